This is an optimization exercise on Yosys and OpenROAD, whose aim is small area, not a production implementation.
At most, simulation tests tie the RTL to the original design; equivalence was not proved.
Runs are listed by start time; runs that overlapped did not see each other's results, and the first one shown may already differ from the original design.
The series may have gaps, and a smaller design here may also do less where the tests do not look.
Function not checked in runs 2 to 5, 7 to 10 and 15: the RTL went through the layout flow alone.

File: flow/run.sh
#!/bin/bash
# synth_recipe.tcl (not shown) runs the flow's synth.tcl, then flattens the netlist and writes it again
# the make line also repeats each setting of config.mk as NAME=value (left out here)
make -C /OpenROAD-flow-scripts/flow DESIGN_CONFIG=/design/flow/config.mk WORK_HOME=/design/flow/orfs CLKGATE_MAP_FILE= SYNTH_SCRIPT=/design/flow/synth_recipe.tcl finish
File: flow/config.mk
export PLATFORM = sky130hd
export DESIGN_NAME = uart_stopwatch
export DESIGN_NICKNAME = uart_stopwatch
export VERILOG_FILES = /design/flow/design.v
export SDC_FILE = /design/flow/constraint.sdc
export NUM_CORES = 4
export LEC_CHECK = 0
export CAP_MARGIN = 20
export CORE_MARGIN = 2
export CORE_UTILIZATION = 40
export SLEW_MARGIN = 20
File: flow/constraint.sdc
create_clock -name core_clock -period 20.0 [get_ports {clk}]
set_input_delay 4.0000 -clock core_clock [delete_from_list [all_inputs] [get_ports {clk}]]
set_output_delay 4.0000 -clock core_clock [all_outputs]
set_load 0.01 [all_outputs]
File: flow/design.v
`timescale 1ns / 1ps
module fifo (
    input  logic       clk,
    input  logic       rst,
    input  logic       wr,
    input  logic       rd,
    input  logic [7:0] wdata,
    output logic [7:0] rdata,
    output logic       full,
    output logic       empty
);
    logic [2:0] waddr,raddr;
    logic wr_en;
    assign wr_en = wr & ~full;
    register_file U_REG_FILE (.*,.wr(wr_en));
    fifo_control_unit U_FIFO_CU (.*);
endmodule
module register_file #(
    parameter AWIDTH = 3
) (
    input  logic                clk,
    input  logic                wr,
    input  logic [         7:0] wdata,
    input  logic [AWIDTH - 1:0] waddr,
    input  logic [AWIDTH - 1:0] raddr,
    output logic [         7:0] rdata
);
    logic [7:0] ram[0 : 2**AWIDTH -1];
    assign rdata = ram[raddr];
    always_ff @(posedge clk) begin
        if (wr) begin
            ram[waddr] = wdata;
        end
    end
endmodule
module fifo_control_unit #(
    parameter AWIDTH = 3
) (
    input  logic                clk,
    input  logic                rst,
    input  logic                wr,
    input  logic                rd,
    output logic [AWIDTH - 1:0] waddr,
    output logic [AWIDTH - 1:0] raddr,
    output logic                full,
    output logic                empty
);
    logic [AWIDTH-1 : 0] waddr_reg, waddr_next;
    logic [AWIDTH-1 : 0] raddr_reg, raddr_next;
    logic full_reg, full_next;
    logic empty_reg, empty_next;
    assign waddr = waddr_reg;
    assign raddr = raddr_reg;
    assign full  = full_reg;
    assign empty = empty_reg;
    always_ff @(posedge clk, posedge rst) begin
        if (rst) begin
            waddr_reg <= 0;
            raddr_reg <= 0;
            full_reg  <= 0;
            empty_reg <= 1'b1;
        end else begin
            waddr_reg <= waddr_next;
            raddr_reg <= raddr_next;
            full_reg  <= full_next;
            empty_reg <= empty_next;
        end
    end
    always_comb begin
        waddr_next = waddr_reg;
        raddr_next = raddr_reg;
        full_next  = full_reg;
        empty_next = empty_reg;
        case ({
            wr, rd
        })
            2'b01: begin   
                if (!empty_reg) begin
                    raddr_next = raddr_reg + 1;
                    full_next  = 1'b0;
                    if (waddr_reg == raddr_next) begin
                        empty_next = 1'b1;
                    end
                end
            end
            2'b10: begin   
                if (!full_reg) begin
                    waddr_next = waddr_reg + 1;
                    empty_next = 1'b0;
                    if (waddr_next == raddr_reg) begin
                        full_next = 1'b1;
                    end
                end
            end
            2'b11: begin   
                if (full_reg) begin
                    raddr_next = raddr_reg + 1;
                    full_next  = 1'b0;
                end else if (empty_reg) begin
                    waddr_next = waddr_reg + 1;
                    empty_next = 1'b0;
                end else begin
                    raddr_next = raddr_reg + 1;
                    waddr_next = waddr_reg + 1;
                end
            end
        endcase
    end
endmodule
`timescale 1ns / 1ps
module button_debounce (
    input  clk,
    input  rst,
    input  i_btn,
    output o_btn
);
    parameter [2:0] IDLE = 3'b000, detect_1 = 3'b001, detect_2 = 3'b010, detect_3 = 3'b011, WAIT = 3'b100;
    reg [2:0] c_state, n_state;
    reg o_btn_reg, o_btn_next;
    assign o_btn = o_btn_reg;
    always @(posedge clk, posedge rst) begin
        if (rst) begin
            o_btn_reg <= 0;
            c_state   <= IDLE;
        end else begin
            o_btn_reg <= o_btn_next;
            c_state   <= n_state;
        end
    end
    always @(*) begin
        o_btn_next = o_btn_reg;
        n_state = c_state;
        case (c_state)
            IDLE: begin
                if (i_btn == 1) begin
                    n_state = detect_1;
                end
            end
            detect_1: begin
                if (i_btn == 1) begin
                    n_state = detect_2;
                end else begin
                    n_state = IDLE;
                end
            end
            detect_2: begin
                if (i_btn == 1) begin
                    n_state = detect_3;
                end else begin
                    n_state = IDLE;
                end
            end
            detect_3: begin
                if (i_btn == 1) begin
                    n_state = WAIT;
                    o_btn_next = 1;
                end else begin
                    n_state = IDLE;
                end
            end
            WAIT: begin
                o_btn_next = 0;
                if (i_btn == 1) begin
                    n_state = WAIT;
                end else begin
                    n_state = IDLE;
                end
            end
        endcase
    end
endmodule
`timescale 1ns / 1ps
module uart_command (
    input        clk,
    input        rst,
    input  [7:0] rx_data,
    input        rx_done,
    output       uart_enable,
    output       uart_clear,
    output       uart_mode
);
    reg uart_enable_reg;   
    reg uart_mode_reg;   
    reg uart_clear_reg;   
    assign uart_enable = uart_enable_reg;
    assign uart_clear = uart_clear_reg;
    assign uart_mode = uart_mode_reg;
    always @(posedge clk, posedge rst) begin
        if (rst) begin
            uart_enable_reg <= 0;
            uart_mode_reg   <= 0;
            uart_clear_reg  <= 0;
        end else begin
            if (rx_done) begin
                if (rx_data == 8'h72) begin
                    uart_enable_reg <= 1;
                end else begin
                    uart_enable_reg <= 0;
                end
                if (rx_data == 8'h6D) begin
                    uart_mode_reg <= 1;
                end else begin
                    uart_mode_reg <= 0;
                end
                if (rx_data == 8'h63) begin
                    uart_clear_reg <= 1;
                end else begin
                    uart_clear_reg <= 0;
                end
            end else begin
                uart_clear_reg <=0;
                uart_enable_reg <= 0;
                uart_mode_reg <= 0;
            end
        end
    end
endmodule
`timescale 1ns / 1ps
module uart_top (
    input        clk,
    input        rst,
    input        rx,
    output       tx,
    output uart_clear,
    output uart_enable,
    output uart_mode
);
    wire w_baud_tick;
    wire [7:0] w_rx_data;
    wire w_rx_done;
    wire w_rx_full;
    wire w_rx_empty;
    wire [7:0] w_rx_rdata,w_tx_rdata;
    wire w_tx_full;
    wire w_tx_empty;
    wire w_tx_busy;
    baud_tick_gen U_BAUD_TICK_GEN (
        .clk(clk),
        .rst(rst),
        .o_baud_tick(w_baud_tick)
    );
    UART_TX U_UART_TX (
        .clk(clk),
        .rst(rst),
        .tx_start(~w_tx_empty),
        .tx_data(w_tx_rdata),
        .b_tick(w_baud_tick),
        .tx_busy(w_tx_busy),
        .tx(tx)
    );
    UART_RX U_UART_RX (
        .clk(clk),
        .rst(rst),
        .rx(rx),
        .b_tick(w_baud_tick),
        .rx_done(w_rx_done),
        .rx_data(w_rx_data)
    );
    fifo U_RX_FIFO (
    .clk(clk),
    .rst(rst),
    .wr(w_rx_done),
    .rd(~w_tx_full),
    .wdata(w_rx_data),
    .rdata(w_rx_rdata),
    .full(w_rx_full),
    .empty(w_rx_empty)
);
fifo U_TX_FIFO (
    .clk(clk),
    .rst(rst),
    .wr(~w_rx_empty),
    .rd(~w_tx_busy),
    .wdata(w_rx_rdata),
    .rdata(w_tx_rdata),
    .full(w_tx_full),
    .empty(w_tx_empty)
);
    uart_command U_COMMAND_CU(
    .clk(clk),
    .rst(rst),
    .rx_data(w_rx_data),
    .rx_done(~w_rx_empty),
    .uart_enable(uart_enable),
    .uart_clear(uart_clear),
    .uart_mode(uart_mode)
);
endmodule
module UART_TX (
    input clk,
    input rst,
    input tx_start,
    input [7:0] tx_data,
    input b_tick,
    output tx_busy,
    output tx
);
    parameter [1:0] IDLE = 2'b0, START = 2'b01, DATA = 2'b10, STOP = 2'b11;
    reg [1:0] state_reg, state_next;
    reg tx_busy_reg, tx_busy_next;
    reg [2:0] bit_cnt_reg, bit_cnt_next;
    reg [3:0] b_tick_cnt_reg, b_tick_cnt_next;
    reg [7:0] data_buf_reg, data_buf_next;
    reg tx_reg, tx_next;
    assign tx = tx_reg;
    assign tx_busy = tx_busy_reg;
    always @(posedge clk, posedge rst) begin
        if (rst) begin
            state_reg <= IDLE;
            tx_busy_reg <= 1'b0;
            data_buf_reg <= 8'h00;
            tx_reg <= 1'b1;
            b_tick_cnt_reg <= 4'b0000;
            bit_cnt_reg <= 3'b000;
        end else begin
            state_reg <= state_next;
            tx_busy_reg <= tx_busy_next;
            data_buf_reg <= data_buf_next;
            tx_reg <= tx_next;
            b_tick_cnt_reg <= b_tick_cnt_next;
            bit_cnt_reg <= bit_cnt_next;
        end
    end
    always @(*) begin
        state_next = state_reg;
        tx_busy_next = tx_busy_reg;
        tx_next = tx_reg;
        data_buf_next = data_buf_reg;
        b_tick_cnt_next = b_tick_cnt_reg;
        bit_cnt_next = bit_cnt_reg;
        case (state_reg)
            IDLE: begin
                tx_next = 1;
                tx_busy_next = 0;
                if (tx_start == 1) begin
                    data_buf_next = tx_data;
                    state_next = START;
                end
            end
            START: begin
                tx_next = 0;
                tx_busy_next = 1;
                if (b_tick) begin
                    if (b_tick_cnt_reg == 15) begin
                        b_tick_cnt_next = 0;
                        bit_cnt_next = 0;
                        state_next = DATA;
                    end else begin
                        b_tick_cnt_next = b_tick_cnt_reg + 1;
                    end
                end
            end
            DATA: begin
                tx_next = data_buf_reg[0];
                if (b_tick) begin
                    if (b_tick_cnt_next == 15) begin
                        if (bit_cnt_reg == 7) begin
                            state_next = STOP;
                            b_tick_cnt_next = 0;
                            bit_cnt_next = 0;
                        end else begin
                            b_tick_cnt_next = 0;
                            bit_cnt_next = bit_cnt_reg + 1;
                            data_buf_next = data_buf_reg >> 1;
                        end
                    end else begin
                        b_tick_cnt_next = b_tick_cnt_reg + 1;
                    end
                end
            end
            STOP: begin
                tx_next = 1'b1;
                if (b_tick) begin
                    if (b_tick_cnt_reg == 15) begin
                        state_next = IDLE;
                        b_tick_cnt_next = 0;
                    end else begin
                        b_tick_cnt_next = b_tick_cnt_reg + 1;
                    end
                end
            end
        endcase
    end
endmodule
module baud_tick_gen (
    input  clk,
    input  rst,
    output o_baud_tick
);
    parameter baud = 6;   
    reg [$clog2(baud) -1 : 0] clk_cnt;
    reg baud_tick;
    assign o_baud_tick = baud_tick;
    always @(posedge clk, posedge rst) begin
        if (rst) begin
            clk_cnt   <= 0;
            baud_tick <= 0;
        end else begin
            if (clk_cnt == baud - 1) begin
                baud_tick <= 1;
                clk_cnt   <= 0;
            end else begin
                baud_tick <= 0;
                clk_cnt   <= clk_cnt + 1;
            end
        end
    end
endmodule
module UART_RX (
    input        clk,
    input        rst,
    input        rx,
    input        b_tick,
    output       rx_done,
    output [7:0] rx_data
);
    parameter [1:0] IDLE = 2'b00, START = 2'b01, DATA = 2'b10, STOP = 2'b11;
    reg [1:0] state_reg, state_next;
    reg [4:0] b_tick_cnt_reg, b_tick_cnt_next;
    reg [3:0] bit_cnt_reg, bit_cnt_next;
    reg rx_done_reg, rx_done_next;
    reg [7:0] rx_data_reg, rx_data_next;
    assign rx_data = rx_data_reg;
    assign rx_done = rx_done_reg;
    always @(posedge clk, posedge rst) begin
        if (rst) begin
            state_reg      <= IDLE;
            b_tick_cnt_reg <= 0;
            bit_cnt_reg    <= 0;
            rx_done_reg    <= 0;
            rx_data_reg    <= 0;
        end else begin
            state_reg      <= state_next;
            b_tick_cnt_reg <= b_tick_cnt_next;
            bit_cnt_reg    <= bit_cnt_next;
            rx_done_reg    <= rx_done_next;
            rx_data_reg    <= rx_data_next;
        end
    end
    always @(*) begin
        state_next      = state_reg;
        b_tick_cnt_next = b_tick_cnt_reg;
        bit_cnt_next    = bit_cnt_reg;
        rx_done_next    = rx_done_reg;
        rx_data_next    = rx_data_reg;
        case (state_reg)
            IDLE: begin
                rx_done_next = 0;
                if (!rx) begin
                    b_tick_cnt_next = 0;
                    bit_cnt_next = 0;
                    state_next = START;
                    rx_data_next = 0;
                end
            end
            START: begin
                if (b_tick) begin
                    if (b_tick_cnt_reg == 23) begin
                        state_next = DATA;
                        rx_data_next[7] = rx;
                        b_tick_cnt_next = 0;
                    end else begin
                        b_tick_cnt_next = b_tick_cnt_reg + 1;
                    end
                end
            end
            DATA: begin
                if (b_tick) begin
                    if (bit_cnt_reg == 7) begin
                        bit_cnt_next = 0;
                        state_next   = STOP;
                    end else begin
                        if (b_tick_cnt_reg == 15) begin
                            b_tick_cnt_next = 0;
                            rx_data_next = rx_data_reg >> 1;
                            rx_data_next[7] = rx;
                            bit_cnt_next = bit_cnt_reg + 1;
                        end else begin
                            b_tick_cnt_next = b_tick_cnt_reg + 1;
                        end
                    end
                end
            end
            STOP: begin
                if (b_tick) begin
                    if (b_tick_cnt_reg == 7) begin
                        state_next = IDLE;
                        b_tick_cnt_next = 0;
                        rx_done_next = 1;
                    end else begin
                        b_tick_cnt_next = b_tick_cnt_reg + 1;
                    end
                end
            end
        endcase
    end
endmodule
`timescale 1ns / 1ps
module segment (
    input        clk,
    input        rst,
    input        mode,
    input        enable,
    input        clear,
    input        uart_enable,
    input        uart_mode,
    input        uart_clear,
    output [3:0] fnd_com,
    output [7:0] fnd_data
);
    wire [13:0] w_counter;
    wire        w_tick;
    wire [ 1:0] w_sel;
    wire [3:0] w_digit_1, w_digit_10, w_digit_100, w_digit_1000;
    wire [3:0] w_bcd;
    wire       w_1khz_clk;
    wire w_enable, w_mode, w_clear;
    wire w_bd_enable, w_bd_mode, w_bd_clear;
    wire w_mix_enable, w_mix_mode, w_mix_clear;
    assign w_mix_enable = w_bd_enable | uart_enable;
    assign w_mix_mode   = w_bd_mode | uart_mode;
    assign w_mix_clear  = w_bd_clear | uart_clear;
    button_debounce U_BUTTON_DEBOUNCE_ENABLE (
        .clk  (clk),
        .rst  (rst),
        .i_btn(enable),
        .o_btn(w_bd_enable)
    );
    button_debounce U_BUTTON_DEBOUNCE_MODE (
        .clk  (clk),
        .rst  (rst),
        .i_btn(mode),
        .o_btn(w_bd_mode)
    );
    button_debounce U_BUTTON_DEBOUNCE_CLEAR (
        .clk  (clk),
        .rst  (rst),
        .i_btn(clear),
        .o_btn(w_bd_clear)
    );
    counter_cu U_COUNTER_CU (
        .clk(clk),
        .rst(rst),
        .i_enable(w_mix_enable),
        .i_mode(w_mix_mode),
        .i_clear(w_mix_clear),
        .o_enable(w_enable),
        .o_mode(w_mode),
        .o_clear(w_clear)
    );
    decoder_2x4 U_DECODER_2x4 (
        .sel(w_sel),
        .fnd_com(fnd_com)
    );
    counter U_COUNTER (
        .clk(clk),
        .rst(rst),
        .mode(w_mode),
        .clear(w_clear),
        .i_tick(w_tick),
        .counter(w_counter)
    );
    fnd_controller U_FND_CNTL (
        .bcd(w_bcd),
        .fnd_com(),
        .fnd_data(fnd_data)
    );
    tick_10hz_gen U_TICK_10HZ_GEN (
        .clk(clk),
        .rst(rst),
        .clear(w_clear),
        .enable(w_enable),
        .o_tick_10hz(w_tick)
    );
    clk_divider_10khz U_CLK_DIV (
        .clk(clk),
        .rst(rst),
        .o_clk_1khz(w_1khz_clk)
    );
    digit_splitter U_DIGIT_SPLITTER (
        .i_counter(w_counter),
        .o_digit_1(w_digit_1),
        .o_digit_10(w_digit_10),
        .o_digit_100(w_digit_100),
        .o_digit_1000(w_digit_1000)
    );
    mux_4x1 U_4x1_MUX (
        .i_digit_1(w_digit_1),
        .i_digit_10(w_digit_10),
        .i_digit_100(w_digit_100),
        .i_digit_1000(w_digit_1000),
        .sel(w_sel),
        .o_digit(w_bcd)
    );
    counter_4 U_COUNTER4 (
        .clk(clk),
        .i_tick(w_1khz_clk),
        .rst(rst),
        .sel(w_sel)
    );
endmodule
module counter_cu (
    input  clk,
    input  rst,
    input  i_enable,
    input  i_mode,
    input  i_clear,
    output o_enable,
    output o_mode,
    output o_clear
);
    parameter [1:0] IDLE = 1'b0, CMD = 1'b1;
    reg n_state, c_state;
    reg n_mode, c_mode;
    reg n_clear, c_clear;
    reg n_enable, c_enable;
    assign o_enable = c_enable;
    assign o_clear  = c_clear;
    assign o_mode   = c_mode;
    always @(posedge clk, posedge rst) begin
        if (rst) begin
            c_state  <= IDLE;
            c_mode   <= 0;
            c_clear  <= 0;
            c_enable <= 0;
        end else begin
            c_state  <= n_state;
            c_mode   <= n_mode;
            c_clear  <= n_clear;
            c_enable <= n_enable;
        end
    end
    always @(*) begin
        n_state  = c_state;
        n_mode   = c_mode;
        n_clear  = c_clear;
        n_enable = c_enable;
        case (c_state)
            IDLE: begin
                if (i_enable == 1) begin
                    if (c_enable == 1) begin
                        n_enable = 0;
                    end else begin
                        n_enable = 1;
                    end
                end
                if (i_clear == 1) begin
                    n_clear = 1;
                    n_state = CMD;
                end
                if (i_mode == 1) begin
                    if (c_mode == 1) begin
                        n_mode = 0;
                    end else begin
                        n_mode = 1;
                    end
                end
            end
            CMD: begin
                n_state = IDLE;
                n_clear = 0;
            end
        endcase
    end
endmodule
module counter (
    input         clk,
    input         rst,
    input         i_tick,
    input         mode,
    input         clear,
    output [13:0] counter
);
    reg [13:0] r_counter;
    assign counter = r_counter;
    always @(posedge clk, posedge rst) begin
        if (rst) begin
            r_counter <= 0;
        end else begin
            if (mode == 0) begin
                if (i_tick) begin
                    r_counter <= r_counter + 1;
                    if (r_counter == 9999) begin
                        r_counter <= 0;
                    end
                end
            end else if (mode == 1) begin
                if (i_tick) begin
                    r_counter <= r_counter - 1;
                    if (r_counter == 0) begin
                        r_counter <= 9999;
                    end
                end
            end
            if (clear) begin
                r_counter <= 0;
            end
        end
    end
endmodule
module fnd_controller (
    input      [3:0] bcd,
    output     [3:0] fnd_com,
    output reg [7:0] fnd_data
);
    always @(bcd) begin
        case (bcd)
            4'b0000: fnd_data = 8'hc0;
            4'b0001: fnd_data = 8'hF9;
            4'b0010: fnd_data = 8'hA4;
            4'b0011: fnd_data = 8'hB0;
            4'b0100: fnd_data = 8'h99;
            4'b0101: fnd_data = 8'h92;
            4'b0110: fnd_data = 8'h82;
            4'b0111: fnd_data = 8'hF8;
            4'b1000: fnd_data = 8'h80;
            4'b1001: fnd_data = 8'h90;
            default: fnd_data = 8'hff;
        endcase
    end
endmodule
module tick_10hz_gen (
    input  clk,
    input  rst,
    input  clear,
    input  enable,
    output o_tick_10hz
);
    parameter TICK_MAX = 30;   
    reg [$clog2(TICK_MAX) - 1:0] clk_cnt;
    reg tick_10hz;
    assign o_tick_10hz = tick_10hz;
    always @(posedge clk, posedge rst) begin
        if (rst) begin
            tick_10hz <= 0;
            clk_cnt   <= 0;
        end else begin
            if (enable == 0) begin
                if (clk_cnt == TICK_MAX) begin
                    tick_10hz <= 1;
                    clk_cnt   <= 0;
                end else begin
                    tick_10hz <= 0;
                    clk_cnt   <= clk_cnt + 1;
                end
                if (clear) begin
                    tick_10hz <= 0;
                    clk_cnt   <= 0;
                end
            end else if (enable == 1) begin
                clk_cnt <= clk_cnt;
            end
        end
    end
endmodule
module digit_splitter (
    input  [13:0] i_counter,
    output [ 3:0] o_digit_1,
    output [ 3:0] o_digit_10,
    output [ 3:0] o_digit_100,
    output [ 3:0] o_digit_1000
);
    reg [3:0] digit_1;
    reg [3:0] digit_10;
    reg [3:0] digit_100;
    reg [3:0] digit_1000;
    assign o_digit_1 = digit_1;
    assign o_digit_10 = digit_10;
    assign o_digit_100 = digit_100;
    assign o_digit_1000 = digit_1000;
    always @(*) begin
        digit_1 = i_counter % 10;
        digit_10 = (i_counter % 100) / 10;
        digit_100 = (i_counter % 1000) / 100;
        digit_1000 = i_counter / 1000;
    end
endmodule
module mux_4x1 (
    input  [3:0] i_digit_1,
    input  [3:0] i_digit_10,
    input  [3:0] i_digit_100,
    input  [3:0] i_digit_1000,
    input  [1:0] sel,
    output [3:0] o_digit
);
    reg [3:0] o_digit_reg;
    assign o_digit = o_digit_reg;
    always @(*) begin
        case (sel)
            2'b00: begin
                o_digit_reg = i_digit_1;
            end
            2'b01: begin
                o_digit_reg = i_digit_10;
            end
            2'b10: begin
                o_digit_reg = i_digit_100;
            end
            2'b11: begin
                o_digit_reg = i_digit_1000;
            end
            default: o_digit_reg = i_digit_1;
        endcase
    end
endmodule
module clk_divider_10khz (
    input  clk,
    input  rst,
    output o_clk_1khz
);
    parameter DIV = 10;   
    reg [$clog2(DIV) - 1:0] clk_cnt;
    reg clk_1khz;
    assign o_clk_1khz = clk_1khz;
    always @(posedge clk, posedge rst) begin
        if (rst) begin
            clk_1khz <= 0;
            clk_cnt  <= 0;
        end else begin
            if (clk_cnt == DIV - 1) begin
                clk_1khz <= 1;
                clk_cnt  <= 0;
            end else begin
                clk_cnt  <= clk_cnt + 1;
                clk_1khz <= 0;
            end
        end
    end
endmodule
module counter_4 (
    input        clk,
    input        i_tick,
    input        rst,
    output [1:0] sel
);
    reg [1:0] sel_reg;
    assign sel = sel_reg;
    always @(posedge clk, posedge rst) begin
        if (rst) begin
            sel_reg <= 0;
        end else begin
            if (i_tick) begin
                sel_reg <= sel_reg + 1;
            end
        end
    end
endmodule
module decoder_2x4 (
    input      [1:0] sel,
    output reg [3:0] fnd_com
);
    always @(*) begin
        case (sel)
            2'b00:   fnd_com = 4'b1110;
            2'b01:   fnd_com = 4'b1101;
            2'b10:   fnd_com = 4'b1011;
            2'b11:   fnd_com = 4'b0111;
            default: fnd_com = 4'b1111;
        endcase
    end
endmodule
`timescale 1ns / 1ps
module uart_stopwatch (
    input        clk,
    input        rst,
    input        btn_R,
    input        btn_L,
    input        btn_U,
    input        rx,
    output       tx,
    output [3:0] fnd_com,
    output [7:0] fnd_data
);
    wire w_uart_clear, w_uart_enable, w_uart_mode;
    segment U_SEGMENT (
        .clk(clk),
        .rst(rst),
        .mode(btn_U),
        .enable(btn_R),
        .clear(btn_L),
        .uart_clear(w_uart_clear),
        .uart_enable(w_uart_enable),
        .uart_mode(w_uart_mode),
        .fnd_com(fnd_com),
        .fnd_data(fnd_data)
    );
    uart_top U_UART_TOP (
        .clk        (clk),
        .rst        (rst),
        .tx         (tx),
        .rx         (rx),
        .uart_clear (w_uart_clear),
        .uart_enable(w_uart_enable),
        .uart_mode  (w_uart_mode)
    );
endmodule
==> results.ini, run 1 <==
[final_layout]
drive_above_1_share=0.111
fin_nets=1942
design_area_mm2=0.0193
mostFrequentLayoutCells=187 x nor2_1, 171 x nand2_1, 138 x o21ai_0
syn_to_final_growth_pct=8.42
final_common_cell=nor2_1
antenna_cells=0

[synth]
ys_async_sr_fraction=0.451
synth-seq-area-share=0.363
synth_cells=1925
synth-seq-cells=233
yosys.cell_types.count=125
ys_warn_count=16
syn_area_mm2=0.0178
syn-num-nets=1974
ys_dominant_reg_cell=edfxtp_1
synth_edf_count=128
syn_avg_cell_area_um2=9.26

[global_route]
grt_use_total=0.188
antenna_found_initial=0
grt_max_degree=57
overflow=0
grt_pass1_vias=14173
grt_pass1_wl_um=73400

[clock_tree]
cts_setup_buffers=0
cts_tree=yes
postCtsHoldBufs=0
clkLatencyLatePin_ps=550
htreeDepth=1
numCtsBuffers=24
clk_pin_slew_worst_paths_ps=60
clockRootBuffer=clkbuf_16
clockBufferDepth=3
cts_resized=0
cts.sinks=233

[route]
wl_met2_um=20700
drt-initial-drc-count=1354
via_per_inst=6.03
wl_per_cell_um=17.7
top_layer_used=met4
drt_wl_total_um=44200
drt-met1-wl_um=20400
wl_met3_um=2190
dr.pass1.iters=8
ant_nets=0
vias=15092
drcViolationCount=0

[timing]
finalCriticalPeriod_ps=16300
worst_pin_slew_ps=1000
skew_ps=20.6
fin_crit_sh=0.815
rsz0062_at_grt=false
slew_headroom=0.321
tns_ps=0
drv_slew=0
setup_viol=0
fmax_mhz=61.3
finalHoldViolations=0

[setup_path]
critical_path.top_delay_family=compound AO/OA/AOI/OAI gates
crit_top_cell=nor2_1
arrival_ps=12300
critPathSlowestCell=dfrtp_1
critPathLaunchType=register
cp.required_ps=16000
worst-path-buf-inv=2
worstSetupPathType=reg -> out
critPathMaxFanout=22
slowest_delay_ps=820
end_kind=output pin

[job]
drv_cap=0

[place]
port_buffers=17
routabilityCongestion=0.906
dpl_cell_area_mm2=0.0185
dp_hpwl_um=31300

[floorplan]
dieHeight_um=215
io_pins=19
fp-row-count=77
dieArea_mm2=0.0462
die_w_um=215
start_util=0.404
core_mm2=0.0441

[worst_hold_path]
hp-class=reg -> reg

[status]
status=timing/DRC/antenna clean

[cell usage after synthesis (all sizes together) (23+ instances only)]
cell | count | area [um2]
nand2 | 171 | 642
nor4 | 25 | 175
dfrtp | 102 | 2550
clkbuf | 58 | 219
a21oi | 107 | 547
edfxtp | 128 | 3840
mux2i | 39 | 390
o21ai | 150 | 766
nand3 | 64 | 320
nor2 | 188 | 708
nor2b | 23 | 144
o211ai | 31 | 263
xnor2 | 61 | 561
a211oi | 29 | 243
inv | 56 | 213
xor2 | 26 | 235
mux4 | 32 | 721
nand2b | 26 | 163
mux2 | 26 | 297
buf | 42 | 230
a31oi | 33 | 240
nor3 | 57 | 305
ha | 43 | 538
[logic make-up after synthesis]
| group | count (synthesis) | synth area share |
|---|---|---|
| muxes | 97 | 0.0790 |
| xor gates and xnor gates | 87 | 0.0447 |
| adders and majority gates | 53 | 0.0358 |
| DFF | 233 | 0.363 |
| other | 1 | 0.000210 |
| AOI/OAI and AO/OA | 613 | 0.251 |
| and+or+nand+nor | 682 | 0.188 |
| buffers and inverters | 159 | 0.0378 |
[path summary, 6_finish.rpt]
kind                                                            start                               endpoint  slack, ps  cells after the start
worst max-delay path                U_SEGMENT.U_COUNTER.r_counter[12]                            fnd_data[3]       3700                     34
worst min-delay path            U_UART_TOP.U_BAUD_TICK_GEN.clk_cnt[2]  U_UART_TOP.U_BAUD_TICK_GEN.clk_cnt[1]        460                      1
worst max register to register       U_SEGMENT.U_COUNTER.r_counter[6]      U_SEGMENT.U_COUNTER.r_counter[10]      16820                      7
worst min register to register  U_UART_TOP.U_BAUD_TICK_GEN.clk_cnt[2]  U_UART_TOP.U_BAUD_TICK_GEN.clk_cnt[1]        460                      1
max in group asynchronous                                         rst   U_UART_TOP.U_UART_TX.data_buf_reg[5]      14920                      3
min in group asynchronous                                         rst    U_UART_TOP.U_UART_RX.rx_data_reg[3]       3890                      2
[worst reg2reg max path, delay by kind of cell (launching register included)]
kind | cells | cell delay, ps
buffers and inverters | 1 | 250
DFF | 1 | 360
AOI/OAI and AO/OA | 2 | 450
and+or+nand+nor | 4 | 2010
[cell type report]
type	count	area [um2]
clock inverters	16	195
flip-flops and latches	233	6470
multi-input cells	1533	10700
clock buffers	28	636
repair buffers	42	358
fillers	4297	24800
well taps	592	741
inverters	59	226
[metal layers]
metal  up-vias  GRT usage
li1       7316          -
met2       426      0.317
met3        63     0.0204
met1      7287      0.258
met5         -          0
met4         0     0.0515
[stage by stage]
stage | hold WS, ps | setup WS [ps] | instances | util
after detailed placement | 460 | 4210 | 2459 | 0.419
after floorplan | 436 | 7320 | 1925 | -
after CTS | 471 | 3620 | 2503 | 0.437
after global routing | 506 | 2680 | 2503 | 0.438
after global placement | 448 | 4460 | 2459 | 0.419
final | 462 | 3700 | 2503 | 0.438
Power of run 1 is not shown: the default activity estimate is doubtful for this run.
==> run 2: changes to the inputs <==
==> flow/design.v (replaced) <==
`timescale 1ns / 1ps
module uart_stopwatch (
    input        clk,
    input        rst,
    input        btn_R,
    input        btn_L,
    input        btn_U,
    input        rx,
    output       tx,
    output [3:0] fnd_com,
    output [7:0] fnd_data
);
    reg [2:0] bcnt;
    wire      btick = (bcnt == 3'd0);
    always @(posedge clk, posedge rst) begin
        if (rst) bcnt <= 3'd6;
        else if (bcnt == 3'd5) bcnt <= 3'd0;
        else if (bcnt == 3'd6) bcnt <= 3'd1;
        else bcnt <= bcnt + 3'd1;
    end
    localparam [7:0] R_IDLE = 8'hFF, R_DONE = 8'h99, R_FIRST = 8'h08;
    reg  [7:0] rc;
    reg  [7:0] rxd;   
    wire       r_wait   = (rc == R_IDLE) | (rc == R_DONE);
    wire       rx_done  = (rc == R_DONE);
    wire       r_start  = (rc[7:5] == 3'd0);   
    wire       r_sample = btick & (rc[3:0] == 4'hF) & (rc[7:4] != 4'h0) & ~r_wait;
    always @(posedge clk, posedge rst) begin
        if (rst) rc <= R_IDLE;
        else if (r_wait) rc <= rx ? R_IDLE : R_FIRST;
        else if (btick) rc <= rc + 8'd1;
    end
    always @(posedge clk) begin
        if (r_sample) rxd <= {rx, r_start ? 7'd0 : rxd[7:1]};
    end
    reg  [7:0] tc;
    reg        busy;
    reg        tx_reg;
    reg  [7:0] dbuf;
    wire       t_idle = (tc[7:4] == 4'h1);
    wire       t_start_bit = ~tc[7] & (tc[6:4] == 3'd7);
    wire       txE;
    wire       t_go = t_idle & ~txE;
    always @(posedge clk, posedge rst) begin
        if (rst) begin
            tc     <= 8'h10;
            busy   <= 1'b0;
            tx_reg <= 1'b1;
        end else begin
            if (t_idle) tc <= txE ? 8'h10 : 8'h70;
            else if (btick) tc <= tc + 8'd1;
            busy   <= ~t_idle;
            tx_reg <= tc[7] ? dbuf[tc[6:4]] : ~t_start_bit;
        end
    end
    assign tx = tx_reg;
    reg  [3:0] H, B, T, Y, C1;
    reg        wpend, cpend;
    reg  [127:0] ring;   
    wire [3:0] Hp1 = H + 4'd1;
    wire rxE = (T == B);
    wire rxF = (T == {~B[3], B[2:0]});
    assign txE = (B == H);
    wire txF = (B == {~H[3], H[2:0]});
    wire incT = rx_done & ~rxF;
    wire incB = ~rxE & ~txF;
    wire incH = ~busy & ~txE;
    wire ins = wpend & (Y == T);              
    wire imm = wpend & (T == Hp1);            
    wire cap = cpend & (Y == C1);             
    always @(posedge clk, posedge rst) begin
        if (rst) begin
            H <= 4'd0;
            B <= 4'd0;
            T <= 4'd0;
            Y <= 4'd0;
            wpend <= 1'b0;
            cpend <= 1'b0;
        end else begin
            if (incH) H <= Hp1;
            if (incB) B <= B + 4'd1;
            if (incT) T <= T + 4'd1;
            Y <= Y + 4'd1;
            wpend <= incT | (wpend & ~ins);
            cpend <= (t_go & ~imm) | (cpend & ~cap);
        end
    end
    always @(posedge clk) begin
        ring <= {ring[119:0], ins ? rxd : ring[127:120]};
        if (t_go) C1 <= Hp1;
        if (t_go & imm) dbuf <= rxd;
        else if (cap) dbuf <= ring[127:120];
    end
    reg [1:0] cmd;
    always @(posedge clk, posedge rst) begin
        if (rst) cmd <= 2'd0;
        else if (rxE | r_start) cmd <= 2'd0;
        else if (rxd == 8'h72) cmd <= 2'd1;
        else if (rxd == 8'h6D) cmd <= 2'd2;
        else if (rxd == 8'h63) cmd <= 2'd3;
        else cmd <= 2'd0;
    end
    reg [2:0] dR, dL, dU;
    always @(posedge clk, posedge rst) begin
        if (rst) begin
            dR <= 3'd0;
            dL <= 3'd0;
            dU <= 3'd0;
        end else begin
            dR <= ~btn_R ? 3'd0 : (dR == 3'd5) ? 3'd5 : dR + 3'd1;
            dL <= ~btn_L ? 3'd0 : (dL == 3'd5) ? 3'd5 : dL + 3'd1;
            dU <= ~btn_U ? 3'd0 : (dU == 3'd5) ? 3'd5 : dU + 3'd1;
        end
    end
    wire i_run   = (dR == 3'd4) | (cmd == 2'd1);
    wire i_mode  = (dU == 3'd4) | (cmd == 2'd2);
    wire i_clear = (dL == 3'd4) | (cmd == 2'd3);
    reg clr, mode, pause;
    always @(posedge clk, posedge rst) begin
        if (rst) begin
            clr   <= 1'b0;
            mode  <= 1'b0;
            pause <= 1'b0;
        end else if (clr) begin
            clr <= 1'b0;
        end else begin
            clr   <= i_clear;
            mode  <= mode ^ i_mode;
            pause <= pause ^ i_run;
        end
    end
    reg  [4:0] pc;
    wire       ptick = (pc == 5'd31);
    always @(posedge clk, posedge rst) begin
        if (rst) pc <= 5'd0;
        else if (~pause) begin
            if (clr) pc <= 5'd0;
            else if (ptick) pc <= 5'd1;
            else pc <= pc + 5'd1;
        end
    end
    reg [3:0] d0, d1, d2, d3;
    wire up = ~mode;
    wire c0 = up ? (d0 == 4'd9) : (d0 == 4'd0);
    wire c1 = up ? (d1 == 4'd9) : (d1 == 4'd0);
    wire c2 = up ? (d2 == 4'd9) : (d2 == 4'd0);
    wire [3:0] n0 = up ? (c0 ? 4'd0 : d0 + 4'd1) : (c0 ? 4'd9 : d0 - 4'd1);
    wire [3:0] n1 = up ? (c1 ? 4'd0 : d1 + 4'd1) : (c1 ? 4'd9 : d1 - 4'd1);
    wire [3:0] n2 = up ? (c2 ? 4'd0 : d2 + 4'd1) : (c2 ? 4'd9 : d2 - 4'd1);
    wire [3:0] n3 = up ? ((d3 == 4'd9) ? 4'd0 : d3 + 4'd1) : ((d3 == 4'd0) ? 4'd9 : d3 - 4'd1);
    always @(posedge clk, posedge rst) begin
        if (rst) begin
            d0 <= 4'd0;
            d1 <= 4'd0;
            d2 <= 4'd0;
            d3 <= 4'd0;
        end else if (clr) begin
            d0 <= 4'd0;
            d1 <= 4'd0;
            d2 <= 4'd0;
            d3 <= 4'd0;
        end else if (ptick) begin
            d0 <= n0;
            if (c0) d1 <= n1;
            if (c0 & c1) d2 <= n2;
            if (c0 & c1 & c2) d3 <= n3;
        end
    end
    reg [3:0] ph;
    reg [1:0] sel;
    always @(posedge clk, posedge rst) begin
        if (rst) begin
            ph  <= 4'd10;
            sel <= 2'd0;
        end else if (ph == 4'd9) begin
            ph  <= 4'd0;
            sel <= sel + 2'd1;
        end else if (ph == 4'd10) begin
            ph <= 4'd0;
        end else begin
            ph <= ph + 4'd1;
        end
    end
    reg [3:0] dig;
    always @(*) begin
        case (sel)
            2'd0: dig = d0;
            2'd1: dig = d1;
            2'd2: dig = d2;
            default: dig = d3;
        endcase
    end
    reg [6:0] seg;
    always @(*) begin
        if (dig[3]) seg = dig[0] ? 7'h10 : 7'h00;
        else begin
            case (dig[2:0])
                3'd0: seg = 7'h40;
                3'd1: seg = 7'h79;
                3'd2: seg = 7'h24;
                3'd3: seg = 7'h30;
                3'd4: seg = 7'h19;
                3'd5: seg = 7'h12;
                3'd6: seg = 7'h02;
                default: seg = 7'h78;
            endcase
        end
    end
    assign fnd_data = {1'b1, seg};
    assign fnd_com  = ~(4'b0001 << sel);
endmodule
==> run 2 against run 1 <==
Still clean. Setup slack better by 9300 ps. Wire length decreased by 69%. Critical path depth is 26 lower. Via count shrank 68%. Fmax grew 130%. Critical path type unchanged. Critical endpoint is now fnd_data[5]. Highest routed layer unchanged.
==> results.ini, run 2 <==
[setup_path]
worstSetupPathType=reg -> out
arrival_ps=2980
critPathLaunchType=register
critPathMaxFanout=6
cp.required_ps=16000
end_kind=output pin

[synth]
syn_area_mm2=0.00835
ys_warn_count=1
syn-num-nets=703
synth_cells=670
synth-seq-area-share=0.620
syn_avg_cell_area_um2=12.5
synth_edf_count=20
synthTopCellsByCount=128 x dfxtp_1, 66 x dfrtp_1, 37 x inv_1, 37 x xnor2_1, 34 x nor2_1
synth-seq-cells=228
synth.area.top_cells=dfxtp_1 31%, dfrtp_1 20%, edfxtp_1 7.2%
ys_dominant_reg_cell=dfxtp_1
synth_top_area_cell=dfxtp_1
synth_top_cell_area_share=0.307
yosys.cell_types.count=71
ys_async_sr_fraction=0.351
yosysMostFrequentCell=dfxtp_1

[final_layout]
utilization=0.470
top_register=ring
fin_cells=983
mostFrequentLayoutCells=128 x dfxtp_1, 66 x dfrtp_1, 37 x xnor2_1
antenna_cells=0
largest_reg_flops=128
drive_above_1_share=0.116
nFillCells=1816
final_common_cell=dfxtp_1
fin_nets=730
syn_to_final_growth_pct=14.6

[global_route]
use_met2=0.215
grt_use_total=0.128
grt_util_met1=0.167
antenna_found_initial=0
grt_pass1_vias=5066
grt_pass1_wl_um=23800
grt-busiest-layer=met2
overflow=0
grt_max_degree=81
gr-usage-met3=0.0239

[timing]
setup_viol=0
tns_ps=0
slew_headroom=0.360
finalHoldViolations=0
finalCriticalPeriod_ps=6980
skew_ps=9.39
rsz0062_at_grt=false
fmax_mhz=143
worst_pin_slew_ps=952
fin_crit_sh=0.349
drv_slew=0

[job]
drv_cap=0

[floorplan]
io_pins=19
dieHeight_um=149
dieArea_mm2=0.0221
fp-row-count=52
die_w_um=149
start_util=0.410
core_mm2=0.0204

[route]
dr.pass1.iters=4
ant_nets=0
drt-initial-drc-count=184
drt_wl_total_um=13500
wl_per_cell_um=13.8
via_per_inst=4.90
vias=4820
drcViolationCount=0

[clock_tree]
cts_resized=0
cts.sinks=228
htreeDepth=1
cts_setup_buffers=0
postCtsHoldBufs=0
clockRootBuffer=clkbuf_16
clk_pin_slew_worst_paths_ps=60
clkLatencyLatePin_ps=510
cts_tree=yes
clockBufferDepth=3
numCtsBuffers=23

[worst_hold_path]
hp-class=reg -> reg

[status]
status=timing/DRC/antenna clean

[place]
routabilityCongestion=0.761
place_inst=942
port_buffers=17
dp_hpwl_um=8960

[run 2: cell count changes after synthesis, sizes merged, moves of 51 or more]
cell	previous run	this run
a21oi	107	21
nor2	188	34
clkbuf	58	7
nand2	171	30
edfxtp	128	20
dfxtp	0	128
o21ai	150	21
[run 2: metal layers]
layer  wire length, um  part of all wire  up-vias
met5                 0                 0        -
met2              6460              0.48       81
met4               264             0.019        0
met3               501             0.037       24
met1              6310              0.47     2344
li1                  -                 -     2371
[run 2: kinds of logic after synthesis]
logic type / synth area share
DFF: 0.620
xor gates and xnor gates: 0.0650
buffers and inverters: 0.0291
other: 0.000449
adders and majority gates: 0.0428
and+or+nand+nor: 0.107
AOI/OAI and AO/OA: 0.0812
muxes: 0.0545
[run 2: final timing paths]
check                      startpoint           to  slack, ps  cells after the start
max                            sel[0]  fnd_data[5]      13020                      8
min                         ring[110]    ring[118]        320                      0
max reg2reg                     pc[0]        d3[0]      17210                      8
min reg2reg                 ring[110]    ring[118]        320                      0
max in group asynchronous         rst       cmd[0]      15470                      3
min in group asynchronous         rst        d3[1]       4010                      3
[run 2: worst max-delay path, cell delays in order, from the launching register on]
cell	delay (ps)
dfrtp_1	420
inv_1	130
ha_1	260
a222oi_1	140
mux2i_1	400
inv_1	120
maj3_1	360
nor2_1	90
clkdlybuf4s50_1	550
[run 2: metrics by stage]
stage	setup WS [ps]	hold slack [ps]	instance area, um2
global placement	13700	310	8800
global route	12800	324	9570
CTS	13010	323	9570
detailed placement	13560	312	8800
floorplan	13970	310	8350
finish	13020	321	9570
[run 2: area by class of cell]
| class | count | area, um2 | share of cell area |
|---|---|---|---|
| timing repair buffer | 21 | 204 | 0.0213 |
| clock buffer | 32 | 694 | 0.0725 |
| inverter | 39 | 148 | 0.0154 |
| tap | 270 | 338 | 0.0353 |
| sequential | 228 | 5180 | 0.541 |
| multi-input combinational | 384 | 2930 | 0.306 |
| clock inverter | 9 | 78.8 | 0.00823 |
Power of run 2 is not shown: the default activity estimate is doubtful for this run.
==> run 3: changes to the inputs <==
--- a/flow/config.mk
+++ b/flow/config.mk
@@ -7,5 +7,8 @@
 export LEC_CHECK = 0
 export CAP_MARGIN = 20
 export CORE_MARGIN = 2
-export CORE_UTILIZATION = 40
+export CORE_UTILIZATION = 50
+export CTS_BUF_LIST = sky130_fd_sc_hd__clkbuf_8
+export CTS_CLUSTER_DIAMETER = 60
+export CTS_CLUSTER_SIZE = 16
 export SLEW_MARGIN = 20
==> run 3 against run 2 <==
First-iteration DRC count is 35% higher. Worst hold slack gained 6.0 ps. Register-to-register slack improved by 360 ps. Utilization increased by 8.5 points. Count of clock-buffer cells in the layout shrank 11. Critical endpoint is now fnd_data[3]. Largest cell class unchanged.
==> results.ini, run 3 <==
[setup_path]
cp.required_ps=16000
timing.rr.start=pc[0]
crit_start=sel[0]
end_kind=output pin
critPathMaxFanout=5
critPathLaunchType=register
worstSetupPathType=reg -> out
arrival_ps=2990
ff2ff_setup_slack_ps=17570

[synth]
yosys.cell_types.count=71
synthTopCellsByCount=128 x dfxtp_1, 66 x dfrtp_1, 37 x inv_1, 37 x xnor2_1, 34 x nor2_1
syn_area_mm2=0.00835
yosysMostFrequentCell=dfxtp_1
synth-seq-area-share=0.620
synth-seq-cells=228
synth_cells=670
synth.area.top_cells=dfxtp_1 31%, dfrtp_1 20%, edfxtp_1 7.2%
synth_edf_count=20
synth_top_area_cell=dfxtp_1
ys_dominant_reg_cell=dfxtp_1
syn-num-nets=703
synth_top_cell_area_share=0.307
ys_warn_count=1
syn_avg_cell_area_um2=12.5
ys_async_sr_fraction=0.351

[timing]
finalHoldViolations=0
tns_ps=0
skew_ps=21.9
drv_slew=0
setup_viol=0
fin_ws_ps=13010
worst_pin_slew_ps=948
fmax_mhz=143
slew_headroom=0.359
rsz0062_at_grt=false
fin_crit_sh=0.350
finalCriticalPeriod_ps=6990

[global_route]
use_met2=0.246
grt_max_degree=81
grt_util_met1=0.208
grt_use_total=0.152
grt_pass1_vias=4612
antenna_found_initial=0
gr-usage-met3=0.0282
overflow=0
grt_pass1_wl_um=22500
grt-busiest-layer=met2

[floorplan]
core_mm2=0.0165
dieHeight_um=133
dieArea_mm2=0.0178
io_pins=19
start_util=0.507
fp-row-count=47
die_w_um=133

[final_layout]
utilization=0.555
final_common_cell=dfxtp_1
mostFrequentLayoutCells=128 x dfxtp_1, 66 x dfrtp_1, 42 x inv_1
largest_reg_flops=128
regArea_mm2=0.00518
fin_cells=926
multi_input_area_mm2=0.00293
nFillCells=1375
drive_above_1_share=0.106
top_register=ring
syn_to_final_growth_pct=9.48
antenna_cells=0
fin_nets=727

[route]
drcViolationCount=0
ant_nets=0
dr.pass1.iters=5
drt_wl_total_um=13100
wl_per_cell_um=14.1
vias=4684
drt-initial-drc-count=248
via_per_inst=5.06

[clock_tree]
clk_pin_slew_worst_paths_ps=100
clkLatencyLatePin_ps=530
clockBufferDepth=3
cts_tree=yes
cts_resized=0
cts_setup_buffers=0
postCtsHoldBufs=0
cts.sinks=228
clockRootBuffer=clkbuf_8
numCtsBuffers=20
htreeDepth=1

[place]
dp_hpwl_um=8740
port_buffers=17
routabilityCongestion=0.825
dp_slack_ps=13580
place_inst=892

[worst_hold_path]
min_from=ring[87]
hp-class=reg -> reg

[job]
drv_cap=0

[status]
status=timing/DRC/antenna clean

-- run 3: critical path, stage by stage, from the launching register on --
cell and delay [ps]:
dfrtp_1 420, inv_1 100, ha_1 260, a222oi_1 440
mux2i_1 220, xnor2_1 180, nor3_2 150, o21bai_1 130
clkdlybuf4s50_1 550
-- run 3: final cells by class --
| cell class | count | area share |
|---|---|---|
| Multi-Input combinational cell | 384 | 0.320 |
| Sequential cell | 228 | 0.567 |
| Clock buffer | 21 | 0.0316 |
| Clock inverter | 13 | 0.0130 |
| Tap cell | 220 | 0.0301 |
| Inverter | 39 | 0.0161 |
| Timing Repair Buffer | 21 | 0.0223 |
-- run 3: cell families (layout without fill, tap and decap cells) --
kind of cell | Yosys count | after routing | synth area share
buf+inv | 58 | 94 | 0.0291
fa+ha+maj | 29 | 29 | 0.0428
flops | 228 | 228 | 0.620
other cells | 1 | 1 | 0.000449
xor+xnor | 62 | 62 | 0.0650
simple gates | 159 | 159 | 0.107
compound gates | 96 | 96 | 0.0812
mux | 37 | 37 | 0.0545
-- run 3: worst paths after layout --
check	cells after the start	end
setup / recovery	8	fnd_data[3]
hold / removal	0	ring[95]
setup reg to reg	8	d3[1]
hold reg to reg	0	ring[95]
max in group asynchronous	3	d0[0]
min in group asynchronous	3	d3[2]
-- run 3: through the flow --
| stage | hold WS (ps) | cell area (um2) |
|---|---|---|
| floorplan | 310 | 8350 |
| global placement | 311 | 8730 |
| detailed placement | 312 | 8730 |
| CTS | 329 | 9140 |
| global route | 337 | 9150 |
| finish | 327 | 9150 |
-- run 3: layer usage --
layer / vias up / wire, um
met5: - / 0
met4: 0 / 199
met3: 18 / 475
met2: 64 / 6120
met1: 2250 / 6300
li1: 2352 / -
Power of run 3 is not shown: the default activity estimate is doubtful for this run.
==> run 4: changes to the inputs <==
--- a/flow/design.v
+++ b/flow/design.v
@@ -139,31 +139,31 @@
             else pc <= pc + 5'd1;
         end
     end
-    reg [3:0] d0, d1, d2, d3;
+    reg [4:0] j0, j1, j2, j3;
     wire up = ~mode;
-    wire c0 = up ? (d0 == 4'd9) : (d0 == 4'd0);
-    wire c1 = up ? (d1 == 4'd9) : (d1 == 4'd0);
-    wire c2 = up ? (d2 == 4'd9) : (d2 == 4'd0);
-    wire [3:0] n0 = up ? (c0 ? 4'd0 : d0 + 4'd1) : (c0 ? 4'd9 : d0 - 4'd1);
-    wire [3:0] n1 = up ? (c1 ? 4'd0 : d1 + 4'd1) : (c1 ? 4'd9 : d1 - 4'd1);
-    wire [3:0] n2 = up ? (c2 ? 4'd0 : d2 + 4'd1) : (c2 ? 4'd9 : d2 - 4'd1);
-    wire [3:0] n3 = up ? ((d3 == 4'd9) ? 4'd0 : d3 + 4'd1) : ((d3 == 4'd0) ? 4'd9 : d3 - 4'd1);
-    always @(posedge clk, posedge rst) begin
-        if (rst) begin
-            d0 <= 4'd0;
-            d1 <= 4'd0;
-            d2 <= 4'd0;
-            d3 <= 4'd0;
+    wire e0 = up ? (j0[4] & ~j0[3]) : (~j0[4] & ~j0[0]);
+    wire e1 = up ? (j1[4] & ~j1[3]) : (~j1[4] & ~j1[0]);
+    wire e2 = up ? (j2[4] & ~j2[3]) : (~j2[4] & ~j2[0]);
+    wire [4:0] s0 = up ? {j0[3:0], ~j0[4]} : {~j0[0], j0[4:1]};
+    wire [4:0] s1 = up ? {j1[3:0], ~j1[4]} : {~j1[0], j1[4:1]};
+    wire [4:0] s2 = up ? {j2[3:0], ~j2[4]} : {~j2[0], j2[4:1]};
+    wire [4:0] s3 = up ? {j3[3:0], ~j3[4]} : {~j3[0], j3[4:1]};
+    always @(posedge clk, posedge rst) begin
+        if (rst) begin
+            j0 <= 5'd0;
+            j1 <= 5'd0;
+            j2 <= 5'd0;
+            j3 <= 5'd0;
         end else if (clr) begin
-            d0 <= 4'd0;
-            d1 <= 4'd0;
-            d2 <= 4'd0;
-            d3 <= 4'd0;
+            j0 <= 5'd0;
+            j1 <= 5'd0;
+            j2 <= 5'd0;
+            j3 <= 5'd0;
         end else if (ptick) begin
-            d0 <= n0;
-            if (c0) d1 <= n1;
-            if (c0 & c1) d2 <= n2;
-            if (c0 & c1 & c2) d3 <= n3;
+            j0 <= s0;
+            if (e0) j1 <= s1;
+            if (e0 & e1) j2 <= s2;
+            if (e0 & e1 & e2) j3 <= s3;
         end
     end
     reg [3:0] ph;
@@ -181,31 +181,34 @@
             ph <= ph + 4'd1;
         end
     end
-    reg [3:0] dig;
+    reg [4:0] dig;
     always @(*) begin
         case (sel)
-            2'd0: dig = d0;
-            2'd1: dig = d1;
-            2'd2: dig = d2;
-            default: dig = d3;
+            2'd0: dig = j0;
+            2'd1: dig = j1;
+            2'd2: dig = j2;
+            default: dig = j3;
         endcase
     end
-    reg [6:0] seg;
-    always @(*) begin
-        if (dig[3]) seg = dig[0] ? 7'h10 : 7'h00;
-        else begin
-            case (dig[2:0])
-                3'd0: seg = 7'h40;
-                3'd1: seg = 7'h79;
-                3'd2: seg = 7'h24;
-                3'd3: seg = 7'h30;
-                3'd4: seg = 7'h19;
-                3'd5: seg = 7'h12;
-                3'd6: seg = 7'h02;
-                default: seg = 7'h78;
-            endcase
-        end
-    end
+    wire [9:0] is;
+    assign is[0] = ~dig[4] & ~dig[0];
+    assign is[1] = dig[0] & ~dig[1];
+    assign is[2] = dig[1] & ~dig[2];
+    assign is[3] = dig[2] & ~dig[3];
+    assign is[4] = dig[3] & ~dig[4];
+    assign is[5] = dig[4] & dig[0];
+    assign is[6] = dig[1] & ~dig[0];
+    assign is[7] = dig[2] & ~dig[1];
+    assign is[8] = dig[3] & ~dig[2];
+    assign is[9] = dig[4] & ~dig[3];
+    wire [6:0] seg;
+    assign seg[0] = is[1] | is[4];
+    assign seg[1] = is[5] | is[6];
+    assign seg[2] = is[2];
+    assign seg[3] = is[1] | is[4] | is[7];
+    assign seg[4] = is[1] | is[3] | is[4] | is[5] | is[7] | is[9];
+    assign seg[5] = is[1] | is[2] | is[3] | is[7];
+    assign seg[6] = is[0] | is[1] | is[7];
     assign fnd_data = {1'b1, seg};
     assign fnd_com  = ~(4'b0001 << sel);
 endmodule
--- a/flow/config.mk
+++ b/flow/config.mk
@@ -8,7 +8,7 @@
 export CAP_MARGIN = 20
 export CORE_MARGIN = 2
 export CORE_UTILIZATION = 50
-export CTS_BUF_LIST = sky130_fd_sc_hd__clkbuf_8
-export CTS_CLUSTER_DIAMETER = 60
-export CTS_CLUSTER_SIZE = 16
+export CTS_BUF_LIST = sky130_fd_sc_hd__clkbuf_16
+export CTS_CLUSTER_DIAMETER = 80
+export CTS_CLUSTER_SIZE = 32
 export SLEW_MARGIN = 20
==> run 4 against run 3 <==
Critical path depth fell by 1. Worst hold slack worse by 12 ps. Non-clock buffer count fell by 1. Clock skew increased by 12 ps. Flip-flop and latch count rose by 4. First-iteration DRC count is 23% higher. Area after synthesis decreased by 3.2%. Die area down 3.1%. Critical path type unchanged. Critical endpoint is now fnd_data[4]. Largest cell class unchanged.
==> results.ini, run 4 <==
[route]
drt_wl_total_um=12500
dr.pass1.iters=6
top_layer_used=met4
drcViolationCount=0
drt-initial-drc-count=305
via_per_inst=5.12
ant_nets=0
wl_per_cell_um=14.4
drt-met1-wl_um=6350
wl_met2_um=5540
wl_met3_um=351
vias=4447

[synth]
synth_top_cell_area_share=0.317
ys_dominant_reg_cell=dfxtp_1
synth_top_area_cell=dfxtp_1
ys_warn_count=1
synth_edf_count=20
ys_async_sr_fraction=0.362
synth-seq-cells=232
synth_cells=630
syn_avg_cell_area_um2=12.8
syn_area_mm2=0.00808
syn-num-nets=650
synth.area.top_cells=dfxtp_1 32%, dfrtp_1 22%, edfxtp_1 7.4%
yosysMostFrequentCell=dfxtp_1
yosys.cell_types.count=63
synth-seq-area-share=0.654
synthTopCellsByCount=128 x dfxtp_1, 70 x dfrtp_1, 38 x nand2_1

[timing]
drv_slew=0
worst_pin_slew_ps=991
fin_crit_sh=0.346
finalCriticalPeriod_ps=6920
finalHoldViolations=0
rsz0062_at_grt=false
setup_viol=0
slew_headroom=0.334
holdWs_ps=315
tns_ps=0
fmax_mhz=144
skew_ps=33.6

[global_route]
overflow=0
grt_pass1_wl_um=21600
grt_max_degree=85
grt_use_total=0.149
grt_pass1_vias=4275
antenna_found_initial=0

[clock_tree]
cts_tree=yes
cts_resized=0
numCtsBuffers=13
postCtsHoldBufs=0
clockBufferDepth=3
htreeDepth=1
clkLatencyLatePin_ps=480
clockRootBuffer=clkbuf_16
clk_pin_slew_worst_paths_ps=110
cts_setup_buffers=0
cts.sinks=232

[floorplan]
io_pins=19
core_mm2=0.0158
dieArea_mm2=0.0172
dieHeight_um=131
start_util=0.511
fp-row-count=46
die_w_um=131

[setup_path]
ff2ff_setup_slack_ps=17280
critPathMaxFanout=8
worstSetupPathType=reg -> out
end_kind=output pin
arrival_ps=2920
critPathLaunchType=register
r2r_end=dbuf[0]
reg2reg_depth=5
timing.rr.start=tc[4]
cp.required_ps=16000

[status]
status=timing/DRC/antenna clean

[final_layout]
utilization=0.560
fin_nets=666
final_common_cell=dfxtp_1
antenna_cells=0
largest_reg_flops=128
mostFrequentLayoutCells=128 x dfxtp_1, 70 x dfrtp_1, 38 x nand2_1
top_register=ring
drive_above_1_share=0.109
syn_to_final_growth_pct=9.57

[place]
port_buffers=17
dp_hpwl_um=8280
routabilityCongestion=0.773

[job]
drv_cap=0

[worst_hold_path]
min_from=ring[111]
hold-path-endpoint=ring[119]
hp-class=reg -> reg
min_path_cells=0

-- run 4: changes by cell type after synthesis, moves of 6 or more --
cell / before / now
clkbuf_1: 7 / 16
o21bai_1: 6 / 0
ha_1: 27 / 14
inv_1: 37 / 26
mux2_1: 11 / 0
nand3_1: 19 / 12
nand2_1: 30 / 38
mux2i_1: 11 / 24
mux2_4: 8 / 0
mux2_2: 5 / 26
xnor2_1: 37 / 31
buf_2: 8 / 0
a21oi_1: 21 / 15
-- run 4: worst max path at each step --
stage,endpoint,slack [ps],from
floorplan,B[0],13860,rst
global placement,fnd_data[4],13690,sel[0]
detailed placement,fnd_data[4],13610,sel[0]
CTS,fnd_data[4],13080,sel[0]
global route,fnd_data[4],12740,sel[0]
finish,fnd_data[4],13080,sel[0]
-- run 4: cell families after synthesis --
kind of cell / after synthesis / share of synthesized area
multiplexers: 52 / 0.0724
adder cells (fa/ha/maj): 15 / 0.0229
other: 1 / 0.000464
AO/OA/AOI/OAI: 77 / 0.0650
flip-flops: 232 / 0.654
XOR/XNOR: 56 / 0.0625
buffers and inverters: 46 / 0.0231
AND/OR/NAND/NOR: 151 / 0.100
-- run 4: layer usage --
layer	vias to the layer above	track usage
met3	15	0.0243
li1	2202	-
met1	2170	0.221
met2	60	0.233
met4	0	0.0338
met5	-	0
-- run 4: layout make-up --
class	count	area, um2
sequential	232	5280
inverter	27	103
clock buffer	13	325
clock inverter	9	65.1
fill	1336	6970
timing repair buffer	20	196
multi-input combinational	352	2610
tap	216	270
-- run 4: metrics by stage --
| step | cells | instance area [um2] | worst slack (ps) |
|---|---|---|---|
| floorplan | 630 | 8080 | 13860 |
| global placement | 847 | 8460 | 13690 |
| detailed placement | 847 | 8460 | 13610 |
| CTS | 869 | 8850 | 13080 |
| global route | 869 | 8860 | 12740 |
| finish | 869 | 8860 | 13080 |
-- run 4: critical path: stages, from the launching register on --
cell             delay [ps]
dfrtp_1                 410
inv_1                   100
ha_1                    280
a222oi_1                400
mux2i_1                 260
a2111oi_0               420
a21oi_1                  80
clkdlybuf4s50_1         490
Power of run 4 is not shown: the default activity estimate is doubtful for this run.
==> run 5: changes to the inputs <==
--- a/flow/config.mk
+++ b/flow/config.mk
@@ -8,7 +8,7 @@
 export CAP_MARGIN = 20
 export CORE_MARGIN = 2
 export CORE_UTILIZATION = 50
-export CTS_BUF_LIST = sky130_fd_sc_hd__clkbuf_16
-export CTS_CLUSTER_DIAMETER = 80
-export CTS_CLUSTER_SIZE = 32
+export CTS_BUF_LIST = sky130_fd_sc_hd__clkbuf_8
+export CTS_CLUSTER_DIAMETER = 60
+export CTS_CLUSTER_SIZE = 20
 export SLEW_MARGIN = 20
==> run 5 against run 4 <==
Global-route usage increased by 0.25 points. Critical endpoint unchanged. Final area decreased by 1.2%. Synthesized cell count unchanged. Critical path depth unchanged. Non-clock buffer count unchanged. Cell count increased by 0.46%.
==> results.ini, run 5 <==
[timing]
finalHoldViolations=0
setup_viol=0
fin_crit_sh=0.346
worst_pin_slew_ps=941
rsz0062_at_grt=false
tns_ps=0
slew_headroom=0.368
skew_ps=15.3
fmax_mhz=144
drv_slew=0
finalCriticalPeriod_ps=6930

[final_layout]
drive_above_1_share=0.114
syn_to_final_growth_pct=8.24
fin_nets=669
final_common_cell=dfxtp_1
antenna_cells=0
mostFrequentLayoutCells=128 x dfxtp_1, 70 x dfrtp_1, 38 x nand2_1
top_register=ring
largest_reg_flops=128

[floorplan]
dieHeight_um=131
core_mm2=0.0158
start_util=0.511
dieArea_mm2=0.0172
die_w_um=131
io_pins=19
fp-row-count=46

[setup_path]
end_kind=output pin
worstSetupPathType=reg -> out
critPathMaxFanout=8
arrival_ps=2930
cp.required_ps=16000
reg2reg_depth=5
critPathLaunchType=register

[clock_tree]
clockBufferDepth=3
cts_resized=0
clockRootBuffer=clkbuf_8
cts_setup_buffers=0
numCtsBuffers=16
htreeDepth=1
cts.sinks=232
postCtsHoldBufs=0
clkLatencyLatePin_ps=520
cts_tree=yes
clk_pin_slew_worst_paths_ps=110

[synth]
ys_warn_count=1
synth_cells=630
syn-num-nets=650
synth-seq-area-share=0.654
syn_avg_cell_area_um2=12.8
synthTopCellsByCount=128 x dfxtp_1, 70 x dfrtp_1, 38 x nand2_1
synth-seq-cells=232
ys_dominant_reg_cell=dfxtp_1
syn_area_mm2=0.00808
ys_async_sr_fraction=0.362
synth_top_cell_area_share=0.317
synth_top_area_cell=dfxtp_1
synth.area.top_cells=dfxtp_1 32%, dfrtp_1 22%, edfxtp_1 7.4%
yosys.cell_types.count=63
yosysMostFrequentCell=dfxtp_1
synth_edf_count=20

[place]
routabilityCongestion=0.773
port_buffers=17
dp_hpwl_um=8280

[route]
ant_nets=0
dr.pass1.iters=5
drt_wl_total_um=12600
via_per_inst=5.09
drcViolationCount=0
wl_per_cell_um=14.4
vias=4441
drt-initial-drc-count=362

[global_route]
antenna_found_initial=0
grt_max_degree=85
grt_pass1_vias=4315
overflow=0
grt_pass1_wl_um=21800
grt_use_total=0.152

[worst_hold_path]
hp-class=reg -> reg
min_path_cells=0

[job]
drv_cap=0

[status]
status=timing/DRC/antenna clean

-- run 5: cell types whose count changed in the layout (fill, tap and decap cells not counted), moves of 2 or more --
cell       before  now
clkbuf_16      13    0
clkinv_1        2    0
inv_1          28   30
clkbuf_8        0   16
-- run 5: worst paths after layout --
path,startpoint,to,slack (ps)
max,sel[0],fnd_data[4],13070
min,ring[51],ring[59],330
max reg2reg,tc[4],dbuf[2],17250
min reg2reg,ring[51],ring[59],330
max in group asynchronous,rst,Y[3],15460
min in group asynchronous,rst,H[1],4020
-- run 5: routing by layer --
| metal | vias to the layer above | GRT usage | part of all wire |
|---|---|---|---|
| li1 | 2198 | - | - |
| met1 | 2172 | 0.228 | 0.50 |
| met2 | 51 | 0.230 | 0.44 |
| met3 | 20 | 0.0270 | 0.032 |
| met4 | 0 | 0.0374 | 0.021 |
| met5 | - | 0 | 0 |
-- run 5: cell type report --
type,count,area (um2)
clock buffers,16,220
clock inverters,10,62.6
fillers,1362,7080
inverters,27,103
multi-input cells,352,2610
flip-flops and latches,232,5280
well taps,216,270
repair buffers,20,196
-- run 5: logic make-up (layout without fill, tap and decap cells) --
kind of cell / after synthesis / count (layout) / share of synthesized area
flip-flops: 232 / 232 / 0.654
AND/OR/NAND/NOR: 151 / 151 / 0.100
AO/OA/AOI/OAI: 77 / 77 / 0.0650
XOR/XNOR: 56 / 56 / 0.0625
multiplexers: 52 / 52 / 0.0724
buffers and inverters: 46 / 73 / 0.0231
adder cells (fa/ha/maj): 15 / 15 / 0.0229
other: 1 / 1 / 0.000464
-- run 5: worst max-delay path, cell delays in order (launching register included) --
cell and delay [ps]:
dfrtp_1 420, inv_1 100, ha_1 280, a222oi_1 380, mux2i_1 250, a2111oi_0 420, a21oi_1 80, clkdlybuf4s50_1 490
-- run 5: stage by stage --
| stage | hold WS [ps] | cells | util | worst slack (ps) | instance area (um2) |
|---|---|---|---|---|---|
| after floorplan | 310 | 630 | - | 13860 | 8080 |
| after detailed placement | 312 | 847 | 0.535 | 13610 | 8460 |
| after global placement | 311 | 847 | 0.535 | 13690 | 8460 |
| after global routing | 328 | 873 | 0.553 | 12700 | 8750 |
| final | 325 | 873 | 0.553 | 13070 | 8750 |
| after CTS | 328 | 873 | 0.552 | 13040 | 8740 |
Power of run 5 is not shown: the default activity estimate is doubtful for this run.
==> run 6: changes to the inputs <==
--- a/flow/design.v
+++ b/flow/design.v
@@ -107,14 +107,14 @@
             dL <= 3'd0;
             dU <= 3'd0;
         end else begin
-            dR <= ~btn_R ? 3'd0 : (dR == 3'd5) ? 3'd5 : dR + 3'd1;
-            dL <= ~btn_L ? 3'd0 : (dL == 3'd5) ? 3'd5 : dL + 3'd1;
-            dU <= ~btn_U ? 3'd0 : (dU == 3'd5) ? 3'd5 : dU + 3'd1;
-        end
-    end
-    wire i_run   = (dR == 3'd4) | (cmd == 2'd1);
-    wire i_mode  = (dU == 3'd4) | (cmd == 2'd2);
-    wire i_clear = (dL == 3'd4) | (cmd == 2'd3);
+            dR <= {btn_R & (dR[1] | dR[2]), btn_R & dR[0], btn_R & ~dR[2]};
+            dL <= {btn_L & (dL[1] | dL[2]), btn_L & dL[0], btn_L & ~dL[2]};
+            dU <= {btn_U & (dU[1] | dU[2]), btn_U & dU[0], btn_U & ~dU[2]};
+        end
+    end
+    wire i_run   = (dR == 3'b110) | (cmd == 2'd1);
+    wire i_mode  = (dU == 3'b110) | (cmd == 2'd2);
+    wire i_clear = (dL == 3'b110) | (cmd == 2'd3);
     reg clr, mode, pause;
     always @(posedge clk, posedge rst) begin
         if (rst) begin
@@ -190,25 +190,15 @@
             default: dig = j3;
         endcase
     end
-    wire [9:0] is;
-    assign is[0] = ~dig[4] & ~dig[0];
-    assign is[1] = dig[0] & ~dig[1];
-    assign is[2] = dig[1] & ~dig[2];
-    assign is[3] = dig[2] & ~dig[3];
-    assign is[4] = dig[3] & ~dig[4];
-    assign is[5] = dig[4] & dig[0];
-    assign is[6] = dig[1] & ~dig[0];
-    assign is[7] = dig[2] & ~dig[1];
-    assign is[8] = dig[3] & ~dig[2];
-    assign is[9] = dig[4] & ~dig[3];
+    wire [4:0] q = dig;
     wire [6:0] seg;
-    assign seg[0] = is[1] | is[4];
-    assign seg[1] = is[5] | is[6];
-    assign seg[2] = is[2];
-    assign seg[3] = is[1] | is[4] | is[7];
-    assign seg[4] = is[1] | is[3] | is[4] | is[5] | is[7] | is[9];
-    assign seg[5] = is[1] | is[2] | is[3] | is[7];
-    assign seg[6] = is[0] | is[1] | is[7];
+    assign seg[0] = (q[0] & ~q[1]) | (q[3] & ~q[4]);
+    assign seg[1] = q[1] & q[4];
+    assign seg[2] = q[1] & ~q[2];
+    assign seg[3] = seg[0] | (~q[1] & q[2]);
+    assign seg[4] = (q[0] & ~q[1]) | (q[0] & q[2]) | (~q[1] & q[2]) | (~q[3] & q[4]);
+    assign seg[5] = (~q[1] & q[2]) | (q[0] & ~q[3]);
+    assign seg[6] = ~q[1] & (q[2] | ~q[4]);
     assign fnd_data = {1'b1, seg};
     assign fnd_com  = ~(4'b0001 << sel);
 endmodule
--- a/flow/config.mk
+++ b/flow/config.mk
@@ -9,6 +9,6 @@
 export CORE_MARGIN = 2
 export CORE_UTILIZATION = 50
 export CTS_BUF_LIST = sky130_fd_sc_hd__clkbuf_8
-export CTS_CLUSTER_DIAMETER = 60
-export CTS_CLUSTER_SIZE = 20
+export CTS_CLUSTER_DIAMETER = 50
+export CTS_CLUSTER_SIZE = 18
 export SLEW_MARGIN = 20
==> run 6 against run 5 <==
Critical endpoint unchanged. Wire length fell by 0.47%. Flip-flop and latch count is the same. Highest routed layer unchanged. Fmax rose by 3.9%. Count of clock-buffer cells in the layout up 7. Still clean. Sequential share of layout area is 0.90 points lower. Non-clock buffer count did not move. Utilization grew 1.0 points. Final area is 1.5% higher.
==> results.ini, run 6 <==
[clock_tree]
htreeDepth=1
numCtsBuffers=22
clk_pin_slew_worst_paths_ps=100
clockRootBuffer=clkbuf_8
clkLatencyLatePin_ps=540
cts_tree=yes
postCtsHoldBufs=0
cts.sinks=232
cts_resized=0
cts_setup_buffers=0
clockBufferDepth=3

[synth]
yosys.cell_types.count=57
syn_area_mm2=0.00800
synthTopCellsByCount=128 x dfxtp_1, 70 x dfrtp_1, 37 x nor2_1
synth_top_cell_area_share=0.320
synth_cells=617
synth.area.top_cells=dfxtp_1 32%, dfrtp_1 22%, edfxtp_1 7.5%
ys_warn_count=1
synth-seq-cells=232
synth-seq-area-share=0.661
synth_edf_count=20
ys_async_sr_fraction=0.362
syn_avg_cell_area_um2=13.0
syn-num-nets=637
ys_dominant_reg_cell=dfxtp_1
yosysMostFrequentCell=dfxtp_1
synth_top_area_cell=dfxtp_1

[route]
ant_nets=0
drt_wl_total_um=12500
via_per_inst=5.05
dr.pass1.iters=4
drcViolationCount=0
drt-initial-drc-count=258
vias=4401
wl_per_cell_um=14.4

[worst_hold_path]
hp-class=reg -> reg
min_from=ring[100]
min_path_cells=0
hold-path-endpoint=ring[108]

[place]
dp_hpwl_um=8070
port_buffers=17
place_inst=832
routabilityCongestion=0.774

[setup_path]
timing.rr.start=tc[4]
crit_start=sel[0]
end_kind=output pin
critPathLaunchType=register
cp.required_ps=16000
ff2ff_setup_slack_ps=17510
worstSetupPathType=reg -> out
reg2reg_depth=4
critPathMaxFanout=6
arrival_ps=2670
r2r_end=dbuf[2]

[timing]
fin_crit_sh=0.333
worst_pin_slew_ps=749
holdWs_ps=327
tns_ps=0
finalCriticalPeriod_ps=6670
skew_ps=32.1
slew_headroom=0.501
rsz0062_at_grt=false
fmax_mhz=150
drv_slew=0
setup_viol=0
finalHoldViolations=0

[final_layout]
nFillCells=1328
largest_reg_flops=128
multi_input_area_mm2=0.00254
regArea_mm2=0.00528
fin_cells=871
mostFrequentLayoutCells=128 x dfxtp_1, 70 x dfrtp_1, 37 x nor2_1
syn_to_final_growth_pct=11.0
fin_nets=661
top_register=ring
drive_above_1_share=0.134
final_common_cell=dfxtp_1
antenna_cells=0

[floorplan]
fp-row-count=46
dieArea_mm2=0.0170
die_w_um=130
core_mm2=0.0158
io_pins=19
start_util=0.507
dieHeight_um=130

[global_route]
antenna_found_initial=0
grt_pass1_vias=4254
overflow=0
grt_pass1_wl_um=21300
grt_use_total=0.155
grt_max_degree=85

[status]
status=timing/DRC/antenna clean

[job]
drv_cap=0

==> run 6: cells by family after synthesis <==
| group | share of synthesized area |
|---|---|
| AND/OR/NAND/NOR | 0.109 |
| flip-flops | 0.661 |
| other | 0.000469 |
| XOR/XNOR | 0.0580 |
| buffers and inverters | 0.0225 |
| AO/OA/AOI/OAI | 0.0610 |
| adder cells (fa/ha/maj) | 0.0232 |
| multiplexers | 0.0654 |
==> run 6: critical path, cell delays in order, from the launching register on <==
cell,delay [ps]
dfrtp_1,410
inv_1,110
ha_1,270
a222oi_1,330
mux2_2,270
a21oi_1,80
o22ai_1,130
clkdlybuf4s50_1,560
==> run 6: metal layers <==
metal	track usage	vias to the layer above	wire length, um
met3	0.0309	22	383
met5	0	-	0
met2	0.249	44	5740
met1	0.218	2157	6120
met4	0.0426	0	280
li1	-	2178	-
==> run 6: through the flow <==
stage / worst slack, ps / area [um2] / util
floorplan: 13860 / 8000 / -
global placement: 13930 / 8360 / 0.530
detailed placement: 13890 / 8360 / 0.530
CTS: 13310 / 8860 / 0.562
global route: 13050 / 8880 / 0.563
finish: 13330 / 8880 / 0.563
==> run 6: layout make-up <==
| type | instances | share of cell area |
|---|---|---|
| well taps | 216 | 0.0304 |
| flip-flops and latches | 232 | 0.595 |
| clock inverters | 15 | 0.0197 |
| multi-input cells | 341 | 0.286 |
| repair buffers | 20 | 0.0230 |
| clock buffers | 23 | 0.0356 |
| inverters | 24 | 0.0103 |
==> run 6: how the worst max path moves through the flow <==
| stage | to | slack, ps |
|---|---|---|
| 2_1_floorplan | B[0] | 13860 |
| 3_3_place_gp | fnd_data[4] | 13930 |
| 3_5_place_dp | fnd_data[4] | 13890 |
| 4_1_cts | fnd_data[4] | 13310 |
| 5_1_grt | fnd_data[4] | 13050 |
| 6_report | fnd_data[4] | 13330 |
Power of run 6 is not shown: the default activity estimate is doubtful for this run.
==> run 7: changes to the inputs <==
--- a/flow/design.v
+++ b/flow/design.v
@@ -54,10 +54,9 @@
         end
     end
     assign tx = tx_reg;
-    reg  [3:0] H, B, T, Y, C1;
-    reg        wpend, cpend;
+    reg  [3:0] H, B, T, Y, C;
+    reg        cpend, wfix;
     reg  [127:0] ring;   
-    wire [3:0] Hp1 = H + 4'd1;
     wire rxE = (T == B);
     wire rxF = (T == {~B[3], B[2:0]});
     assign txE = (B == H);
@@ -65,31 +64,30 @@
     wire incT = rx_done & ~rxF;
     wire incB = ~rxE & ~txF;
     wire incH = ~busy & ~txE;
-    wire ins = wpend & (Y == T);              
-    wire imm = wpend & (T == Hp1);            
-    wire cap = cpend & (Y == C1);             
+    wire cap = cpend & (Y == C);          
+    wire ins = (Y == T) & (~(rxF & txF) | cap);
+    wire cpend_next = t_go | (cpend & ~cap);
     always @(posedge clk, posedge rst) begin
         if (rst) begin
             H <= 4'd0;
             B <= 4'd0;
             T <= 4'd0;
             Y <= 4'd0;
-            wpend <= 1'b0;
             cpend <= 1'b0;
-        end else begin
-            if (incH) H <= Hp1;
+            wfix  <= 1'b0;
+        end else begin
+            if (incH) H <= H + 4'd1;
             if (incB) B <= B + 4'd1;
             if (incT) T <= T + 4'd1;
             Y <= Y + 4'd1;
-            wpend <= incT | (wpend & ~ins);
-            cpend <= (t_go & ~imm) | (cpend & ~cap);
+            cpend <= cpend_next;
+            wfix  <= cpend_next & (wfix | incT);
         end
     end
     always @(posedge clk) begin
-        ring <= {ring[119:0], ins ? rxd : ring[127:120]};
-        if (t_go) C1 <= Hp1;
-        if (t_go & imm) dbuf <= rxd;
-        else if (cap) dbuf <= ring[127:120];
+        ring <= {ring[119:0], (ins | (cap & wfix)) ? rxd : ring[127:120]};
+        if (t_go) C <= H;
+        if (cap) dbuf <= ring[127:120];
     end
     reg [1:0] cmd;
     always @(posedge clk, posedge rst) begin
==> flow/flow/run.sh (new file) <==
#!/bin/bash
cp standard.sh standard_copy.log 2>/dev/null
export CTS_ARGS="-sink_clustering_enable -repair_clock_nets -dont_use_dummy_load -sink_clustering_size 20 -sink_clustering_max_diameter 60 -buf_list sky130_fd_sc_hd__clkbuf_8"
bash standard.sh > standard_flow.log 2>&1
==> flow/standard.sh (new file) <==
#!/bin/bash
# synth_recipe.tcl (not shown) runs the flow's synth.tcl, then flattens the netlist and writes it again
# the make line also repeats each setting of config.mk as NAME=value (left out here)
make -C /OpenROAD-flow-scripts/flow DESIGN_CONFIG=/design/flow/config.mk WORK_HOME=/design/flow/orfs CLKGATE_MAP_FILE= SYNTH_SCRIPT=/design/flow/synth_recipe.tcl "${@:-finish}"
--- a/flow/config.mk
+++ b/flow/config.mk
@@ -8,7 +8,4 @@
 export CAP_MARGIN = 20
 export CORE_MARGIN = 2
 export CORE_UTILIZATION = 50
-export CTS_BUF_LIST = sky130_fd_sc_hd__clkbuf_8
-export CTS_CLUSTER_DIAMETER = 50
-export CTS_CLUSTER_SIZE = 18
 export SLEW_MARGIN = 20
removed: flow/run.sh
==> run 7 against run 6 <==
Register-to-register slack lost 330 ps. Largest cell class unchanged. Flip-flop and latch count unchanged. Global-route usage decreased by 0.22 points. Highest routed layer unchanged.
==> results.ini, run 7 <==
[timing]
tns_ps=0
setup_viol=0
finalCriticalPeriod_ps=6670
fmax_mhz=150
finalHoldViolations=0
skew_ps=57.5
worst_pin_slew_ps=1020
drv_slew=0
rsz0062_at_grt=false
slew_headroom=0.319
fin_crit_sh=0.333

[job]
drv_cap=0

[final_layout]
antenna_cells=0
final_common_cell=dfxtp_1
nFillCells=1270
mostFrequentLayoutCells=128 x dfxtp_1, 70 x dfrtp_1, 50 x nor2_1
fin_nets=632
top_register=ring
drive_above_1_share=0.0951
largest_reg_flops=128
syn_to_final_growth_pct=7.71

[global_route]
grt_use_total=0.153
antenna_found_initial=0
overflow=0
grt_pass1_wl_um=20500
grt_pass1_vias=4138
grt_max_degree=47

[setup_path]
critPathMaxFanout=6
crit_start=sel[0]
end_kind=output pin
timing.rr.start=pc[0]
arrival_ps=2670
worstSetupPathType=reg -> out
critPathLaunchType=register
cp.required_ps=16000

[synth]
syn-num-nets=608
ys_async_sr_fraction=0.362
syn_area_mm2=0.00771
synth_cells=588
synth.area.top_cells=dfxtp_1 33%, dfrtp_1 23%, edfxtp_1 7.8%
ys_warn_count=1
yosysMostFrequentCell=dfxtp_1
synthTopCellsByCount=128 x dfxtp_1, 70 x dfrtp_1, 50 x nor2_1
syn_avg_cell_area_um2=13.1
synth-seq-area-share=0.685
synth_edf_count=20
synth-seq-cells=232
ys_dominant_reg_cell=dfxtp_1
yosys.cell_types.count=59
synth_top_cell_area_share=0.332
synth_top_area_cell=dfxtp_1

[clock_tree]
cts.sinks=232
cts_resized=0
cts_tree=yes
cts_setup_buffers=0
htreeDepth=1
clk_pin_slew_worst_paths_ps=100
clkLatencyLatePin_ps=510
numCtsBuffers=17
clockRootBuffer=clkbuf_8
clockBufferDepth=3
postCtsHoldBufs=0

[place]
dp_hpwl_um=7740
routabilityCongestion=0.775
port_buffers=17

[route]
via_per_inst=5.15
drcViolationCount=0
dr.pass1.iters=4
drt-initial-drc-count=255
vias=4109
wl_per_cell_um=14.8
drt_wl_total_um=11800
ant_nets=0

[status]
status=timing/DRC/antenna clean

[floorplan]
io_pins=19
start_util=0.509
core_mm2=0.0151
fp-row-count=45
dieArea_mm2=0.0164
dieHeight_um=128
die_w_um=128

[worst_hold_path]
hp-class=reg -> reg
min_from=ring[7]

run 7: layout make-up:
class,instances,area [um2],area share
Sequential cell,232,5280,0.636
Multi-Input combinational cell,323,2290,0.276
Tap cell,188,235,0.0283
Clock buffer,17,234,0.0282
Timing Repair Buffer,20,193,0.0232
Inverter,18,68.8,0.00829
run 7: metal layers:
metal	vias to the layer above	share of wire	global-route usage
li1	2045	-	-
met1	1993	0.49	0.216
met2	48	0.45	0.243
met3	23	0.031	0.0309
met4	0	0.023	0.0414
met5	-	0	0
run 7: cell families (layout without fill, tap and decap cells):
kind of cell | Yosys count | in the layout | share of synthesized area
compound gates | 79 | 79 | 0.0675
fa+ha+maj | 15 | 15 | 0.0240
simple gates | 146 | 146 | 0.100
flops | 232 | 232 | 0.685
other cells | 1 | 1 | 0.000486
mux | 35 | 35 | 0.0508
buf+inv | 33 | 55 | 0.0183
xor+xnor | 47 | 47 | 0.0534
run 7: stage by stage:
stage / worst slack [ps] / cells / area [um2] / utilization / hold WS (ps)
floorplan: 13860 / 588 / 7710 / - / 310
global placement: 13950 / 781 / 8070 / 0.533 / 311
detailed placement: 13850 / 781 / 8070 / 0.533 / 312
CTS: 13310 / 798 / 8310 / 0.548 / 305
global route: 13120 / 798 / 8310 / 0.548 / 299
finish: 13330 / 798 / 8310 / 0.548 / 299
run 7: final timing paths:
check,endpoint,slack (ps),cells after the start
min,ring[15],300,0
max in group asynchronous,j1[4],15060,3
min reg2reg,ring[15],300,0
max reg2reg,j3[1],17180,7
max,fnd_data[3],13330,8
min in group asynchronous,wfix,3910,2
run 7: critical path: stages, from the launching register on:
cell	delay (ps)
dfrtp_1	430
inv_1	140
ha_1	280
a222oi_1	130
a21oi_1	290
inv_1	110
and2_1	150
o21ai_0	130
clkdlybuf4s50_1	550
Power of run 7 is not shown: the default activity estimate is doubtful for this run.
==> run 8: changes to the inputs <==
==> flow/run.sh (new file) <==
#!/bin/bash
# synth_recipe.tcl (not shown) runs the flow's synth.tcl, then flattens the netlist and writes it again
# the make line also repeats each setting of config.mk as NAME=value (left out here)
make -C /OpenROAD-flow-scripts/flow DESIGN_CONFIG=/design/flow/config.mk WORK_HOME=/design/flow/orfs CLKGATE_MAP_FILE= SYNTH_SCRIPT=/design/flow/synth_recipe.tcl finish
--- a/flow/config.mk
+++ b/flow/config.mk
@@ -8,4 +8,7 @@
 export CAP_MARGIN = 20
 export CORE_MARGIN = 2
 export CORE_UTILIZATION = 50
+export CTS_BUF_LIST = sky130_fd_sc_hd__clkbuf_8
+export CTS_CLUSTER_DIAMETER = 60
+export CTS_CLUSTER_SIZE = 20
 export SLEW_MARGIN = 20
removed: flow/flow/run.sh
removed: flow/standard.sh
==> run 8 against run 7 <==
Still clean on timing, DRC and antenna. Final area grew 1.3%. Critical path depth is the same. Die area is the same. Utilization grew 0.71 points. Fmax shrank 0.66%. Non-clock buffer count is the same. Clock skew shrank 26 ps. Area after synthesis is the same. Worst hold slack gained 22 ps. Synthesized cell count is the same. Wire length grew 0.22%. Register-to-register slack is essentially flat.
==> results.ini, run 8 <==
[synth]
ys_warn_count=1
synth-seq-area-share=0.685
syn_avg_cell_area_um2=13.1
yosys.cell_types.count=59
synth_edf_count=20
synth_top_area_cell=dfxtp_1
synth_top_cell_area_share=0.332
synth.area.top_cells=dfxtp_1 33%, dfrtp_1 23%, edfxtp_1 7.8%
synth_cells=588
ys_dominant_reg_cell=dfxtp_1
synthTopCellsByCount=128 x dfxtp_1, 70 x dfrtp_1, 50 x nor2_1
synth-seq-cells=232
yosysMostFrequentCell=dfxtp_1
ys_async_sr_fraction=0.362
syn-num-nets=608
syn_area_mm2=0.00771

[final_layout]
utilization=0.555
top_register=ring
mostFrequentLayoutCells=128 x dfxtp_1, 70 x dfrtp_1, 50 x nor2_1
fin_nets=632
nFillCells=1271
final_common_cell=dfxtp_1
drive_above_1_share=0.106
largest_reg_flops=128
antenna_cells=0
syn_to_final_growth_pct=9.10

[place]
port_buffers=17
dp_hpwl_um=7740
routabilityCongestion=0.775

[setup_path]
slowest_delay_ps=550
crit_chain=inv_1, ha_1, a222oi_1, a21oi_1, inv_1, and2_1, o21ai_0, clkdlybuf4s50_1
crit_top_cell=inv_1
critPathSlowestCell=clkdlybuf4s50_1
timing.rr.start=pc[0]
reg2reg_depth=7
critPathLaunchType=register
worstSetupPathType=reg -> out
end_kind=output pin
r2r_end=j3[3]
arrival_ps=2710
critPathMaxFanout=6
cp.required_ps=16000
ff2ff_setup_slack_ps=17180

[worst_hold_path]
min_from=ring[88]
min_path_cells=0
hold-path-endpoint=ring[96]
hp-class=reg -> reg

[floorplan]
start_util=0.509
die_w_um=128
io_pins=19
dieArea_mm2=0.0164
core_mm2=0.0151
fp-row-count=45
dieHeight_um=128

[global_route]
grt_pass1_vias=4172
grt_max_degree=47
grt_pass1_wl_um=20500
antenna_found_initial=0
grt_use_total=0.153
overflow=0

[route]
ant_nets=0
wl_per_cell_um=14.7
drt_wl_total_um=11900
drt-initial-drc-count=252
vias=4111
dr.pass1.iters=7
drcViolationCount=0
via_per_inst=5.08

[clock_tree]
cts.sinks=232
clkLatencyLatePin_ps=520
clockBufferDepth=3
postCtsHoldBufs=0
clockRootBuffer=clkbuf_8
cts_resized=0
numCtsBuffers=17
cts_tree=yes
cts_setup_buffers=0
htreeDepth=1
clk_pin_slew_worst_paths_ps=110

[timing]
drv_slew=0
rsz0062_at_grt=false
slew_headroom=0.319
fin_crit_sh=0.336
tns_ps=0
skew_ps=31.9
finalCriticalPeriod_ps=6710
worst_pin_slew_ps=1020
finalHoldViolations=0
setup_viol=0
fmax_mhz=149

[job]
drv_cap=0

[status]
status=timing/DRC/antenna clean

[run 8: cell counts after synthesis]
Identical to the previous run, type by type.
[run 8: stage by stage]
stage	hold WS, ps	std cells	setup WS [ps]	instance area [um2]
4_1_cts	329	809	13260	8410
2_1_floorplan	310	588	13860	7710
3_3_place_gp	311	781	13950	8070
5_1_grt	333	809	13080	8410
3_5_place_dp	312	781	13850	8070
6_report	321	809	13290	8410
[run 8: worst max-delay path by stage]
stage | from | end | slack [ps]
3_3_place_gp | sel[0] | fnd_data[4] | 13950
3_5_place_dp | sel[0] | fnd_data[4] | 13850
6_report | sel[0] | fnd_data[3] | 13290
5_1_grt | sel[1] | fnd_data[0] | 13080
2_1_floorplan | rst | B[0] | 13860
4_1_cts | sel[0] | fnd_data[4] | 13260
[run 8: worst max-delay path: cells and delay by family (launching register included)]
kind / cells / cell delay, ps
adder cells (fa/ha/maj): 1 / 270
buffers and inverters: 3 / 790
AND/OR/NAND/NOR: 1 / 150
AO/OA/AOI/OAI: 3 / 550
flip-flops: 1 / 430
[run 8: area by class of cell]
cell class              count  area (um2)  area share
clock buffers              17         234      0.0278
clock inverters            11         108      0.0128
inverters                  18        68.8     0.00818
multi-input cells         323        2290       0.272
flip-flops and latches    232        5280       0.628
well taps                 188         235      0.0280
repair buffers             20         193      0.0229
[run 8: cells by family (layout without fill, tap and decap cells)]
logic type               count (synthesis)  count (layout)  synth area share
XOR/XNOR                                47              47            0.0534
buffers and inverters                   33              66            0.0183
flip-flops                             232             232             0.685
multiplexers                            35              35            0.0508
AND/OR/NAND/NOR                        146             146             0.100
other                                    1               1          0.000486
adder cells (fa/ha/maj)                 15              15            0.0240
AO/OA/AOI/OAI                           79              79            0.0675
[run 8: per-layer routing]
| metal | track usage | part of all wire |
|---|---|---|
| met5 | 0 | 0 |
| met2 | 0.244 | 0.45 |
| met1 | 0.216 | 0.49 |
| met3 | 0.0309 | 0.030 |
| met4 | 0.0407 | 0.025 |
Power of run 8 is not shown: the default activity estimate is doubtful for this run.
==> run 9: changes to the inputs <==
==> flow/flow/run.sh (new file) <==
#!/bin/bash
export CTS_ARGS="-sink_clustering_enable -repair_clock_nets -dont_use_dummy_load -sink_clustering_size 32 -sink_clustering_max_diameter 80 -buf_list sky130_fd_sc_hd__clkbuf_16"
export BUFFER_PORTS_ARGS="-buffer_cell sky130_fd_sc_hd__buf_1"
bash standard.sh > standard_flow.log 2>&1
==> flow/standard.sh (new file) <==
#!/bin/bash
# synth_recipe.tcl (not shown) runs the flow's synth.tcl, then flattens the netlist and writes it again
# the make line also repeats each setting of config.mk as NAME=value (left out here)
make -C /OpenROAD-flow-scripts/flow DESIGN_CONFIG=/design/flow/config.mk WORK_HOME=/design/flow/orfs CLKGATE_MAP_FILE= SYNTH_SCRIPT=/design/flow/synth_recipe.tcl "${@:-finish}"
--- a/flow/config.mk
+++ b/flow/config.mk
@@ -8,7 +8,4 @@
 export CAP_MARGIN = 20
 export CORE_MARGIN = 2
 export CORE_UTILIZATION = 50
-export CTS_BUF_LIST = sky130_fd_sc_hd__clkbuf_8
-export CTS_CLUSTER_DIAMETER = 60
-export CTS_CLUSTER_SIZE = 20
 export SLEW_MARGIN = 20
removed: flow/run.sh
==> run 9 against run 8 <==
Count of clock-buffer cells in the layout fell by 5. First-iteration DRC count rose by 24%. Utilization decreased by 0.97 points. Worst hold slack got worse by 16 ps. Global-route usage down 0.83 points. Non-clock buffer count increased by 1. Sequential share of layout area grew 1.1 points. Via count up 0.36%. Fmax grew 6.8%. Cell count is 1.9% lower. Die area did not move.
==> results.ini, run 9 <==
[timing]
worst_pin_slew_ps=989
setup_viol=0
drv_slew=0
finalCriticalPeriod_ps=6280
skew_ps=62.6
finalHoldViolations=0
slew_headroom=0.341
rsz0062_at_grt=false
tns_ps=0
fin_crit_sh=0.314
fmax_mhz=159

[job]
drv_cap=0

[setup_path]
r2r_end=j3[1]
arrival_ps=2280
ff2ff_setup_slack_ps=17120
critical_path.top_delay_family=compound AO/OA/AOI/OAI gates
worst-path-buf-inv=2
crit_chain=inv_1, ha_1, a222oi_1, nand2_1, o21ai_0, a21boi_0, o22ai_1, buf_1
slowest_delay_ps=410
critPathMaxFanout=6
end_kind=output pin
cp.required_ps=16000
timing.rr.start=pc[0]
worstSetupPathType=reg -> out
critPathSlowestCell=dfrtp_1
critPathLaunchType=register
reg2reg_depth=7

[clock_tree]
clkLatencyLatePin_ps=470
clockBufferDepth=3
htreeDepth=1
numCtsBuffers=12
clockRootBuffer=clkbuf_16
clk_pin_slew_worst_paths_ps=110
postCtsHoldBufs=0
cts_resized=0
cts.sinks=232
cts_setup_buffers=0
cts_tree=yes

[route]
dr.pass1.iters=5
via_per_inst=5.20
drcViolationCount=0
drt_wl_total_um=11500
drt-initial-drc-count=313
ant_nets=0
vias=4126
wl_per_cell_um=14.5

[synth]
synth-seq-cells=232
syn-num-nets=608
synth.area.top_cells=dfxtp_1 33%, dfrtp_1 23%, edfxtp_1 7.8%
synthTopCellsByCount=128 x dfxtp_1, 70 x dfrtp_1, 50 x nor2_1
synth_top_cell_area_share=0.332
ys_async_sr_fraction=0.362
syn_area_mm2=0.00771
synth-seq-area-share=0.685
synth_top_area_cell=dfxtp_1
synth_edf_count=20
syn_avg_cell_area_um2=13.1
yosysMostFrequentCell=dfxtp_1
ys_warn_count=1
ys_dominant_reg_cell=dfxtp_1
yosys.cell_types.count=59
synth_cells=588

[final_layout]
largest_reg_flops=128
antenna_cells=0
top_register=ring
fin_nets=628
mostFrequentLayoutCells=128 x dfxtp_1, 70 x dfrtp_1, 50 x nor2_1
syn_to_final_growth_pct=7.19
final_common_cell=dfxtp_1
drive_above_1_share=0.0875

[floorplan]
dieArea_mm2=0.0164
start_util=0.509
dieHeight_um=128
core_mm2=0.0151
fp-row-count=45
die_w_um=128
io_pins=19

[place]
dp_hpwl_um=7640
routabilityCongestion=0.775
port_buffers=17

[worst_hold_path]
min_from=ring[70]
min_path_cells=0
hold-path-endpoint=ring[78]
hp-class=reg -> reg

[status]
status=timing/DRC/antenna clean

[global_route]
antenna_found_initial=0
grt_use_total=0.145
grt_pass1_vias=4011
overflow=0
grt_max_degree=46
grt_pass1_wl_um=19600

-- run 9: cell count changes in the layout (fill, tap and decap cells not counted), sizes merged, moves of 4 or more --
cell	previous run	this run
inv	21	16
clkinv	6	2
clkdlybuf4s50	17	0
clkbuf	17	12
buf	3	21
-- run 9: per-stage QoR --
stage	util	hold WS, ps	cell area, um2	setup slack (ps)	cells
after floorplan	-	310	7710	13860	588
after global placement	0.526	310	7960	14310	781
after detailed placement	0.526	312	7970	14190	782
after CTS	0.546	308	8270	13750	794
after global routing	0.546	307	8270	13610	794
final	0.546	305	8270	13720	794
-- run 9: cell type report --
cell class / instances / area (um2)
fill: 1278 / 6880
sequential: 232 / 5280
multi-input combinational: 323 / 2290
timing repair buffer: 21 / 91.3
tap: 188 / 235
clock buffer: 12 / 300
inverter: 18 / 68.8
-- run 9: worst max path at each step --
stage	slack, ps	from	cells past startpoint	endpoint
2_1_floorplan	13860	rst	1	B[0]
3_3_place_gp	14310	sel[0]	8	fnd_data[4]
3_5_place_dp	14190	sel[0]	8	fnd_data[4]
4_1_cts	13750	sel[0]	8	fnd_data[4]
5_1_grt	13610	sel[0]	8	fnd_data[4]
6_report	13720	sel[0]	8	fnd_data[4]
-- run 9: per-layer routing --
layer	vias to the layer above	global-route usage	wire, um
met2	46	0.231	5090
met1	2019	0.213	5890
met3	15	0.0184	247
li1	2046	-	-
met5	-	0	0
met4	0	0.0356	261
-- run 9: worst reg2reg max path, delay by kind of cell, from the launching register on --
kind	cells	cell delay [ps]
compound gates	2	810
fa+ha+maj	2	690
simple gates	3	830
flops	1	420
-- run 9: logic make-up (layout without fill, tap and decap cells) --
group                      after synthesis  in the layout  share of synthesized area
AOI/OAI and AO/OA                       79             79                     0.0675
xor gates and xnor gates                47             47                     0.0534
adders and majority gates               15             15                     0.0240
buffers and inverters                   33             51                     0.0183
DFF                                    232            232                      0.685
muxes                                   35             35                     0.0508
other                                    1              1                   0.000486
and+or+nand+nor                        146            146                      0.100
Power of run 9 is not shown: the default activity estimate is doubtful for this run.
==> run 10: changes to the inputs <==
==> flow/flow/run.sh (replaced) <==
#!/bin/bash
export CTS_ARGS="-sink_clustering_enable -repair_clock_nets -dont_use_dummy_load -sink_clustering_size 20 -sink_clustering_max_diameter 60 -buf_list sky130_fd_sc_hd__clkbuf_8"
export BUFFER_PORTS_ARGS="-buffer_cell sky130_fd_sc_hd__buf_1"
bash standard.sh > standard_flow.log 2>&1
==> run 10 against run 9 <==
Flip-flop and latch count unchanged. Count of clock-buffer cells in the layout increased by 6. Highest routed layer unchanged. Still clean on timing, DRC and antenna. Clock skew decreased by 12 ps. Register-to-register slack improved by 20 ps. Synthesized cell count unchanged. Wire length increased by 0.82%. Critical path depth unchanged. Fmax decreased by 0.44%. Sequential share of layout area increased by 0.41 points.
==> results.ini, run 10 <==
[status]
status=timing/DRC/antenna clean

[clock_tree]
htreeDepth=1
cts_tree=yes
clkLatencyLatePin_ps=490
numCtsBuffers=18
clockRootBuffer=clkbuf_8
clk_pin_slew_worst_paths_ps=100
cts_resized=0
cts_setup_buffers=0
postCtsHoldBufs=0
clockBufferDepth=3
cts.sinks=232

[route]
vias=4146
drcViolationCount=0
wl_per_cell_um=14.5
drt_wl_total_um=11600
via_per_inst=5.18
drt-initial-drc-count=294
dr.pass1.iters=5
ant_nets=0

[timing]
skew_ps=50.2
finalCriticalPeriod_ps=6310
tns_ps=0
setup_viol=0
fin_ws_ps=13690
finalHoldViolations=0
worst_pin_slew_ps=979
slew_headroom=0.348
fmax_mhz=158
drv_slew=0
fin_crit_sh=0.316
rsz0062_at_grt=false
holdWs_ps=288

[synth]
syn-num-nets=608
synth_edf_count=20
ys_async_sr_fraction=0.362
synthTopCellsByCount=128 x dfxtp_1, 70 x dfrtp_1, 50 x nor2_1
yosys.cell_types.count=59
synth-seq-cells=232
ys_dominant_reg_cell=dfxtp_1
synth_top_cell_area_share=0.332
synth-seq-area-share=0.685
syn_area_mm2=0.00771
synth.area.top_cells=dfxtp_1 33%, dfrtp_1 23%, edfxtp_1 7.8%
synth_top_area_cell=dfxtp_1
synth_cells=588
yosysMostFrequentCell=dfxtp_1
ys_warn_count=1
syn_avg_cell_area_um2=13.1

[floorplan]
dieArea_mm2=0.0164
die_w_um=128
start_util=0.509
io_pins=19
fp-row-count=45
core_mm2=0.0151
dieHeight_um=128

[final_layout]
drive_above_1_share=0.0964
nFillCells=1291
mostFrequentLayoutCells=128 x dfxtp_1, 70 x dfrtp_1, 50 x nor2_1
syn_to_final_growth_pct=6.51
fin_cells=800
largest_reg_flops=128
top_register=ring
final_common_cell=dfxtp_1
antenna_cells=0
fin_nets=634

[global_route]
overflow=0
grt_pass1_wl_um=19700
grt_util_met1=0.209
grt_pass1_vias=4115
grt_max_degree=46
use_met2=0.232
grt_use_total=0.147
grt-busiest-layer=met2
gr-usage-met3=0.0238
antenna_found_initial=0

[setup_path]
end_kind=output pin
arrival_ps=2310
cp.required_ps=16000
critPathLaunchType=register
critPathMaxFanout=6
worstSetupPathType=reg -> out

[place]
routabilityCongestion=0.775
port_buffers=17
dp_slack_ps=14190
dp_hpwl_um=7640
place_inst=782

[worst_hold_path]
hp-class=reg -> reg

[job]
drv_cap=0

==> run 10: cell counts after synthesis <==
Identical to the previous run, type by type.
==> run 10: cell type report <==
class / instances / area (um2) / share of cell area
sequential: 232 / 5280 / 0.643
multi-input combinational: 323 / 2290 / 0.278
clock buffer: 18 / 248 / 0.0302
tap: 188 / 235 / 0.0286
timing repair buffer: 21 / 91.3 / 0.0111
inverter: 18 / 68.8 / 0.00838
==> run 10: worst paths after layout <==
path | startpoint | to | slack (ps) | cells past startpoint
max | sel[1] | fnd_data[4] | 13690 | 8
min | ring[71] | ring[79] | 290 | 0
max reg2reg | pc[0] | j3[3] | 17140 | 7
min reg2reg | ring[71] | ring[79] | 290 | 0
max in group asynchronous | rst | j1[3] | 15370 | 3
min in group asynchronous | rst | tc[7] | 3560 | 2
==> run 10: layer usage <==
layer  vias to the layer above  routed length, um
met1                      2012               5880
met4                         0                204
li1                       2052                  -
met2                        64               5080
met5                         -                  0
met3                        18                413
==> run 10: cell families after synthesis <==
logic type / share of synthesized area
and+or+nand+nor: 0.100
xor gates and xnor gates: 0.0534
muxes: 0.0508
DFF: 0.685
AOI/OAI and AO/OA: 0.0675
buffers and inverters: 0.0183
adders and majority gates: 0.0240
other: 0.000486
==> run 10: critical path, stage by stage, from the launching register on <==
cell and delay [ps]:
dfrtp_1 410, inv_1 90, ha_1 260, a222oi_1 360, nand2_1 80, o21ai_0 160, a21boi_0 240, o22ai_1 100
buf_1 140
==> run 10: stage by stage <==
stage	util	cell area, um2
2_1_floorplan	-	7710
3_3_place_gp	0.526	7960
3_5_place_dp	0.526	7970
4_1_cts	0.542	8210
5_1_grt	0.542	8210
6_report	0.542	8210
Power of run 10 is not shown: the default activity estimate is doubtful for this run.
==> run 11: changes to the inputs <==
--- a/flow/design.v
+++ b/flow/design.v
@@ -18,7 +18,7 @@
         else if (bcnt == 3'd6) bcnt <= 3'd1;
         else bcnt <= bcnt + 3'd1;
     end
-    localparam [7:0] R_IDLE = 8'hFF, R_DONE = 8'h99, R_FIRST = 8'h08;
+    localparam [7:0] R_IDLE = 8'h9B, R_DONE = 8'h99, R_FIRST = 8'h08;
     reg  [7:0] rc;
     reg  [7:0] rxd;   
     wire       r_wait   = (rc == R_IDLE) | (rc == R_DONE);
==> flow/flow/run.sh (replaced) <==
#!/bin/bash
# The standard layout (standard.sh) with three changes:
#  - synthesis maps the logic with the area-oriented ABC script flow/area.abc
#    (registers are mapped before ABC, exactly as in the standard synthesis);
#  - clock tree synthesis adds no dummy loads;
#  - the port buffers are the smallest buffer cell.
set -euo pipefail
W=$PWD
cat flow/abc_override.tcl synth_recipe.tcl > synth_recipe_area.tcl
sed "s#SYNTH_SCRIPT=[^ ]*#SYNTH_SCRIPT=$W/synth_recipe_area.tcl#" standard.sh > standard_area.sh
export MY_ABC_SCRIPT=$W/flow/area.abc
export CTS_ARGS="-sink_clustering_enable -repair_clock_nets -dont_use_dummy_load -sink_clustering_size 20 -sink_clustering_max_diameter 60 -buf_list sky130_fd_sc_hd__clkbuf_8"
export BUFFER_PORTS_ARGS="-buffer_cell sky130_fd_sc_hd__buf_1"
bash standard_area.sh > standard_flow.log 2>&1
==> flow/flow/abc_override.tcl (new file) <==
# Prepended to the standard flow's synthesis script: every abc call runs the ABC script
# named by MY_ABC_SCRIPT (an area-oriented mapping) instead of ORFS's.
# Registers are mapped before abc runs, so they are the standard synthesis's.
proc abc {args} {
  set i [lsearch $args -script]
  if { $i >= 0 && [info exists ::env(MY_ABC_SCRIPT)] } {
    set args [lreplace $args [expr {$i + 1}] [expr {$i + 1}] $::env(MY_ABC_SCRIPT)]
  }
  yosys abc {*}$args
}
==> flow/flow/area.abc (new file) <==
&get -n
&st
&synch2
&if -K 6 -a
&mfs
&st
&dch -f
&nf -a -R 1000
&put
==> run 11 against run 10 <==
Non-clock buffer count shrank 2. Fmax shrank 1.9%. Area after synthesis fell by 3.1%. Still clean on timing, DRC and antenna. Sequential share of layout area up 1.6 points. Setup slack worse by 120 ps.
==> results.ini, run 11 <==
[status]
status=timing/DRC/antenna clean

[final_layout]
drive_above_1_share=0.0561
top_register=ring
utilization=0.549
final_common_cell=dfxtp_1
nFillCells=1201
fin_nets=628
antenna_cells=0
syn_to_final_growth_pct=7.25
mostFrequentLayoutCells=128 x dfxtp_1, 72 x dfrtp_1, 43 x nand2_1
largest_reg_flops=128

[timing]
slew_headroom=0.307
finalHoldViolations=0
finalCriticalPeriod_ps=6440
holdWs_ps=307
fmax_mhz=155
rsz0062_at_grt=false
drv_slew=0
fin_crit_sh=0.322
worst_pin_slew_ps=1030
setup_viol=0
skew_ps=62.5
tns_ps=0

[global_route]
overflow=0
grt_pass1_vias=4093
gr-usage-met3=0.0293
grt_pass1_wl_um=19700
grt_max_degree=85
grt-busiest-layer=met2
grt_util_met1=0.218
grt_use_total=0.149
use_met2=0.228
antenna_found_initial=0

[synth]
ys_warn_count=1
yosys.cell_types.count=43
ys_dominant_reg_cell=dfxtp_1
synth_top_area_cell=dfxtp_1
syn_avg_cell_area_um2=13.1
synthTopCellsByCount=128 x dfxtp_1, 73 x dfrtp_1, 43 x nand2_1
synth-seq-area-share=0.707
synth_edf_count=20
synth-seq-cells=232
yosysMostFrequentCell=dfxtp_1
syn_area_mm2=0.00747
ys_async_sr_fraction=0.362
synth.area.top_cells=dfxtp_1 34%, dfrtp_1 24%, edfxtp_1 8.0%
synth_cells=571
synth_top_cell_area_share=0.343
syn-num-nets=591

[setup_path]
end_kind=output pin
timing.rr.start=Y[2]
crit_chain=clkinv_1, ha_1, a222oi_1, o21ai_0, nor2b_1, o211ai_1, buf_1
worstSetupPathType=reg -> out
r2r_end=ring[4]
critPathMaxFanout=6
arrival_ps=2440
critPathLaunchType=register
slowest_delay_ps=410
reg2reg_depth=6
ff2ff_setup_slack_ps=17070
critPathSlowestCell=dfrtp_1
critical_path.top_delay_family=compound AO/OA/AOI/OAI gates
cp.required_ps=16000
worst-path-buf-inv=2

[route]
drt_wl_total_um=11200
drcViolationCount=0
ant_nets=0
drt-initial-drc-count=246
via_per_inst=5.14
dr.pass1.iters=4
wl_per_cell_um=14.2
vias=4064

[worst_hold_path]
hold-path-endpoint=ring[71]
min_from=ring[63]
hp-class=reg -> reg
min_path_cells=0

[clock_tree]
numCtsBuffers=17
cts.sinks=232
cts_tree=yes
cts_setup_buffers=0
postCtsHoldBufs=0
clockRootBuffer=clkbuf_8
cts_resized=0
clkLatencyLatePin_ps=510
htreeDepth=1
clockBufferDepth=3
clk_pin_slew_worst_paths_ps=100

[floorplan]
die_w_um=126
fp-row-count=44
core_mm2=0.0146
dieHeight_um=126
start_util=0.512
io_pins=19
dieArea_mm2=0.0159

[place]
routabilityCongestion=0.806
dp_hpwl_um=7320
port_buffers=17

[job]
drv_cap=0

## run 11: cell count changes after synthesis, sizes merged, moves of 9 or more
| cell | before | now |
|---|---|---|
| clkinv | 1 | 19 |
| nand2 | 31 | 43 |
| mux2i | 20 | 11 |
| o31ai | 1 | 12 |
| nor2 | 51 | 38 |
| inv | 17 | 0 |
## run 11: worst max-delay path by stage
stage	start	end	slack [ps]	depth (start not counted)
2_1_floorplan	sel[0]	fnd_data[3]	14290	6
3_3_place_gp	sel[0]	fnd_data[4]	14160	7
3_5_place_dp	sel[0]	fnd_data[4]	14070	7
4_1_cts	sel[0]	fnd_data[4]	13530	7
5_1_grt	sel[0]	fnd_data[4]	13290	7
6_report	sel[0]	fnd_data[4]	13560	7
## run 11: worst reg2reg max path: cells and delay by family, from the launching register on
family          cells  cell delay, ps
simple gates        3            1690
flops               1             440
mux                 1             430
xor+xnor            1             180
compound gates      1             150
## run 11: cell families (layout without fill, tap and decap cells)
group                      count (synthesis)  in the layout  synth area share
DFF                                      232            232             0.707
and+or+nand+nor                          149            149            0.0950
AOI/OAI and AO/OA                         89             89            0.0767
xor gates and xnor gates                  40             40            0.0469
muxes                                     26             26            0.0404
buffers and inverters                     20             55            0.0106
adders and majority gates                 14             14            0.0234
other                                      1              1          0.000502
## run 11: through the flow
stage | setup WS (ps) | instance area, um2 | std cells
final | 13560 | 8010 | 790
after CTS | 13530 | 8010 | 790
after detailed placement | 14070 | 7770 | 773
after global routing | 13290 | 8010 | 790
after global placement | 14160 | 7770 | 773
after floorplan | 14290 | 7470 | 571
## run 11: per-layer routing
metal  part of all wire  routed length (um)
met5                  0                   0
met2               0.44                4950
met3              0.032                 356
met1               0.50                5600
met4              0.027                 299
## run 11: layout make-up
| type | instances | area, um2 | area share |
|---|---|---|---|
| Sequential cell | 232 | 5280 | 0.659 |
| Clock buffer | 17 | 234 | 0.0292 |
| Timing Repair Buffer | 19 | 82.6 | 0.0103 |
| Tap cell | 184 | 230 | 0.0287 |
| Inverter | 19 | 72.6 | 0.00906 |
| Multi-Input combinational cell | 319 | 2110 | 0.264 |
Power of run 11 is not shown: the default activity estimate is doubtful for this run.
==> run 12: changes to the inputs <==
--- a/flow/flow/run.sh
+++ b/flow/flow/run.sh
@@ -9,6 +9,6 @@
 cat flow/abc_override.tcl synth_recipe.tcl > synth_recipe_area.tcl
 sed "s#SYNTH_SCRIPT=[^ ]*#SYNTH_SCRIPT=$W/synth_recipe_area.tcl#" standard.sh > standard_area.sh
 export MY_ABC_SCRIPT=$W/flow/area.abc
-export CTS_ARGS="-sink_clustering_enable -repair_clock_nets -dont_use_dummy_load -sink_clustering_size 20 -sink_clustering_max_diameter 60 -buf_list sky130_fd_sc_hd__clkbuf_8"
+export CTS_ARGS="-sink_clustering_enable -repair_clock_nets -dont_use_dummy_load -sink_clustering_size 22 -sink_clustering_max_diameter 50 -buf_list sky130_fd_sc_hd__clkbuf_8"
 export BUFFER_PORTS_ARGS="-buffer_cell sky130_fd_sc_hd__buf_1"
 bash standard_area.sh > standard_flow.log 2>&1
==> flow/flow/area.abc (replaced) <==
&get -n
&st
&dc2
&syn3
&synch2
&if -K 6 -a
&mfs
&st
&dch -f
&nf -a -R 2000
&put
==> run 12 against run 11 <==
First-iteration DRC count decreased by 25%. Area after synthesis down 0.84%. Largest cell class unchanged. Worst hold slack worse by 22 ps. Sequential share of layout area up 0.14 points. Critical path type unchanged. Highest routed layer unchanged. Fmax is 0.53% lower. Still clean on timing, DRC and antenna. Register-to-register slack lost 700 ps. Wire length fell by 2.1%.
==> results.ini, run 12 <==
[timing]
drv_slew=0
fin_crit_sh=0.323
tns_ps=0
worst_pin_slew_ps=956
finalCriticalPeriod_ps=6470
holdWs_ps=285
rsz0062_at_grt=false
fmax_mhz=155
slew_headroom=0.362
finalHoldViolations=0
skew_ps=92.2
setup_viol=0

[setup_path]
cp.required_ps=16000
slowest_delay_ps=410
r2r_end=j3[3]
critPathMaxFanout=6
worstSetupPathType=reg -> out
critPathLaunchType=register
end_kind=output pin
worst-path-buf-inv=2
timing.rr.start=pc[0]
crit_chain=clkinv_1, ha_1, a222oi_1, o21ai_0, nor2b_1, o211ai_1, buf_1
critPathSlowestCell=dfrtp_1
reg2reg_depth=11
critical_path.top_delay_family=compound AO/OA/AOI/OAI gates
ff2ff_setup_slack_ps=16370
arrival_ps=2470

[final_layout]
fin_nets=614
antenna_cells=0
nFillCells=1202
drive_above_1_share=0.0642
final_common_cell=dfxtp_1
mostFrequentLayoutCells=128 x dfxtp_1, 72 x dfrtp_1, 43 x nor2_1
top_register=ring
utilization=0.552
largest_reg_flops=128
syn_to_final_growth_pct=7.92

[synth]
synthTopCellsByCount=128 x dfxtp_1, 73 x dfrtp_1, 43 x nor2_1
syn_avg_cell_area_um2=13.4
yosys.cell_types.count=40
synth.area.top_cells=dfxtp_1 35%, dfrtp_1 25%, edfxtp_1 8.1%
synth_edf_count=20
ys_async_sr_fraction=0.362
ys_warn_count=1
synth_top_area_cell=dfxtp_1
syn-num-nets=573
ys_dominant_reg_cell=dfxtp_1
synth-seq-area-share=0.713
synth-seq-cells=232
syn_area_mm2=0.00741
synth_top_cell_area_share=0.346
yosysMostFrequentCell=dfxtp_1
synth_cells=553

[floorplan]
start_util=0.512
die_w_um=126
dieHeight_um=126
dieArea_mm2=0.0158
core_mm2=0.0145
fp-row-count=44
io_pins=19

[global_route]
antenna_found_initial=0
grt_pass1_vias=3998
grt_use_total=0.145
grt_max_degree=77
overflow=0
grt_pass1_wl_um=19100

[clock_tree]
clkLatencyLatePin_ps=540
clk_pin_slew_worst_paths_ps=120
cts_tree=yes
postCtsHoldBufs=0
cts_resized=0
clockRootBuffer=clkbuf_8
cts.sinks=232
numCtsBuffers=20
cts_setup_buffers=0
clockBufferDepth=3
htreeDepth=1

[route]
drt_wl_total_um=11000
dr.pass1.iters=5
drcViolationCount=0
drt-initial-drc-count=185
vias=4009
wl_per_cell_um=14.1
ant_nets=0
via_per_inst=5.17

[job]
drv_cap=0

[place]
routabilityCongestion=0.785
dp_hpwl_um=7190
port_buffers=17

[status]
status=timing/DRC/antenna clean

[worst_hold_path]
min_path_cells=0
hold-path-endpoint=ring[116]
min_from=ring[108]
hp-class=reg -> reg

-- run 12: cell count changes after synthesis, moves of 4 or more --
cell      delta
o31ai_1     -12
xnor2_1      +5
a211oi_1    +14
nor2_1       +5
a21oi_1      -4
nand2_1     -17
nand3_1      -5
nor3_1       -4
-- run 12: worst max-delay path by stage --
stage / startpoint / endpoint / slack (ps) / depth (start not counted)
after floorplan: sel[0] / fnd_data[3] / 14290 / 6
final: sel[0] / fnd_data[4] / 13530 / 7
after CTS: sel[0] / fnd_data[4] / 13550 / 7
after global routing: sel[0] / fnd_data[5] / 13310 / 8
after global placement: sel[0] / fnd_data[4] / 14170 / 7
after detailed placement: sel[0] / fnd_data[4] / 14060 / 7
-- run 12: cells by family (layout without fill, tap and decap cells) --
kind of cell             count (synthesis)  after routing  share of synthesized area
adder cells (fa/ha/maj)                 14             14                     0.0236
XOR/XNOR                                42             42                     0.0497
AND/OR/NAND/NOR                        134            134                     0.0893
AO/OA/AOI/OAI                           82             82                     0.0704
flip-flops                             232            232                      0.713
other                                    1              1                   0.000506
buffers and inverters                   20             59                     0.0106
multiplexers                            28             28                     0.0432
-- run 12: per-layer routing --
layer	share of wire	GRT usage	vias up
li1	-	-	1973
met1	0.49	0.210	1956
met2	0.45	0.225	59
met3	0.032	0.0285	21
met4	0.025	0.0438	0
met5	0	0	-
-- run 12: through the flow --
stage / instance area [um2] / std cells / worst slack, ps
detailed placement: 7720 / 756 / 14060
CTS: 7990 / 776 / 13550
finish: 8000 / 776 / 13530
global placement: 7720 / 756 / 14170
global route: 8000 / 776 / 13310
floorplan: 7410 / 553 / 14290
-- run 12: cell type report --
class	instances	area (um2)	share of cell area
sequential	232	5280	0.660
multi-input combinational	301	2050	0.256
clock buffer	20	275	0.0344
tap	184	230	0.0288
timing repair buffer	20	86.3	0.0108
inverter	19	72.6	0.00908
Power of run 12 is not shown: the default activity estimate is doubtful for this run.
==> run 13: changes to the inputs <==
--- a/flow/flow/run.sh
+++ b/flow/flow/run.sh
@@ -9,6 +9,6 @@
 cat flow/abc_override.tcl synth_recipe.tcl > synth_recipe_area.tcl
 sed "s#SYNTH_SCRIPT=[^ ]*#SYNTH_SCRIPT=$W/synth_recipe_area.tcl#" standard.sh > standard_area.sh
 export MY_ABC_SCRIPT=$W/flow/area.abc
-export CTS_ARGS="-sink_clustering_enable -repair_clock_nets -dont_use_dummy_load -sink_clustering_size 22 -sink_clustering_max_diameter 50 -buf_list sky130_fd_sc_hd__clkbuf_8"
+export CTS_ARGS="-sink_clustering_enable -repair_clock_nets -dont_use_dummy_load -sink_clustering_size 10 -sink_clustering_max_diameter 40 -buf_list sky130_fd_sc_hd__clkbuf_4"
 export BUFFER_PORTS_ARGS="-buffer_cell sky130_fd_sc_hd__buf_1"
 bash standard_area.sh > standard_flow.log 2>&1
==> run 13 against run 12 <==
Wire length up 0.49%. Critical endpoint unchanged. Via count up 2.2%. First-iteration DRC count down 4.9%. Critical path type unchanged. Final area down 0.25%. Global-route usage up 0.50 points. Still clean. Flip-flop and latch count unchanged.
==> results.ini, run 13 <==
[route]
drt-met1-wl_um=5230
wl_per_cell_um=14.0
drt_wl_total_um=11000
wl_met2_um=5120
dr.pass1.iters=5
wl_met3_um=439
vias=4099
top_layer_used=met4
via_per_inst=5.19
ant_nets=0
drcViolationCount=0
drt-initial-drc-count=176

[setup_path]
r2r_end=j3[1]
critPathLaunchType=register
cp.required_ps=16000
critPathMaxFanout=6
ff2ff_setup_slack_ps=16340
worstSetupPathType=reg -> out
timing.rr.start=pc[0]
end_kind=output pin
arrival_ps=2480
reg2reg_depth=11

[timing]
tns_ps=0
finalHoldViolations=0
setup_viol=0
fmax_mhz=154
rsz0062_at_grt=false
worst_pin_slew_ps=940
slew_headroom=0.369
fin_crit_sh=0.324
finalCriticalPeriod_ps=6480
drv_slew=0
skew_ps=94.0

[global_route]
grt_max_degree=77
grt_pass1_vias=4140
grt_pass1_wl_um=19600
antenna_found_initial=0
grt_use_total=0.150
overflow=0

[clock_tree]
postCtsHoldBufs=0
cts_tree=yes
cts_resized=0
clockRootBuffer=clkbuf_4
clockBufferDepth=3
clkLatencyLatePin_ps=600
numCtsBuffers=34
cts_setup_buffers=0
htreeDepth=2
clk_pin_slew_worst_paths_ps=90
cts.sinks=232

[place]
port_buffers=17
routabilityCongestion=0.785
dp_hpwl_um=7190
place_inst=756
dpl_cell_area_mm2=0.00772

[synth]
yosysMostFrequentCell=dfxtp_1
synth-seq-cells=232
syn_area_mm2=0.00741
ys_async_sr_fraction=0.362
yosys.cell_types.count=40
synth_top_cell_area_share=0.346
ys_dominant_reg_cell=dfxtp_1
syn-num-nets=573
synth_top_area_cell=dfxtp_1
synth_cells=553
syn_avg_cell_area_um2=13.4
ys_warn_count=1
synthTopCellsByCount=128 x dfxtp_1, 73 x dfrtp_1, 43 x nor2_1
synth-seq-area-share=0.713
synth.area.top_cells=dfxtp_1 35%, dfrtp_1 25%, edfxtp_1 8.1%
synth_edf_count=20

[final_layout]
syn_to_final_growth_pct=7.65
mostFrequentLayoutCells=128 x dfxtp_1, 72 x dfrtp_1, 43 x nor2_1
fin_cells=790
top_register=ring
drive_above_1_share=0.0858
final_common_cell=dfxtp_1
design_area_mm2=0.00798
antenna_cells=0
utilization=0.551
fin_nets=628
largest_reg_flops=128

[floorplan]
fp-row-count=44
dieArea_mm2=0.0158
dieHeight_um=126
io_pins=19
core_mm2=0.0145
start_util=0.512
die_w_um=126

[worst_hold_path]
min_path_cells=0
hold-path-endpoint=ring[101]
hp-class=reg -> reg
min_from=ring[93]

[job]
drv_cap=0

[status]
status=timing/DRC/antenna clean

-- run 13: cell counts after synthesis --
Identical to the previous run, type by type.
-- run 13: cells by family after synthesis --
group,after synthesis,share of synthesized area
AOI/OAI and AO/OA,82,0.0704
xor gates and xnor gates,42,0.0497
adders and majority gates,14,0.0236
buffers and inverters,20,0.0106
DFF,232,0.713
muxes,28,0.0432
other,1,0.000506
and+or+nand+nor,134,0.0893
-- run 13: cell type report --
class / count / area (um2)
Multi-Input combinational cell: 301 / 2050
Fill cell: 1214 / 6500
Clock buffer: 34 / 255
Sequential cell: 232 / 5280
Inverter: 19 / 72.6
Timing Repair Buffer: 20 / 86.3
Tap cell: 184 / 230
-- run 13: worst max-delay path by stage --
stage          slack, ps  startpoint     endpoint  cells after the start
2_1_floorplan      14290      sel[0]  fnd_data[3]                      6
3_3_place_gp       14170      sel[0]  fnd_data[4]                      7
3_5_place_dp       14060      sel[0]  fnd_data[4]                      7
4_1_cts            13500      sel[0]  fnd_data[4]                      7
5_1_grt            13250      sel[0]  fnd_data[5]                      8
6_report           13520      sel[0]  fnd_data[4]                      7
-- run 13: worst max-delay path, cell delays in order (launching register included) --
cell      delay [ps]
dfrtp_1          400
clkinv_1         160
ha_1             310
a222oi_1         310
o21ai_0          220
nor2b_1          210
o211ai_1         200
buf_1            170
-- run 13: metal layers --
layer  GRT usage  vias to the layer above
li1            -                     2015
met1       0.207                     1987
met2       0.228                       74
met3      0.0408                       23
met4      0.0595                        0
met5           0                        -
-- run 13: per-stage QoR --
stage | setup WS [ps] | hold WS, ps
CTS | 13500 | 299
global route | 13250 | 312
finish | 13520 | 311
global placement | 14170 | 312
detailed placement | 14060 | 312
floorplan | 14290 | 310
Power of run 13 is not shown: the default activity estimate is doubtful for this run.
==> run 14: changes to the inputs <==
--- a/flow/flow/run.sh
+++ b/flow/flow/run.sh
@@ -9,6 +9,6 @@
 cat flow/abc_override.tcl synth_recipe.tcl > synth_recipe_area.tcl
 sed "s#SYNTH_SCRIPT=[^ ]*#SYNTH_SCRIPT=$W/synth_recipe_area.tcl#" standard.sh > standard_area.sh
 export MY_ABC_SCRIPT=$W/flow/area.abc
-export CTS_ARGS="-sink_clustering_enable -repair_clock_nets -dont_use_dummy_load -sink_clustering_size 10 -sink_clustering_max_diameter 40 -buf_list sky130_fd_sc_hd__clkbuf_4"
+export CTS_ARGS="-sink_clustering_enable -repair_clock_nets -dont_use_dummy_load -sink_clustering_size 16 -sink_clustering_max_diameter 50 -buf_list \"sky130_fd_sc_hd__clkbuf_4 sky130_fd_sc_hd__clkbuf_8\""
 export BUFFER_PORTS_ARGS="-buffer_cell sky130_fd_sc_hd__buf_1"
 bash standard_area.sh > standard_flow.log 2>&1
==> run 14 against run 13 <==
Still clean on timing, DRC and antenna. Clock skew rose by 1.6 ps. Via count decreased by 2.2%. Register-to-register slack hardly changed. Critical path depth unchanged. Synthesized cell count did not move. Utilization up 0.33 points. Sequential share of layout area fell by 0.39 points. First-iteration DRC count is 26% higher. Wire length down 0.74%. Cell count down 1.5%. Die area unchanged. Setup slack improved by 14 ps. Critical endpoint unchanged.
==> results.ini, run 14 <==
[setup_path]
critical_path.top_delay_family=compound AO/OA/AOI/OAI gates
worst-path-buf-inv=2
reg2reg_depth=11
critPathSlowestCell=dfrtp_1
critPathMaxFanout=6
ff2ff_setup_slack_ps=16350
slowest_delay_ps=410
cp.required_ps=16000
arrival_ps=2470
worstSetupPathType=reg -> out
critPathLaunchType=register
end_kind=output pin
crit_chain=clkinv_1, ha_1, a222oi_1, o21ai_0, nor2b_1, o211ai_1, buf_1
cp.depth=7

[synth]
synth-seq-area-share=0.713
synth.area.top_cells=dfxtp_1 35%, dfrtp_1 25%, edfxtp_1 8.1%
synth_top_cell_area_share=0.346
yosysMostFrequentCell=dfxtp_1
ys_dominant_reg_cell=dfxtp_1
synth_edf_count=20
synth_cells=553
ys_async_sr_fraction=0.362
synth-seq-cells=232
syn-num-nets=573
syn_area_mm2=0.00741
ys_warn_count=1
synthTopCellsByCount=128 x dfxtp_1, 73 x dfrtp_1, 43 x nor2_1
synth_top_area_cell=dfxtp_1
yosys.cell_types.count=40
syn_avg_cell_area_um2=13.4

[final_layout]
final_common_cell=dfxtp_1
multi_input_area_mm2=0.00205
design_area_mm2=0.00802
top_register=ring
nFillCells=1204
syn_to_final_growth_pct=8.29
regArea_mm2=0.00528
fin_nets=616
mostFrequentLayoutCells=128 x dfxtp_1, 72 x dfrtp_1, 43 x nor2_1
drive_above_1_share=0.0673
largest_reg_flops=128
antenna_cells=0

[timing]
drv_slew=0
skew_ps=95.6
fmax_mhz=155
fin_crit_sh=0.323
worst_pin_slew_ps=946
rsz0062_at_grt=false
tns_ps=0
holdWs_ps=289
finalCriticalPeriod_ps=6470
finalHoldViolations=0
setup_viol=0
slew_headroom=0.365

[route]
drt-initial-drc-count=221
dr.pass1.iters=5
ant_nets=0
vias=4010
drt_wl_total_um=10900
via_per_inst=5.15
wl_per_cell_um=14.1
drcViolationCount=0

[floorplan]
io_pins=19
dieHeight_um=126
die_w_um=126
fp-row-count=44
core_mm2=0.0145
dieArea_mm2=0.0158
start_util=0.512

[global_route]
grt_pass1_wl_um=19200
grt_pass1_vias=3980
grt_max_degree=77
grt_use_total=0.146
overflow=0
antenna_found_initial=0

[place]
routabilityCongestion=0.785
port_buffers=17
dpl_cell_area_mm2=0.00772
dp_hpwl_um=7190

[worst_hold_path]
min_path_cells=0
hp-class=reg -> reg

[clock_tree]
cts_resized=0
clkLatencyLatePin_ps=540
cts_setup_buffers=0
clk_pin_slew_worst_paths_ps=90
htreeDepth=1
cts.sinks=232
postCtsHoldBufs=0
clockBufferDepth=3
clockRootBuffer=clkbuf_8
numCtsBuffers=22
cts_tree=yes

[job]
drv_cap=0

[status]
status=timing/DRC/antenna clean

-- run 14: cell types whose count changed in the layout (fill, tap and decap cells not counted), sizes merged --
cell	previous run	this run
clkbuf	34	22
-- run 14: cells by family after synthesis --
group | share of synthesized area
other | 0.000506
adder cells (fa/ha/maj) | 0.0236
XOR/XNOR | 0.0497
multiplexers | 0.0432
AO/OA/AOI/OAI | 0.0704
buffers and inverters | 0.0106
AND/OR/NAND/NOR | 0.0893
flip-flops | 0.713
-- run 14: metal layers --
metal | wire length, um | share of wire | track usage
met1 | 5400 | 0.49 | 0.211
met3 | 316 | 0.029 | 0.0302
met2 | 5010 | 0.46 | 0.223
met4 | 215 | 0.020 | 0.0444
met5 | 0 | 0 | 0
-- run 14: final timing paths --
path	startpoint	end
worst min-delay path	ring[87]	ring[95]
worst max-delay path	sel[0]	fnd_data[4]
worst min register to register	ring[87]	ring[95]
min in group asynchronous	rst	Y[3]
worst max register to register	pc[0]	j3[3]
max in group asynchronous	rst	pc[1]
-- run 14: final cells by class --
| type | instances | area share |
|---|---|---|
| multi-input combinational | 301 | 0.256 |
| clock buffer | 22 | 0.0377 |
| sequential | 232 | 0.658 |
| inverter | 19 | 0.00905 |
| timing repair buffer | 20 | 0.0108 |
| tap | 184 | 0.0287 |
-- run 14: worst register-to-register path, cell delays in order, from the launching register on --
cell and delay, ps:
dfrtp_1 390, ha_1 200, and3_1 170, ha_1 360, o21ai_0 210, nor2_1 480
o21ai_0 230, nor2_1 510, o21a_1 220, and2_0 460, nor2_1 80, a211oi_1 230
-- run 14: metrics by stage --
step,setup WS [ps],std cells,utilization
final,13530,778,0.554
after global routing,13310,778,0.554
after CTS,13550,778,0.554
after detailed placement,14060,756,0.533
after global placement,14170,756,0.533
after floorplan,14290,553,-
Power of run 14 is not shown: the default activity estimate is doubtful for this run.
==> run 15: changes to the inputs <==
--- a/flow/design.v
+++ b/flow/design.v
@@ -11,12 +11,10 @@
     output [7:0] fnd_data
 );
     reg [2:0] bcnt;
-    wire      btick = (bcnt == 3'd0);
+    wire      btick = (bcnt == 3'b110);
     always @(posedge clk, posedge rst) begin
-        if (rst) bcnt <= 3'd6;
-        else if (bcnt == 3'd5) bcnt <= 3'd0;
-        else if (bcnt == 3'd6) bcnt <= 3'd1;
-        else bcnt <= bcnt + 3'd1;
+        if (rst) bcnt <= 3'b010;
+        else bcnt <= {bcnt[1:0], ~bcnt[2] & (bcnt[0] | ~bcnt[1])};
     end
     localparam [7:0] R_IDLE = 8'h9B, R_DONE = 8'h99, R_FIRST = 8'h08;
     reg  [7:0] rc;
@@ -166,17 +164,14 @@
     end
     reg [3:0] ph;
     reg [1:0] sel;
+    wire ph_last = ~ph[0] & ph[1] & ~ph[3];
     always @(posedge clk, posedge rst) begin
         if (rst) begin
-            ph  <= 4'd10;
+            ph  <= 4'b1010;
             sel <= 2'd0;
-        end else if (ph == 4'd9) begin
-            ph  <= 4'd0;
-            sel <= sel + 2'd1;
-        end else if (ph == 4'd10) begin
-            ph <= 4'd0;
         end else begin
-            ph <= ph + 4'd1;
+            ph <= {ph[2:0], (ph[0] & ~ph[3]) | (~ph[0] & ~ph[1] & ph[3])};
+            if (ph_last) sel <= sel + 2'd1;
         end
     end
     reg [4:0] dig;
--- a/flow/flow/run.sh
+++ b/flow/flow/run.sh
@@ -9,6 +9,6 @@
 cat flow/abc_override.tcl synth_recipe.tcl > synth_recipe_area.tcl
 sed "s#SYNTH_SCRIPT=[^ ]*#SYNTH_SCRIPT=$W/synth_recipe_area.tcl#" standard.sh > standard_area.sh
 export MY_ABC_SCRIPT=$W/flow/area.abc
-export CTS_ARGS="-sink_clustering_enable -repair_clock_nets -dont_use_dummy_load -sink_clustering_size 16 -sink_clustering_max_diameter 50 -buf_list \"sky130_fd_sc_hd__clkbuf_4 sky130_fd_sc_hd__clkbuf_8\""
+export CTS_ARGS="-sink_clustering_enable -repair_clock_nets -dont_use_dummy_load -sink_clustering_size 12 -sink_clustering_max_diameter 40 -buf_list sky130_fd_sc_hd__clkbuf_4"
 export BUFFER_PORTS_ARGS="-buffer_cell sky130_fd_sc_hd__buf_1"
 bash standard_area.sh > standard_flow.log 2>&1
==> run 15 against run 14 <==
Final area is 1.5% lower. Critical path depth is 1 higher. Worst hold slack worse by 35 ps. Fmax decreased by 2.3%. Global-route usage increased by 0.67 points. Non-clock buffer count is 1 lower. Setup slack worse by 150 ps. Clock skew decreased by 27 ps. Via count rose by 0.47%. Wire length increased by 2.7%. Register-to-register slack better by 660 ps.
==> results.ini, run 15 <==
[global_route]
overflow=0
grt_pass1_vias=4141
grt_pass1_wl_um=20000
grt_max_degree=85
grt-busiest-layer=met2
grt_use_total=0.152
grt_util_met1=0.217
antenna_found_initial=0
use_met2=0.237
gr-usage-met3=0.0347

[final_layout]
antenna_cells=0
final_common_cell=dfxtp_1
syn_to_final_growth_pct=7.20
mostFrequentLayoutCells=128 x dfxtp_1, 73 x dfrtp_1, 34 x nand2_1
drive_above_1_share=0.0777
largest_reg_flops=128
nFillCells=1211
fin_nets=614
top_register=ring

[timing]
finalCriticalPeriod_ps=6620
drv_slew=0
fin_crit_sh=0.331
setup_viol=0
fmax_mhz=151
skew_ps=68.3
rsz0062_at_grt=false
slew_headroom=0.453
worst_pin_slew_ps=816
finalHoldViolations=0
tns_ps=0

[floorplan]
io_pins=19
start_util=0.509
dieHeight_um=125
dieArea_mm2=0.0157
core_mm2=0.0145
fp-row-count=44
die_w_um=125

[synth]
synth_top_cell_area_share=0.348
yosys.cell_types.count=43
synth.area.mux_share=0.0423
ys_dominant_reg_cell=dfxtp_1
synthTopCellsByCount=128 x dfxtp_1, 74 x dfrtp_1, 34 x nand2_1
ys_warn_count=1
syn_avg_cell_area_um2=13.5
synthAdderAreaFrac=0.0238
synth.area.top_cells=dfxtp_1 35%, dfrtp_1 25%, edfxtp_1 8.1%
yosysMostFrequentCell=dfxtp_1
syn_area_mm2=0.00737
synth_cells=545
synth_top_family_by_area=simple AND/OR/NAND/NOR gates
synth_edf_count=20
ys_async_sr_fraction=0.362
synth_compound_area_frac=0.0725
synthSimpleGateAreaFrac=0.0891
synth-seq-area-share=0.716
syn-num-nets=565
synth-seq-cells=232
synth_top_area_cell=dfxtp_1
synth_xor_area_frac=0.0452

[clock_tree]
numCtsBuffers=29
clockBufferDepth=3
cts_resized=0
clkLatencyLatePin_ps=640
cts_setup_buffers=0
clockRootBuffer=clkbuf_4
clk_pin_slew_worst_paths_ps=110
htreeDepth=1
postCtsHoldBufs=0
cts_tree=yes
cts.sinks=232

[place]
routabilityCongestion=0.764
dp_hpwl_um=7290
port_buffers=17

[worst_hold_path]
hp-class=reg -> reg
min_path_cells=0
min_from=ring[79]
hold-path-endpoint=ring[87]

[setup_path]
critPathMaxFanout=6
critPathLaunchType=register
cp.required_ps=16000
ff2ff_setup_slack_ps=17010
timing.rr.start=Y[0]
reg2reg_depth=6
r2r_end=ring[5]
end_kind=output pin
arrival_ps=2620
worstSetupPathType=reg -> out

[route]
dr.pass1.iters=4
drcViolationCount=0
wl_per_cell_um=14.5
vias=4029
drt_wl_total_um=11200
drt-initial-drc-count=216
ant_nets=0
via_per_inst=5.19

[job]
drv_cap=0

[status]
status=timing/DRC/antenna clean

[run 15: cell count changes after synthesis, moves of 4 or more]
cell | before | now
nor2_1 | 43 | 30
a211oi_1 | 17 | 4
a22o_1 | 1 | 7
nand2_1 | 26 | 34
xnor2_1 | 19 | 13
o21ai_0 | 22 | 18
o31ai_1 | 0 | 9
[run 15: kinds of logic after synthesis]
| family | after synthesis |
|---|---|
| adders and majority gates | 14 |
| muxes | 27 |
| xor gates and xnor gates | 38 |
| other | 1 |
| and+or+nand+nor | 130 |
| DFF | 232 |
| AOI/OAI and AO/OA | 83 |
| buffers and inverters | 20 |
[run 15: layer usage]
metal	vias to the layer above	share of wire	wire length, um
met5	-	0	0
met4	0	0.024	265
met3	25	0.037	413
met2	61	0.45	5050
met1	1958	0.49	5500
li1	1985	-	-
[run 15: worst max-delay path by stage]
stage | start | endpoint | slack [ps] | depth (start not counted)
floorplan | sel[0] | fnd_data[3] | 14260 | 6
global placement | sel[0] | fnd_data[4] | 14140 | 7
detailed placement | sel[0] | fnd_data[3] | 14050 | 8
CTS | sel[0] | fnd_data[3] | 13310 | 8
global route | sel[0] | fnd_data[4] | 13100 | 7
finish | sel[0] | fnd_data[3] | 13380 | 8
[run 15: worst max-delay path: stages, from the launching register on]
cell,delay [ps]
dfrtp_1,450
clkinv_1,120
ha_1,290
a222oi_1,370
nor2_1,70
a21oi_1,250
o22ai_1,150
nand2b_1,160
buf_1,120
[run 15: stage by stage]
| stage | setup slack [ps] | std cells | area, um2 | util | hold slack [ps] |
|---|---|---|---|---|---|
| 6_report | 13380 | 776 | 7900 | 0.546 | 254 |
| 3_5_place_dp | 14050 | 747 | 7670 | 0.530 | 312 |
| 3_3_place_gp | 14140 | 747 | 7670 | 0.530 | 311 |
| 5_1_grt | 13100 | 776 | 7900 | 0.546 | 256 |
| 4_1_cts | 13310 | 776 | 7890 | 0.545 | 256 |
| 2_1_floorplan | 14260 | 545 | 7370 | - | 310 |
[run 15: final cells by class]
class                      count  area, um2  area share
sequential                   232       5280       0.668
multi-input combinational    293       2020       0.256
tap                          184        230      0.0291
clock buffer                  29        218      0.0276
inverter                      19       72.6     0.00918
timing repair buffer          19       82.6      0.0105
Power of run 15 is not shown: the default activity estimate is doubtful for this run.
==> run 16: changes to the inputs <==
--- a/flow/design.v
+++ b/flow/design.v
@@ -26,7 +26,7 @@
     always @(posedge clk, posedge rst) begin
         if (rst) rc <= R_IDLE;
         else if (r_wait) rc <= rx ? R_IDLE : R_FIRST;
-        else if (btick) rc <= rc + 8'd1;
+        else rc <= rc + {7'd0, btick};
     end
     always @(posedge clk) begin
         if (r_sample) rxd <= {rx, r_start ? 7'd0 : rxd[7:1]};
@@ -46,7 +46,7 @@
             tx_reg <= 1'b1;
         end else begin
             if (t_idle) tc <= txE ? 8'h10 : 8'h70;
-            else if (btick) tc <= tc + 8'd1;
+            else tc <= tc + {7'd0, btick};
             busy   <= ~t_idle;
             tx_reg <= tc[7] ? dbuf[tc[6:4]] : ~t_start_bit;
         end
@@ -74,9 +74,9 @@
             cpend <= 1'b0;
             wfix  <= 1'b0;
         end else begin
-            if (incH) H <= H + 4'd1;
-            if (incB) B <= B + 4'd1;
-            if (incT) T <= T + 4'd1;
+            H <= H + {3'd0, incH};
+            B <= B + {3'd0, incB};
+            T <= T + {3'd0, incT};
             Y <= Y + 4'd1;
             cpend <= cpend_next;
             wfix  <= cpend_next & (wfix | incT);
@@ -129,11 +129,8 @@
     wire       ptick = (pc == 5'd31);
     always @(posedge clk, posedge rst) begin
         if (rst) pc <= 5'd0;
-        else if (~pause) begin
-            if (clr) pc <= 5'd0;
-            else if (ptick) pc <= 5'd1;
-            else pc <= pc + 5'd1;
-        end
+        else if (~pause & clr) pc <= 5'd0;
+        else pc <= pc + {3'd0, ~pause & ptick, ~pause & ~ptick};   
     end
     reg [4:0] j0, j1, j2, j3;
     wire up = ~mode;
@@ -164,14 +161,14 @@
     end
     reg [3:0] ph;
     reg [1:0] sel;
-    wire ph_last = ~ph[0] & ph[1] & ~ph[3];
+    wire ph_last = ph[0] & ~ph[1] & ~ph[3];
     always @(posedge clk, posedge rst) begin
         if (rst) begin
-            ph  <= 4'b1010;
+            ph  <= 4'b1001;
             sel <= 2'd0;
         end else begin
-            ph <= {ph[2:0], (ph[0] & ~ph[3]) | (~ph[0] & ~ph[1] & ph[3])};
-            if (ph_last) sel <= sel + 2'd1;
+            ph <= {ph[2:0], (ph[0] & ~ph[1]) | (~ph[0] & ~ph[3]) | (ph[0] & ph[3])};
+            sel <= sel + {1'b0, ph_last};
         end
     end
     reg [4:0] dig;
==> run 16 against run 15 <==
Still clean on timing, DRC and antenna. First-iteration DRC count down 4.6%. Count of clock-buffer cells in the layout down 1. Flip-flop and latch count unchanged. Area after synthesis down 0.98%. Critical endpoint unchanged.
==> results.ini, run 16 <==
[status]
status=timing/DRC/antenna clean

[final_layout]
final_common_cell=dfxtp_1
top_register=ring
utilization=0.545
antenna_cells=0
largest_reg_flops=128
fin_nets=605
mostFrequentLayoutCells=128 x dfxtp_1, 74 x dfrtp_1, 47 x nor2_1
drive_above_1_share=0.0773
syn_to_final_growth_pct=7.29

[clock_tree]
postCtsHoldBufs=0
htreeDepth=1
clk_pin_slew_worst_paths_ps=110
clkLatencyLatePin_ps=650
cts_resized=0
clockBufferDepth=3
numCtsBuffers=28
cts_tree=yes
cts_setup_buffers=0
clockRootBuffer=clkbuf_4
cts.sinks=232

[place]
routabilityCongestion=0.835
dp_hpwl_um=6900
port_buffers=17

[setup_path]
arrival_ps=2480
critPathLaunchType=register
end_kind=output pin
crit_start=sel[1]
cp.required_ps=16000
worstSetupPathType=reg -> out
timing.rr.start=Y[0]
critPathMaxFanout=6

[synth]
synth-seq-area-share=0.723
synth_xor_area_frac=0.0492
synth_edf_count=20
syn_area_mm2=0.00730
syn_avg_cell_area_um2=13.7
synthTopCellsByCount=128 x dfxtp_1, 74 x dfrtp_1, 47 x nor2_1
synth_top_family_by_area=simple AND/OR/NAND/NOR gates
synth_top_cell_area_share=0.351
synth-seq-cells=232
yosys.cell_types.count=44
synthAdderAreaFrac=0.0267
synth_compound_area_frac=0.0627
synth.area.top_cells=dfxtp_1 35%, dfrtp_1 25%, edfxtp_1 8.2%
ys_dominant_reg_cell=dfxtp_1
synth_cells=534
ys_warn_count=1
synth.area.mux_share=0.0363
yosysMostFrequentCell=dfxtp_1
syn-num-nets=555
synth_top_area_cell=dfxtp_1
ys_async_sr_fraction=0.362
synthSimpleGateAreaFrac=0.0941

[floorplan]
core_mm2=0.0144
dieHeight_um=125
fp-row-count=44
start_util=0.508
dieArea_mm2=0.0156
io_pins=19
die_w_um=125

[route]
ant_nets=0
dr.pass1.iters=4
via_per_inst=5.09
drt_wl_total_um=10700
wl_per_cell_um=13.9
drcViolationCount=0
drt-initial-drc-count=206
vias=3900

[timing]
rsz0062_at_grt=false
skew_ps=102
worst_pin_slew_ps=943
fin_crit_sh=0.324
finalCriticalPeriod_ps=6480
finalHoldViolations=0
tns_ps=0
setup_viol=0
slew_headroom=0.372
drv_slew=0
fmax_mhz=154

[job]
drv_cap=0

[global_route]
overflow=0
antenna_found_initial=0
grt_pass1_vias=3915
grt_max_degree=85
grt_pass1_wl_um=19000
grt_use_total=0.145

[worst_hold_path]
hp-class=reg -> reg
min_from=ring[55]

==> run 16: area by class of cell <==
cell class	instances	area, um2
clock buffer	28	210
timing repair buffer	21	97.6
inverter	12	46.3
multi-input combinational	289	1970
fill	1231	6540
tap	184	230
sequential	232	5280
==> run 16: path summary, 6_finish.rpt <==
path | cells after the start | endpoint | slack [ps]
max in group asynchronous | 3 | j2[2] | 15870
worst min-delay path | 0 | ring[63] | 320
min in group asynchronous | 3 | busy | 3540
worst max-delay path | 7 | fnd_data[3] | 13520
worst min register to register | 0 | ring[63] | 320
worst max register to register | 6 | ring[1] | 17450
==> run 16: cell families after synthesis <==
group | Yosys count
adders and majority gates | 15
xor gates and xnor gates | 41
other | 1
buffers and inverters | 13
DFF | 232
muxes | 23
AOI/OAI and AO/OA | 69
and+or+nand+nor | 140
==> run 16: critical path, stage by stage, from the launching register on <==
cell	delay, ps
dfrtp_1	420
and2_0	260
a22o_1	230
a221oi_1	440
nor2b_1	220
a21o_1	110
nand2b_1	90
buf_1	160
==> run 16: metal layers <==
layer / up-vias / part of all wire / global-route usage
met2: 69 / 0.43 / 0.220
li1: 1931 / - / -
met4: 0 / 0.023 / 0.0399
met5: - / 0 / 0
met1: 1874 / 0.50 / 0.210
met3: 26 / 0.045 / 0.0357
==> run 16: through the flow <==
| stage | std cells | area, um2 | worst slack [ps] | hold WS [ps] |
|---|---|---|---|---|
| 6_report | 766 | 7830 | 13520 | 318 |
| 5_1_grt | 766 | 7830 | 13300 | 324 |
| 4_1_cts | 766 | 7830 | 13470 | 320 |
| 3_5_place_dp | 738 | 7620 | 14100 | 312 |
| 3_3_place_gp | 738 | 7620 | 14210 | 311 |
| 2_1_floorplan | 534 | 7300 | 14320 | 310 |
Power of run 16 is not shown: the default activity estimate is doubtful for this run.
==> run 17: changes to the inputs <==
--- a/flow/config.mk
+++ b/flow/config.mk
@@ -5,7 +5,7 @@
 export SDC_FILE = /design/flow/constraint.sdc
 export NUM_CORES = 4
 export LEC_CHECK = 0
-export CAP_MARGIN = 20
+export CAP_MARGIN = 0
 export CORE_MARGIN = 2
 export CORE_UTILIZATION = 50
-export SLEW_MARGIN = 20
+export SLEW_MARGIN = 0
==> run 17 against run 16 <==
Still clean on timing, DRC and antenna. Setup slack about the same. Final area about the same. Area after synthesis unchanged. Wire length about the same. Utilization about the same. Count of clock-buffer cells in the layout unchanged. Sequential share of layout area about the same. Clock skew about the same. Register-to-register slack about the same. Flip-flop and latch count unchanged. First-iteration DRC count unchanged. Cell count unchanged.
==> results.ini, run 17 <==
[worst_hold_path]
hp-class=reg -> reg
min_path_cells=0

[final_layout]
final_common_cell=dfxtp_1
fin_nets=605
fin_cells=766
design_area_mm2=0.00783
drive_above_1_share=0.0773
mostFrequentLayoutCells=128 x dfxtp_1, 74 x dfrtp_1, 47 x nor2_1
top_register=ring
largest_reg_flops=128
syn_to_final_growth_pct=7.23
utilization=0.545
antenna_cells=0
nFillCells=1231

[floorplan]
dieHeight_um=125
io_pins=19
core_mm2=0.0144
fp-row-count=44
start_util=0.508
dieArea_mm2=0.0156
die_w_um=125

[timing]
drv_slew=0
skew_ps=102
slew_headroom=0.313
tns_ps=0
rsz0062_at_grt=false
fmax_mhz=154
finalCriticalPeriod_ps=6480
setup_viol=0
finalHoldViolations=0
fin_crit_sh=0.324
worst_pin_slew_ps=1030

[clock_tree]
clockRootBuffer=clkbuf_4
clk_pin_slew_worst_paths_ps=110
cts_resized=0
numCtsBuffers=28
clockBufferDepth=3
htreeDepth=1
postCtsHoldBufs=0
cts.sinks=232
cts_tree=yes
clkLatencyLatePin_ps=650
cts_setup_buffers=0

[route]
dr.pass1.iters=4
ant_nets=0
via_per_inst=5.09
drcViolationCount=0
drt_wl_total_um=10700
wl_per_cell_um=13.9
drt-initial-drc-count=206
vias=3898

[global_route]
grt_pass1_wl_um=19000
grt_use_total=0.145
antenna_found_initial=0
grt_max_degree=85
grt_pass1_vias=3915
overflow=0

[synth]
synth_cells=534
ys_dominant_reg_cell=dfxtp_1
synth_edf_count=20
yosysMostFrequentCell=dfxtp_1
synthSimpleGateAreaFrac=0.0941
synth-seq-cells=232
synth_top_area_cell=dfxtp_1
synth.area.mux_share=0.0363
synth-seq-area-share=0.723
synth_top_cell_area_share=0.351
synth_top_family_by_area=simple AND/OR/NAND/NOR gates
ys_warn_count=1
synthTopCellsByCount=128 x dfxtp_1, 74 x dfrtp_1, 47 x nor2_1
synth_compound_area_frac=0.0627
synth.area.top_cells=dfxtp_1 35%, dfrtp_1 25%, edfxtp_1 8.2%
synthAdderAreaFrac=0.0267
syn_avg_cell_area_um2=13.7
syn-num-nets=555
ys_async_sr_fraction=0.362
yosys.cell_types.count=44
syn_area_mm2=0.00730
synth_xor_area_frac=0.0492

[setup_path]
end_kind=output pin
slowest_delay_ps=440
critPathSlowestCell=a221oi_1
cp.required_ps=16000
crit_chain=and2_0, a22o_1, a221oi_1, nor2b_1, a21o_1, nand2b_1, buf_1
critPathMaxFanout=6
critPathLaunchType=register
arrival_ps=2480
reg2reg_depth=6
worstSetupPathType=reg -> out

[job]
drv_cap=0

[place]
port_buffers=17
dpl_cell_area_mm2=0.00762
dp_hpwl_um=6900
place_inst=738
routabilityCongestion=0.835

[status]
status=timing/DRC/antenna clean

[run 17: metrics by stage]
| stage | hold slack, ps | setup WS (ps) |
|---|---|---|
| floorplan | 310 | 14320 |
| global placement | 311 | 14210 |
| detailed placement | 312 | 14100 |
| finish | 318 | 13520 |
| global route | 324 | 13300 |
| CTS | 320 | 13470 |
[run 17: final timing paths]
path / slack (ps) / from / endpoint
worst max-delay path: 13520 / sel[1] / fnd_data[3]
worst min-delay path: 320 / ring[55] / ring[63]
worst max register to register: 17450 / Y[0] / ring[1]
worst min register to register: 320 / ring[55] / ring[63]
max in group asynchronous: 15590 / rst / j2[2]
min in group asynchronous: 3670 / rst / busy
[run 17: per-layer routing]
metal / routed length (um) / up-vias / global-route usage
li1: - / 1931 / -
met1: 5320 / 1872 / 0.210
met2: 4630 / 69 / 0.220
met3: 482 / 26 / 0.0357
met4: 244 / 0 / 0.0399
met5: 0 / - / 0
[run 17: layout make-up]
class / count / area, um2 / share of cell area
well taps: 184 / 230 / 0.0294
flip-flops and latches: 232 / 5280 / 0.674
inverters: 12 / 46.3 / 0.00592
multi-input cells: 289 / 1970 / 0.251
repair buffers: 21 / 93.8 / 0.0120
clock buffers: 28 / 210 / 0.0269
[run 17: cells by family after synthesis]
kind of cell,Yosys count
AO/OA/AOI/OAI,69
XOR/XNOR,41
adder cells (fa/ha/maj),15
buffers and inverters,13
flip-flops,232
multiplexers,23
other,1
AND/OR/NAND/NOR,140
[run 17: worst max-delay path, delay by kind of cell, from the launching register on]
family,cells,cell delay [ps]
compound gates,3,780
buf+inv,1,160
flops,1,420
simple gates,3,570
Power of run 17 is not shown: the default activity estimate is doubtful for this run.
==> run 18: changes to the inputs <==
--- a/flow/flow/run.sh
+++ b/flow/flow/run.sh
@@ -9,6 +9,6 @@
 cat flow/abc_override.tcl synth_recipe.tcl > synth_recipe_area.tcl
 sed "s#SYNTH_SCRIPT=[^ ]*#SYNTH_SCRIPT=$W/synth_recipe_area.tcl#" standard.sh > standard_area.sh
 export MY_ABC_SCRIPT=$W/flow/area.abc
-export CTS_ARGS="-sink_clustering_enable -repair_clock_nets -dont_use_dummy_load -sink_clustering_size 12 -sink_clustering_max_diameter 40 -buf_list sky130_fd_sc_hd__clkbuf_4"
+export CTS_ARGS="-sink_clustering_enable -repair_clock_nets -dont_use_dummy_load -sink_clustering_size 11 -sink_clustering_max_diameter 40 -buf_list sky130_fd_sc_hd__clkbuf_4"
 export BUFFER_PORTS_ARGS="-buffer_cell sky130_fd_sc_hd__buf_1"
 bash standard_area.sh > standard_flow.log 2>&1
--- a/flow/config.mk
+++ b/flow/config.mk
@@ -5,7 +5,7 @@
 export SDC_FILE = /design/flow/constraint.sdc
 export NUM_CORES = 4
 export LEC_CHECK = 0
-export CAP_MARGIN = 0
+export CAP_MARGIN = 20
 export CORE_MARGIN = 2
 export CORE_UTILIZATION = 50
-export SLEW_MARGIN = 0
+export SLEW_MARGIN = 20
==> run 18 against run 17 <==
Die area is the same. Via count shrank 0.21%. Clock skew shrank 38 ps. Sequential share of layout area shrank 0.12 points. Largest cell class unchanged. Register-to-register slack lost 40 ps. Setup slack lost 67 ps. Still clean on timing, DRC and antenna. Area after synthesis is the same.
==> results.ini, run 18 <==
[timing]
rsz0062_at_grt=false
setup_viol=0
finalCriticalPeriod_ps=6540
holdWs_ps=296
finalHoldViolations=0
tns_ps=0
worst_pin_slew_ps=947
drv_slew=0
fmax_mhz=153
fin_crit_sh=0.327
slew_headroom=0.369
skew_ps=64.1

[synth]
yosysMostFrequentCell=dfxtp_1
syn_area_mm2=0.00730
synth-seq-area-share=0.723
synth-seq-cells=232
ys_dominant_reg_cell=dfxtp_1
synth_edf_count=20
synthTopCellsByCount=128 x dfxtp_1, 74 x dfrtp_1, 47 x nor2_1
synth_top_cell_area_share=0.351
ys_warn_count=1
synth_top_area_cell=dfxtp_1
synth.area.top_cells=dfxtp_1 35%, dfrtp_1 25%, edfxtp_1 8.2%
synth_cells=534
syn_avg_cell_area_um2=13.7
yosys.cell_types.count=44
ys_async_sr_fraction=0.362
syn-num-nets=555

[route]
dr.pass1.iters=4
ant_nets=0
wl_per_cell_um=14.1
via_per_inst=5.07
drt_wl_total_um=10800
drcViolationCount=0
vias=3890
drt-initial-drc-count=254

[setup_path]
critPathSlowestCell=a221oi_1
worst-path-buf-inv=1
cp.required_ps=16000
arrival_ps=2540
worstSetupPathType=reg -> out
crit_chain=and2_0, a22o_1, a221oi_1, nor2b_1, a21o_1, nand2b_1, buf_1
critical_path.top_delay_family=compound AO/OA/AOI/OAI gates
critPathLaunchType=register
end_kind=output pin
slowest_delay_ps=450
critPathMaxFanout=6

[place]
routabilityCongestion=0.835
dp_hpwl_um=6900
place_inst=738
port_buffers=17

[floorplan]
dieArea_mm2=0.0156
die_w_um=125
io_pins=19
fp-row-count=44
start_util=0.508
core_mm2=0.0144
dieHeight_um=125

[job]
drv_cap=0

[final_layout]
syn_to_final_growth_pct=7.42
mostFrequentLayoutCells=128 x dfxtp_1, 74 x dfrtp_1, 47 x nor2_1
top_register=ring
utilization=0.546
fin_cells=768
largest_reg_flops=128
fin_nets=606
drive_above_1_share=0.0789
final_common_cell=dfxtp_1

[clock_tree]
cts_resized=0
clockBufferDepth=3
cts_tree=yes
postCtsHoldBufs=0
htreeDepth=1
clk_pin_slew_worst_paths_ps=100
numCtsBuffers=29
cts.sinks=232
cts_setup_buffers=0
clockRootBuffer=clkbuf_4
clkLatencyLatePin_ps=660

[global_route]
grt_use_total=0.146
grt_max_degree=85
grt_pass1_vias=3944
overflow=0
antenna_found_initial=1
grt_pass1_wl_um=19000

[worst_hold_path]
hp-class=reg -> reg

[status]
status=timing/DRC/antenna clean

## run 18: cell count changes in the layout (fill, tap and decap cells not counted)
cell | before | now
buf_4 | 4 | 3
buf_6 | 0 | 1
clkbuf_4 | 28 | 29
diode_2 | 0 | 1
## run 18: final timing paths
path                               end  slack [ps]      from  depth (start not counted)
setup / recovery           fnd_data[3]       13460    sel[1]                          7
hold / removal                ring[76]         300  ring[68]                          0
setup reg to reg               ring[5]       17410      Y[0]                          6
hold reg to reg               ring[76]         300  ring[68]                          0
max in group asynchronous        rc[6]       15920       rst                          3
min in group asynchronous       cmd[0]        3530       rst                          3
## run 18: cell families (layout without fill, tap and decap cells)
group	after synthesis	after routing	synth area share
buf+inv	13	62	0.00720
compound gates	69	69	0.0628
mux	23	23	0.0363
flops	232	232	0.723
xor+xnor	41	41	0.0492
other cells	1	2	0.000514
fa+ha+maj	15	15	0.0267
simple gates	140	140	0.0941
## run 18: metrics by stage
step           setup WS, ps  instance area, um2
3_3_place_gp          14210                7620
4_1_cts               13400                7830
5_1_grt               13210                7840
6_report              13460                7840
3_5_place_dp          14100                7620
2_1_floorplan         14320                7300
## run 18: final cells by class
cell class                      count  area [um2]
Antenna cell                        1        2.50
Clock buffer                       29         218
Fill cell                        1234        6530
Inverter                           12        46.3
Multi-Input combinational cell    289        1970
Sequential cell                   232        5280
Tap cell                          184         230
Timing Repair Buffer               21        97.6
## run 18: routing by layer
layer  global-route usage  wire [um]  vias to the layer above
li1                     -          -                     1933
met1                0.211       5470                     1876
met2                0.220       4690                       63
met3               0.0331        479                       18
met4               0.0503        193                        0
met5                    0          0                        -
Power of run 18 is not shown: the default activity estimate is doubtful for this run.
==> run 19: changes to the inputs <==
--- a/flow/flow/run.sh
+++ b/flow/flow/run.sh
@@ -9,6 +9,6 @@
 cat flow/abc_override.tcl synth_recipe.tcl > synth_recipe_area.tcl
 sed "s#SYNTH_SCRIPT=[^ ]*#SYNTH_SCRIPT=$W/synth_recipe_area.tcl#" standard.sh > standard_area.sh
 export MY_ABC_SCRIPT=$W/flow/area.abc
-export CTS_ARGS="-sink_clustering_enable -repair_clock_nets -dont_use_dummy_load -sink_clustering_size 11 -sink_clustering_max_diameter 40 -buf_list sky130_fd_sc_hd__clkbuf_4"
+export CTS_ARGS="-sink_clustering_enable -repair_clock_nets -dont_use_dummy_load -sink_clustering_size 12 -sink_clustering_max_diameter 40 -buf_list sky130_fd_sc_hd__clkbuf_4"
 export BUFFER_PORTS_ARGS="-buffer_cell sky130_fd_sc_hd__buf_1"
 bash standard_area.sh > standard_flow.log 2>&1
--- a/flow/config.mk
+++ b/flow/config.mk
@@ -8,4 +8,5 @@
 export CAP_MARGIN = 20
 export CORE_MARGIN = 2
 export CORE_UTILIZATION = 50
+export PLACE_DENSITY = 0.75
 export SLEW_MARGIN = 20
==> run 19 against run 18 <==
Still clean. Final area is 0.45% lower. Via count rose by 0.69%. First-iteration DRC count down 42%. Flip-flop and latch count unchanged. Clock skew increased by 10 ps. Synthesized cell count unchanged. Critical path depth is the same. Die area unchanged. Critical path type unchanged.
==> results.ini, run 19 <==
[synth]
synth-seq-area-share=0.723
ys_async_sr_fraction=0.362
syn-num-nets=555
ys_dominant_reg_cell=dfxtp_1
syn_area_mm2=0.00730
synth_cells=534
yosys.cell_types.count=44
ys_warn_count=1
synth.area.top_cells=dfxtp_1 35%, dfrtp_1 25%, edfxtp_1 8.2%
synth_edf_count=20
synth_top_area_cell=dfxtp_1
synth_top_cell_area_share=0.351
yosysMostFrequentCell=dfxtp_1
syn_avg_cell_area_um2=13.7
synthTopCellsByCount=128 x dfxtp_1, 74 x dfrtp_1, 47 x nor2_1
synth-seq-cells=232

[setup_path]
ff2ff_setup_slack_ps=17530
arrival_ps=2490
critPathLaunchType=register
cp.required_ps=16000
worstSetupPathType=reg -> out
timing.rr.start=Y[0]
critPathMaxFanout=6
end_kind=output pin
crit_start=sel[1]
reg2reg_depth=6

[final_layout]
largest_reg_flops=128
fin_nets=601
mostFrequentLayoutCells=128 x dfxtp_1, 74 x dfrtp_1, 47 x nor2_1
nFillCells=1182
drive_above_1_share=0.0727
antenna_cells=0
final_common_cell=dfxtp_1
top_register=ring
syn_to_final_growth_pct=6.94

[floorplan]
fp-row-count=44
core_mm2=0.0144
start_util=0.508
die_w_um=125
dieHeight_um=125
io_pins=19
dieArea_mm2=0.0156

[route]
drcViolationCount=0
drt-initial-drc-count=147
wl_per_cell_um=13.8
vias=3917
dr.pass1.iters=4
drt_wl_total_um=10600
via_per_inst=5.14
ant_nets=0

[clock_tree]
clockBufferDepth=3
cts.sinks=232
clkLatencyLatePin_ps=610
htreeDepth=1
cts_setup_buffers=0
numCtsBuffers=25
cts_resized=0
clk_pin_slew_worst_paths_ps=110
postCtsHoldBufs=0
cts_tree=yes
clockRootBuffer=clkbuf_4

[global_route]
overflow=0
grt_use_total=0.141
grt_max_degree=85
grt_pass1_vias=3940
antenna_found_initial=0
grt_pass1_wl_um=18500

[worst_hold_path]
hp-class=reg -> reg
min_path_cells=0
min_from=ring[72]

[timing]
tns_ps=0
finalHoldViolations=0
fin_crit_sh=0.324
rsz0062_at_grt=false
fmax_mhz=154
drv_slew=0
setup_viol=0
skew_ps=74.4
slew_headroom=0.448
finalCriticalPeriod_ps=6490
worst_pin_slew_ps=829

[place]
dp_hpwl_um=7090
port_buffers=17
routabilityCongestion=0.860

[status]
status=timing/DRC/antenna clean

[job]
drv_cap=0

run 19: cell count changes in the layout (fill, tap and decap cells not counted), sizes merged:
cell | previous run | this run
clkbuf | 29 | 25
buf | 21 | 20
diode | 1 | 0
run 19: worst paths after layout:
check,endpoint
max in group asynchronous,j2[0]
max,fnd_data[3]
min reg2reg,ring[80]
min,ring[80]
min in group asynchronous,rc[2]
max reg2reg,ring[6]
run 19: cells by family after synthesis:
family | after synthesis | synth area share
muxes | 23 | 0.0363
DFF | 232 | 0.723
buffers and inverters | 13 | 0.00720
adders and majority gates | 15 | 0.0267
AOI/OAI and AO/OA | 69 | 0.0628
other | 1 | 0.000514
xor gates and xnor gates | 41 | 0.0492
and+or+nand+nor | 140 | 0.0941
run 19: worst max-delay path, cell delays in order (launching register included):
cell	delay, ps
dfrtp_1	430
and2_0	270
a22o_1	230
a221oi_1	450
nor2b_1	210
a21o_1	100
nand2b_1	90
buf_1	150
run 19: layout make-up:
type	count	area [um2]	area share
Clock buffer	25	188	0.0240
Tap cell	184	230	0.0295
Inverter	12	46.3	0.00593
Multi-Input combinational cell	289	1970	0.253
Sequential cell	232	5280	0.676
Timing Repair Buffer	20	90.1	0.0115
run 19: metrics by stage:
step / setup WS (ps) / hold WS [ps] / cell area, um2 / instances / utilization
final: 13510 / 254 / 7800 / 762 / 0.543
after CTS: 13470 / 236 / 7800 / 762 / 0.543
after global placement: 14220 / 310 / 7610 / 737 / 0.530
after detailed placement: 14090 / 312 / 7610 / 737 / 0.530
after floorplan: 14320 / 310 / 7300 / 534 / -
after global routing: 13280 / 244 / 7800 / 762 / 0.543
run 19: metal layers:
metal	vias up	share of wire	wire length, um	track usage
met3	20	0.035	367	0.0292
met1	1906	0.47	5000	0.193
met2	62	0.47	4970	0.230
li1	1929	-	-	-
met5	-	0	0	0
met4	0	0.020	215	0.0392
Power of run 19 is not shown: the default activity estimate is doubtful for this run.
==> run 20: changes to the inputs <==
--- a/flow/config.mk
+++ b/flow/config.mk
@@ -8,5 +8,5 @@
 export CAP_MARGIN = 20
 export CORE_MARGIN = 2
 export CORE_UTILIZATION = 50
-export PLACE_DENSITY = 0.75
+export PLACE_DENSITY = 0.85
 export SLEW_MARGIN = 20
==> run 20 against run 19 <==
Sequential share of layout area down 0.13 points. Synthesized cell count unchanged. Still clean on timing, DRC and antenna. Setup slack got worse by 48 ps. Cell count increased by 0.26%.
==> results.ini, run 20 <==
[synth]
ys_async_sr_fraction=0.362
ys_warn_count=1
synthTopCellsByCount=128 x dfxtp_1, 74 x dfrtp_1, 47 x nor2_1
syn-num-nets=555
yosys.cell_types.count=44
syn_avg_cell_area_um2=13.7
synth.area.top_cells=dfxtp_1 35%, dfrtp_1 25%, edfxtp_1 8.2%
synth_top_cell_area_share=0.351
synth-seq-area-share=0.723
synth_top_area_cell=dfxtp_1
synth-seq-cells=232
yosysMostFrequentCell=dfxtp_1
syn_area_mm2=0.00730
synth_edf_count=20
synth_cells=534
ys_dominant_reg_cell=dfxtp_1

[place]
place_inst=737
port_buffers=17
routabilityCongestion=0.850
dp_hpwl_um=7600

[route]
vias=3959
drt_wl_total_um=11300
drcViolationCount=0
ant_nets=0
via_per_inst=5.18
drt-initial-drc-count=306
wl_per_cell_um=14.7
dr.pass1.iters=4

[global_route]
grt_pass1_wl_um=19500
overflow=0
grt_max_degree=85
grt_use_total=0.149
grt_pass1_vias=4145
antenna_found_initial=0

[setup_path]
critPathLaunchType=register
timing.rr.start=Y[0]
critPathMaxFanout=6
end_kind=output pin
cp.required_ps=16000
arrival_ps=2530
crit_start=sel[1]
reg2reg_depth=6
crit_chain=and2_0, a22o_1, a221oi_1, nor2b_1, a21o_1, nand2b_1, buf_1
ff2ff_setup_slack_ps=17480
worstSetupPathType=reg -> out
slowest_delay_ps=460
critPathSlowestCell=a221oi_1

[floorplan]
die_w_um=125
io_pins=19
dieArea_mm2=0.0156
core_mm2=0.0144
dieHeight_um=125
fp-row-count=44
start_util=0.508

[worst_hold_path]
hp-class=reg -> reg
min_path_cells=0
min_from=ring[116]

[clock_tree]
htreeDepth=1
postCtsHoldBufs=0
clkLatencyLatePin_ps=620
numCtsBuffers=27
cts_resized=0
cts_tree=yes
clockRootBuffer=clkbuf_4
clk_pin_slew_worst_paths_ps=100
cts_setup_buffers=0
cts.sinks=232
clockBufferDepth=3

[timing]
fmax_mhz=153
worst_pin_slew_ps=836
skew_ps=40.4
setup_viol=0
finalCriticalPeriod_ps=6530
finalHoldViolations=0
fin_crit_sh=0.327
holdWs_ps=300
tns_ps=0
slew_headroom=0.443
drv_slew=0
rsz0062_at_grt=false

[final_layout]
fin_nets=603
drive_above_1_share=0.0759
mostFrequentLayoutCells=128 x dfxtp_1, 74 x dfrtp_1, 47 x nor2_1
largest_reg_flops=128
antenna_cells=0
utilization=0.544
fin_cells=764
final_common_cell=dfxtp_1
top_register=ring
syn_to_final_growth_pct=7.15

[status]
status=timing/DRC/antenna clean

[job]
drv_cap=0

==> run 20: cell counts after synthesis <==
Identical to the previous run, type by type.
==> run 20: final cells by class <==
cell class                 count  area [um2]
inverter                      12        46.3
clock buffer                  27         203
sequential                   232        5280
fill                        1182        6550
timing repair buffer          20        90.1
tap                          184         230
multi-input combinational    289        1970
==> run 20: logic make-up after synthesis <==
family | Yosys count | share of synthesized area
AO/OA/AOI/OAI | 69 | 0.0628
XOR/XNOR | 41 | 0.0492
adder cells (fa/ha/maj) | 15 | 0.0267
buffers and inverters | 13 | 0.00720
flip-flops | 232 | 0.723
multiplexers | 23 | 0.0363
other | 1 | 0.000514
AND/OR/NAND/NOR | 140 | 0.0941
==> run 20: stage by stage <==
| stage | setup WS [ps] | instance area (um2) |
|---|---|---|
| floorplan | 14320 | 7300 |
| global placement | 14230 | 7610 |
| detailed placement | 14040 | 7610 |
| CTS | 13400 | 7810 |
| global route | 13220 | 7820 |
| finish | 13470 | 7820 |
==> run 20: critical path, delay by kind of cell (launching register included) <==
family / cells / cell delay (ps)
AO/OA/AOI/OAI: 3 / 780
AND/OR/NAND/NOR: 3 / 600
flip-flops: 1 / 430
buffers and inverters: 1 / 160
==> run 20: final timing paths <==
path,end
worst max register to register,ring[7]
worst max-delay path,fnd_data[3]
max in group asynchronous,dU[1]
min in group asynchronous,Y[0]
worst min-delay path,ring[124]
worst min register to register,ring[124]
==> run 20: metal layers <==
| layer | global-route usage | wire, um | part of all wire | vias to the layer above |
|---|---|---|---|---|
| met3 | 0.0352 | 498 | 0.044 | 19 |
| met4 | 0.0471 | 217 | 0.019 | 0 |
| met2 | 0.245 | 5480 | 0.49 | 82 |
| met1 | 0.199 | 5050 | 0.45 | 1934 |
| met5 | 0 | 0 | 0 | - |
| li1 | - | - | - | 1924 |
Power of run 20 is not shown: the default activity estimate is doubtful for this run.
==> run 21: changes to the inputs <==
--- a/flow/design.v
+++ b/flow/design.v
@@ -52,7 +52,7 @@
         end
     end
     assign tx = tx_reg;
-    reg  [3:0] H, B, T, Y, C;
+    reg  [3:0] H, B, T, Y;
     reg        cpend, wfix;
     reg  [127:0] ring;   
     wire rxE = (T == B);
@@ -62,8 +62,9 @@
     wire incT = rx_done & ~rxF;
     wire incB = ~rxE & ~txF;
     wire incH = ~busy & ~txE;
-    wire cap = cpend & (Y == C);          
-    wire ins = (Y == T) & (~(rxF & txF) | cap);
+    wire [3:0] Yn = Y + 4'd1;
+    wire cap = cpend & busy & (Yn == H);
+    wire ins = (Y == T) & (~(rxF & txF) | cap) & ~(cpend & ~busy);
     wire cpend_next = t_go | (cpend & ~cap);
     always @(posedge clk, posedge rst) begin
         if (rst) begin
@@ -77,14 +78,13 @@
             H <= H + {3'd0, incH};
             B <= B + {3'd0, incB};
             T <= T + {3'd0, incT};
-            Y <= Y + 4'd1;
+            Y <= Yn;
             cpend <= cpend_next;
             wfix  <= cpend_next & (wfix | incT);
         end
     end
     always @(posedge clk) begin
         ring <= {ring[119:0], (ins | (cap & wfix)) ? rxd : ring[127:120]};
-        if (t_go) C <= H;
         if (cap) dbuf <= ring[127:120];
     end
     reg [1:0] cmd;
--- a/flow/config.mk
+++ b/flow/config.mk
@@ -8,5 +8,4 @@
 export CAP_MARGIN = 20
 export CORE_MARGIN = 2
 export CORE_UTILIZATION = 50
-export PLACE_DENSITY = 0.85
 export SLEW_MARGIN = 20
==> run 21 against run 20 <==
First-iteration DRC count down 52%. Fmax up 0.72%. Synthesized cell count is 1.1% higher. Worst hold slack improved by 23 ps. Area after synthesis down 1.2%. Highest routed layer unchanged. Final area is 1.2% lower. Wire length shrank 4.3%. Register-to-register slack worse by 130 ps. Count of clock-buffer cells in the layout unchanged.
==> results.ini, run 21 <==
[route]
top_layer_used=met4
wl_met2_um=4800
vias=3880
drt-initial-drc-count=148
drt-met1-wl_um=5250
wl_met3_um=483
wl_per_cell_um=14.1
dr.pass1.iters=5
ant_nets=0
drt_wl_total_um=10800
via_per_inst=5.07
drcViolationCount=0

[synth]
synth_cells=540
synth.area.top_cells=dfxtp_1 36%, dfrtp_1 26%, edfxtp_1 6.7%
ys_warn_count=1
synth_top_area_cell=dfxtp_1
syn-num-nets=561
ys_async_sr_fraction=0.368
synth-seq-cells=228
synth-seq-area-share=0.715
synthTopCellsByCount=128 x dfxtp_1, 74 x dfrtp_1, 34 x nand2_1, 34 x nor2_1, 22 x xor2_1
yosys.cell_types.count=45
synth_edf_count=16
syn_avg_cell_area_um2=13.4
syn_area_mm2=0.00721
yosysMostFrequentCell=dfxtp_1
synth_top_cell_area_share=0.355
ys_dominant_reg_cell=dfxtp_1

[setup_path]
cp.required_ps=16000
critPathSlowestCell=a221oi_1
critPathLaunchType=register
arrival_ps=2490
worst-path-buf-inv=1
worstSetupPathType=reg -> out
slowest_delay_ps=450
crit_chain=and2_0, a22o_1, a221oi_1, nor2b_1, a21o_1, nand2b_1, buf_1
critPathMaxFanout=6
ff2ff_setup_slack_ps=17350
critical_path.top_delay_family=compound AO/OA/AOI/OAI gates
end_kind=output pin

[floorplan]
dieHeight_um=124
start_util=0.516
dieArea_mm2=0.0154
fp-row-count=43
core_mm2=0.0140
io_pins=19
die_w_um=124

[global_route]
antenna_found_initial=0
grt_pass1_wl_um=18100
overflow=0
grt_pass1_vias=3894
grt_max_degree=85
grt_use_total=0.147

[final_layout]
fin_cells=766
syn_to_final_growth_pct=7.09
drive_above_1_share=0.0734
antenna_cells=0
nFillCells=1183
largest_reg_flops=128
fin_nets=609
mostFrequentLayoutCells=128 x dfxtp_1, 74 x dfrtp_1, 34 x nand2_1, 34 x nor2_1, 27 x clkbuf_4
top_register=ring
final_common_cell=dfxtp_1

[timing]
rsz0062_at_grt=false
worst_pin_slew_ps=757
drv_slew=0
fmax_mhz=154
slew_headroom=0.495
holdWs_ps=323
setup_viol=0
fin_crit_sh=0.324
finalHoldViolations=0
finalCriticalPeriod_ps=6490
tns_ps=0
skew_ps=90.6

[clock_tree]
cts.sinks=228
postCtsHoldBufs=0
numCtsBuffers=27
clkLatencyLatePin_ps=660
cts_resized=0
htreeDepth=1
cts_setup_buffers=0
clk_pin_slew_worst_paths_ps=110
cts_tree=yes
clockBufferDepth=3
clockRootBuffer=clkbuf_4

[place]
routabilityCongestion=0.827
dp_hpwl_um=7070
place_inst=739
port_buffers=17

[worst_hold_path]
hp-class=reg -> reg

[job]
drv_cap=0

[status]
status=timing/DRC/antenna clean

run 21: cell families after synthesis:
family                     share of synthesized area
muxes                                         0.0368
xor gates and xnor gates                      0.0486
buffers and inverters                         0.0104
adders and majority gates                     0.0271
other                                       0.000520
DFF                                            0.715
and+or+nand+nor                               0.0951
AOI/OAI and AO/OA                             0.0666
run 21: through the flow:
step	worst slack (ps)	cell area, um2	util
after floorplan	14320	7210	-
after global placement	14200	7520	0.537
after detailed placement	14110	7520	0.537
after CTS	13440	7720	0.552
after global routing	13240	7720	0.552
final	13510	7720	0.552
run 21: worst paths after layout:
kind,depth (start not counted),start,endpoint
min reg2reg,0,ring[72],ring[80]
max reg2reg,6,mode,j3[2]
max in group asynchronous,3,rst,j1[3]
min,0,ring[72],ring[80]
min in group asynchronous,3,rst,j0[0]
max,7,sel[1],fnd_data[3]
run 21: layer usage:
| metal | up-vias | track usage |
|---|---|---|
| met3 | 25 | 0.0394 |
| met2 | 59 | 0.231 |
| met1 | 1876 | 0.202 |
| li1 | 1920 | - |
| met5 | - | 0 |
| met4 | 0 | 0.0442 |
run 21: final cells by class:
| class | instances | area [um2] | area share |
|---|---|---|---|
| Tap cell | 180 | 225 | 0.0292 |
| Inverter | 18 | 68.8 | 0.00891 |
| Sequential cell | 228 | 5160 | 0.668 |
| Multi-Input combinational cell | 293 | 1980 | 0.256 |
| Timing Repair Buffer | 20 | 90.1 | 0.0117 |
| Clock buffer | 27 | 203 | 0.0262 |
Power of run 21 is not shown: the default activity estimate is doubtful for this run.
==> run 22: changes to the inputs <==
--- a/flow/config.mk
+++ b/flow/config.mk
@@ -8,4 +8,5 @@
 export CAP_MARGIN = 20
 export CORE_MARGIN = 2
 export CORE_UTILIZATION = 50
+export PLACE_DENSITY = 0.75
 export SLEW_MARGIN = 20
==> run 22 against run 21 <==
Still clean. Utilization is 0.054 points higher. Register-to-register slack better by 320 ps. Clock skew is 31 ps lower. Final area hardly changed. Synthesized cell count stayed put. Wire length is 0.96% higher. Area after synthesis stayed put. Largest cell class unchanged.
==> results.ini, run 22 <==
[setup_path]
worstSetupPathType=reg -> out
r2r_end=j3[3]
timing.rr.start=pc[2]
cp-endpoint=fnd_data[3]
cp.required_ps=16000
ff2ff_setup_slack_ps=17670
reg2reg_depth=6
critPathLaunchType=register
critPathMaxFanout=6
arrival_ps=2590
end_kind=output pin
crit_start=sel[0]

[clock_tree]
cts_resized=0
clockRootBuffer=clkbuf_4
cts.sinks=228
postCtsHoldBufs=0
cts_tree=yes
numCtsBuffers=28
clkLatencyLatePin_ps=640
clk_pin_slew_worst_paths_ps=120
htreeDepth=1
clockBufferDepth=3
cts_setup_buffers=0

[global_route]
overflow=0
grt_max_degree=85
grt_pass1_wl_um=18300
grt_use_total=0.149
grt_pass1_vias=3914
antenna_found_initial=0

[floorplan]
dieArea_mm2=0.0154
io_pins=19
dieHeight_um=124
start_util=0.516
fp-row-count=43
die_w_um=124
core_mm2=0.0140

[timing]
rsz0062_at_grt=false
slew_headroom=0.476
fin_crit_sh=0.330
skew_ps=59.5
worst_pin_slew_ps=787
drv_slew=0
holdWs_ps=289
fmax_mhz=152
finalHoldViolations=0
setup_viol=0
tns_ps=0
finalCriticalPeriod_ps=6590

[worst_hold_path]
hp-class=reg -> reg

[synth]
synth_cells=540
synth_edf_count=16
synthTopCellsByCount=128 x dfxtp_1, 74 x dfrtp_1, 34 x nand2_1, 34 x nor2_1, 22 x xor2_1
synth-seq-cells=228
syn_area_mm2=0.00721
ys_dominant_reg_cell=dfxtp_1
syn-num-nets=561
yosysMostFrequentCell=dfxtp_1
synth.area.mux_share=0.0368
synth_xor_area_frac=0.0486
synth-seq-area-share=0.715
ys_warn_count=1
synthAdderAreaFrac=0.0271
ys_async_sr_fraction=0.368
syn_avg_cell_area_um2=13.4
yosys.cell_types.count=45
synth_top_area_cell=dfxtp_1
synthSimpleGateAreaFrac=0.0951
synth.area.top_cells=dfxtp_1 36%, dfrtp_1 26%, edfxtp_1 6.7%
synth_compound_area_frac=0.0666
synth_top_family_by_area=simple AND/OR/NAND/NOR gates
synth_top_cell_area_share=0.355

[final_layout]
utilization=0.553
design_area_mm2=0.00773
final_common_cell=dfxtp_1
multi_input_area_mm2=0.00198
nFillCells=1174
fin_nets=610
syn_to_final_growth_pct=7.20
drive_above_1_share=0.0750
regArea_mm2=0.00516
mostFrequentLayoutCells=128 x dfxtp_1, 74 x dfrtp_1, 34 x nand2_1, 34 x nor2_1, 28 x clkbuf_4
antenna_cells=0
top_register=ring
largest_reg_flops=128

[route]
drt-met1-wl_um=5200
via_per_inst=5.14
top_layer_used=met4
ant_nets=0
wl_met2_um=5040
wl_per_cell_um=14.2
wl_met3_um=415
drt_wl_total_um=10900
dr.pass1.iters=4
vias=3945
drcViolationCount=0
drt-initial-drc-count=218

[job]
drv_cap=0

[place]
routabilityCongestion=0.838
port_buffers=17
dp_hpwl_um=7180
dpl_cell_area_mm2=0.00752

[status]
status=timing/DRC/antenna clean

[run 22: worst max-delay path: stages (launching register included)]
cell and delay, ps:
dfrtp_1 430, and2_0 250, a22o_1 230, a221oi_1 490, nor2b_1 200, a21o_1 110
nand2b_1 100, buf_1 150
[run 22: per-layer routing]
metal | vias to the layer above | global-route usage
li1 | 1931 | -
met1 | 1924 | 0.202
met2 | 67 | 0.236
met3 | 23 | 0.0343
met4 | 0 | 0.0534
met5 | - | 0
[run 22: worst min path at each step]
stage | end | cells after the start | startpoint | slack, ps
2_1_floorplan | ring[100] | 0 | ring[92] | 310
3_3_place_gp | ring[20] | 0 | ring[12] | 310
3_5_place_dp | ring[50] | 0 | ring[42] | 310
4_1_cts | ring[59] | 0 | ring[51] | 290
5_1_grt | ring[32] | 0 | ring[24] | 300
6_report | ring[59] | 0 | ring[51] | 290
[run 22: through the flow]
stage / instances / setup slack [ps]
3_3_place_gp: 739 / 14210
3_5_place_dp: 739 / 14050
5_1_grt: 767 / 13230
4_1_cts: 767 / 13330
6_report: 767 / 13410
2_1_floorplan: 540 / 14320
[run 22: kinds of logic (layout without fill, tap and decap cells)]
family | after synthesis | in the layout
AO/OA/AOI/OAI | 76 | 76
XOR/XNOR | 40 | 40
adder cells (fa/ha/maj) | 15 | 15
buffers and inverters | 19 | 66
flip-flops | 228 | 228
multiplexers | 23 | 23
other | 1 | 1
AND/OR/NAND/NOR | 138 | 138
[run 22: cell type report]
type                       count  share of cell area
clock buffer                  28              0.0272
multi-input combinational    293               0.256
tap                          180              0.0291
timing repair buffer          20              0.0117
inverter                      18             0.00890
sequential                   228               0.667
Power of run 22 is not shown: the default activity estimate is doubtful for this run.

==> afterwards: timing with drivers on the ports <==
The flow's constraints put no driver on any port. The routed layouts listed below were extracted and timed again, unchanged, in two steps. Step 1, drivers: a clkbuf_16 drives clk and a buf_2 each remaining input, both assumed. Step 2 times the ports against the registers' clock, not the clock port: input delays grow and output delays shrink by t, the midpoint of the rising clock arrivals with the driver on. Slacks: ideal ports / drivers / drivers and shift; pairs: ideal ports / drivers.
| run | t (ns) | slack for setup (ns) | worst setup path after step 2 | worst slew at a driven data input, ns |
|---|---|---|---|---|
| run 1 | 0.593 | 3.698 / 3.646 / 4.238 | register to output | 0.05 |
| run 2 | 0.542 | 13.024 / 12.985 / 13.528 | register to output | 0.04 |
| run 3 | 0.554 | 13.009 / 12.974 / 13.529 | register to output | 0.03 |
| run 4 | 0.504 | 13.077 / 13.037 / 13.541 | register to output | 0.04 |
| run 5 | 0.542 | 13.073 / 13.038 / 13.580 | register to output | 0.04 |
| run 6 | 0.566 | 13.331 / 13.293 / 13.859 | register to output | 0.03 |
| run 7 | 0.516 | 13.333 / 13.297 / 13.813 | register to output | 0.03 |
| run 8 | 0.543 | 13.289 / 13.253 / 13.796 | register to output | 0.03 |
| run 9 | 0.478 | 13.716 / 13.677 / 14.155 | register to output | 0.03 |
| run 10 | 0.506 | 13.688 / 13.652 / 14.159 | register to output | 0.03 |
| run 11 | 0.518 | 13.565 / 13.528 / 14.046 | register to output | 0.03 |
| run 12 | 0.528 | 13.531 / 13.495 / 14.023 | register to output | 0.05 |
| run 13 | 0.583 | 13.518 / 13.485 / 14.068 | register to output | 0.05 |
| run 14 | 0.525 | 13.531 / 13.496 / 14.021 | register to output | 0.05 |
| run 15 | 0.636 | 13.381 / 13.347 / 13.983 | register to output | 0.03 |
| run 16 | 0.627 | 13.522 / 13.489 / 14.117 | register to output | 0.04 |
| run 17 | 0.627 | 13.522 / 13.489 / 14.117 | register to output | 0.04 |
| run 18 | 0.657 | 13.455 / 13.421 / 14.079 | register to output | 0.04 |
| run 19 | 0.597 | 13.513 / 13.481 / 14.078 | register to output | 0.03 |
| run 20 | 0.623 | 13.465 / 13.433 / 14.055 | register to output | 0.03 |
| run 21 | 0.645 | 13.512 / 13.477 / 14.122 | register to output | 0.03 |
| run 22 | 0.639 | 13.410 / 13.377 / 14.016 | register to output | 0.03 |
After both steps setup and hold are still met in every run listed.
